Context: an optimization exercise on an open-source flow, tuned for small area, a short achievable clock period and few clock cycles per item. The choices shown serve that exercise and are no tape-out recipe. Where RTL was checked, it was by simulation tests only, not by an equivalence proof against the original. The runs stand in the order in which they began. Some may have run side by side, so a run need not build on the results above it, and the first need not be the original design. Not every run is shown, and edits may drop behaviour that the tests do not exercise. For runs 2 to 10 and 14 to 17, only the layout was checked, not whether the RTL still works. Power and IR drop assume default switching activity.

[design.v]
`timescale 1ns / 1ps
module udp_parser_top(
    input clock,
    input reset,
    input out_tready,
    output in_tready,
    input [255:0] in_tdata,
    input in_tvalid,
    input in_tlast,
    output reg out_tvalid,
    output [255:0] out_tdata
    );
    parameter   IDLE = 0,                     
                FIRST_FRAME_RECEIVED = 1,     
                SECOND_FRAME_RECEIVED = 2;    
    reg [1:0] state;
    reg [15:0] opCode;           
    reg [255:0] data_under_operation;
    reg [7:0]   lane_valid;      
    reg         frame_valid;     
    reg         frame_first;     
    reg         frame_last;      
    reg [31:0] sum;
    reg [31:0] max;
    reg [31:0] min;
    reg [31:0] output_buffer;
    integer i;
    wire advance = ~out_tvalid | out_tready;
    assign in_tready = advance;
    wire in_fire = in_tvalid & advance;
    assign out_tdata = {224'd0, output_buffer};
    always @ (posedge clock) begin
        if (reset) begin
            state <= IDLE;
            opCode <= 0;
            data_under_operation <= 0;
            lane_valid <= 0;
            frame_valid <= 0;
            frame_first <= 0;
            frame_last <= 0;
        end
        else if (advance) begin
            frame_valid <= 0;
            frame_first <= 0;
            frame_last <= 0;
            case (state)
                IDLE: begin
                    if (in_fire) state <= FIRST_FRAME_RECEIVED;    
                end
                FIRST_FRAME_RECEIVED: begin
                    if (in_fire) begin
                        opCode <= in_tdata[160 +: 16];
                        data_under_operation <= {96'd0, in_tdata[0 +: 160]};
                        lane_valid <= 8'b0001_1111;
                        frame_valid <= 1;
                        frame_first <= 1;
                        state <= SECOND_FRAME_RECEIVED;
                    end
                end
                SECOND_FRAME_RECEIVED: begin
                    if (in_fire) begin
                        frame_valid <= 1;
                        if (in_tlast) begin
                            data_under_operation <= {128'd0, in_tdata[0 +: 128]};
                            lane_valid <= 8'b0000_1111;
                            frame_last <= 1;
                            state <= IDLE;
                        end
                        else begin
                            data_under_operation <= in_tdata;
                            lane_valid <= 8'b1111_1111;
                        end
                    end
                end
                default: state <= IDLE;
            endcase
        end
    end
    reg [31:0] sum_next, max_next, min_next;
    always @ (*) begin
        sum_next = frame_first ? 32'd0 : sum;
        max_next = frame_first ? 32'd0 : max;
        min_next = frame_first ? 32'hFFFF_FFFF : min;
        for (i = 0; i < 8; i = i + 1) begin
            if (lane_valid[i]) begin
                sum_next = sum_next + data_under_operation[i*32 +: 32];
                if (data_under_operation[i*32 +: 32] > max_next) max_next = data_under_operation[i*32 +: 32];
                if (data_under_operation[i*32 +: 32] < min_next) min_next = data_under_operation[i*32 +: 32];
            end
        end
    end
    always @ (posedge clock) begin
        if (reset) begin
            sum <= 0;
            max <= 0;
            min <= 32'hFFFF_FFFF;
            output_buffer <= 0;
            out_tvalid <= 0;
        end
        else if (advance) begin
            if (frame_valid) begin
                sum <= sum_next;
                max <= max_next;
                min <= min_next;
            end
            out_tvalid <= frame_valid & frame_last;
            if (frame_valid & frame_last) begin
                case (opCode)
                    0: output_buffer <= sum_next;
                    1: output_buffer <= max_next;
                    2: output_buffer <= min_next;
                    default: output_buffer <= 0;
                endcase
            end
        end
    end
endmodule
[run.sh]
#!/bin/bash
# synth_recipe.tcl (not shown) runs the flow's synth.tcl, then flattens the netlist and writes it again
# the make line also repeats each setting of config.mk as NAME=value (left out here)
make -C /OpenROAD-flow-scripts/flow DESIGN_CONFIG=/design/flow/config.mk WORK_HOME=/design/flow/orfs CLKGATE_MAP_FILE= SYNTH_SCRIPT=/design/flow/synth_recipe.tcl finish
[config.mk]
export PLATFORM = sky130hd
export DESIGN_NAME = udp_parser_top
export DESIGN_NICKNAME = udp_parser_top
export VERILOG_FILES = /design/flow/design.v
export SDC_FILE = /design/flow/constraint.sdc
export NUM_CORES = 4
export LEC_CHECK = 0
export CAP_MARGIN = 40
export CORE_MARGIN = 2
export CORE_UTILIZATION = 40
export SLEW_MARGIN = 40
[constraint.sdc]
create_clock -name core_clock -period 28.0 [get_ports {clock}]
set_input_delay 5.6000 -clock core_clock [delete_from_list [all_inputs] [get_ports {clock}]]
set_output_delay 5.6000 -clock core_clock [all_outputs]
set_load 0.01 [all_outputs]
==> results of run 1 <==
layout by cell type, fill, tap and decap left out, types with 113 or more instances in the layout:
master	n
nand2_1	660
ha_1	744
conb_1	224
nor3_1	183
a21oi_1	523
nor2b_1	118
nor2_1	524
clkdlybuf4s50_1	293
o21ai_0	369
a22oi_1	170
xnor2_1	113
mux2_2	212
inv_1	498
a21o_1	186
buf_4	196
dfxtp_1	406
critical path, delay by kind of cell (launching register included):
family,cells,cell delay [ns]
AND/OR/NAND/NOR,41,9.27
buffers and inverters,14,2.35
multiplexers,4,1.62
AO/OA/AOI/OAI,48,10.58
flip-flops,1,0.42
adder cells (fa/ha/maj),8,2.49
Yosys cell counts (10+ instances only):
master	n
nor3b_1	13
buf_1	29
mux2i_4	20
o21ai_0	386
o211ai_1	37
and3_1	52
or2_2	19
ha_1	744
o31ai_1	60
nand3_1	86
o21ai_1	29
o21bai_1	30
a211o_1	39
nor3_1	186
o21a_1	36
a21o_1	186
a21oi_1	525
nor2_1	529
xor2_1	60
a22oi_1	170
or3_1	48
inv_1	499
a211oi_1	69
o2111ai_1	16
nand2b_1	99
mux2i_1	69
nor4_1	14
nand4_1	107
a221o_1	24
a31oi_1	28
and2_1	43
a22o_1	11
buf_4	227
o41ai_1	10
a21boi_0	47
nand2_1	663
mux2_2	212
xnor2_1	113
dfxtp_1	409
nor2b_1	119
clkbuf_1	232
stage by stage:
stage                     std cells  hold WS [ns]
after floorplan                6712         0.432
after global placement         8342         0.442
after detailed placement       8345         0.448
after CTS                      8436         0.457
after global routing           8439         0.476
final                          8441         0.455
what timing repair did:
action                                  in CTS  in global routing
endpoints found under the setup margin       0                 64
hold buffers                                 0                  0
gates resized for setup                      0                 18
power groups by stage:
| stage | combinational (mW) | clock (mW) | sequential (mW) |
|---|---|---|---|
| 3_5_place_dp | 2.62 | 0 | 0.744 |
| 6_report | 2.73 | 0.722 | 0.734 |
| 2_1_floorplan | 1.59 | 0 | 0.680 |
| 3_3_place_gp | 2.60 | 0 | 0.744 |
| 5_1_grt | 2.89 | 0.752 | 0.734 |
| 4_1_cts | 2.63 | 0.732 | 0.731 |
layout make-up:
cell class / count / share of cell area, %
multi-input combinational: 5304 / 66.2
clock inverter: 25 / 0.674
timing repair buffer: 521 / 8.89
inverter: 502 / 3.38
tap: 1612 / 3.62
clock buffer: 66 / 2.50
sequential: 409 / 14.7
antenna: 2 / 0.00898
kinds of logic after synthesis:
logic type / Yosys count / share of synthesized area [%]
buffers and inverters: 999 / 9.54
other: 1 / 0.00771
flip-flops: 409 / 16.8
adder cells (fa/ha/maj): 752 / 19.5
multiplexers: 306 / 7.39
XOR/XNOR: 174 / 3.16
AND/OR/NAND/NOR: 2021 / 19.4
AO/OA/AOI/OAI: 1827 / 24.2
registers in the layout, indices dropped and copies added (netlist names):
register              cells
data_under_operation    256
frame_first               1
frame_last                1
frame_valid               1
lane_valid                3
max                      32
min                      32
opCode                   16
out_tvalid                1
output_buffer            32
state                     2
sum                      32
per-layer routing:
layer  wire length [um]  track usage (%)
met4              19200             25.3
met5                 20                0
met2             100000             55.1
met3              18700             5.80
met1             100000             47.9
worst max path at each step:
stage,cells after the start,endpoint
after floorplan,137,output_buffer[1]
after global placement,117,output_buffer[23]
after detailed placement,116,output_buffer[11]
after CTS,116,output_buffer[23]
after global routing,123,output_buffer[26]
final,115,output_buffer[23]
==> metrics.yaml, run 1 <==
status: "no timing/DRC/antenna violations"
yosysTopAreaCell: "ha_1"
stdcell_area_um2: 55700
h-tree-depth: 2
maxSlewViolCount: 0
grt_usage_pct: 36.6
dr.pass1.iters: 8
hold_path.class: "flop to flop"
reg2reg_from: "frame_first"
cts.sinks: 409
ant_nets: 0
io_buffers: 294
coreArea_um2: 120000
r2r_slack_ns: 1.01
rsz0062_at_grt: "no"
seq_area_um2: 8190
grt_max_degree: 87
die_x_um: 353
grt_pass1_vias: 46600
dpl_worst_slack_ns: 0.791
synth_ff_type: "dfxtp_1"
crit_start: "frame_first"
irDropWorstVdd_v: 0.0000515
p_seq_share_pct: 17.6
num-fill-cells: 12300
gp_congestion: 1.06
setup-tns-final_ns: 0
hold_path_end: "opCode[7]"
clock_skew_ns: 0.0316
numCtsBuffers: 49
drtIter0Drc: 5420
ioPinCount: 519
drcViolationCount: 0
postSynthAreaPerCell_um2: 7.50
clkPwrFrac_pct: 17.3
post_cts_buffers: 0
r2r-end: "output_buffer[23]"
rr_worst_depth: 115
yosys-top-cells-area: "ha_1, dfxtp_1, a21oi_1, nand2_1, mux2_2"
fin_ws_ns: 1.01
combPwrFrac_pct: 65.2
crit_type: "flop to flop"
synth_area_um2: 48600
yosysTopAreaCellShare_pct: 19.1
start_util_pct: 40.4
antenna_found_initial: 7
synth_seq_area_share_pct: 16.8
die_area_um2: 124000
worst_pin_slew_ns: 1.00
place_area_um2: 53800
finalPower_mw: 4.18
swShare_pct: 51.0
yosysUniqueCellTypes: 106
setup_viol: 0
power_switching_mw: 2.13
slowest_delay_ns: 0.73
slew_headroom_pct: 33.3
dp_hpwl_um: 195000
clkLatencyLatePin_ns: 0.69
fin_crit_sh_pct: 96.4
clk_pin_slew_worst_paths_ns: 0.06
min_path_cells: 2
finalHoldViolations: 0
drive_gt1_share_pct: 9.37
ys_ff_latch: 409
crit_fanout: 64
area_growth_pct: 14.6
wl_um: 238000
fp.dieH_um: 353
multi_input_area_um2: 36900
tritoncts: "done"
synthArstFlopShare_pct: 0
worstPathArrival_ns: 27.54
clockBufferDepth: 3
power.leakage_nw: 26.0
max_freq_mhz: 37.0
viasPerCell: 5.96
synth_warnings: 1
cp-start-kind: "flop"
crit_top_cell: "a21oi_1"
maxCapViolCount: 0
cp-end-kind: "flop"
holdCritStartpoint: "opCode[7]"
syn_inst: 6489
num_vias: 50300
period_needed_ns: 26.99
synth_edf_count: 0
num_rows: 127
finish.utilization_pct: 46.3
gr-total-overflow: 0
avgRoutedWirePerCell_um: 28.2
nets: 7800
root_buffer: "clkbuf_16"
powerDensity_nw_per_um2: 75.0
critPathSlowestCell: "o21ai_0"
timing.critical_path.required_ns: 28.55
grt_pass1_wl_um: 333000
internal_power_mw: 2.05
Testbench counts, summed over its fixed seeds: cycles 6,465, packets 512.
==> run 2, diff against run 1 <==
==> design.v (replaced) <==
`timescale 1ns / 1ps
module udp_parser_top(
    input clock,
    input reset,
    input out_tready,
    output in_tready,
    input [255:0] in_tdata,
    input in_tvalid,
    input in_tlast,
    output reg out_tvalid,
    output [255:0] out_tdata
    );
    localparam HDR = 2'd0, OPC = 2'd1, DAT = 2'd2;
    reg [1:0] state;
    reg       rdy;
    assign in_tready = rdy;
    wire fire = in_tvalid & rdy;
    reg [255:0] d1;
    reg v1, f1, l1;
    always @(posedge clock) begin
        d1 <= in_tdata;
        if (reset) begin
            state <= HDR;
            v1 <= 0; f1 <= 0; l1 <= 0;
        end else begin
            v1 <= fire & (state != HDR);
            f1 <= fire & (state == OPC);
            l1 <= fire & (state == DAT) & in_tlast;
            if (fire) begin
                case (state)
                    HDR: state <= OPC;
                    OPC: state <= DAT;
                    default: if (in_tlast) state <= HDR;
                endcase
            end
        end
    end
    reg m_sum, m_max, m_min;         
    wire [15:0] opc = d1[175:160];
    wire s_sum = f1 ? (opc == 16'd0) : m_sum;
    wire s_max = f1 ? (opc == 16'd1) : m_max;
    wire s_min = f1 ? (opc == 16'd2) : m_min;
    always @(posedge clock)
        if (f1) begin
            m_sum <= (opc == 16'd0);
            m_max <= (opc == 16'd1);
            m_min <= (opc == 16'd2);
        end
    wire mid = ~f1 & ~l1;
    wire [31:0] x0 = d1[0 +: 32], x1 = d1[32 +: 32], x2 = d1[64 +: 32], x3 = d1[96 +: 32];
    wire [31:0] x4 = d1[128 +: 32], x5 = d1[160 +: 32], x6 = d1[192 +: 32], x7 = d1[224 +: 32];
    wire [31:0] bsum = x0 + x1 + x2 + x3 + (x4 & {32{~l1}})
                     + ((x5 & {32{mid}}) + (x6 & {32{mid}}) + (x7 & {32{mid}}));
    function [31:0] pick;
        input [31:0] a, b;
        input use_b_ok, is_min;
        begin
            pick = (use_b_ok & ((b > a) ^ is_min)) ? b : a;
        end
    endfunction
    wire [31:0] p0 = pick(x0, x4, ~l1, s_min);
    wire [31:0] p1 = pick(x1, x5, mid, s_min);
    wire [31:0] p2 = pick(x2, x6, mid, s_min);
    wire [31:0] p3 = pick(x3, x7, mid, s_min);
    wire [31:0] q0 = pick(p0, p2, 1'b1, s_min);
    wire [31:0] q1 = pick(p1, p3, 1'b1, s_min);
    wire [31:0] bm = pick(q0, q1, 1'b1, s_min);
    reg  [31:0] acc;
    reg         done;                
    wire [31:0] acc_sum = (f1 ? 32'd0 : acc) + bsum;
    wire [31:0] acc_mm  = f1 ? bm : pick(acc, bm, 1'b1, s_min);
    wire [31:0] acc_nxt = s_sum ? acc_sum : (s_max | s_min) ? acc_mm : 32'd0;
    always @(posedge clock)
        if (v1) acc <= acc_nxt;
    reg  [31:0] obuf;
    reg  [1:0]  owed;                
    wire slot = ~out_tvalid | out_tready;
    wire xfer = done & slot;
    wire take = out_tvalid & out_tready;
    wire last_in = fire & (state == DAT) & in_tlast;
    wire [1:0] owed_nxt = owed + {1'b0, last_in} - {1'b0, take};
    assign out_tdata = {224'd0, obuf};
    always @(posedge clock) begin
        if (slot) obuf <= acc;
        if (reset) begin
            done <= 0;
            out_tvalid <= 0;
            owed <= 0;
            rdy <= 1;
        end else begin
            done <= (v1 & l1) | (done & ~xfer);
            if (slot) out_tvalid <= done;
            owed <= owed_nxt;
            rdy <= ~owed_nxt[1];
        end
    end
endmodule
==> run 2 against run 1 <==
  * Still clean on timing, DRC and antenna
  * Combinational power down 22%
  * Global-route usage is 11 points lower
  * Synthesized area down 47%
  * Final cell count shrank 56%
  * Critical path depth decreased by 72
  * Worst hold slack better by 0.019 ns
  * Sequential power fell by 24%
  * Utilization grew 1.5 points
  * Flip-flop and latch count shrank 76
  * Wire length down 64%
  * First-iteration DRC count fell by 79%
  * Largest cell class unchanged
  * Largest power group unchanged
==> metrics.yaml, run 2 <==
hold_buffers: 0
synth_edf_count: 64
top_regs: "d1 (256), acc (32), obuf (32)"
nets: 3599
top_register: "d1"
setup-tns-final_ns: 0
crit_fanout: 33
clkPwrFrac_pct: 16.1
setup_viol: 0
post_cts_buffers: 0
wl_um: 85100
ioPinCount: 519
clockBufferDepth: 3
layout_common_cells: "inv_1, clkdlybuf4s50_1, ha_1, dfxtp_1, conb_1"
combPwrFrac_pct: 66.5
yosysUniqueCellTypes: 69
synthArstFlopShare_pct: 0
maxSlewViolCount: 0
viasPerCell: 5.11
drcViolationCount: 0
fin_ws_ns: 14.31
yosysTopAreaCellShare_pct: 21.0
postSynthAreaPerCell_um2: 10.1
slowest_delay_ns: 0.71
gp_congestion: 0.926
start_util_pct: 40.6
wl_met2_um: 43200
cts-resized-gates: 0
yosys-top-cells-area: "dfxtp_1, fa_1, ha_1, edfxtp_1, buf_4"
worst_pin_slew_ns: 0.902
largest_reg_flops: 256
hold_path.class: "flop to flop"
grt_pass1_vias: 20200
grt_usage_pct: 25.4
avgRoutedWirePerCell_um: 22.9
yosysTopAreaCell: "dfxtp_1"
drtIter0Drc: 1142
h-tree-depth: 2
cts.sinks: 333
die_x_um: 257
timing.critical_path.required_ns: 28.24
die_area_um2: 66200
max_freq_mhz: 73.1
fp.dieH_um: 257
coreArea_um2: 63200
area_growth_pct: 17.7
slew_headroom_pct: 39.4
synth_ff_type: "dfxtp_1"
r2r_slack_ns: 14.31
ys_ff_latch: 333
p_seq_share_pct: 17.4
cp-end-kind: "flop"
synth.most_common_cell: "inv_1"
status: "no timing/DRC/antenna violations"
rsz0062_at_grt: "no"
grt_pass1_wl_um: 126000
crit_type: "flop to flop"
num_vias: 18900
final_common_cell: "inv_1"
dpl_worst_slack_ns: 14.36
critPathSlowestCell: "nor3_1"
swShare_pct: 46.6
internal_power_mw: 1.70
gr-total-overflow: 0
period_needed_ns: 13.69
synth_area_um2: 25700
top_layer_used: "met4"
irDropWorstVdd_v: 0.0000770
holdCritStartpoint: "done"
clock_skew_ns: 0.0201
place_area_um2: 28900
wl_met3_um: 3950
root_buffer: "clkbuf_16"
reg2reg_from: "d1[43]"
dr.pass1.iters: 5
num_rows: 92
antenna_found_initial: 1
numCtsBuffers: 39
syn_inst: 2529
maxCapViolCount: 0
stdcell_area_um2: 30200
ant_nets: 0
dp_hpwl_um: 70500
power_switching_mw: 1.49
power.leakage_nw: 14.4
io_buffers: 294
worstPathArrival_ns: 13.92
drive_gt1_share_pct: 5.83
fin_crit_sh_pct: 48.9
wirelength_met1_um: 35400
clkLatencyLatePin_ns: 0.58
synth_warnings: 1
synth_common_cells: "inv_1, ha_1, dfxtp_1"
grt_max_degree: 58
powerDensity_nw_per_um2: 106
cp-start-kind: "flop"
clk_pin_slew_worst_paths_ns: 0.06
synth_seq_area_share_pct: 28.5
finalHoldViolations: 0
diodes: 0
tritoncts: "done"
crit_start: "d1[43]"
## run 2: final timing paths
path	end	cells after the start
hold reg to reg	out_tvalid	2
setup reg to reg	acc[23]	43
setup / recovery	acc[23]	43
hold / removal	out_tvalid	2
## run 2: power by group through the flow
| stage | clock (mW) | sequential (mW) | combinational, mW |
|---|---|---|---|
| floorplan | 0 | 0.551 | 1.50 |
| global placement | 0 | 0.566 | 2.08 |
| detailed placement | 0 | 0.566 | 2.09 |
| CTS | 0.525 | 0.556 | 2.10 |
| global route | 0.543 | 0.558 | 2.33 |
| finish | 0.513 | 0.555 | 2.12 |
## run 2: layout make-up
cell class,count,area (um^2)
fill,5932,33000
multi-input combinational,1820,16200
clock buffer,52,1100
inverter,323,1210
tap,846,1060
clock inverter,19,181
sequential,333,7310
timing repair buffer,318,3150
## run 2: cells by family after synthesis
group                      Yosys count  share of synthesized area (%)
muxes                              206                           8.30
DFF                                333                           28.5
adders and majority gates          503                           30.8
and+or+nand+nor                    475                           9.03
other                                1                         0.0146
AOI/OAI and AO/OA                  366                           9.69
buffers and inverters              599                           12.2
xor gates and xnor gates            46                           1.57
## run 2: metrics by stage
step | std cells | power [mW] | utilization [%] | hold WS, ns
floorplan | 2752 | 2.05 | - | 0.426
global placement | 3636 | 2.64 | 45.7 | 0.459
detailed placement | 3640 | 2.65 | 45.8 | 0.462
CTS | 3711 | 3.19 | 47.8 | 0.480
global route | 3711 | 3.43 | 47.8 | 0.505
finish | 3711 | 3.19 | 47.8 | 0.474
## run 2: metal layers
metal | vias up | global-route usage [%]
li1 | 8801 | -
met2 | 630 | 45.9
met4 | 0 | 7.74
met5 | - | 0
met3 | 122 | 3.03
met1 | 9392 | 31.6
## run 2: worst max-delay path: cells and delay by family, from the launching register on
kind / cells / cell delay (ns)
AO/OA/AOI/OAI: 16 / 4.02
XOR/XNOR: 2 / 0.83
adder cells (fa/ha/maj): 4 / 1.34
buffers and inverters: 6 / 2.23
flip-flops: 1 / 0.40
multiplexers: 4 / 1.08
AND/OR/NAND/NOR: 11 / 3.36
==> run 3, diff against run 2 <==
==> design.v (replaced) <==
`timescale 1ns / 1ps
module udp_parser_top(
    input clock,
    input reset,
    input out_tready,
    output in_tready,
    input [255:0] in_tdata,
    input in_tvalid,
    input in_tlast,
    output reg out_tvalid,
    output [255:0] out_tdata
    );
    function [31:0] pick;
        input [31:0] a, b;
        input use_b_ok, is_min;
        begin
            pick = (use_b_ok & ((b > a) ^ is_min)) ? b : a;
        end
    endfunction
    localparam HDR = 2'd0, OPC = 2'd1, DAT = 2'd2;
    reg [1:0] state;
    reg       rdy;
    assign in_tready = rdy;
    wire fire = in_tvalid & rdy;
    reg m_sum, m_max, m_min;
    wire [15:0] opc = in_tdata[175:160];
    wire is_opc = (state == OPC);
    wire c_min = is_opc ? (opc == 16'd2) : m_min;
    always @(posedge clock)
        if (fire & is_opc) begin
            m_sum <= (opc == 16'd0);
            m_max <= (opc == 16'd1);
            m_min <= (opc == 16'd2);
        end
    wire ok4 = ~(state == DAT & in_tlast);
    wire ok5 = (state == DAT) & ~in_tlast;
    wire [31:0] x0 = in_tdata[0 +: 32], x1 = in_tdata[32 +: 32];
    wire [31:0] x2 = in_tdata[64 +: 32], x3 = in_tdata[96 +: 32];
    wire [31:0] x4 = in_tdata[128 +: 32], x5 = in_tdata[160 +: 32];
    wire [31:0] x6 = in_tdata[192 +: 32], x7 = in_tdata[224 +: 32];
    wire [31:0] y4 = x4 & {32{ok4}}, y5 = x5 & {32{ok5}};
    wire [31:0] y6 = x6 & {32{ok5}}, y7 = x7 & {32{ok5}};
    wire [31:0] a0 = x0 ^ x1 ^ x2, b0 = {(x0 & x1 | x0 & x2 | x1 & x2), 1'b0} ;
    wire [31:0] a1 = x3 ^ y4 ^ y5, b1 = {(x3 & y4 | x3 & y5 | y4 & y5), 1'b0};
    wire [31:0] a2 = y6 ^ y7 ^ a0, b2 = {(y6 & y7 | y6 & a0 | y7 & a0), 1'b0};
    wire [31:0] a3 = b0 ^ a1 ^ b1, b3 = {(b0 & a1 | b0 & b1 | a1 & b1), 1'b0};
    wire [31:0] a4 = a2 ^ b2 ^ a3, b4 = {(a2 & b2 | a2 & a3 | b2 & a3), 1'b0};
    wire [31:0] a5 = a4 ^ b4 ^ b3, b5 = {(a4 & b4 | a4 & b3 | b4 & b3), 1'b0};
    reg [31:0] w0, w1, w2, w3, cs_s, cs_c;
    reg v1, f1, l1;
    always @(posedge clock) begin
        w0 <= pick(x0, x4, ok4, c_min);
        w1 <= pick(x1, x5, ok5, c_min);
        w2 <= pick(x2, x6, ok5, c_min);
        w3 <= pick(x3, x7, ok5, c_min);
        cs_s <= a5;
        cs_c <= b5;
        if (reset) begin
            state <= HDR;
            v1 <= 0; f1 <= 0; l1 <= 0;
        end else begin
            v1 <= fire & (state != HDR);
            f1 <= fire & is_opc;
            l1 <= fire & (state == DAT) & in_tlast;
            if (fire) begin
                case (state)
                    HDR: state <= OPC;
                    OPC: state <= DAT;
                    default: if (in_tlast) state <= HDR;
                endcase
            end
        end
    end
    wire [31:0] q0 = pick(w0, w2, 1'b1, m_min);
    wire [31:0] q1 = pick(w1, w3, 1'b1, m_min);
    wire [31:0] bm = pick(q0, q1, 1'b1, m_min);
    reg  [31:0] acc;
    reg         done;                
    wire [31:0] acc_sum = (f1 ? 32'd0 : acc) + cs_s + cs_c;
    wire [31:0] acc_mm  = f1 ? bm : pick(acc, bm, 1'b1, m_min);
    wire [31:0] acc_nxt = m_sum ? acc_sum : (m_max | m_min) ? acc_mm : 32'd0;
    always @(posedge clock)
        if (v1) acc <= acc_nxt;
    reg  [31:0] obuf;
    reg  [1:0]  owed;                
    wire slot = ~out_tvalid | out_tready;
    wire xfer = done & slot;
    wire take = out_tvalid & out_tready;
    wire last_in = fire & (state == DAT) & in_tlast;
    wire [1:0] owed_nxt = owed + {1'b0, last_in} - {1'b0, take};
    assign out_tdata = {224'd0, obuf};
    always @(posedge clock) begin
        if (slot) obuf <= acc;
        if (reset) begin
            done <= 0;
            out_tvalid <= 0;
            owed <= 0;
            rdy <= 1;
        end else begin
            done <= (v1 & l1) | (done & ~xfer);
            if (slot) out_tvalid <= done;
            owed <= owed_nxt;
            rdy <= ~owed_nxt[1];
        end
    end
endmodule
==> run 3 against run 2 <==
  * Sequential share of layout area is 4.3 points lower
  * Setup slack better by 4.1 ns
  * Count of clock-buffer cells in the layout is 1 higher
  * Critical path depth is 13 lower
  * Fmax is 43% higher
  * Combinational power is 44% lower
  * Flip-flop and latch count is 66 lower
  * Final area is 0.34% higher
  * Clock power is 7.0% lower
  * First-iteration DRC count is 35% higher
  * Sequential power is 3% lower
==> metrics.yaml, run 3 <==
synthArstFlopShare_pct: 0
ioPinCount: 519
max_freq_mhz: 104
slowest_delay_ns: 0.70
io_buffers: 294
yosys-top-cells-area: "fa_1, dfxtp_1, ha_1, edfxtp_1, inv_1"
hold_buffers: 0
cp-start-kind: "flop"
syn_inst: 2729
worstPathArrival_ns: 9.79
setup-tns-final_ns: 0
cts.sinks: 267
rsz0062_at_grt: "no"
numCtsBuffers: 35
p_seq_share_pct: 24.5
fp.dieH_um: 259
gp_congestion: 0.937
slew_headroom_pct: 39.2
die_area_um2: 66900
min_path_cells: 0
post_cts_buffers: 0
gr-total-overflow: 0
die_x_um: 259
setup_viol: 0
cp-end-kind: "flop"
drive_gt1_share_pct: 8.16
timing.critical_path.required_ns: 28.19
synth_ff_type: "dfxtp_1"
internal_power_mw: 1.26
worst_pin_slew_ns: 0.913
start_util_pct: 40.4
multi_input_area_um2: 17000
maxCapViolCount: 0
fin_crit_sh_pct: 34.3
stdcell_area_um2: 30300
reg2reg_from: "w1[13]"
irDropWorstVdd_v: 0.0000437
synth_area_um2: 25900
holdCritStartpoint: "acc[30]"
finish.utilization_pct: 47.2
crit_type: "flop to flop"
grt_pass1_wl_um: 125000
antenna_found_initial: 4
seq_area_um2: 6020
swShare_pct: 42.6
wl_um: 85100
h-tree-depth: 2
hold_path_end: "obuf[30]"
coreArea_um2: 64200
synth_common_cells: "inv_1, ha_1, buf_4"
viasPerCell: 5.15
yosysUniqueCellTypes: 71
clkLatencyLatePin_ns: 0.55
power_switching_uw: 934
tritoncts: "done"
area_growth_pct: 16.9
ys_ff_latch: 267
grt_pass1_vias: 20500
maxSlewViolCount: 0
synth.most_common_cell: "inv_1"
yosysTopAreaCell: "fa_1"
ant_nets: 0
power.leakage_nw: 14.5
layout_common_cells: "inv_1, clkdlybuf4s50_1, ha_1, conb_1, fa_1"
final_common_cell: "inv_1"
hold_path.class: "flop to flop"
combPwrFrac_pct: 53.8
yosysTopAreaCellShare_pct: 16.4
rr_worst_depth: 30
crit_fanout: 36
root_buffer: "clkbuf_16"
grt_max_degree: 97
drtIter0Drc: 1547
holdWs_ns: 0.447
cts-resized-gates: 0
critPathSlowestCell: "nor4_1"
num_vias: 20100
synth_warnings: 1
clk_pin_slew_worst_paths_ns: 0.06
nets: 3778
period_needed_ns: 9.60
r2r-end: "acc[27]"
clkPwrFrac_pct: 21.7
place_area_um2: 29100
status: "no timing/DRC/antenna violations"
clockBufferDepth: 3
powerDensity_nw_per_um2: 72.4
drcViolationCount: 0
avgRoutedWirePerCell_um: 21.9
r2r_slack_ns: 18.40
synth_edf_count: 67
grt_usage_pct: 25.0
finalHoldViolations: 0
num_rows: 93
postSynthAreaPerCell_um2: 9.50
dr.pass1.iters: 5
clock_skew_ns: 0.0221
num-fill-cells: 6016
synth_seq_area_share_pct: 23.2
dp_hpwl_um: 71900
==> run 3: cell types whose count changed after synthesis, moves of 19 or more <==
cell and delta:
nor2_1 +54, inv_1 +182, nor2b_1 -25, clkbuf_1 +19, nand2_1 -110, o22ai_1 -26
a221oi_1 +51, mux2i_1 -89, dfxtp_1 -69, o21ai_0 +35, a221o_1 -19, and2_1 +92
mux2_2 +84
==> run 3: power groups by stage <==
| stage | clock network, mW | logic [mW] | registers (mW) |
|---|---|---|---|
| floorplan | 0 | 0.836 | 0.512 |
| global placement | 0 | 1.13 | 0.543 |
| detailed placement | 0 | 1.16 | 0.543 |
| CTS | 0.483 | 1.17 | 0.535 |
| global route | 0.498 | 1.31 | 0.540 |
| finish | 0.477 | 1.18 | 0.537 |
==> run 3: kinds of logic after synthesis <==
| group | share of synthesized area (%) |
|---|---|
| other | 0.0145 |
| and+or+nand+nor | 10.3 |
| muxes | 8.43 |
| buffers and inverters | 14.9 |
| adders and majority gates | 30.5 |
| DFF | 23.2 |
| AOI/OAI and AO/OA | 11.3 |
| xor gates and xnor gates | 1.45 |
==> run 3: layout make-up <==
| class | count | share of cell area, % |
|---|---|---|
| Antenna cell | 1 | 0.00826 |
| Multi-Input combinational cell | 1891 | 56.1 |
| Clock inverter | 10 | 0.434 |
| Clock buffer | 53 | 3.52 |
| Timing Repair Buffer | 315 | 10.3 |
| Sequential cell | 267 | 19.9 |
| Inverter | 503 | 6.23 |
| Tap cell | 855 | 3.53 |
==> run 3: metal layers <==
layer  share of wire, %  global-route usage [%]  up-vias
met5                  0                       0        -
met4                2.9                    7.56        0
met3                7.5                    4.05      115
met2                 46                    41.1      820
met1                 43                    33.9     9806
li1                   -                       -     9310
==> run 3: worst max path at each step <==
stage                        startpoint        to  slack [ns]  cells past startpoint
after global placement     in_tdata[58]     w1[8]       18.04                     10
after global routing             w1[13]   acc[27]       17.99                     31
after CTS                        w1[13]   acc[27]       18.56                     30
after floorplan                in_tlast  cs_s[10]       19.35                     11
after detailed placement  in_tdata[163]    w3[25]       18.28                      9
final                            w1[13]   acc[27]       18.40                     30
==> run 3: worst max-delay path, delay by kind of cell, from the launching register on <==
family	cells	cell delay [ns]
XOR/XNOR	2	0.41
buffers and inverters	5	1.67
AND/OR/NAND/NOR	14	3.82
adder cells (fa/ha/maj)	3	0.98
flip-flops	1	0.37
AO/OA/AOI/OAI	4	1.04
multiplexers	2	0.86
==> run 3: through the flow <==
step           setup slack, ns  instances  total power [mW]
2_1_floorplan            19.35       2952              1.35
3_3_place_gp             18.04       3827              1.68
3_5_place_dp             18.28       3830              1.70
4_1_cts                  18.56       3893              2.18
5_1_grt                  17.99       3894              2.35
6_report                 18.40       3895              2.19
==> run 4, diff against run 3 <==
==> design.v: back to that of run 2 <==
--- a/config.mk
+++ b/config.mk
@@ -10,2 +10,2 @@
 export CORE_UTILIZATION = 40
-export SLEW_MARGIN = 40
+export SLEW_MARGIN = 80
==> run 4 against run 3 <==
  * Wire length rose by 2.1%
  * Critical path depth grew 28
  * Sequential power increased by 4.3%
  * Fmax decreased by 28%
  * Clock power is 9.9% higher
  * Synthesized cell count is 7.3% lower
  * Sequential share of layout area rose by 2.5 points
  * Critical path type unchanged
  * Largest power group unchanged
==> metrics.yaml, run 4 <==
fp.dieH_um: 257
place_area_um2: 31200
synth_compound_area_share_pct: 9.69
top_regs: "d1 (256), acc (32), obuf (32)"
die_area_um2: 66200
yosys-top-cells-area: "dfxtp_1, fa_1, ha_1, edfxtp_1, buf_4"
endpoint: "acc[1]"
syn_inst: 2529
area_growth_pct: 28.0
r2r_slack_ns: 14.64
layout_common_cells: "inv_1, clkdlybuf4s50_1, ha_1, dfxtp_1, conb_1"
grt_usage_pct: 26.0
post_cts_buffers: 0
yosysUniqueCellTypes: 69
gr-total-overflow: 0
synthArstFlopShare_pct: 0
synthXorXnorAreaFrac_pct: 1.57
setup-tns-final_ns: 0
grt_pass1_vias: 21200
io_buffers: 294
multi_input_area_um2: 17900
num_rows: 92
synth_seq_area_share_pct: 28.5
yosys.area_share.adder_pct: 30.8
cts-resized-gates: 0
rsz0062_at_grt: "no"
clock_skew_ns: 0.0191
clkLatencyLatePin_ns: 0.58
powerDensity_nw_per_um2: 110
use_met1_pct: 32.4
postSynthAreaPerCell_um2: 10.1
dp_hpwl_um: 73900
top_register: "d1"
coreArea_um2: 63200
period_needed_ns: 13.36
ioPinCount: 519
synth_warnings: 1
rr_worst_depth: 58
dr.pass1.iters: 5
hold_path.class: "flop to flop"
grt_pass1_wl_um: 130000
cp-start-kind: "flop"
ys_ff_latch: 333
synth.most_common_cell: "inv_1"
synth_top_family_by_area: "adder cells"
diodes: 0
finalHoldViolations: 0
synth_ff_type: "dfxtp_1"
power.leakage_nw: 14.9
root_buffer: "clkbuf_16"
largest_reg_flops: 256
clk_pin_slew_worst_paths_ns: 0.06
fin_crit_sh_pct: 47.7
stdcell_area_um2: 32900
seq_area_um2: 7330
max_freq_mhz: 74.8
grtUsageMet3_pct: 2.56
reg2reg_from: "d1[31]"
clockBufferDepth: 3
wl_um: 86900
viasPerCell: 5.09
irDropWorstVdd_v: 0.0000949
synth_area_um2: 25700
worstPathArrival_ns: 13.63
h-tree-depth: 2
crit_type: "flop to flop"
cts.sinks: 333
grt_util_met2_pct: 46.8
drtIter0Drc: 1233
synthMuxAreaShare_pct: 8.30
slowest_delay_ns: 0.55
gp_congestion: 0.926
final_common_cell: "inv_1"
synth_edf_count: 64
holdWs_ns: 0.482
num_vias: 19500
numCtsBuffers: 39
timing.critical_path.required_ns: 28.27
top_usage_layer: "met2"
synth_common_cells: "inv_1, ha_1, dfxtp_1"
yosysTopAreaCellShare_pct: 21.0
synthSimpleGateAreaFrac_pct: 9.03
maxCapViolCount: 0
status: "no timing/DRC/antenna violations"
grt_max_degree: 38
crit_fanout: 24
nets: 3727
num-fill-cells: 5650
antenna_found_initial: 0
critPathSlowestCell: "clkdlybuf4s50_1"
ant_nets: 0
drcViolationCount: 0
r2r-end: "acc[1]"
die_x_um: 257
cp-end-kind: "flop"
start_util_pct: 40.6
avgRoutedWirePerCell_um: 22.6
crit_top_cell: "buf_2"
tritoncts: "done"
crit_start: "d1[31]"
setup_viol: 0
drive_gt1_share_pct: 16.0
finalPower_mw: 3.62
hold_buffers: 0
maxSlewViolCount: 0
finish.utilization_pct: 52.0
yosysTopAreaCell: "dfxtp_1"
[run 4: cell types whose count changed in the layout (fill, tap and decap cells not counted), sizes merged, moves of 19 or more]
cell    previous run  this run
nor2b             24        49
o22ai              2        30
inv              504       334
o21ai             80        40
dfxtp            200       269
nand2             65       175
buf               20       135
a221oi            66         2
nor2             118        64
mux2             138        54
and2             125        32
mux2i             63       152
a221o              1        20
[run 4: cells by family after synthesis]
kind of cell,count (synthesis)
multiplexers,206
XOR/XNOR,46
other,1
flip-flops,333
adder cells (fa/ha/maj),503
AND/OR/NAND/NOR,475
buffers and inverters,599
AO/OA/AOI/OAI,366
[run 4: routing by layer]
metal / vias up / share of wire (%)
met1: 9706 / 41
met5: - / 0
met4: 0 / 3.6
li1: 9070 / -
met2: 637 / 51
met3: 133 / 4.4
[run 4: worst min-delay path by stage]
| stage | from | endpoint | slack [ns] | depth (start not counted) |
|---|---|---|---|---|
| floorplan | acc[30] | obuf[30] | 0.43 | 0 |
| global placement | m_max | m_max | 0.46 | 2 |
| detailed placement | done | out_tvalid | 0.46 | 2 |
| CTS | done | out_tvalid | 0.49 | 2 |
| global route | done | out_tvalid | 0.52 | 2 |
| finish | done | out_tvalid | 0.48 | 2 |
[run 4: worst max-delay path, delay by kind of cell (launching register included)]
family,cells,cell delay [ns]
AOI/OAI and AO/OA,17,3.24
xor gates and xnor gates,2,0.37
adders and majority gates,4,1.21
buffers and inverters,24,5.14
DFF,1,0.46
muxes,5,1.53
and+or+nand+nor,6,1.03
[run 4: final cells by class]
type / instances / share of cell area (%)
multi-input combinational: 1820 / 54.4
sequential: 333 / 22.3
timing repair buffer: 446 / 12.4
inverter: 323 / 3.72
tap: 846 / 3.22
clock buffer: 47 / 3.22
clock inverter: 23 / 0.720
[run 4: where the power goes]
group          switching (mW)  internal, mW  total [mW]
logic                    1.42          1.12        2.54
clock network           0.222         0.301       0.524
registers              0.0379         0.523       0.560
[run 4: metrics by stage]
step / instances / worst slack, ns
2_1_floorplan: 2752 / 15.71
3_3_place_gp: 3636 / 14.06
3_5_place_dp: 3763 / 14.76
4_1_cts: 3833 / 14.71
5_1_grt: 3838 / 13.87
6_report: 3838 / 14.64
==> run 5, diff against run 4 <==
--- a/design.v
+++ b/design.v
@@ -12,2 +12,9 @@
     );
+    function [31:0] pick;
+        input [31:0] a, b;
+        input use_b_ok, is_min;
+        begin
+            pick = (use_b_ok & ((b > a) ^ is_min)) ? b : a;
+        end
+    endfunction
     localparam HDR = 2'd0, OPC = 2'd1, DAT = 2'd2;
@@ -39,4 +46,2 @@
     wire [15:0] opc = d1[175:160];
-    wire s_sum = f1 ? (opc == 16'd0) : m_sum;
-    wire s_max = f1 ? (opc == 16'd1) : m_max;
     wire s_min = f1 ? (opc == 16'd2) : m_min;
@@ -51,11 +56,2 @@
     wire [31:0] x4 = d1[128 +: 32], x5 = d1[160 +: 32], x6 = d1[192 +: 32], x7 = d1[224 +: 32];
-    wire [31:0] bsum = x0 + x1 + x2 + x3 + (x4 & {32{~l1}})
-                     + ((x5 & {32{mid}}) + (x6 & {32{mid}}) + (x7 & {32{mid}}));
-    function [31:0] pick;
-        input [31:0] a, b;
-        input use_b_ok, is_min;
-        begin
-            pick = (use_b_ok & ((b > a) ^ is_min)) ? b : a;
-        end
-    endfunction
     wire [31:0] p0 = pick(x0, x4, ~l1, s_min);
@@ -64,12 +60,23 @@
     wire [31:0] p3 = pick(x3, x7, mid, s_min);
-    wire [31:0] q0 = pick(p0, p2, 1'b1, s_min);
-    wire [31:0] q1 = pick(p1, p3, 1'b1, s_min);
-    wire [31:0] bm = pick(q0, q1, 1'b1, s_min);
+    reg [31:0] q0, q1, bsum;
+    reg v2, f2, l2;
+    always @(posedge clock) begin
+        q0 <= pick(p0, p2, 1'b1, s_min);
+        q1 <= pick(p1, p3, 1'b1, s_min);
+        bsum <= x0 + x1 + x2 + x3 + (x4 & {32{~l1}})
+              + ((x5 & {32{mid}}) + (x6 & {32{mid}}) + (x7 & {32{mid}}));
+        if (reset) begin
+            v2 <= 0; f2 <= 0; l2 <= 0;
+        end else begin
+            v2 <= v1; f2 <= f1; l2 <= v1 & l1;
+        end
+    end
+    wire [31:0] bm = pick(q0, q1, 1'b1, m_min);
     reg  [31:0] acc;
     reg         done;                
-    wire [31:0] acc_sum = (f1 ? 32'd0 : acc) + bsum;
-    wire [31:0] acc_mm  = f1 ? bm : pick(acc, bm, 1'b1, s_min);
-    wire [31:0] acc_nxt = s_sum ? acc_sum : (s_max | s_min) ? acc_mm : 32'd0;
+    wire [31:0] acc_sum = (f2 ? 32'd0 : acc) + bsum;
+    wire [31:0] acc_mm  = f2 ? bm : pick(acc, bm, 1'b1, m_min);
+    wire [31:0] acc_nxt = m_sum ? acc_sum : (m_max | m_min) ? acc_mm : 32'd0;
     always @(posedge clock)
-        if (v1) acc <= acc_nxt;
+        if (v2) acc <= acc_nxt;
     reg  [31:0] obuf;
@@ -90,3 +97,3 @@
         end else begin
-            done <= (v1 & l1) | (done & ~xfer);
+            done <= l2 | (done & ~xfer);
             if (slot) out_tvalid <= done;
--- a/config.mk
+++ b/config.mk
@@ -10,2 +10,2 @@
 export CORE_UTILIZATION = 40
-export SLEW_MARGIN = 80
+export SLEW_MARGIN = 40
==> run 5 against run 4 <==
  * Still clean on timing, DRC and antenna
  * Clock skew increased by 0.013 ns
  * First-iteration DRC count increased by 9.0%
  * Total power is 11% lower
  * Final area up 2.5%
  * Combinational power fell by 31%
==> metrics.yaml, run 5 <==
clkLatencyLatePin_ns: 0.61
gp_congestion: 0.911
yosysTopAreaCell: "dfxtp_1"
grt_pass1_vias: 20400
status: "no timing/DRC/antenna violations"
reg2reg_from: "q0[9]"
fin_crit_sh_pct: 25.9
worstPathArrival_ns: 7.51
largest_reg_flops: 256
ant_nets: 0
timing.critical_path.required_ns: 28.26
finish.utilization_pct: 47.2
max_freq_mhz: 138
num_rows: 98
synth_edf_count: 66
ioPinCount: 519
drcViolationCount: 0
coreArea_um2: 71400
nets: 3880
hold_buffers: 0
root_buffer: "clkbuf_16"
critPathSlowestCell: "a2111oi_1"
holdCritStartpoint: "l2"
slowest_delay_ns: 0.79
cts-resized-gates: 0
numCtsBuffers: 50
ys_ff_latch: 432
maxCapViolCount: 0
synthArstFlopShare_pct: 0
cp-end-kind: "flop"
maxSlewViolCount: 0
synth_seq_area_share_pct: 32.3
slew_headroom_pct: 41.5
grt_max_degree: 69
area_growth_pct: 17.0
clockBufferDepth: 3
tritoncts: "done"
crit_fanout: 20
top_register: "d1"
clock_skew_ns: 0.0321
wl_um: 82000
drtIter0Drc: 1344
power.leakage_nw: 16.2
synth.most_common_cell: "inv_1"
die_x_um: 272
antenna_found_initial: 6
dpl_worst_slack_ns: 20.19
period_needed_ns: 7.25
fin_ws_ns: 20.75
yosys-top-cells-area: "dfxtp_1, ha_1, fa_1, edfxtp_1, buf_4"
layout_common_cells: "inv_1, dfxtp_1, ha_1, clkdlybuf4s50_1, conb_1"
yosysTopAreaCellShare_pct: 25.5
drive_gt1_share_pct: 5.96
hold_path.class: "flop to flop"
cp-start-kind: "flop"
setup-tns-final_ns: 0
final_common_cell: "inv_1"
cts.sinks: 432
worst_pin_slew_ns: 0.870
yosysUniqueCellTypes: 80
path_cells: "inv_1 -> ha_1 -> a21oi_2 -> nor2_1 -> a2111oi_2 -> nor3_1 -> a2111oi_1 -> o21ai_1 -> xnor2_4 -> buf_4 -> mux2_4 -> ha_1 -> a21o_1 -> a21o_1 -> a21oi_1 -> o211ai_1 -> a221oi_1 -> o221ai_1 -> o31ai_1 -> mux2i_1 -> o31a_1 -> buf_4"
num-fill-cells: 6654
clk_pin_slew_worst_paths_ns: 0.06
irDropWorstVdd_v: 0.0000563
die_area_um2: 74100
fp.dieH_um: 272
grt_pass1_wl_um: 122000
h-tree-depth: 2
syn_inst: 2813
synth_ff_type: "dfxtp_1"
dp_hpwl_um: 69100
post_cts_buffers: 0
postSynthAreaPerCell_um2: 10.2
avgRoutedWirePerCell_um: 20.0
rsz0062_at_grt: "no"
num_vias: 20000
synth_area_um2: 28800
crit_type: "flop to flop"
start_util_pct: 40.3
grt_usage_pct: 21.9
dr.pass1.iters: 5
finalHoldViolations: 0
io_buffers: 294
viasPerCell: 4.86
gr-total-overflow: 0
synth_warnings: 1
setup_viol: 0
crit_start: "q0[9]"
powerDensity_nw_per_um2: 95.9
synth_common_cells: "inv_1, dfxtp_1, ha_1"
## run 5: kinds of logic (layout without fill, tap and decap cells)
family                   count (synthesis)  in the layout  synth area share, %
adder cells (fa/ha/maj)                505            505                 26.7
buffers and inverters                  654            773                 11.9
other                                    1            225               0.0130
XOR/XNOR                                68             68                 2.10
flip-flops                             432            432                 32.3
multiplexers                           201            201                 7.65
AO/OA/AOI/OAI                          424            424                 10.1
AND/OR/NAND/NOR                        528            528                 9.15
## run 5: path summary, 6_finish.rpt
path         cells after the start       to  slack (ns)
max                             22  acc[19]       20.75
min                              2     done        0.44
max reg2reg                     22  acc[19]       20.75
min reg2reg                      2     done        0.44
## run 5: per-layer routing
metal | wire length [um] | share of wire (%) | up-vias | global-route usage (%)
li1 | - | - | 9705 | -
met4 | 2450 | 3.0 | 4 | 6.51
met3 | 5070 | 6.2 | 122 | 4.07
met5 | 31 | 0.038 | - | 0
met2 | 37000 | 45 | 650 | 35.5
met1 | 37500 | 46 | 9490 | 29.8
## run 5: report_power, final
part / internal (mW) / switching [mW] / leakage (nW) / total, mW
clock network: 0.412 / 0.281 / 0.857 / 0.693
registers: 0.738 / 0.0602 / 3.73 / 0.799
logic: 0.735 / 1.00 / 11.6 / 1.74
## run 5: critical path: cells and delay by family, from the launching register on
family	cells	cell delay (ns)
and+or+nand+nor	2	0.18
muxes	2	0.62
AOI/OAI and AO/OA	12	3.48
buffers and inverters	3	0.91
xor gates and xnor gates	1	0.73
DFF	1	0.34
adders and majority gates	2	0.63
## run 5: layout make-up
class	instances	area, um^2	area share (%)
Timing Repair Buffer	308	3060	9.08
Clock buffer	68	1490	4.41
Tap cell	950	1190	3.53
Sequential cell	432	9310	27.7
Clock inverter	25	274	0.814
Antenna cell	1	2.50	0.00743
Inverter	372	1400	4.15
Multi-Input combinational cell	1950	17000	50.4
## run 5: through the flow
step | instance area (um^2) | hold slack, ns | std cells | total power [mW]
after global routing | 33700 | 0.471 | 4105 | 3.46
after floorplan | 29600 | 0.413 | 3036 | 2.01
after CTS | 33700 | 0.444 | 4105 | 3.23
final | 33700 | 0.435 | 4106 | 3.23
after global placement | 31900 | 0.425 | 4011 | 2.51
after detailed placement | 31900 | 0.432 | 4012 | 2.52
==> run 6, diff against run 5 <==
==> design.v (replaced) <==
`timescale 1ns / 1ps
module udp_parser_top(
    input clock,
    input reset,
    input out_tready,
    output in_tready,
    input [255:0] in_tdata,
    input in_tvalid,
    input in_tlast,
    output reg out_tvalid,
    output [255:0] out_tdata
    );
    function gt32;
        input [31:0] a, b;
        reg [31:0] g, l;
        integer k, n;
        begin
            g = a & ~b;
            l = ~a & b;
            for (n = 1; n < 32; n = n * 2)
                for (k = 0; k < 32; k = k + 2 * n) begin
                    g[k] = g[k + n] | (~l[k + n] & g[k]);
                    l[k] = l[k + n] | (~g[k + n] & l[k]);
                end
            gt32 = g[0];
        end
    endfunction
    function [31:0] pick;
        input [31:0] a, b;
        input use_b_ok, is_min;
        begin
            pick = (use_b_ok & (gt32(b, a) ^ is_min)) ? b : a;
        end
    endfunction
    localparam HDR = 2'd0, OPC = 2'd1, DAT = 2'd2;
    reg [1:0] state;
    reg       rdy;
    assign in_tready = rdy;
    wire fire = in_tvalid & rdy;
    reg m_sum, m_max, m_min;
    wire [15:0] opc = in_tdata[175:160];
    wire is_opc = (state == OPC);
    wire c_min = is_opc ? (opc == 16'd2) : m_min;
    always @(posedge clock)
        if (fire & is_opc) begin
            m_sum <= (opc == 16'd0);
            m_max <= (opc == 16'd1);
            m_min <= (opc == 16'd2);
        end
    wire ok4 = ~(state == DAT & in_tlast);
    wire ok5 = (state == DAT) & ~in_tlast;
    wire [31:0] x0 = in_tdata[0 +: 32], x1 = in_tdata[32 +: 32];
    wire [31:0] x2 = in_tdata[64 +: 32], x3 = in_tdata[96 +: 32];
    wire [31:0] x4 = in_tdata[128 +: 32], x5 = in_tdata[160 +: 32];
    wire [31:0] x6 = in_tdata[192 +: 32], x7 = in_tdata[224 +: 32];
    wire [31:0] y4 = x4 & {32{ok4}}, y5 = x5 & {32{ok5}};
    wire [31:0] y6 = x6 & {32{ok5}}, y7 = x7 & {32{ok5}};
    wire [31:0] a0 = x0 ^ x1 ^ x2, b0 = {(x0 & x1 | x0 & x2 | x1 & x2), 1'b0} ;
    wire [31:0] a1 = x3 ^ y4 ^ y5, b1 = {(x3 & y4 | x3 & y5 | y4 & y5), 1'b0};
    wire [31:0] a2 = y6 ^ y7 ^ a0, b2 = {(y6 & y7 | y6 & a0 | y7 & a0), 1'b0};
    wire [31:0] a3 = b0 ^ a1 ^ b1, b3 = {(b0 & a1 | b0 & b1 | a1 & b1), 1'b0};
    wire [31:0] a4 = a2 ^ b2 ^ a3, b4 = {(a2 & b2 | a2 & a3 | b2 & a3), 1'b0};
    wire [31:0] a5 = a4 ^ b4 ^ b3, b5 = {(a4 & b4 | a4 & b3 | b4 & b3), 1'b0};
    reg [31:0] w0, w1, w2, w3, cs_s, cs_c;
    reg v1, f1, l1;
    always @(posedge clock) begin
        w0 <= pick(x0, x4, ok4, c_min);
        w1 <= pick(x1, x5, ok5, c_min);
        w2 <= pick(x2, x6, ok5, c_min);
        w3 <= pick(x3, x7, ok5, c_min);
        cs_s <= a5;
        cs_c <= b5;
        if (reset) begin
            state <= HDR;
            v1 <= 0; f1 <= 0; l1 <= 0;
        end else begin
            v1 <= fire & (state != HDR);
            f1 <= fire & is_opc;
            l1 <= fire & (state == DAT) & in_tlast;
            if (fire) begin
                case (state)
                    HDR: state <= OPC;
                    OPC: state <= DAT;
                    default: if (in_tlast) state <= HDR;
                endcase
            end
        end
    end
    wire [31:0] q0 = pick(w0, w2, 1'b1, m_min);
    wire [31:0] q1 = pick(w1, w3, 1'b1, m_min);
    wire [31:0] bm = pick(q0, q1, 1'b1, m_min);
    reg  [31:0] acc;
    reg         done;                
    wire [31:0] acc_sum = (f1 ? 32'd0 : acc) + cs_s + cs_c;
    wire [31:0] acc_mm  = f1 ? bm : pick(acc, bm, 1'b1, m_min);
    wire [31:0] acc_nxt = m_sum ? acc_sum : (m_max | m_min) ? acc_mm : 32'd0;
    always @(posedge clock)
        if (v1) acc <= acc_nxt;
    reg  [31:0] obuf;
    reg  [1:0]  owed;                
    wire slot = ~out_tvalid | out_tready;
    wire xfer = done & slot;
    wire take = out_tvalid & out_tready;
    wire last_in = fire & (state == DAT) & in_tlast;
    wire [1:0] owed_nxt = owed + {1'b0, last_in} - {1'b0, take};
    assign out_tdata = {224'd0, obuf};
    always @(posedge clock) begin
        if (slot) obuf <= acc;
        if (reset) begin
            done <= 0;
            out_tvalid <= 0;
            owed <= 0;
            rdy <= 1;
        end else begin
            done <= (v1 & l1) | (done & ~xfer);
            if (slot) out_tvalid <= done;
            owed <= owed_nxt;
            rdy <= ~owed_nxt[1];
        end
    end
endmodule
--- a/config.mk
+++ b/config.mk
@@ -7,2 +7,3 @@
 export LEC_CHECK = 0
+export ABC_AREA = 1
 export CAP_MARGIN = 40
==> run 6 against run 5 <==
  * Via count rose by 7.8%
  * Die area fell by 16%
  * Critical path depth fell by 7
  * Flip-flop and latch count fell by 165
  * Sequential share of layout area fell by 6.2 points
  * Synthesized area fell by 16%
  * Count of clock-buffer cells in the layout fell by 19
  * Final area fell by 17%
  * Highest routed layer unchanged
  * Largest cell class unchanged
  * Sequential power fell by 33%
==> metrics.yaml, run 6 <==
synth.most_common_cell: "nand2_1"
irDropWorstVdd_v: 0.0000384
maxCapViolCount: 0
powerDensity_nw_per_um2: 74.4
avgRoutedWirePerCell_um: 17.6
yosys-top-cells-area: "fa_1, dfxtp_1, nand2_1, inv_1, edfxtp_1"
wl_um: 79500
dp_hpwl_um: 65900
cp-start-kind: "input port"
ioPinCount: 519
grt_max_degree: 77
slew_headroom_pct: 44.1
io_buffers: 294
finalHoldViolations: 0
clkLatencyLatePin_ns: 0.55
synth_top_family_by_area: "simple AND/OR/NAND/NOR gates"
synthSimpleGateAreaFrac_pct: 23.4
crit_top_cell: "o21ai_0"
synth_compound_area_share_pct: 12.1
grt_usage_pct: 25.2
synth_edf_count: 67
die_x_um: 249
cts.sinks: 267
dpl.cell_count: 4441
tritoncts: "done"
hold_path.class: "flop to flop"
num_rows: 89
drcViolationCount: 0
crit_type: "input port to flop"
critPathTopFamily: "compound AO/OA/AOI/OAI gates"
critPathSlowestCell: "clkdlybuf4s50_1"
coreArea_um2: 59200
yosysUniqueCellTypes: 59
clk_pin_slew_worst_paths_ns: 0.06
die_area_um2: 62200
slowest_delay_ns: 0.59
worst_pin_slew_ns: 0.834
maxSlewViolCount: 0
drtIter0Drc: 1669
yosysTopAreaCell: "fa_1"
num_vias: 21500
start_util_pct: 40.6
area_growth_pct: 16.6
power.leakage_nw: 14.6
synthMuxAreaShare_pct: 0
fp.dieH_um: 249
synth_ff_type: "dfxtp_1"
path_cells: "clkdlybuf4s50_1 -> nand2_1 -> a311o_1 -> a31oi_1 -> a21oi_1 -> o21ai_0 -> o21ai_0 -> a311oi_1 -> a2111oi_0 -> nor3_1 -> o21ai_0 -> a211o_1 -> o21ai_4 -> buf_4 -> o21ai_0"
final_common_cell: "nand2_1"
gr-total-overflow: 0
ys_ff_latch: 267
dr.pass1.iters: 6
clockBufferDepth: 3
synth_area_um2: 24100
numCtsBuffers: 34
hold_buffers: 0
layout_common_cells: "nand2_1, inv_1, nor2_1, clkdlybuf4s50_1, o21ai_0"
gp_congestion: 0.951
grt_pass1_vias: 20400
crit_fanout: 56
ant_nets: 0
viasPerCell: 4.77
status: "no timing/DRC/antenna violations"
syn_inst: 3429
cp-end-kind: "flop"
antenna_found_initial: 16
max_freq_mhz: 104
root_buffer: "clkbuf_16"
synth_warnings: 1
fin_crit_sh_pct: 34.2
h-tree-depth: 2
post_cts_buffers: 0
synthXorXnorAreaFrac_pct: 1.20
r2r_slack_ns: 20.68
nets: 4213
grt_pass1_wl_um: 119000
period_needed_ns: 9.58
yosys.area_share.adder_pct: 19.5
drive_gt1_share_pct: 3.11
rsz0062_at_grt: "no"
synth_seq_area_share_pct: 25.0
setup_viol: 0
synthArstFlopShare_pct: 0
clock_skew_ns: 0.0211
setup-tns-final_ns: 0
layoutNonFillerInstCount: 4513
yosysTopAreaCellShare_pct: 17.6
postSynthAreaPerCell_um2: 7.02
timing.critical_path.required_ns: 28.36
cts-resized-gates: 0
crit_buf_inv: 2
worstPathArrival_ns: 9.94
synth_common_cells: "nand2_1, inv_1, nor2_1"
## run 6: cell count changes after synthesis, moves of 45 or more
cell     change
mux2i_1    -140
nor2b_1     -52
ha_1       -285
nand2_1    +772
nand4_1     -45
o21ai_0    +168
a21o_1      -57
nor2_1     +221
nand3_1     +62
dfxtp_1    -166
inv_1      +288
## run 6: through the flow
step                setup slack [ns]  utilization (%)  hold WS (ns)  instance area [um^2]  power, mW
floorplan                      19.08                -         0.423                 24900       1.34
global placement               17.88             45.5         0.431                 26900       1.64
detailed placement             17.96             45.5         0.440                 27000       1.65
finish                         18.42             47.4         0.450                 28100       2.09
CTS                            18.54             47.3         0.452                 28000       2.09
global route                   18.32             47.4         0.469                 28100       2.27
## run 6: power by group
part           switching [mW]  leakage, nW  total, mW  internal (mW)
clock network           0.177        0.515      0.430          0.253
registers              0.0593         2.35      0.537          0.478
logic                   0.707         11.7       1.12          0.414
total                   0.944         14.6       2.09           1.14
## run 6: layout make-up
cell class | count | area [um^2]
tap | 773 | 967
fill | 6025 | 31200
timing repair buffer | 305 | 3030
antenna | 11 | 27.5
clock inverter | 12 | 95.1
multi-input combinational | 2426 | 14400
inverter | 670 | 2510
sequential | 267 | 6020
clock buffer | 49 | 978
## run 6: cell families after synthesis
group / Yosys count
xor gates and xnor gates: 33
adders and majority gates: 248
and+or+nand+nor: 1420
other: 1
DFF: 267
buffers and inverters: 959
AOI/OAI and AO/OA: 501
## run 6: final timing paths
path                                   start          to  cells after the start
worst max register to register         w1[3]     acc[15]                     35
worst min-delay path                    done  out_tvalid                      2
worst min register to register          done  out_tvalid                      2
worst max-delay path            in_tdata[98]      w3[25]                     15
## run 6: metal layers
metal	vias to the layer above	GRT usage [%]	wire, um
li1	10700	-	-
met1	9890	34.3	35300
met2	834	38.7	34600
met3	142	5.69	6780
met4	12	9.72	2810
met5	-	0	83
## run 6: worst min-delay path: stages (launching register included)
cell and delay (ns):
dfxtp_1 0.30, inv_1 0.05, a21oi_1 0.05
==> run 7, diff against run 6 <==
==> design.v: back to that of run 5 <==
--- a/config.mk
+++ b/config.mk
@@ -7,3 +7,2 @@
 export LEC_CHECK = 0
-export ABC_AREA = 1
 export CAP_MARGIN = 40
@@ -11,2 +10,3 @@
 export CORE_UTILIZATION = 40
+export CTS_BUF_LIST = sky130_fd_sc_hd__clkbuf_4
 export SLEW_MARGIN = 40
==> run 7 against run 6 <==
  * Synthesized cell count shrank 18%
  * Clock power grew 32%
  * Clock skew rose by 0.058 ns
  * Highest routed layer unchanged
  * Count of clock-buffer cells in the layout is 118 higher
  * Die area is 19% higher
  * Fmax grew 29%
  * Final area rose by 19%
  * Synthesized area up 20%
  * Critical path type is now flop to output pin
  * Via count decreased by 5.0%
  * Setup slack better by 2.2 ns
  * Total power rose by 49%
  * Still clean
==> metrics.yaml, run 7 <==
max_freq_mhz: 135
synth_area_um2: 28800
yosysTopAreaCell: "dfxtp_1"
syn_inst: 2813
viasPerCell: 4.84
grt_pass1_vias: 21200
fp.dieH_um: 272
clockBufferDepth: 3
synth_top_family_by_area: "adder cells"
avgRoutedWirePerCell_um: 19.5
postSynthAreaPerCell_um2: 10.2
crit_fanout: 4
irDropWorstVdd_v: 0.0000524
synthMuxAreaShare_pct: 7.65
cts-resized-gates: 0
tritoncts: "done"
slowest_delay_ns: 0.55
dr.pass1.iters: 7
final_common_cell: "inv_1"
synth_edf_count: 66
path_cells: "clkdlybuf4s50_1"
crit_buf_inv: 1
drtIter0Drc: 1472
synth_warnings: 1
drive_gt1_share_pct: 8.79
critPathSlowestCell: "clkdlybuf4s50_1"
finalHoldViolations: 0
clock_skew_ns: 0.0793
worst_pin_slew_ns: 0.843
start_util_pct: 40.3
finalPower_mw: 3.10
area_growth_pct: 16.1
synthXorXnorAreaFrac_pct: 2.10
antenna_found_initial: 6
setup_viol: 0
clk_pin_slew_worst_paths_ns: 0.06
gr-total-overflow: 0
maxCapViolCount: 0
worstPathArrival_ns: 1.81
cp-end-kind: "output pin"
ant_nets: 0
root_buffer: "clkbuf_4"
yosysUniqueCellTypes: 80
dp_hpwl_um: 69100
numCtsBuffers: 119
coreArea_um2: 71400
grt_pass1_wl_um: 124000
top_register: "d1"
status: "no timing/DRC/antenna violations"
grt_max_degree: 69
synth.most_common_cell: "inv_1"
hold_path.class: "flop to flop"
rsz0062_at_grt: "no"
num_rows: 98
nets: 3949
num_vias: 20500
gp_congestion: 0.911
wl_um: 82700
setup-tns-final_ns: 0
layout_common_cells: "inv_1, dfxtp_1, ha_1, clkdlybuf4s50_1, conb_1"
crit_type: "flop to output pin"
critPathTopFamily: "buffers and inverters"
io_buffers: 294
synthArstFlopShare_pct: 0
largest_reg_flops: 256
die_area_um2: 74100
hold_buffers: 0
ys_ff_latch: 432
cp-start-kind: "flop"
yosysTopAreaCellShare_pct: 25.5
yosys-top-cells-area: "dfxtp_1, ha_1, fa_1, edfxtp_1, buf_4"
clkLatencyLatePin_ns: 0.93
fin_crit_sh_pct: 26.5
cts.sinks: 432
ioPinCount: 519
timing.critical_path.required_ns: 22.40
synth_ff_type: "dfxtp_1"
post_cts_buffers: 0
r2r_slack_ns: 20.68
synth_common_cells: "inv_1, dfxtp_1, ha_1"
synth_compound_area_share_pct: 10.1
synthSimpleGateAreaFrac_pct: 9.15
synth_seq_area_share_pct: 32.3
slew_headroom_pct: 42.7
power.leakage_nw: 16.2
die_x_um: 272
h-tree-depth: 3
grt_usage_pct: 22.2
powerDensity_nw_per_um2: 92.8
drcViolationCount: 0
period_needed_ns: 7.41
yosys.area_share.adder_pct: 26.7
maxSlewViolCount: 0
-- run 7: cell count changes after synthesis, moves of 62 or more --
cell	previous run	this run
dfxtp_1	200	366
o21ai_0	227	59
inv_1	660	372
mux2i_1	0	140
nand3_1	102	40
ha_1	36	321
nor2_1	332	111
nand2_1	921	149
-- run 7: report_power, final --
part	total, mW	leakage, nW	switching [mW]	internal (mW)
registers	0.798	3.73	0.0601	0.738
logic	1.74	11.6	1.00	0.736
clock network	0.569	0.908	0.275	0.293
-- run 7: per-layer routing --
metal	vias to the layer above	track usage (%)	routed length, um
met5	-	0	13
met4	2	6.68	1750
met3	115	3.58	4840
met2	651	36.4	38300
met1	9789	30.1	37800
li1	9906	-	-
-- run 7: final timing paths --
check	from	endpoint	cells past startpoint
max	rdy	in_tready	1
min	acc[12]	obuf[12]	0
max reg2reg	d1[89]	q0[28]	24
min reg2reg	acc[12]	obuf[12]	0
-- run 7: cells by family (layout without fill, tap and decap cells) --
group,count (synthesis),count (layout)
other,1,229
buffers and inverters,654,894
muxes,201,201
AOI/OAI and AO/OA,424,424
and+or+nand+nor,528,528
adders and majority gates,505,505
xor gates and xnor gates,68,68
DFF,432,432
-- run 7: area by class of cell --
cell class | count | area (um^2)
repair buffers | 308 | 3060
diodes | 5 | 12.5
well taps | 950 | 1190
multi-input cells | 1950 | 17000
fillers | 6791 | 37900
inverters | 372 | 1400
flip-flops and latches | 432 | 9310
clock inverters | 47 | 245
clock buffers | 167 | 1250
-- run 7: per-stage QoR --
stage / setup slack, ns / hold WS, ns / instances / cell area (um^2) / util, %
2_1_floorplan: 20.80 / 0.413 / 3036 / 29600 / -
3_3_place_gp: 20.18 / 0.425 / 4011 / 31900 / 44.7
3_5_place_dp: 20.19 / 0.432 / 4012 / 31900 / 44.7
4_1_cts: 20.47 / 0.447 / 4226 / 33400 / 46.8
5_1_grt: 20.39 / 0.473 / 4231 / 33400 / 46.8
6_report: 20.59 / 0.426 / 4231 / 33400 / 46.8
==> run 8, diff against run 7 <==
--- a/config.mk
+++ b/config.mk
@@ -10,3 +10,3 @@
 export CORE_UTILIZATION = 40
-export CTS_BUF_LIST = sky130_fd_sc_hd__clkbuf_4
+export CTS_BUF_LIST = sky130_fd_sc_hd__clkbuf_8
 export SLEW_MARGIN = 40
==> run 8 against run 7 <==
  * Still clean on timing, DRC and antenna
  * Combinational power is essentially flat
  * Utilization grew 0.32 points
  * Clock skew shrank 0.029 ns
  * Synthesized area is the same
  * Critical path depth grew 21
  * Wire length grew 0.19%
  * Fmax grew 2.5%
  * Critical path type is now flop to flop
  * Critical endpoint is now acc[10]
  * Largest power group unchanged
==> metrics.yaml, run 8 <==
dpl_worst_slack_ns: 20.19
drtIter0Drc: 1410
fin_crit_sh_pct: 25.8
irDropWorstVdd_v: 0.0000596
gr-total-overflow: 0
timing.critical_path.required_ns: 28.34
root_buffer: "clkbuf_8"
grt_max_degree: 69
antenna_found_initial: 7
num_rows: 98
top_register: "d1"
yosysUniqueCellTypes: 80
powerDensity_nw_per_um2: 94.9
finish.utilization_pct: 47.1
slowest_delay_ns: 0.75
synth_edf_count: 66
status: "no timing/DRC/antenna violations"
viasPerCell: 4.86
setup-tns-final_ns: 0
coreArea_um2: 71400
dr.pass1.iters: 5
clkPwrFrac_pct: 20.6
power_switching_mw: 1.35
postSynthAreaPerCell_um2: 10.2
largest_reg_flops: 256
combPwrFrac_pct: 54.4
num_vias: 20200
rsz0062_at_grt: "no"
drcViolationCount: 0
wl_um: 82800
p_seq_share_pct: 25.0
maxCapViolCount: 0
grt_pass1_wl_um: 123000
layout_common_cells: "inv_1, dfxtp_1, ha_1, clkdlybuf4s50_1, conb_1"
max_freq_mhz: 138
gp_congestion: 0.911
setup_viol: 0
die_area_um2: 74100
power.leakage_nw: 16.2
critPathSlowestCell: "a2111oi_1"
cp-end-kind: "flop"
tritoncts: "done"
synth_warnings: 1
h-tree-depth: 3
die_x_um: 272
yosysTopAreaCellShare_pct: 25.5
fp.dieH_um: 272
grt_pass1_vias: 20800
yosys-top-cells-area: "dfxtp_1, ha_1, fa_1, edfxtp_1, buf_4"
period_needed_ns: 7.23
avgRoutedWirePerCell_um: 19.9
synth_ff_type: "dfxtp_1"
synth.most_common_cell: "inv_1"
synth_seq_area_share_pct: 32.3
worst_pin_slew_ns: 0.824
hold_buffers: 0
clockBufferDepth: 3
crit_buf_inv: 3
yosysTopAreaCell: "dfxtp_1"
drive_gt1_share_pct: 7.27
numCtsBuffers: 77
clock_skew_ns: 0.0504
slew_headroom_pct: 44.0
ant_nets: 0
ys_ff_latch: 432
num-fill-cells: 6712
area_growth_pct: 16.9
worstPathArrival_ns: 7.57
cts-resized-gates: 0
synthArstFlopShare_pct: 0
nets: 3907
crit_fanout: 20
critPathTopFamily: "compound AO/OA/AOI/OAI gates"
clk_pin_slew_worst_paths_ns: 0.07
path_cells: "inv_1 -> ha_1 -> a21oi_2 -> nor2_1 -> a2111oi_2 -> nor3_1 -> a2111oi_1 -> o21ai_1 -> xnor2_4 -> buf_4 -> mux2_4 -> ha_1 -> a21o_1 -> a21o_1 -> a21oi_1 -> o211ai_1 -> a221oi_1 -> o221ai_1 -> o31ai_1 -> mux2i_1 -> o31a_1 -> buf_4"
internal_power_mw: 1.84
ioPinCount: 519
final_common_cell: "inv_1"
crit_type: "flop to flop"
post_cts_buffers: 0
swShare_pct: 42.4
dp_hpwl_um: 69100
syn_inst: 2813
io_buffers: 294
cts.sinks: 432
maxSlewViolCount: 0
cp-start-kind: "flop"
synth_common_cells: "inv_1, dfxtp_1, ha_1"
synth_area_um2: 28800
finalHoldViolations: 0
clkLatencyLatePin_ns: 0.70
fin_ws_ns: 20.77
start_util_pct: 40.3
grt_usage_pct: 22.2
hold_path.class: "flop to flop"
## run 8: cell types whose count changed in the layout (fill, tap and decap cells not counted)
cell,change
diode_2,+1
bufinv_16,+3
clkinv_4,+4
clkbuf_8,+98
inv_2,-4
clkinv_1,-25
inv_1,+8
clkinvlp_4,+10
inv_6,+1
clkbuf_4,-167
## run 8: stage by stage
stage	power, mW	hold WS [ns]	cells	instance area, um^2
2_1_floorplan	2.01	0.413	3036	29600
3_3_place_gp	2.51	0.425	4011	31900
3_5_place_dp	2.52	0.432	4012	31900
4_1_cts	3.19	0.445	4154	33600
5_1_grt	3.43	0.472	4159	33600
6_report	3.19	0.435	4160	33600
## run 8: logic make-up (layout without fill, tap and decap cells)
| family | count (synthesis) | in the layout | share of synthesized area, % |
|---|---|---|---|
| XOR/XNOR | 68 | 68 | 2.10 |
| adder cells (fa/ha/maj) | 505 | 505 | 26.7 |
| other | 1 | 230 | 0.0130 |
| buffers and inverters | 654 | 822 | 11.9 |
| flip-flops | 432 | 432 | 32.3 |
| multiplexers | 201 | 201 | 7.65 |
| AO/OA/AOI/OAI | 424 | 424 | 10.1 |
| AND/OR/NAND/NOR | 528 | 528 | 9.15 |
## run 8: tightest hold or removal path: cells and delay by family (launching register included)
| kind | cells | cell delay, ns |
|---|---|---|
| flops | 1 | 0.30 |
| simple gates | 1 | 0.06 |
| compound gates | 1 | 0.03 |
## run 8: power groups by stage
stage               logic [mW]  registers (mW)  clock network (mW)
CTS                       1.72           0.798               0.677
global route              1.92           0.805               0.704
floorplan                 1.23           0.783                   0
finish                    1.74           0.799               0.657
global placement          1.70           0.810                   0
detailed placement        1.71           0.811                   0
## run 8: final timing paths
kind / startpoint / endpoint / slack (ns) / cells past startpoint
max: q0[9] / acc[10] / 20.77 / 22
min: l2 / done / 0.44 / 2
max reg2reg: q0[9] / acc[10] / 20.77 / 22
min reg2reg: l2 / done / 0.44 / 2
## run 8: routing by layer
metal | vias up | part of all wire [%] | track usage, %
met5 | - | 0.037 | 0
met4 | 4 | 2.7 | 7.29
met3 | 130 | 6.7 | 4.23
met2 | 680 | 46 | 35.9
met1 | 9621 | 45 | 29.9
li1 | 9766 | - | -
## run 8: area by class of cell
cell class              count  area [um^2]  share of cell area, %
diodes                      6         15.0                 0.0446
clock buffers              98         1350                   4.01
clock inverters            44          375                   1.12
inverters                 372         1400                   4.15
multi-input cells        1950        17000                   50.4
flip-flops and latches    432         9310                   27.7
well taps                 950         1190                   3.53
repair buffers            308         3060                   9.08
==> run 9, diff against run 8 <==
==> design.v (replaced) <==
`timescale 1ns / 1ps
module udp_parser_top(
    input clock,
    input reset,
    input out_tready,
    output in_tready,
    input [255:0] in_tdata,
    input in_tvalid,
    input in_tlast,
    output reg out_tvalid,
    output [255:0] out_tdata
    );
    function [31:0] pick;
        input [31:0] a, b;
        input is_min;
        begin
            pick = ((b > a) ^ is_min) ? b : a;
        end
    endfunction
    localparam HDR = 2'd0, OPC = 2'd1, DAT = 2'd2;
    reg [1:0] state;
    reg       rdy;
    assign in_tready = rdy;
    wire fire = in_tvalid & rdy;
    wire is_opc = (state == OPC);
    wire is_dat = (state == DAT);
    reg m_sum, m_max, m_min;
    wire [15:0] opc = in_tdata[175:160];
    wire c_min = is_opc ? (opc == 16'd2) : m_min;
    wire ok4 = ~(is_dat & in_tlast);
    wire ok5 = is_dat & ~in_tlast;
    wire [31:0] x0 = in_tdata[0 +: 32], x1 = in_tdata[32 +: 32];
    wire [31:0] x2 = in_tdata[64 +: 32], x3 = in_tdata[96 +: 32];
    wire [31:0] x4 = in_tdata[128 +: 32], x5 = in_tdata[160 +: 32];
    wire [31:0] x6 = in_tdata[192 +: 32], x7 = in_tdata[224 +: 32];
    reg [255:0] d1;                  
    reg [3:0]   s1;                  
    reg v1, f1, l1;
    always @(posedge clock) begin
        d1 <= {x7 & {32{ok5}}, x6 & {32{ok5}}, x5 & {32{ok5}}, x4 & {32{ok4}},
               x3, x2, x1, x0};
        s1[0] <= ok4 & ((x4 > x0) ^ c_min);
        s1[1] <= ok5 & ((x5 > x1) ^ c_min);
        s1[2] <= ok5 & ((x6 > x2) ^ c_min);
        s1[3] <= ok5 & ((x7 > x3) ^ c_min);
        if (fire & is_opc) begin
            m_sum <= (opc == 16'd0);
            m_max <= (opc == 16'd1);
            m_min <= (opc == 16'd2);
        end
        if (reset) begin
            state <= HDR;
            v1 <= 0; f1 <= 0; l1 <= 0;
        end else begin
            v1 <= fire & ~(state == HDR);
            f1 <= fire & is_opc;
            l1 <= fire & is_dat & in_tlast;
            if (fire) begin
                case (state)
                    HDR: state <= OPC;
                    OPC: state <= DAT;
                    default: if (in_tlast) state <= HDR;
                endcase
            end
        end
    end
    wire [31:0] y0 = d1[0 +: 32], y1 = d1[32 +: 32], y2 = d1[64 +: 32], y3 = d1[96 +: 32];
    wire [31:0] y4 = d1[128 +: 32], y5 = d1[160 +: 32], y6 = d1[192 +: 32], y7 = d1[224 +: 32];
    wire [31:0] p0 = s1[0] ? y4 : y0;
    wire [31:0] p1 = s1[1] ? y5 : y1;
    wire [31:0] p2 = s1[2] ? y6 : y2;
    wire [31:0] p3 = s1[3] ? y7 : y3;
    reg [31:0] q0, q1, bsum;
    reg v2, f2, l2;
    always @(posedge clock) begin
        q0 <= pick(p0, p2, m_min);
        q1 <= pick(p1, p3, m_min);
        bsum <= ((y0 + y1) + (y2 + y3)) + ((y4 + y5) + (y6 + y7));
        if (reset) begin
            v2 <= 0; f2 <= 0; l2 <= 0;
        end else begin
            v2 <= v1; f2 <= f1; l2 <= v1 & l1;
        end
    end
    wire [31:0] bm = pick(q0, q1, m_min);
    reg  [31:0] acc;
    reg         done;                
    wire [31:0] acc_sum = (f2 ? 32'd0 : acc) + bsum;
    wire [31:0] acc_mm  = f2 ? bm : pick(acc, bm, m_min);
    wire [31:0] acc_nxt = m_sum ? acc_sum : (m_max | m_min) ? acc_mm : 32'd0;
    always @(posedge clock)
        if (v2) acc <= acc_nxt;
    reg  [31:0] obuf;
    reg  [1:0]  owed;                
    wire slot = ~out_tvalid | out_tready;
    wire xfer = done & slot;
    wire take = out_tvalid & out_tready;
    wire last_in = fire & is_dat & in_tlast;
    wire [1:0] owed_nxt = owed + {1'b0, last_in} - {1'b0, take};
    assign out_tdata = {224'd0, obuf};
    always @(posedge clock) begin
        if (slot) obuf <= acc;
        if (reset) begin
            done <= 0;
            out_tvalid <= 0;
            owed <= 0;
            rdy <= 1;
        end else begin
            done <= l2 | (done & ~xfer);
            if (slot) out_tvalid <= done;
            owed <= owed_nxt;
            rdy <= ~owed_nxt[1];
        end
    end
endmodule
--- a/config.mk
+++ b/config.mk
@@ -10,3 +10,2 @@
 export CORE_UTILIZATION = 40
-export CTS_BUF_LIST = sky130_fd_sc_hd__clkbuf_8
 export SLEW_MARGIN = 40
==> run 9 against run 8 <==
  * Utilization is 0.29 points lower
  * Final area rose by 3.2%
  * Synthesized area grew 3.6%
  * Die area up 3.6%
  * Non-clock buffer count rose by 6
  * Flip-flop and latch count is 4 higher
  * Global-route usage is 0.40 points lower
  * Critical path type is now input port to flop
  * Critical endpoint is now s1[2]
  * Largest cell class unchanged
==> metrics.yaml, run 9 <==
tritoncts: "done"
io_buffers: 294
num-fill-cells: 7018
synth_edf_count: 67
use_met1_pct: 29.8
antenna_found_initial: 4
crit_start: "in_tdata[95]"
cts-resized-gates: 0
status: "no timing/DRC/antenna violations"
cts.sinks: 436
synth_ff_type: "dfxtp_1"
slew_headroom_pct: 42.7
power.leakage_nw: 16.2
fin_ws_ns: 19.95
worst_pin_slew_ns: 0.859
crit_type: "input port to flop"
numCtsBuffers: 50
clockBufferDepth: 3
top_register: "d1"
worstPathArrival_ns: 8.57
grt_max_degree: 81
seq_area_um2: 9400
top_usage_layer: "met2"
drive_gt1_share_pct: 4.94
dr.pass1.iters: 8
layout_common_cells: "inv_1, dfxtp_1, ha_1, clkdlybuf4s50_1, conb_1"
cp-end-kind: "flop"
yosysTopAreaCell: "dfxtp_1"
grt_pass1_vias: 21300
gr-total-overflow: 0
wl_um: 85400
fp.dieH_um: 277
largest_reg_flops: 256
dpl_worst_slack_ns: 19.35
multi_input_area_um2: 17400
coreArea_um2: 74100
synth_area_um2: 29800
drcViolationCount: 0
hold_buffers: 0
synth_common_cells: "inv_1, dfxtp_1, ha_1"
crit_fanout: 2
h-tree-depth: 2
syn_inst: 2994
num_rows: 100
irDropWorstVdd_v: 0.0000522
finalPower_mw: 2.55
holdCritStartpoint: "l1"
finalHoldViolations: 0
grt_pass1_wl_um: 128000
ioPinCount: 519
dp_hpwl_um: 71400
num_vias: 21100
setup_viol: 0
start_util_pct: 40.3
gp_congestion: 0.887
holdWs_ns: 0.425
die_area_um2: 76800
ant_nets: 0
avgRoutedWirePerCell_um: 19.9
yosysUniqueCellTypes: 72
yosys-top-cells-area: "dfxtp_1, ha_1, fa_1, edfxtp_1, inv_1"
fin_crit_sh_pct: 28.7
clkLatencyLatePin_ns: 0.61
nets: 4044
grt_util_met2_pct: 36.1
powerDensity_nw_per_um2: 73.4
synth_warnings: 1
grt_usage_pct: 21.8
timing.critical_path.required_ns: 28.53
yosysTopAreaCellShare_pct: 24.8
cp-start-kind: "input port"
maxCapViolCount: 0
maxSlewViolCount: 0
final_common_cell: "inv_1"
root_buffer: "clkbuf_16"
clock_skew_ns: 0.0253
clk_pin_slew_worst_paths_ns: 0.06
grtUsageMet3_pct: 2.81
ys_ff_latch: 436
synth_seq_area_share_pct: 31.5
die_x_um: 277
max_freq_mhz: 124
drtIter0Drc: 1571
viasPerCell: 4.92
rsz0062_at_grt: "no"
post_cts_buffers: 0
postSynthAreaPerCell_um2: 9.96
hold_path.class: "flop to flop"
setup-tns-final_ns: 0
synth.most_common_cell: "inv_1"
area_growth_pct: 16.4
reg2reg_from: "q0[11]"
synthArstFlopShare_pct: 0
period_needed_ns: 8.05
-- run 9: cell count changes after synthesis, moves of 32 or more --
cell      delta
inv_1      +114
and2_1      +98
nand2_1     -86
o221ai_1    +59
a21o_1      +32
-- run 9: logic make-up after synthesis --
| group | after synthesis | share of synthesized area (%) |
|---|---|---|
| other cells | 1 | 0.0126 |
| xor+xnor | 68 | 2.00 |
| compound gates | 508 | 12.2 |
| simple gates | 485 | 8.71 |
| flops | 436 | 31.5 |
| buf+inv | 792 | 12.9 |
| fa+ha+maj | 505 | 25.8 |
| mux | 199 | 6.82 |
-- run 9: path summary, 6_finish.rpt --
kind	to	slack, ns	cells after the start
setup / recovery	s1[2]	19.95	11
hold / removal	l2	0.43	1
setup reg to reg	acc[16]	21.72	21
hold reg to reg	l2	0.43	1
-- run 9: final cells by class --
class,count,area share [%]
multi-input cells,1989,50.3
repair buffers,314,8.91
well taps,969,3.49
clock inverters,27,0.898
flip-flops and latches,436,27.1
clock buffers,64,4.05
diodes,3,0.0216
inverters,487,5.27
-- run 9: worst max-delay path, cell delays in order --
cell and delay [ns]:
clkdlybuf4s50_1 0.49, inv_1 0.05, ha_1 0.31, nand4_1 0.23, nor2_1 0.21, nand2_1 0.18
nor3_1 0.27, nand2_1 0.20, or4_1 0.65, o21ai_0 0.16, mux2i_1 0.21
-- run 9: stage by stage --
step / util (%) / area, um^2 / cells
6_report: 46.9 / 34700 / 4289
5_1_grt: 46.9 / 34700 / 4289
4_1_cts: 46.9 / 34700 / 4286
3_5_place_dp: 44.5 / 33000 / 4195
3_3_place_gp: 44.5 / 33000 / 4195
2_1_floorplan: - / 30700 / 3217
-- run 9: power breakdown --
| group | switching (mW) | total (mW) | leakage, nW | internal, mW |
|---|---|---|---|---|
| clock network | 0.278 | 0.689 | 0.849 | 0.411 |
| logic | 0.621 | 1.12 | 11.6 | 0.496 |
| registers | 0.0346 | 0.742 | 3.74 | 0.708 |
-- run 9: per-layer routing --
layer  vias to the layer above  routed length (um)
li1                      10300                   -
met2                       606               39800
met5                         -                   0
met3                       108                4220
met1                     10100               39100
met4                         0                2380
==> run 10, diff against run 9 <==
==> design.v (replaced) <==
`timescale 1ns / 1ps
module udp_parser_top(
    input clock,
    input reset,
    input out_tready,
    output in_tready,
    input [255:0] in_tdata,
    input in_tvalid,
    input in_tlast,
    output reg out_tvalid,
    output [255:0] out_tdata
    );
    function [31:0] pick;
        input [31:0] a, b;
        input use_b_ok, is_min;
        begin
            pick = (use_b_ok & ((b > a) ^ is_min)) ? b : a;
        end
    endfunction
    localparam HDR = 2'd0, OPC = 2'd1, DAT = 2'd2;
    reg [1:0] state;
    reg       rdy;
    assign in_tready = rdy;
    wire fire = in_tvalid & rdy;
    reg [255:0] d1;
    reg v1, f1, l1;
    reg op0, op1, op2;               
    always @(posedge clock) begin
        op0 <= (in_tdata[175:160] == 16'd0);
        op1 <= (in_tdata[175:160] == 16'd1);
        op2 <= (in_tdata[175:160] == 16'd2);
        d1 <= in_tdata;
        if (reset) begin
            state <= HDR;
            v1 <= 0; f1 <= 0; l1 <= 0;
        end else begin
            v1 <= fire & (state != HDR);
            f1 <= fire & (state == OPC);
            l1 <= fire & (state == DAT) & in_tlast;
            if (fire) begin
                case (state)
                    HDR: state <= OPC;
                    OPC: state <= DAT;
                    default: if (in_tlast) state <= HDR;
                endcase
            end
        end
    end
    reg m_sum, m_max, m_min;         
    wire s_min = f1 ? op2 : m_min;
    always @(posedge clock)
        if (f1) begin
            m_sum <= op0;
            m_max <= op1;
            m_min <= op2;
        end
    wire mid = ~f1 & ~l1;
    wire [31:0] x0 = d1[0 +: 32], x1 = d1[32 +: 32], x2 = d1[64 +: 32], x3 = d1[96 +: 32];
    wire [31:0] x4 = d1[128 +: 32], x5 = d1[160 +: 32], x6 = d1[192 +: 32], x7 = d1[224 +: 32];
    wire [31:0] p0 = pick(x0, x4, ~l1, s_min);
    wire [31:0] p1 = pick(x1, x5, mid, s_min);
    wire [31:0] p2 = pick(x2, x6, mid, s_min);
    wire [31:0] p3 = pick(x3, x7, mid, s_min);
    wire [31:0] t0 = x5 ^ x6 ^ x7;
    wire [31:0] t1 = {x5[30:0] & x6[30:0] | x5[30:0] & x7[30:0] | x6[30:0] & x7[30:0], 1'b0};
    wire [31:0] bsum_nxt = x0 + x1 + x2 + x3 + (x4 & {32{~l1}})
                         + (t0 & {32{mid}}) + (t1 & {32{mid}});
    reg [31:0] q0, q1, bsum;
    reg v2, f2, l2;
    always @(posedge clock) begin
        q0 <= pick(p0, p2, 1'b1, s_min);
        q1 <= pick(p1, p3, 1'b1, s_min);
        bsum <= bsum_nxt;
        if (reset) begin
            v2 <= 0; f2 <= 0; l2 <= 0;
        end else begin
            v2 <= v1; f2 <= f1; l2 <= v1 & l1;
        end
    end
    wire [31:0] bm = pick(q0, q1, 1'b1, m_min);
    reg  [31:0] acc;
    reg         done;                
    wire [31:0] acc_sum = (f2 ? 32'd0 : acc) + bsum;
    wire [31:0] acc_mm  = f2 ? bm : pick(acc, bm, 1'b1, m_min);
    wire [31:0] acc_nxt = m_sum ? acc_sum : (m_max | m_min) ? acc_mm : 32'd0;
    always @(posedge clock)
        if (v2) acc <= acc_nxt;
    reg  [31:0] obuf;
    reg  [1:0]  owed;                
    wire slot = ~out_tvalid | out_tready;
    wire xfer = done & slot;
    wire take = out_tvalid & out_tready;
    wire last_in = fire & (state == DAT) & in_tlast;
    wire [1:0] owed_nxt = owed + {1'b0, last_in} - {1'b0, take};
    assign out_tdata = {224'd0, obuf};
    always @(posedge clock) begin
        if (slot) obuf <= acc;
        if (reset) begin
            done <= 0;
            out_tvalid <= 0;
            owed <= 0;
            rdy <= 1;
        end else begin
            done <= l2 | (done & ~xfer);
            if (slot) out_tvalid <= done;
            owed <= owed_nxt;
            rdy <= ~owed_nxt[1];
        end
    end
endmodule
==> flow/run.sh (new file) <==
#!/bin/bash
# The standard layout (standard.sh), with plain buffers (buf_2) on the
# ports in place of the delay-cell buffers that port buffering picks itself.
# The whole make output goes to standard.log; each ORFS step keeps its own
# log under orfs/logs/.
set -o pipefail
export BUFFER_PORTS_ARGS="-buffer_cell sky130_fd_sc_hd__buf_2"
bash standard.sh > standard.log 2>&1
==> standard.sh (new file) <==
#!/bin/bash
# synth_recipe.tcl (not shown) runs the flow's synth.tcl, then flattens the netlist and writes it again
# the make line also repeats each setting of config.mk as NAME=value (left out here)
make -C /OpenROAD-flow-scripts/flow DESIGN_CONFIG=/design/flow/config.mk WORK_HOME=/design/flow/orfs CLKGATE_MAP_FILE= SYNTH_SCRIPT=/design/flow/synth_recipe.tcl "${@:-finish}"
removed: run.sh
==> run 10 against run 9 <==
  * Non-clock buffer count decreased by 4
  * Clock power decreased by 7.8%
  * Global-route usage decreased by 0.60 points
  * Fmax increased by 9.2%
  * Setup slack improved by 0.68 ns
  * Critical path depth increased by 13
  * Largest cell class unchanged
  * Largest power group unchanged
==> metrics.yaml, run 10 <==
ant_nets: 0
synth_seq_area_share_pct: 32.9
syn_inst: 2776
synth_area_um2: 28500
setup_viol: 0
holdWs_ns: 0.440
yosysTopAreaCellShare_pct: 25.9
diodes: 0
period_needed_ns: 7.37
dr.pass1.iters: 5
wl_um: 78700
synth_warnings: 1
grt_usage_pct: 21.2
antenna_found_initial: 2
num-fill-cells: 6723
post_cts_buffers: 0
final_common_cell: "inv_1"
slew_headroom_pct: 45.6
grt_pass1_wl_um: 118000
nets: 3854
gr-total-overflow: 0
drtIter0Drc: 1296
stdcell_area_um2: 31900
timing.critical_path.required_ns: 28.51
die_area_um2: 73300
yosysTopAreaCell: "dfxtp_1"
rsz0062_at_grt: "no"
coreArea_um2: 70300
clock_skew_ns: 0.0201
crit_type: "flop to flop"
postSynthAreaPerCell_um2: 10.3
powerDensity_nw_per_um2: 96.8
numCtsBuffers: 45
power.leakage_nw: 16.5
clk_pin_slew_worst_paths_ns: 0.07
synth_ff_type: "dfxtp_1"
maxCapViolCount: 0
status: "no timing/DRC/antenna violations"
rr_worst_depth: 24
endpoint: "q0[7]"
multi_input_area_um2: 16500
fin_crit_sh_pct: 26.3
synth.most_common_cell: "inv_1"
layout_common_cells: "inv_1, dfxtp_1, ha_1, buf_2, conb_1"
cp-end-kind: "flop"
num_rows: 97
r2r_slack_ns: 20.63
root_buffer: "clkbuf_16"
seq_area_um2: 9370
r2r-end: "q0[7]"
synth_edf_count: 66
drcViolationCount: 0
worstPathArrival_ns: 7.88
place_area_um2: 30300
clockBufferDepth: 3
irDropWorstVdd_v: 0.0000606
area_growth_pct: 11.9
max_freq_mhz: 136
holdCritStartpoint: "l2"
gp_congestion: 0.905
num_vias: 19600
viasPerCell: 4.81
top_register: "d1"
hold_buffers: 0
yosys-top-cells-area: "dfxtp_1, ha_1, fa_1, edfxtp_1, mux2i_1"
ys_ff_latch: 435
cts.sinks: 435
h-tree-depth: 2
fp.dieH_um: 271
hold_path.class: "flop to flop"
io_buffers: 294
start_util_pct: 40.5
synthArstFlopShare_pct: 0
grt_max_degree: 39
setup-tns-final_ns: 0
ioPinCount: 519
die_x_um: 271
synth_common_cells: "inv_1, dfxtp_1, ha_1"
drive_gt1_share_pct: 14.2
crit_fanout: 20
clkLatencyLatePin_ns: 0.58
dp_hpwl_um: 66300
tritoncts: "done"
finalHoldViolations: 0
largest_reg_flops: 256
reg2reg_from: "d1[25]"
grt_pass1_vias: 19600
avgRoutedWirePerCell_um: 19.4
worst_pin_slew_ns: 0.799
yosysUniqueCellTypes: 74
maxSlewViolCount: 0
cp-start-kind: "flop"
crit_start: "d1[25]"
cts-resized-gates: 0
[run 10: cell count changes after synthesis, sizes merged, moves of 6 or more]
cell,delta
mux2i,+32
nand2b,+28
inv,-53
and2,-104
o211ai,-8
o221ai,-60
buf,-14
a222oi,-31
clkbuf,-24
nand2,+7
nor2,+6
[run 10: worst max-delay path, stage by stage, from the launching register on]
cell	delay, ns
dfxtp_1	0.40
inv_1	0.07
ha_1	0.31
a21o_1	0.18
a21o_1	0.17
a21oi_1	0.35
o211ai_1	0.15
a221oi_1	0.58
a41oi_1	0.11
a21oi_2	0.24
mux2i_4	0.73
buf_4	0.52
mux2i_1	0.35
ha_1	0.30
a21oi_1	0.15
nor2b_1	0.06
o21ai_0	0.15
a21oi_1	0.10
o21a_1	0.18
o21ai_0	0.42
a2111oi_0	0.19
o21ai_0	0.47
xnor2_4	0.33
buf_4	0.50
mux2i_1	0.24
[run 10: worst min path at each step]
| stage | to | slack [ns] | cells after the start |
|---|---|---|---|
| after floorplan | m_max | 0.39 | 0 |
| after global placement | done | 0.43 | 2 |
| after detailed placement | done | 0.43 | 2 |
| after CTS | done | 0.45 | 2 |
| after global routing | obuf[7] | 0.47 | 0 |
| final | done | 0.44 | 2 |
[run 10: area by class of cell]
class / instances / area share (%)
Multi-Input combinational cell: 1863 / 51.9
Sequential cell: 435 / 29.4
Inverter: 434 / 5.11
Timing Repair Buffer: 310 / 5.01
Clock buffer: 54 / 3.96
Tap cell: 940 / 3.69
Clock inverter: 27 / 0.927
[run 10: logic make-up after synthesis]
logic type / Yosys count / synth area share, %
other: 1 / 0.0132
adders and majority gates: 504 / 27.0
xor gates and xnor gates: 68 / 2.12
buffers and inverters: 701 / 12.4
and+or+nand+nor: 428 / 7.77
muxes: 229 / 8.20
AOI/OAI and AO/OA: 410 / 9.63
DFF: 435 / 32.9
[run 10: stage by stage]
stage          worst slack, ns  std cells  total power, mW  util (%)
2_1_floorplan            20.80       2999             2.03         -
3_3_place_gp             20.63       3981             2.44      43.1
3_5_place_dp             20.57       3982             2.44      43.1
4_1_cts                  20.65       4063             3.09      45.4
5_1_grt                  20.35       4063             3.32      45.4
6_report                 20.63       4063             3.09      45.4
[run 10: layer usage]
metal  global-route usage (%)  share of wire, %  vias to the layer above  routed length [um]
li1                         -                 -                     9513                   -
met5                        0             0.015                        -                  12
met3                     3.12               5.3                       90                4210
met1                     29.7                47                     9316               37000
met2                     34.3                45                      631               35600
met4                     5.35               2.3                        2                1820
[run 10: where the power goes]
part           switching, mW  total (mW)  leakage (nW)  internal (mW)
Clock                  0.265       0.635         0.773          0.371
Sequential            0.0554       0.796          3.75          0.740
Combinational          0.923        1.65          11.9          0.731
Total                   1.24        3.09          16.5           1.84
==> run 11, diff against run 10 <==
--- a/design.v
+++ b/design.v
@@ -27,2 +27,4 @@
     reg op0, op1, op2;               
+    wire ok4 = ~((state == DAT) & in_tlast);
+    wire ok5 = (state == DAT) & ~in_tlast;
     always @(posedge clock) begin
@@ -31,3 +33,3 @@
         op2 <= (in_tdata[175:160] == 16'd2);
-        d1 <= in_tdata;
+        d1 <= {in_tdata[255:160] & {96{ok5}}, in_tdata[159:128] & {32{ok4}}, in_tdata[127:0]};
         if (reset) begin
@@ -63,6 +65,2 @@
     wire [31:0] p3 = pick(x3, x7, mid, s_min);
-    wire [31:0] t0 = x5 ^ x6 ^ x7;
-    wire [31:0] t1 = {x5[30:0] & x6[30:0] | x5[30:0] & x7[30:0] | x6[30:0] & x7[30:0], 1'b0};
-    wire [31:0] bsum_nxt = x0 + x1 + x2 + x3 + (x4 & {32{~l1}})
-                         + (t0 & {32{mid}}) + (t1 & {32{mid}});
     reg [31:0] q0, q1, bsum;
@@ -72,3 +70,3 @@
         q1 <= pick(p1, p3, 1'b1, s_min);
-        bsum <= bsum_nxt;
+        bsum <= ((x0 + x1) + (x2 + x3)) + ((x4 + x5) + (x6 + x7));
         if (reset) begin
==> run 11 against run 10 <==
  * Still clean on timing, DRC and antenna
  * Flip-flop and latch count did not move
  * Total power fell by 19%
  * Utilization rose by 0.14 points
  * Sequential share of layout area fell by 0.68 points
  * Critical path type is now input port to flop
  * Critical endpoint is now rdy
  * Highest routed layer unchanged
==> metrics.yaml, run 11 <==
largest_reg_flops: 256
layout_common_cells: "inv_1, dfxtp_1, ha_1, buf_2, conb_1"
avgRoutedWirePerCell_um: 19.3
synth_seq_area_share_pct: 32.2
antenna_found_initial: 5
worst_pin_slew_ns: 0.894
crit_fanout: 34
fin_crit_sh_pct: 24.9
period_needed_ns: 6.97
timing.critical_path.required_ns: 28.47
ant_nets: 0
ioPinCount: 519
yosysTopAreaCell: "dfxtp_1"
yosys-top-cells-area: "dfxtp_1, ha_1, fa_1, mux2i_1, edfxtp_1"
cp-start-kind: "input port"
grt_pass1_vias: 20400
num_rows: 98
h-tree-depth: 2
yosysTopAreaCellShare_pct: 25.4
clk_pin_slew_worst_paths_ns: 0.06
syn_inst: 2881
hold_buffers: 0
drive_gt1_share_pct: 14.0
synth_edf_count: 66
viasPerCell: 4.82
synth.most_common_cell: "inv_1"
drcViolationCount: 0
synth_common_cells: "inv_1, dfxtp_1, ha_1"
synthArstFlopShare_pct: 0
stdcell_area_um2: 32600
dp_hpwl_um: 67800
postSynthAreaPerCell_um2: 10.1
status: "no timing/DRC/antenna violations"
root_buffer: "clkbuf_16"
fp.dieH_um: 274
yosysUniqueCellTypes: 77
finish.utilization_pct: 45.5
slew_headroom_pct: 38.9
io_buffers: 294
numCtsBuffers: 50
finalHoldViolations: 0
setup_viol: 0
setup-tns-final_ns: 0
synth_warnings: 1
max_freq_mhz: 143
wl_um: 80900
top_register: "d1"
maxCapViolCount: 0
clockBufferDepth: 3
coreArea_um2: 71700
num_vias: 20200
clock_skew_ns: 0.0391
crit_type: "input port to flop"
synth_area_um2: 29100
area_growth_pct: 12.3
cp-end-kind: "flop"
powerDensity_nw_per_um2: 76.3
grt_pass1_wl_um: 121000
rsz0062_at_grt: "no"
tritoncts: "done"
ys_ff_latch: 435
cts.sinks: 435
final_common_cell: "inv_1"
hold_path.class: "flop to flop"
grt_max_degree: 97
clkLatencyLatePin_ns: 0.61
dr.pass1.iters: 5
worstPathArrival_ns: 7.44
post_cts_buffers: 0
power.leakage_nw: 16.8
maxSlewViolCount: 0
drtIter0Drc: 1218
start_util_pct: 40.5
die_x_um: 274
irDropWorstVdd_v: 0.0000469
synth_ff_type: "dfxtp_1"
gr-total-overflow: 0
place_area_um2: 30900
die_area_um2: 74800
cts-resized-gates: 0
gp_congestion: 0.903
grt_usage_pct: 21.5
nets: 3961
==> run 11: cells by family (layout without fill, tap and decap cells) <==
logic type	count (synthesis)	in the layout	synth area share, %
compound gates	417	417	9.40
flops	435	435	32.2
buf+inv	734	865	12.6
fa+ha+maj	505	505	26.5
other cells	1	225	0.0129
xor+xnor	67	67	2.02
simple gates	492	492	9.20
mux	230	230	8.06
==> run 11: critical path, cell delays in order <==
cell and delay (ns):
buf_2 0.12, nand3b_1 0.08, buf_4 0.29, or2_2 0.36, ha_1 0.28, inv_1 0.04, ha_1 0.17, xnor2_1 0.16
xnor2_1 0.13, nor2b_1 0.16, inv_1 0.05
==> run 11: final cells by class <==
| class | count | area [um^2] |
|---|---|---|
| timing repair buffer | 311 | 1600 |
| clock buffer | 71 | 1480 |
| tap | 950 | 1190 |
| multi-input combinational | 1935 | 17000 |
| inverter | 462 | 1730 |
| fill | 6837 | 39100 |
| sequential | 435 | 9370 |
| antenna | 1 | 2.50 |
| clock inverter | 21 | 270 |
==> run 11: through the flow <==
stage | hold WS [ns] | instances | power [mW] | setup WS (ns)
after CTS | 0.448 | 4185 | 2.50 | 21.03
after floorplan | 0.386 | 3104 | 1.52 | 20.90
final | 0.439 | 4186 | 2.49 | 21.03
after global placement | 0.424 | 4093 | 1.79 | 20.39
after detailed placement | 0.421 | 4093 | 1.80 | 20.40
after global routing | 0.456 | 4185 | 2.66 | 20.76
==> run 11: routing by layer <==
layer  GRT usage, %  vias to the layer above  routed length [um]
met5              0                        -                  24
met4           7.19                        4                2630
met3           4.18                      131                5030
met2           33.7                      612               36000
met1           29.7                     9614               37200
li1               -                     9834                   -
==> run 11: worst paths after layout <==
path                            startpoint    end  slack (ns)  cells past startpoint
worst min register to register          l2   done        0.44                      2
worst min-delay path                    l2   done        0.44                      2
worst max-delay path              in_tlast    rdy       21.03                     11
worst max register to register      d1[41]  q1[0]       21.18                     22
==> run 11: power breakdown <==
part | total [mW] | leakage (nW) | internal (mW) | switching [mW]
logic | 1.05 | 12.2 | 0.449 | 0.606
clock network | 0.688 | 0.860 | 0.414 | 0.274
registers | 0.747 | 3.73 | 0.703 | 0.0440
total | 2.49 | 16.8 | 1.57 | 0.924
Testbench counts for the RTL of run 11, summed over its fixed seeds: cycles 6,503, packets 512.
==> run 12, diff against run 11 <==
--- a/config.mk
+++ b/config.mk
@@ -10,2 +10,4 @@
 export CORE_UTILIZATION = 40
+export CTS_CLUSTER_DIAMETER = 100
+export CTS_CLUSTER_SIZE = 24
 export SLEW_MARGIN = 40
==> run 12 against run 11 <==
  * Register-to-register slack barely moved
  * Wire length is 1.0% lower
  * Setup slack gained 0.017 ns
  * Clock power shrank 39%
  * Worst hold slack improved by 0.0067 ns
  * Via count decreased by 0.99%
  * Die area stayed put
  * Utilization fell by 1.3 points
  * Sequential power barely moved
==> metrics.yaml, run 12 <==
finish.utilization_pct: 44.2
slew_headroom_pct: 42.8
start_util_pct: 40.5
hold_buffers: 0
crit_fanout: 34
worst_pin_slew_ns: 0.837
power.leakage_nw: 16.4
clk_pin_slew_worst_paths_ns: 0.09
period_needed_ns: 6.95
tritoncts: "done"
avgRoutedWirePerCell_um: 19.4
max_freq_mhz: 144
synth_compound_area_share_pct: 9.40
syn_inst: 2881
layout_common_cells: "inv_1, dfxtp_1, ha_1, buf_2, conb_1"
dp_hpwl_um: 67800
wl_um: 80100
gp_congestion: 0.903
synth_top_family_by_area: "adder cells"
clkPwrFrac_pct: 18.9
power_switching_uw: 885
internal_power_mw: 1.33
timing.critical_path.required_ns: 28.49
ys_ff_latch: 435
antenna_found_initial: 5
synth_common_cells: "inv_1, dfxtp_1, ha_1"
clkLatencyLatePin_ns: 0.63
num_rows: 98
p_seq_share_pct: 33.7
cp-start-kind: "input port"
hold_path.class: "flop to flop"
swShare_pct: 40.0
drcViolationCount: 0
area_growth_pct: 9.14
num_vias: 20000
gr-total-overflow: 0
largest_reg_flops: 256
fin_crit_sh_pct: 24.8
yosys.area_share.adder_pct: 26.5
crit_type: "input port to flop"
use_met1_pct: 29.8
synth_warnings: 1
synthSimpleGateAreaFrac_pct: 9.20
synthXorXnorAreaFrac_pct: 2.02
maxSlewViolCount: 0
synth.most_common_cell: "inv_1"
fp.dieH_um: 274
status: "no timing/DRC/antenna violations"
synth_edf_count: 66
yosysUniqueCellTypes: 77
nets: 3937
rsz0062_at_grt: "no"
io_buffers: 294
die_x_um: 274
ant_nets: 0
setup_viol: 0
top_register: "d1"
cp-end-kind: "flop"
ioPinCount: 519
grt_max_degree: 97
dr.pass1.iters: 5
final_common_cell: "inv_1"
powerDensity_nw_per_um2: 69.9
synth_seq_area_share_pct: 32.2
grt_util_met2_pct: 33.7
yosysTopAreaCellShare_pct: 25.4
clockBufferDepth: 3
grt_pass1_wl_um: 119000
cts-resized-gates: 0
synthMuxAreaShare_pct: 8.06
postSynthAreaPerCell_um2: 10.1
post_cts_buffers: 0
h-tree-depth: 1
viasPerCell: 4.83
root_buffer: "clkbuf_16"
numCtsBuffers: 26
maxCapViolCount: 0
grtUsageMet3_pct: 3.28
cts.sinks: 435
clock_skew_ns: 0.0571
drtIter0Drc: 1178
top_usage_layer: "met2"
grt_pass1_vias: 20100
combPwrFrac_pct: 47.5
yosys-top-cells-area: "dfxtp_1, ha_1, fa_1, mux2i_1, edfxtp_1"
drive_gt1_share_pct: 12.8
holdWs_ns: 0.446
worstPathArrival_ns: 7.44
setup-tns-final_ns: 0
synthArstFlopShare_pct: 0
synth_area_um2: 29100
coreArea_um2: 71700
irDropWorstVdd_v: 0.0000490
grt_usage_pct: 21.2
synth_ff_type: "dfxtp_1"
finalPower_mw: 2.22
yosysTopAreaCell: "dfxtp_1"
die_area_um2: 74800
finalHoldViolations: 0
==> run 12: worst max-delay path, stage by stage <==
cell and delay [ns]:
buf_2 0.13, nand3b_1 0.08, buf_4 0.29, or2_2 0.36
ha_1 0.28, inv_1 0.04, ha_1 0.17, xnor2_1 0.16
xnor2_1 0.13, nor2b_1 0.17, inv_1 0.05
==> run 12: cell type report <==
class	instances	area (um^2)
antenna	1	2.50
clock buffer	29	662
clock inverter	14	169
fill	6927	40000
inverter	462	1730
multi-input combinational	1935	17000
sequential	435	9370
tap	950	1190
timing repair buffer	311	1600
==> run 12: power by group through the flow <==
stage	registers, mW	logic [mW]	clock network [mW]
after global placement	0.759	1.03	0
after floorplan	0.741	0.778	0
after global routing	0.752	1.18	0.454
after detailed placement	0.760	1.04	0
after CTS	0.746	1.05	0.432
final	0.746	1.05	0.418
==> run 12: worst paths after layout <==
check / start / to / slack, ns / cells after the start
setup / recovery: in_tlast / rdy / 21.05 / 11
hold / removal: l2 / done / 0.45 / 2
setup reg to reg: d1[87] / q0[24] / 21.18 / 22
hold reg to reg: l2 / done / 0.45 / 2
==> run 12: metal layers <==
| layer | vias to the layer above | wire (um) |
|---|---|---|
| met2 | 609 | 35900 |
| li1 | 9752 | - |
| met5 | - | 24 |
| met1 | 9532 | 37300 |
| met4 | 4 | 2220 |
| met3 | 98 | 4660 |
==> run 12: cells by family (layout without fill, tap and decap cells) <==
family / count (synthesis) / in the layout
adder cells (fa/ha/maj): 505 / 505
XOR/XNOR: 67 / 67
flip-flops: 435 / 435
multiplexers: 230 / 230
other: 1 / 225
AO/OA/AOI/OAI: 417 / 417
buffers and inverters: 734 / 816
AND/OR/NAND/NOR: 492 / 492
==> run 12: stage by stage <==
stage / instance area [um^2] / setup WS [ns] / instances
after floorplan: 29900 / 20.90 / 3104
after global placement: 30800 / 20.39 / 4093
after detailed placement: 30900 / 20.40 / 4093
after CTS: 31700 / 21.04 / 4136
after global routing: 31700 / 20.76 / 4136
final: 31700 / 21.05 / 4137
==> run 13, diff against run 12 <==
==> flow/run.sh (replaced) <==
#!/bin/bash
# The standard layout (standard.sh) with two changes:
#  - plain buffers (buf_2) on the ports in place of the delay-cell buffers
#    that port buffering picks itself;
#  - after global placement, constant output ports share tie cells
#    (merge_ties.tcl) instead of having one each.
# Each step's output goes to a log of its own here; ORFS keeps its step logs
# under orfs/logs/.
set -euo pipefail
export BUFFER_PORTS_ARGS="-buffer_cell sky130_fd_sc_hd__buf_2"
bash standard.sh 3_3_place_gp > standard_to_gp.log 2>&1
ODB_IN=$(ls -d "$PWD"/orfs/results/*/udp_parser_top/base)/3_3_place_gp.odb TIE_GROUP=12 \
  openroad -no_init -exit flow/merge_ties.tcl > merge_ties.log 2>&1
bash standard.sh > standard.log 2>&1
==> flow/merge_ties.tcl (new file) <==
# Share tie cells between constant output ports. Port buffering leaves one
# tie cell per constant output; after global placement, neighbouring
# ports along the die edge are put on one tie cell, $::env(TIE_GROUP) at a time.
read_db $::env(ODB_IN)
set block [ord::get_db_block]
set die [$block getDieArea]
set W [$die xMax]
set H [$die yMax]
# position of a point along the die's perimeter, counter-clockwise from (0,0)
proc perim {x y} {
  global W H
  set d [list [expr {$y}] [expr {$W - $x}] [expr {$H - $y}] [expr {$x}]]
  set m [lsort -integer [list [lindex $d 0] [lindex $d 1] [lindex $d 2] [lindex $d 3]]]
  set m [lindex $m 0]
  if {$m == [lindex $d 0]} { return $x }
  if {$m == [lindex $d 1]} { return [expr {$W + $y}] }
  if {$m == [lindex $d 2]} { return [expr {$W + $H + ($W - $x)}] }
  return [expr {2 * $W + $H + ($H - $y)}]
}
set ties {}
foreach inst [$block getInsts] {
  if {[[$inst getMaster] getName] ne "sky130_fd_sc_hd__conb_1"} continue
  foreach pin {LO HI} {
    set it [$inst findITerm $pin]
    set net [$it getNet]
    if {$net eq "NULL"} continue
    set bts [$net getBTerms]
    if {[llength $bts] != 1 || [llength [$net getITerms]] != 1} continue
    set bt [lindex $bts 0]
    set bb [$bt getBBox]
    set p [perim [expr {([$bb xMin] + [$bb xMax]) / 2}] [expr {([$bb yMin] + [$bb yMax]) / 2}]]
    lappend ties [list $p $pin $inst $net $bt]
  }
}
set n 0
set removed 0
foreach pin {LO HI} {
  set group {}
  foreach t [lsort -real -index 0 $ties] {
    if {[lindex $t 1] ne $pin} continue
    lappend group $t
  }
  set i 0
  set lead ""
  foreach t $group {
    if {$i % $::env(TIE_GROUP) == 0} {
      set lead [lindex $t 3]
      incr n
    } else {
      set bt [lindex $t 4]
      set net [lindex $t 3]
      $bt disconnect
      $bt connect $lead
      odb::dbInst_destroy [lindex $t 2]
      odb::dbNet_destroy $net
      incr removed
    }
    incr i
  }
}
puts "merge_ties: [llength $ties] tie cells on output ports, kept $n, removed $removed"
write_db $::env(ODB_IN)
--- a/config.mk
+++ b/config.mk
@@ -10,4 +10,2 @@
 export CORE_UTILIZATION = 40
-export CTS_CLUSTER_DIAMETER = 100
-export CTS_CLUSTER_SIZE = 24
 export SLEW_MARGIN = 40
==> run 13 against run 12 <==
  * Final area is 0.51% higher
  * Synthesized cell count stayed put
  * Utilization is 0.23 points higher
  * Setup slack better by 0.0041 ns
  * Non-clock buffer count stayed put
  * Total power is 12% higher
  * Wire length is 1.0% higher
  * Clock skew is 0.026 ns lower
  * Flip-flop and latch count stayed put
  * Critical endpoint unchanged
  * Largest power group unchanged
==> metrics.yaml, run 13 <==
die_area_um2: 74800
h-tree-depth: 2
syn_inst: 2881
hold_path.class: "flop to flop"
max_freq_mhz: 144
post_cts_buffers: 0
finalHoldViolations: 0
coreArea_um2: 71700
synth_common_cells: "inv_1, dfxtp_1, ha_1"
crit_fanout: 34
synth_ff_type: "dfxtp_1"
fin_crit_sh_pct: 24.8
internal_power_mw: 1.55
grt_max_degree: 97
irDropWorstVdd_v: 0.0000475
avgRoutedWirePerCell_um: 20.3
dpl_worst_slack_ns: 20.41
clockBufferDepth: 3
yosys-top-cells-area: "dfxtp_1, ha_1, fa_1, mux2i_1, edfxtp_1"
crit_start: "in_tlast"
antenna_found_initial: 5
ioPinCount: 519
ys_ff_latch: 435
numCtsBuffers: 51
setup_viol: 0
clock_skew_ns: 0.0313
crit_buf_inv: 4
root_buffer: "clkbuf_16"
period_needed_ns: 6.95
start_util_pct: 40.5
nets: 3757
largest_reg_flops: 256
dp_hpwl_um: 67200
ant_nets: 0
timing.critical_path.required_ns: 28.50
synth_area_um2: 29100
wl_um: 80900
grt_pass1_vias: 20600
area_growth_pct: 9.70
worst_pin_slew_ns: 0.826
power.leakage_nw: 16.2
slowest_delay_ns: 0.36
clkPwrFrac_pct: 27.6
synthArstFlopShare_pct: 0
setup-tns-final_ns: 0
worstPathArrival_ns: 7.45
critPathSlowestCell: "or2_2"
status: "no timing/DRC/antenna violations"
rsz0062_at_grt: "no"
fin_ws_ns: 21.05
crit_type: "input port to flop"
postSynthAreaPerCell_um2: 10.1
powerDensity_nw_per_um2: 78.1
num_vias: 19700
grt_usage_pct: 21.7
slew_headroom_pct: 43.8
yosysTopAreaCellShare_pct: 25.4
path_cells: "buf_2 -> nand3b_1 -> buf_4 -> or2_2 -> ha_1 -> inv_1 -> ha_1 -> xnor2_1 -> xnor2_1 -> nor2b_1 -> inv_1"
num_rows: 98
gp_congestion: 0.903
layout_common_cells: "inv_1, dfxtp_1, ha_1, buf_2, mux2i_1"
grt_pass1_wl_um: 122000
synth.most_common_cell: "inv_1"
yosysTopAreaCell: "dfxtp_1"
reg2reg_from: "d1[87]"
power_switching_uw: 937
cts.sinks: 435
r2r_slack_ns: 21.31
critPathTopFamily: "simple AND/OR/NAND/NOR gates"
rr_worst_depth: 22
min_path_cells: 2
maxCapViolCount: 0
clkLatencyLatePin_ns: 0.63
die_x_um: 274
gr-total-overflow: 0
synth_seq_area_share_pct: 32.2
io_buffers: 294
synth_edf_count: 66
viasPerCell: 4.95
drcViolationCount: 0
cp-end-kind: "flop"
tritoncts: "done"
cts-resized-gates: 0
final_common_cell: "inv_1"
dr.pass1.iters: 5
top_register: "d1"
swShare_pct: 37.6
p_seq_share_pct: 30.0
drive_gt1_share_pct: 15.2
fp.dieH_um: 274
combPwrFrac_pct: 42.4
drtIter0Drc: 1202
num-fill-cells: 6910
clk_pin_slew_worst_paths_ns: 0.06
hold_buffers: 0
crit_cells: 11
holdCritStartpoint: "l2"
synth_warnings: 1
maxSlewViolCount: 0
cp-start-kind: "input port"
yosysUniqueCellTypes: 77
-- run 13: cell counts after synthesis --
Identical to the previous run, type by type.
-- run 13: metrics by stage --
step                      power, mW  utilization (%)  hold slack (ns)  std cells  cell area (um^2)
after floorplan                1.52                -            0.386       3104             29900
after global placement         1.79             43.0            0.424       4093             30800
after detailed placement       1.80             42.0            0.430       3888             30100
after CTS                      2.50             44.4            0.443       3983             31900
after global routing           2.66             44.4            0.475       3983             31900
final                          2.49             44.4            0.440       3984             31900
-- run 13: path summary, 6_finish.rpt --
path | to
worst max-delay path | rdy
worst max register to register | q0[24]
worst min-delay path | done
worst min register to register | done
-- run 13: final cells by class --
| type | instances | area, um^2 | area share [%] |
|---|---|---|---|
| clock inverters | 26 | 255 | 0.801 |
| inverters | 462 | 1730 | 5.44 |
| clock buffers | 69 | 1510 | 4.73 |
| repair buffers | 311 | 1600 | 5.03 |
| diodes | 1 | 2.50 | 0.00785 |
| multi-input cells | 1730 | 16200 | 50.9 |
| well taps | 950 | 1190 | 3.73 |
| flip-flops and latches | 435 | 9370 | 29.4 |
-- run 13: power groups by stage --
stage          clock (mW)  combinational, mW  sequential, mW
6_report            0.687               1.06           0.747
5_1_grt             0.727               1.18           0.752
4_1_cts             0.702               1.05           0.747
3_5_place_dp            0               1.04           0.760
3_3_place_gp            0               1.03           0.759
2_1_floorplan           0              0.778           0.741
-- run 13: layer usage --
metal | vias to the layer above | wire length, um | GRT usage [%]
met2 | 508 | 36600 | 34.8
li1 | 9627 | - | -
met3 | 112 | 4320 | 3.76
met4 | 4 | 2000 | 5.68
met1 | 9488 | 38000 | 30.0
met5 | - | 22 | 0
-- run 13: worst reg2reg max path: stages, from the launching register on --
cell,delay (ns)
dfxtp_1,0.47
inv_1,0.08
ha_1,0.31
nand4_1,0.22
a21oi_1,0.10
a211oi_1,0.55
o21ai_0,0.29
o2bb2ai_1,0.25
mux2i_4,0.55
buf_4,0.59
mux2i_1,0.38
inv_1,0.07
ha_1,0.34
a21o_1,0.19
a21oi_1,0.18
nor2b_1,0.06
o21ai_0,0.18
a221o_1,0.23
o2111ai_1,0.24
o22ai_1,0.38
xnor2_2,0.16
buf_4,0.41
mux2i_1,0.37
-- run 13: logic make-up after synthesis --
logic type / Yosys count / share of synthesized area [%]
AO/OA/AOI/OAI: 417 / 9.40
XOR/XNOR: 67 / 2.02
adder cells (fa/ha/maj): 505 / 26.5
buffers and inverters: 734 / 12.6
flip-flops: 435 / 32.2
multiplexers: 230 / 8.06
other: 1 / 0.0129
AND/OR/NAND/NOR: 492 / 9.20
==> run 14, diff against run 13 <==
--- a/design.v
+++ b/design.v
@@ -86,3 +86,3 @@
     reg  [31:0] obuf;
-    reg  [1:0]  owed;                
+    reg         owed1, owed2;
     wire slot = ~out_tvalid | out_tready;
@@ -91,3 +91,4 @@
     wire last_in = fire & (state == DAT) & in_tlast;
-    wire [1:0] owed_nxt = owed + {1'b0, last_in} - {1'b0, take};
+    wire owed2_nxt = ~take & (owed2 | (owed1 & last_in));
+    wire owed1_nxt = last_in | (take ? owed2 : owed1);
     assign out_tdata = {224'd0, obuf};
@@ -98,3 +99,4 @@
             out_tvalid <= 0;
-            owed <= 0;
+            owed1 <= 0;
+            owed2 <= 0;
             rdy <= 1;
@@ -103,4 +105,5 @@
             if (slot) out_tvalid <= done;
-            owed <= owed_nxt;
-            rdy <= ~owed_nxt[1];
+            owed1 <= owed1_nxt;
+            owed2 <= owed2_nxt;
+            rdy <= ~owed2_nxt;
         end
--- a/config.mk
+++ b/config.mk
@@ -10,2 +10,4 @@
 export CORE_UTILIZATION = 40
+export CTS_CLUSTER_DIAMETER = 100
+export CTS_CLUSTER_SIZE = 24
 export SLEW_MARGIN = 40
==> run 14 against run 13 <==
  * Critical endpoint is now q1[23]
  * Flip-flop and latch count stayed put
  * Die area is 0.34% higher
  * Sequential power is 0.7% higher
==> metrics.yaml, run 14 <==
status: "no timing/DRC/antenna violations"
reg2reg_from: "d1[55]"
syn_inst: 2893
r2r_slack_ns: 21.09
num_vias: 19600
synth_ff_type: "dfxtp_1"
synth_area_um2: 29200
post_cts_buffers: 0
drive_gt1_share_pct: 13.5
num-fill-cells: 7081
postSynthAreaPerCell_um2: 10.1
synth_seq_area_share_pct: 32.1
nets: 3736
die_x_um: 274
fin_crit_sh_pct: 24.7
top_usage_layer: "met2"
finalHoldViolations: 0
final_common_cell: "inv_1"
layout_common_cells: "inv_1, dfxtp_1, ha_1, buf_2, mux2i_1"
rr_worst_depth: 22
dp_hpwl_um: 67800
grt_usage_pct: 21.3
tritoncts: "done"
gp_congestion: 0.930
top_register: "d1"
crit_type: "flop to flop"
period_needed_ns: 6.91
cp-start-kind: "flop"
rsz0062_at_grt: "no"
internal_power_mw: 1.35
synth_common_cells: "inv_1, dfxtp_1, ha_1"
p_seq_share_pct: 33.1
largest_reg_flops: 256
grt_util_met2_pct: 33.4
clkLatencyLatePin_ns: 0.61
clkPwrFrac_pct: 18.6
swShare_pct: 40.5
die_area_um2: 75100
ioPinCount: 519
synthArstFlopShare_pct: 0
hold_path_end: "done"
clk_pin_slew_worst_paths_ns: 0.10
yosysUniqueCellTypes: 81
synth_warnings: 1
worst_pin_slew_ns: 0.875
setup-tns-final_ns: 0
area_growth_pct: 5.93
coreArea_um2: 71900
timing.critical_path.required_ns: 28.54
powerDensity_nw_per_um2: 73.5
grt_pass1_vias: 20000
clock_skew_ns: 0.0322
wl_um: 80200
use_met1_pct: 29.4
io_buffers: 294
yosys-top-cells-area: "dfxtp_1, ha_1, fa_1, edfxtp_1, mux2i_1"
grtUsageMet3_pct: 4.76
maxSlewViolCount: 0
hold_path.class: "flop to flop"
holdCritStartpoint: "l2"
combPwrFrac_pct: 48.2
ant_nets: 0
irDropWorstVdd_v: 0.0000524
r2r-end: "q1[23]"
yosysTopAreaCell: "dfxtp_1"
dr.pass1.iters: 5
fp.dieH_um: 274
maxCapViolCount: 0
num_rows: 98
antenna_found_initial: 6
holdWs_ns: 0.454
cts-resized-gates: 0
root_buffer: "clkbuf_16"
max_freq_mhz: 145
hold_buffers: 0
start_util_pct: 40.6
clockBufferDepth: 3
gr-total-overflow: 0
setup_viol: 0
avgRoutedWirePerCell_um: 20.4
min_path_cells: 2
numCtsBuffers: 26
cts.sinks: 435
viasPerCell: 4.97
power_switching_uw: 919
drtIter0Drc: 1180
cp-end-kind: "flop"
power.leakage_nw: 15.3
ys_ff_latch: 435
h-tree-depth: 1
synth.most_common_cell: "inv_1"
crit_fanout: 24
grt_max_degree: 97
drcViolationCount: 0
synth_edf_count: 66
yosysTopAreaCellShare_pct: 25.3
slew_headroom_pct: 41.1
worstPathArrival_ns: 7.45
grt_pass1_wl_um: 120000
-- run 14: cell count changes after synthesis, sizes merged, moves of 7 or more --
cell / change
inv: +7
nor3: +9
nor2b: -8
nand2: +12
a21oi: -8
o21ai: +7
a21o: -26
-- run 14: kinds of logic after synthesis --
kind of cell / after synthesis / synth area share (%)
buf+inv: 747 / 13.0
simple gates: 509 / 9.32
fa+ha+maj: 503 / 26.3
flops: 435 / 32.1
compound gates: 403 / 9.08
mux: 230 / 8.07
xor+xnor: 65 / 2.04
other cells: 1 / 0.0129
-- run 14: layout make-up --
cell class | count | area, um^2 | share of cell area, %
clock buffers | 28 | 689 | 2.23
flip-flops and latches | 435 | 9370 | 30.3
clock inverters | 14 | 140 | 0.454
multi-input cells | 1729 | 16100 | 52.2
well taps | 950 | 1190 | 3.85
repair buffers | 310 | 1600 | 5.19
inverters | 470 | 1760 | 5.71
diodes | 1 | 2.50 | 0.00810
-- run 14: per-layer routing --
metal / wire length (um) / up-vias
li1: - / 9573
met1: 37300 / 9328
met2: 35100 / 576
met3: 5720 / 101
met4: 2150 / 0
met5: 0 / -
-- run 14: worst max path at each step --
stage	startpoint	to	depth (start not counted)
finish	d1[55]	q1[23]	22
global route	d1[55]	q1[23]	20
floorplan	out_tready	obuf[0]	2
global placement	in_tdata[175]	op1	4
CTS	obuf[15]	out_tdata[15]	1
detailed placement	in_tlast	d1[208]	4
-- run 14: metrics by stage --
step	utilization, %	power (mW)	instance area (um^2)	instances	setup slack (ns)
2_1_floorplan	-	1.55	30000	3116	21.33
3_3_place_gp	42.8	1.83	30800	4098	20.88
3_5_place_dp	41.8	1.84	30000	3894	21.13
4_1_cts	43.0	2.27	30900	3936	21.17
5_1_grt	43.0	2.44	30900	3936	20.73
6_report	43.0	2.27	30900	3937	21.09
-- run 14: worst max-delay path, cell delays in order (launching register included) --
cell and delay (ns):
dfxtp_1 0.46, inv_1 0.07, ha_1 0.31, and4_1 0.28, nand4_1 0.31, nor3_1 0.45
o21ai_0 0.17, nand3_1 0.14, a2bb2oi_2 0.21, mux2i_4 0.58, buf_4 0.46, mux2i_1 0.32
ha_1 0.31, nor2b_1 0.14, o21a_1 0.17, o211ai_1 0.21, nand3_1 0.19, a221o_1 0.35
o41ai_2 0.33, a31oi_2 0.21, xnor2_4 0.40, buf_4 0.48, mux2i_1 0.24
-- run 14: power groups by stage --
stage | logic, mW | clock network, mW | registers (mW)
finish | 1.09 | 0.423 | 0.752
global route | 1.22 | 0.460 | 0.758
CTS | 1.08 | 0.438 | 0.752
detailed placement | 1.07 | 0 | 0.766
global placement | 1.07 | 0 | 0.766
floorplan | 0.807 | 0 | 0.744
==> run 15, diff against run 14 <==
--- a/design.v
+++ b/design.v
@@ -88,3 +88,2 @@
     wire slot = ~out_tvalid | out_tready;
-    wire xfer = done & slot;
     wire take = out_tvalid & out_tready;
@@ -95,3 +94,3 @@
     always @(posedge clock) begin
-        if (slot) obuf <= acc;
+        if (slot) obuf <= l2 ? acc_nxt : acc;
         if (reset) begin
@@ -103,4 +102,4 @@
         end else begin
-            done <= l2 | (done & ~xfer);
-            if (slot) out_tvalid <= done;
+            done <= ~slot & (l2 | done);
+            if (slot) out_tvalid <= l2 | done;
             owed1 <= owed1_nxt;
==> run 15 against run 14 <==
  * Count of clock-buffer cells in the layout rose by 2
  * Clock skew rose by 0.012 ns
  * Combinational power is essentially flat
  * Sequential share of layout area down 0.78 points
  * Largest cell class unchanged
  * Largest power group unchanged
  * Fmax fell by 5.1%
  * Setup slack lost 0.37 ns
  * Flip-flop and latch count is the same
  * Still clean
  * Register-to-register slack got worse by 0.37 ns
==> metrics.yaml, run 15 <==
synth_top_family_by_area: "adder cells"
final_common_cell: "inv_1"
finalPower_mw: 2.27
numCtsBuffers: 26
drcViolationCount: 0
synth_compound_area_share_pct: 11.0
hold_path.class: "flop to flop"
stdcell_area_um2: 31700
drive_gt1_share_pct: 12.8
dpl_worst_slack_ns: 20.79
crit_fanout: 24
fin_ws_ns: 20.72
seq_area_um2: 9370
finalHoldViolations: 0
worstPathArrival_ns: 7.81
synth_edf_count: 66
rsz0062_at_grt: "no"
yosys-top-cells-area: "dfxtp_1, ha_1, fa_1, mux2i_1, edfxtp_1"
tritoncts: "done"
synthSimpleGateAreaFrac_pct: 9.39
synthXorXnorAreaFrac_pct: 1.93
layout_common_cells: "inv_1, dfxtp_1, ha_1, buf_2, mux2i_1"
start_util_pct: 40.3
grt_max_degree: 97
num-fill-cells: 7272
viasPerCell: 5.03
synthArstFlopShare_pct: 0
num_rows: 100
slew_headroom_pct: 45.7
num_vias: 20700
root_buffer: "clkbuf_16"
power.leakage_nw: 16.1
clockBufferDepth: 3
area_growth_pct: 6.06
syn_inst: 3063
coreArea_um2: 74200
synth.most_common_cell: "inv_1"
top_register: "d1"
finish.utilization_pct: 42.7
nets: 3899
gr-total-overflow: 0
max_freq_mhz: 137
cp-end-kind: "flop"
antenna_found_initial: 3
cts.sinks: 435
yosysTopAreaCell: "dfxtp_1"
io_buffers: 294
grt_usage_pct: 21.7
h-tree-depth: 1
cts-resized-gates: 0
synth_area_um2: 29900
status: "no timing/DRC/antenna violations"
die_x_um: 277
maxSlewViolCount: 0
synth_common_cells: "inv_1, dfxtp_1, ha_1"
fin_crit_sh_pct: 26.0
powerDensity_nw_per_um2: 71.7
timing.critical_path.required_ns: 28.53
synthMuxAreaShare_pct: 7.75
clock_skew_ns: 0.0440
setup-tns-final_ns: 0
cp-start-kind: "flop"
synth_seq_area_share_pct: 31.3
ant_nets: 0
yosys.area_share.adder_pct: 25.7
diodes: 0
yosysTopAreaCellShare_pct: 24.7
yosysUniqueCellTypes: 76
multi_input_area_um2: 16800
wl_um: 84500
crit_type: "flop to flop"
irDropWorstVdd_v: 0.0000501
setup_viol: 0
postSynthAreaPerCell_um2: 9.76
largest_reg_flops: 256
ioPinCount: 519
grt_pass1_vias: 21000
synth_warnings: 1
place_area_um2: 30900
ys_ff_latch: 435
dr.pass1.iters: 5
fp.dieH_um: 277
worst_pin_slew_ns: 0.814
period_needed_ns: 7.28
dp_hpwl_um: 70400
clk_pin_slew_worst_paths_ns: 0.09
clkLatencyLatePin_ns: 0.62
avgRoutedWirePerCell_um: 20.5
die_area_um2: 77000
drtIter0Drc: 1388
post_cts_buffers: 0
grt_pass1_wl_um: 127000
hold_buffers: 0
maxCapViolCount: 0
synth_ff_type: "dfxtp_1"
gp_congestion: 0.922
==> run 15: changes by cell type after synthesis, sizes merged, moves of 21 or more <==
cell,change
inv,+21
a21oi,+46
a22oi,+23
nor2,+33
o21ai,+33
a21o,+37
==> run 15: metal layers <==
layer	wire length [um]	part of all wire, %	GRT usage, %
met4	1630	1.9	4.56
met2	39700	47	36.6
met3	4200	5.0	2.43
met5	23	0.027	0
met1	39000	46	29.8
==> run 15: layout make-up <==
cell class / instances / area share [%]
flip-flops and latches: 435 / 29.6
clock inverters: 14 / 0.505
inverters: 490 / 5.80
clock buffers: 30 / 2.13
well taps: 969 / 3.82
multi-input cells: 1869 / 53.1
repair buffers: 313 / 5.10
==> run 15: cells by family (layout without fill, tap and decap cells) <==
kind of cell,count (synthesis),after routing
XOR/XNOR,65,65
multiplexers,229,229
buffers and inverters,777,847
flip-flops,435,435
other,1,19
AND/OR/NAND/NOR,542,542
AO/OA/AOI/OAI,511,511
adder cells (fa/ha/maj),503,503
==> run 15: report_power, final <==
group / internal (mW) / total, mW / switching, mW
combinational: 0.453 / 1.10 / 0.643
sequential: 0.702 / 0.752 / 0.0494
clock: 0.183 / 0.427 / 0.243
==> run 15: metrics by stage <==
| step | hold WS [ns] | std cells |
|---|---|---|
| after global placement | 0.442 | 4280 |
| after detailed placement | 0.439 | 4076 |
| final | 0.442 | 4120 |
| after floorplan | 0.386 | 3286 |
| after global routing | 0.439 | 4120 |
| after CTS | 0.445 | 4120 |
==> run 15: path summary, 6_finish.rpt <==
check | startpoint | endpoint | slack (ns) | cells past startpoint
max reg2reg | d1[193] | q0[15] | 20.72 | 23
max | d1[193] | q0[15] | 20.72 | 23
min reg2reg | op0 | m_sum | 0.44 | 0
min | op0 | m_sum | 0.44 | 0
==> run 15: critical path: stages (launching register included) <==
cell and delay (ns):
dfxtp_1 0.46, ha_1 0.29, nor2b_1 0.13, o21a_1 0.16
o21a_1 0.16, o21ai_0 0.54, a211oi_1 0.18, a211o_2 0.38
a311oi_4 0.72, buf_4 0.55, mux2i_1 0.29, inv_1 0.07
ha_1 0.31, a21o_1 0.19, a21o_1 0.17, a21oi_1 0.23
o21ai_0 0.11, a21oi_1 0.32, nor4_1 0.12, a211o_1 0.29
o21ai_0 0.30, xnor2_2 0.32, buf_4 0.55, mux2i_1 0.29
==> run 16, diff against run 15 <==
--- a/design.v
+++ b/design.v
@@ -51,2 +51,3 @@
     reg m_sum, m_max, m_min;         
+    wire s_sum = f1 ? op0 : m_sum;
     wire s_min = f1 ? op2 : m_min;
@@ -65,3 +66,3 @@
     wire [31:0] p3 = pick(x3, x7, mid, s_min);
-    reg [31:0] q0, q1, bsum;
+    reg [31:0] q0, q1;
     reg v2, f2, l2;
@@ -69,4 +70,4 @@
         q0 <= pick(p0, p2, 1'b1, s_min);
-        q1 <= pick(p1, p3, 1'b1, s_min);
-        bsum <= ((x0 + x1) + (x2 + x3)) + ((x4 + x5) + (x6 + x7));
+        q1 <= s_sum ? ((x0 + x1) + (x2 + x3)) + ((x4 + x5) + (x6 + x7))
+                    : pick(p1, p3, 1'b1, s_min);
         if (reset) begin
@@ -80,3 +81,3 @@
     reg         done;                
-    wire [31:0] acc_sum = (f2 ? 32'd0 : acc) + bsum;
+    wire [31:0] acc_sum = (f2 ? 32'd0 : acc) + q1;
     wire [31:0] acc_mm  = f2 ? bm : pick(acc, bm, 1'b1, m_min);
==> run 16 against run 15 <==
  * Still clean on timing, DRC and antenna
  * Via count increased by 2.0%
  * First-iteration DRC count up 16%
  * Sequential power decreased by 6.0%
  * Combinational power increased by 5%
  * Global-route usage increased by 0.91 points
  * Clock skew is 0.020 ns lower
  * Wire length is 1.2% higher
  * Critical path type unchanged
  * Critical endpoint is now q1[27]
  * Largest cell class unchanged
  * Largest power group unchanged
  * Highest routed layer unchanged
==> metrics.yaml, run 16 <==
slew_headroom_pct: 42.6
largest_reg_flops: 256
nets: 3888
hold_path.class: "flop to flop"
rsz0062_at_grt: "no"
yosysTopAreaCellShare_pct: 23.2
yosysTopAreaCell: "dfxtp_1"
area_growth_pct: 6.00
yosysUniqueCellTypes: 76
avgRoutedWirePerCell_um: 20.9
hold_buffers: 0
gr-total-overflow: 0
gp_congestion: 0.964
finalHoldViolations: 0
max_freq_mhz: 145
start_util_pct: 40.2
syn_inst: 3063
num_vias: 21200
drive_gt1_share_pct: 12.9
synth_warnings: 1
setup-tns-final_ns: 0
post_cts_buffers: 0
period_needed_ns: 6.90
layout_common_cells: "inv_1, dfxtp_1, ha_1, buf_2, fa_1"
drtIter0Drc: 1614
worst_pin_slew_ns: 0.860
viasPerCell: 5.16
setup_viol: 0
synthArstFlopShare_pct: 0
crit_type: "flop to flop"
num-fill-cells: 7235
synth_seq_area_share_pct: 29.9
worstPathArrival_ns: 7.37
multi_input_area_um2: 17000
final_common_cell: "inv_1"
drcViolationCount: 0
clock_skew_ns: 0.0236
maxSlewViolCount: 0
cp-start-kind: "flop"
die_area_um2: 75200
synth_common_cells: "inv_1, dfxtp_1, ha_1"
grt_pass1_wl_um: 128000
yosys-top-cells-area: "dfxtp_1, ha_1, fa_1, edfxtp_1, buf_4"
h-tree-depth: 1
postSynthAreaPerCell_um2: 9.53
grt_usage_pct: 22.6
io_buffers: 294
powerDensity_nw_per_um2: 72.6
die_x_um: 274
seq_area_um2: 8720
cts.sinks: 403
clkLatencyLatePin_ns: 0.60
status: "no timing/DRC/antenna violations"
grt_pass1_vias: 21000
stdcell_area_um2: 30900
rr_worst_depth: 21
numCtsBuffers: 24
antenna_found_initial: 6
wl_um: 85500
endpoint: "q1[27]"
dpl_worst_slack_ns: 20.59
crit_start: "d1[113]"
fp.dieH_um: 274
dp_hpwl_um: 71900
synth_ff_type: "dfxtp_1"
r2r-end: "q1[27]"
fin_crit_sh_pct: 24.6
synth_edf_count: 65
timing.critical_path.required_ns: 28.47
synth.most_common_cell: "inv_1"
root_buffer: "clkbuf_16"
top_register: "d1"
place_area_um2: 30200
irDropWorstVdd_v: 0.0000497
coreArea_um2: 72600
ant_nets: 0
clockBufferDepth: 3
num_rows: 99
grt_max_degree: 97
cp-end-kind: "flop"
r2r_slack_ns: 21.10
tritoncts: "done"
reg2reg_from: "d1[113]"
maxCapViolCount: 0
holdCritStartpoint: "v1"
crit_fanout: 40
clk_pin_slew_worst_paths_ns: 0.09
power.leakage_nw: 15.0
fin_ws_ns: 21.10
dr.pass1.iters: 6
ioPinCount: 519
synth_area_um2: 29200
cts-resized-gates: 0
ys_ff_latch: 403
run 16: final cells by class:
type,count,area share (%)
sequential,403,28.2
timing repair buffer,314,5.30
clock buffer,27,2.05
inverter,418,5.07
antenna,4,0.0323
tap,959,3.88
clock inverter,12,0.441
multi-input combinational,1963,55.1
run 16: worst max-delay path, cell delays in order, from the launching register on:
cell	delay, ns
dfxtp_1	0.55
inv_1	0.08
ha_1	0.31
a21oi_1	0.24
o221a_2	0.23
o21ai_0	0.19
a221o_1	0.44
o22ai_1	0.32
mux2i_4	0.72
buf_4	0.52
o21ai_0	0.26
ha_1	0.36
nand4_1	0.11
nor2_1	0.16
o21ai_0	0.13
o211a_1	0.13
o21ai_0	0.26
o22ai_1	0.23
xnor2_4	0.54
buf_4	0.47
o21ai_0	0.14
o21ai_1	0.33
run 16: cell families (layout without fill, tap and decap cells):
| group | Yosys count | count (layout) | share of synthesized area, % |
|---|---|---|---|
| buffers and inverters | 715 | 771 | 12.2 |
| flip-flops | 403 | 403 | 29.9 |
| XOR/XNOR | 65 | 65 | 1.95 |
| AO/OA/AOI/OAI | 584 | 584 | 12.6 |
| adder cells (fa/ha/maj) | 503 | 503 | 26.3 |
| multiplexers | 175 | 175 | 6.20 |
| other | 1 | 23 | 0.0128 |
| AND/OR/NAND/NOR | 617 | 617 | 10.8 |
run 16: how the worst min path moves through the flow:
| stage | end | depth (start not counted) |
|---|---|---|
| 2_1_floorplan | m_max | 0 |
| 3_3_place_gp | v2 | 1 |
| 3_5_place_dp | v2 | 1 |
| 4_1_cts | v2 | 1 |
| 5_1_grt | v2 | 1 |
| 6_report | v2 | 1 |
run 16: stage by stage:
| step | std cells | hold WS [ns] | total power, mW | utilization [%] |
|---|---|---|---|---|
| after floorplan | 3286 | 0.386 | 1.56 | - |
| after global placement | 4260 | 0.441 | 1.84 | 42.6 |
| after detailed placement | 4057 | 0.444 | 1.85 | 41.6 |
| after CTS | 4096 | 0.458 | 2.25 | 42.6 |
| after global routing | 4096 | 0.471 | 2.41 | 42.6 |
| final | 4100 | 0.456 | 2.25 | 42.6 |
run 16: where the power goes:
part	internal (mW)	switching (mW)
sequential	0.645	0.0617
combinational	0.478	0.667
clock	0.175	0.221
total	1.30	0.950
run 16: routing by layer:
layer  track usage, %  vias up  wire length [um]
met5                0        -                77
met4             5.36        8              2350
met3             2.47      112              5300
met2             37.3      709             39100
met1             31.7    10100             38700
li1                 -    10300                 -
==> run 17, diff against run 16 <==
--- a/design.v
+++ b/design.v
@@ -51,3 +51,2 @@
     reg m_sum, m_max, m_min;         
-    wire s_sum = f1 ? op0 : m_sum;
     wire s_min = f1 ? op2 : m_min;
@@ -66,3 +65,3 @@
     wire [31:0] p3 = pick(x3, x7, mid, s_min);
-    reg [31:0] q0, q1;
+    reg [31:0] q0, q1, bsum;
     reg v2, f2, l2;
@@ -70,4 +69,4 @@
         q0 <= pick(p0, p2, 1'b1, s_min);
-        q1 <= s_sum ? ((x0 + x1) + (x2 + x3)) + ((x4 + x5) + (x6 + x7))
-                    : pick(p1, p3, 1'b1, s_min);
+        q1 <= pick(p1, p3, 1'b1, s_min);
+        bsum <= ((x0 + x1) + (x2 + x3)) + ((x4 + x5) + (x6 + x7));
         if (reset) begin
@@ -81,3 +80,3 @@
     reg         done;                
-    wire [31:0] acc_sum = (f2 ? 32'd0 : acc) + q1;
+    wire [31:0] acc_sum = (f2 ? 32'd0 : acc) + bsum;
     wire [31:0] acc_mm  = f2 ? bm : pick(acc, bm, 1'b1, m_min);
--- a/config.mk
+++ b/config.mk
@@ -9,5 +9,6 @@
 export CORE_MARGIN = 2
-export CORE_UTILIZATION = 40
+export CORE_UTILIZATION = 65
 export CTS_CLUSTER_DIAMETER = 100
 export CTS_CLUSTER_SIZE = 24
+export PLACE_DENSITY = 0.75
 export SLEW_MARGIN = 40
==> run 17 against run 16 <==
  * Via count increased by 2.7%
  * Synthesized cell count unchanged
  * Flip-flop and latch count increased by 32
  * Sequential power increased by 5.8%
  * Combinational power about the same
  * Clock skew decreased by 0.0019 ns
  * Setup slack got worse by 0.20 ns
  * Global-route usage increased by 11 points
  * Wire length decreased by 5.3%
  * Die area decreased by 37%
  * Count of clock-buffer cells in the layout unchanged
==> metrics.yaml, run 17 <==
clockBufferDepth: 3
maxSlewViolCount: 0
avgRoutedWirePerCell_um: 21.6
maxCapViolCount: 0
worst_pin_slew_ns: 0.817
drtIter0Drc: 1781
wl_um: 81000
ioPinCount: 519
yosysTopAreaCellShare_pct: 24.7
largest_reg_flops: 256
io_buffers: 294
cp-end-kind: "flop"
top_register: "d1"
powerDensity_nw_per_um2: 72.8
cts-resized-gates: 0
die_x_um: 218
hold_path.class: "flop to flop"
use_met1_pct: 45.2
cp-start-kind: "flop"
synth_area_um2: 29900
clock_skew_ns: 0.0217
yosysTopAreaCell: "dfxtp_1"
synth_ff_type: "dfxtp_1"
area_growth_pct: 3.82
grt_pass1_wl_um: 123000
period_needed_ns: 7.10
post_cts_buffers: 0
syn_inst: 3063
viasPerCell: 5.80
irDropWorstVdd_v: 0.0000602
crit_type: "flop to flop"
num_rows: 78
slew_headroom_pct: 45.0
synth_edf_count: 66
numCtsBuffers: 22
top_usage_layer: "met2"
worstPathArrival_ns: 7.60
synth_seq_area_share_pct: 31.3
setup_viol: 0
root_buffer: "clkbuf_16"
drcViolationCount: 0
drive_gt1_share_pct: 12.3
yosys-top-cells-area: "dfxtp_1, ha_1, fa_1, mux2i_1, edfxtp_1"
crit_fanout: 24
grt_pass1_vias: 22000
die_area_um2: 47700
synthArstFlopShare_pct: 0
num_vias: 21700
synth_common_cells: "inv_1, dfxtp_1, ha_1"
clk_pin_slew_worst_paths_ns: 0.10
rsz0062_at_grt: "no"
nets: 3897
grt_util_met2_pct: 56.5
start_util_pct: 65.9
fp.dieH_um: 218
max_freq_mhz: 141
grtUsageMet3_pct: 4.30
clkLatencyLatePin_ns: 0.58
ant_nets: 0
postSynthAreaPerCell_um2: 9.76
status: "no timing/DRC/antenna violations"
layout_common_cells: "inv_1, dfxtp_1, ha_1, buf_2, mux2i_1"
dpl_worst_slack_ns: 20.98
fin_ws_ns: 20.90
gr-total-overflow: 0
grt_usage_pct: 33.8
h-tree-depth: 1
timing.critical_path.required_ns: 28.50
antenna_found_initial: 2
power.leakage_nw: 16.0
grt_max_degree: 66
num-fill-cells: 3599
yosysUniqueCellTypes: 76
setup-tns-final_ns: 0
dr.pass1.iters: 7
fin_crit_sh_pct: 25.4
finalHoldViolations: 0
cts.sinks: 435
ys_ff_latch: 435
dp_hpwl_um: 67700
gp_congestion: 0.989
coreArea_um2: 45400
synth_warnings: 1
final_common_cell: "inv_1"
tritoncts: "done"
synth.most_common_cell: "inv_1"
hold_buffers: 0
## run 17: cell types whose count changed in the layout (fill, tap and decap cells not counted), sizes merged, moves of 16 or more
cell	before	now
a22o	3	19
dfxtp	338	369
inv	426	491
a21oi	142	168
nand2	138	87
o211ai	26	10
o21ai	184	111
and2	148	130
mux2i	150	212
## run 17: cells by family (layout without fill, tap and decap cells)
group	Yosys count	after routing	synth area share, %
xor gates and xnor gates	65	65	1.93
adders and majority gates	503	503	25.7
and+or+nand+nor	542	542	9.39
AOI/OAI and AO/OA	511	511	11.0
muxes	229	229	7.75
other	1	20	0.0125
DFF	435	435	31.3
buffers and inverters	777	836	12.9
## run 17: power by group
group          leakage [nW]  total, mW  internal, mW  switching (mW)
clock network         0.307      0.360         0.153           0.207
registers              3.73      0.748         0.702          0.0456
logic                  12.0       1.15         0.457           0.697
total                  16.0       2.26          1.31           0.949
## run 17: layout make-up
cell class,instances,area [um^2],share of cell area (%)
Clock buffer,27,601,1.93
Antenna cell,1,2.50,0.00806
Multi-Input combinational cell,1869,16800,54.2
Clock inverter,4,26.3,0.0846
Inverter,490,1840,5.93
Sequential cell,435,9370,30.2
Tap cell,600,751,2.42
Timing Repair Buffer,315,1640,5.27
## run 17: final timing paths
check | from | to | slack [ns] | cells after the start
worst max-delay path | d1[95] | q0[16] | 20.90 | 24
worst min-delay path | v1 | v2 | 0.46 | 1
worst max register to register | d1[95] | q0[16] | 20.90 | 24
worst min register to register | v1 | v2 | 0.46 | 1
## run 17: per-layer routing
metal  vias up  wire length [um]
met5         -                 9
met4         2              3050
met3       160              6120
met2       890             38100
met1     10500             33800
li1      10100                 -
## run 17: through the flow
stage	power [mW]	area, um^2	std cells	hold WS [ns]	util (%)
2_1_floorplan	1.57	30700	3286	0.386	-
3_3_place_gp	1.85	31200	3912	0.440	68.6
3_5_place_dp	1.88	30400	3709	0.446	67.0
4_1_cts	2.24	31000	3740	0.461	68.4
5_1_grt	2.40	31000	3740	0.473	68.4
6_report	2.26	31000	3741	0.457	68.4
## run 17: critical path, cell delays in order (launching register included)
cell	delay [ns]
dfxtp_1	0.40
inv_1	0.06
ha_1	0.29
nand4_1	0.28
or2_1	0.37
nor3_2	0.29
nand2_1	0.08
a211oi_1	0.20
a211o_2	0.18
o221ai_1	0.16
a311oi_4	0.71
buf_4	0.55
mux2i_1	0.41
inv_1	0.08
ha_1	0.32
a21o_1	0.14
a21oi_1	0.07
o21ai_0	0.25
a21oi_1	0.16
nor4_1	0.36
a211o_1	0.15
o21ai_0	0.13
xnor2_2	0.55
buf_4	0.52
mux2i_1	0.25
==> run 18, diff against run 17 <==
--- a/design.v
+++ b/design.v
@@ -25,3 +25,5 @@
     reg [255:0] d1;
+    integer i;
     reg v1, f1, l1;
+    reg [15:0] cg, ce;
     reg op0, op1, op2;               
@@ -30,2 +32,6 @@
     always @(posedge clock) begin
+        for (i = 0; i < 16; i = i + 1) begin
+            cg[i] <= in_tdata[128 + 32 * (i / 4) + 8 * (i % 4) +: 8] > in_tdata[32 * (i / 4) + 8 * (i % 4) +: 8];
+            ce[i] <= in_tdata[128 + 32 * (i / 4) + 8 * (i % 4) +: 8] == in_tdata[32 * (i / 4) + 8 * (i % 4) +: 8];
+        end
         op0 <= (in_tdata[175:160] == 16'd0);
@@ -51,2 +57,3 @@
     reg m_sum, m_max, m_min;         
+    wire s_sum = f1 ? op0 : m_sum;
     wire s_min = f1 ? op2 : m_min;
@@ -61,7 +68,18 @@
     wire [31:0] x4 = d1[128 +: 32], x5 = d1[160 +: 32], x6 = d1[192 +: 32], x7 = d1[224 +: 32];
-    wire [31:0] p0 = pick(x0, x4, ~l1, s_min);
-    wire [31:0] p1 = pick(x1, x5, mid, s_min);
-    wire [31:0] p2 = pick(x2, x6, mid, s_min);
-    wire [31:0] p3 = pick(x3, x7, mid, s_min);
-    reg [31:0] q0, q1, bsum;
+    function gt4;
+        input [3:0] g, e;
+        begin
+            gt4 = g[3] | e[3] & (g[2] | e[2] & (g[1] | e[1] & g[0]));
+        end
+    endfunction
+    wire [3:0] sel;
+    assign sel[0] = ~l1 & (gt4(cg[3:0], ce[3:0]) ^ s_min);
+    assign sel[1] = mid & (gt4(cg[7:4], ce[7:4]) ^ s_min);
+    assign sel[2] = mid & (gt4(cg[11:8], ce[11:8]) ^ s_min);
+    assign sel[3] = mid & (gt4(cg[15:12], ce[15:12]) ^ s_min);
+    wire [31:0] p0 = sel[0] ? x4 : x0;
+    wire [31:0] p1 = sel[1] ? x5 : x1;
+    wire [31:0] p2 = sel[2] ? x6 : x2;
+    wire [31:0] p3 = sel[3] ? x7 : x3;
+    reg [31:0] q0, q1;
     reg v2, f2, l2;
@@ -69,4 +87,4 @@
         q0 <= pick(p0, p2, 1'b1, s_min);
-        q1 <= pick(p1, p3, 1'b1, s_min);
-        bsum <= ((x0 + x1) + (x2 + x3)) + ((x4 + x5) + (x6 + x7));
+        q1 <= s_sum ? ((x0 + x1) + (x2 + x3)) + ((x4 + x5) + (x6 + x7))
+                    : pick(p1, p3, 1'b1, s_min);
         if (reset) begin
@@ -80,3 +98,3 @@
     reg         done;                
-    wire [31:0] acc_sum = (f2 ? 32'd0 : acc) + bsum;
+    wire [31:0] acc_sum = (f2 ? 32'd0 : acc) + q1;
     wire [31:0] acc_mm  = f2 ? bm : pick(acc, bm, 1'b1, m_min);
@@ -88,2 +106,3 @@
     wire slot = ~out_tvalid | out_tready;
+    wire xfer = done & slot;
     wire take = out_tvalid & out_tready;
@@ -94,3 +113,3 @@
     always @(posedge clock) begin
-        if (slot) obuf <= l2 ? acc_nxt : acc;
+        if (slot) obuf <= acc;
         if (reset) begin
@@ -102,7 +121,7 @@
         end else begin
-            done <= ~slot & (l2 | done);
-            if (slot) out_tvalid <= l2 | done;
+            done <= l2 | (done & ~xfer);
+            if (slot) out_tvalid <= done;
             owed1 <= owed1_nxt;
             owed2 <= owed2_nxt;
-            rdy <= ~owed2_nxt;
+            rdy <= take | ~owed2 | ((state == HDR) & ~fire);
         end
--- a/config.mk
+++ b/config.mk
@@ -9,6 +9,5 @@
 export CORE_MARGIN = 2
-export CORE_UTILIZATION = 65
+export CORE_UTILIZATION = 40
 export CTS_CLUSTER_DIAMETER = 100
 export CTS_CLUSTER_SIZE = 24
-export PLACE_DENSITY = 0.75
 export SLEW_MARGIN = 40
==> run 18 against run 17 <==
  * Global-route usage down 13 points
  * First-iteration DRC count shrank 40%
  * Largest cell class unchanged
  * Final cell count grew 7.8%
  * Register-to-register slack improved by 0.68 ns
==> metrics.yaml, run 18 <==
status: "no timing/DRC/antenna violations"
dp_hpwl_um: 65300
yosysUniqueCellTypes: 70
fin_crit_sh_pct: 24.2
layout_common_cells: "inv_1, dfxtp_1, ha_1, buf_2, fa_1"
final_common_cell: "inv_1"
clkPwrFrac_pct: 16.8
crit_buf_inv: 2
avgRoutedWirePerCell_um: 19.1
viasPerCell: 4.92
clkLatencyLatePin_ns: 0.60
die_area_um2: 75100
slew_headroom_pct: 48.9
clk_pin_slew_worst_paths_ns: 0.09
nets: 3825
dpl.cell_count: 3994
power_switching_uw: 967
synth_compound_area_share_pct: 11.5
synthSimpleGateAreaFrac_pct: 11.1
synthMuxAreaShare_pct: 5.22
yosysTopAreaCellShare_pct: 25.1
crit_top_cell: "o21a_1"
tritoncts: "done"
postSynthAreaPerCell_um2: 9.74
synth.most_common_cell: "inv_1"
fp.dieH_um: 274
num_rows: 99
crit_fanout: 2
coreArea_um2: 72600
ys_ff_latch: 431
cp-start-kind: "input port"
drtIter0Drc: 1068
power.leakage_nw: 14.9
hold_buffers: 0
num_vias: 19800
cts.sinks: 431
io_buffers: 294
dr.pass1.iters: 5
path_cells: "buf_2 -> inv_1 -> ha_1 -> nor2b_1 -> o21a_1 -> o21a_1 -> o21a_1 -> o21a_1 -> o21ai_0 -> nand2b_1 -> a21oi_1 -> nor2_1"
synth_seq_area_share_pct: 31.8
hold_path.class: "flop to flop"
synth_top_family_by_area: "adder cells"
powerDensity_nw_per_um2: 76.8
gr-total-overflow: 0
grt_usage_pct: 20.4
crit_type: "input port to flop"
synthXorXnorAreaFrac_pct: 2.13
largest_reg_flops: 256
irDropWorstVdd_v: 0.0000492
setup-tns-final_ns: 0
synth_ff_type: "dfxtp_1"
synth_common_cells: "inv_1, dfxtp_1, ha_1"
h-tree-depth: 1
rsz0062_at_grt: "no"
synthArstFlopShare_pct: 0
antenna_found_initial: 5
maxSlewViolCount: 0
p_seq_share_pct: 31.3
synth_warnings: 1
die_x_um: 274
timing.critical_path.required_ns: 28.48
clock_skew_ns: 0.0288
numCtsBuffers: 24
yosys-top-cells-area: "dfxtp_1, ha_1, fa_1, edfxtp_1, buf_4"
max_freq_mhz: 148
critPathTopFamily: "compound AO/OA/AOI/OAI gates"
area_growth_pct: 5.93
syn_inst: 2996
ioPinCount: 519
ant_nets: 0
period_needed_ns: 6.76
internal_power_mw: 1.41
drive_gt1_share_pct: 13.2
num-fill-cells: 7181
drcViolationCount: 0
gp_congestion: 0.881
maxCapViolCount: 0
grt_pass1_vias: 20200
grt_pass1_wl_um: 118000
start_util_pct: 40.2
finalHoldViolations: 0
grt_max_degree: 79
root_buffer: "clkbuf_16"
cts-resized-gates: 0
top_register: "d1"
layoutNonFillerInstCount: 4031
synth_area_um2: 29200
worstPathArrival_ns: 7.24
critPathSlowestCell: "ha_1"
synth_edf_count: 65
slowest_delay_ns: 0.30
setup_viol: 0
combPwrFrac_pct: 51.9
yosys.area_share.adder_pct: 26.3
swShare_pct: 40.7
post_cts_buffers: 0
wl_um: 77000
clockBufferDepth: 3
cp-end-kind: "flop"
yosysTopAreaCell: "dfxtp_1"
worst_pin_slew_ns: 0.762
-- run 18: logic make-up after synthesis --
family / Yosys count
compound gates: 514
xor+xnor: 70
fa+ha+maj: 503
buf+inv: 698
flops: 431
mux: 147
other cells: 1
simple gates: 632
-- run 18: cell type report --
cell class | instances | area, um^2 | share of cell area [%]
Antenna cell | 2 | 5.00 | 0.0162
Clock buffer | 28 | 637 | 2.06
Clock inverter | 7 | 121 | 0.393
Inverter | 409 | 1540 | 4.97
Multi-Input combinational cell | 1885 | 16500 | 53.5
Sequential cell | 431 | 9280 | 30.0
Tap cell | 959 | 1200 | 3.88
Timing Repair Buffer | 310 | 1590 | 5.15
-- run 18: per-layer routing --
layer	part of all wire, %	vias up	track usage (%)
li1	-	9900	-
met1	48	9357	29.3
met2	45	499	32.9
met3	4.6	78	2.33
met4	2.2	2	4.61
met5	0.018	-	0
-- run 18: stage by stage --
step           util [%]  setup slack [ns]  hold WS [ns]  total power [mW]  cell area [um^2]
5_1_grt            42.6             21.12         0.451              2.56             30900
4_1_cts            42.6             21.19         0.422              2.38             30900
6_report           42.6             21.24         0.414              2.37             30900
3_5_place_dp       41.5             20.64         0.390              1.98             30200
3_3_place_gp       42.6             20.67         0.397              1.97             30900
2_1_floorplan         -             20.88         0.371              1.69             30000
-- run 18: worst paths after layout --
path	startpoint	end	slack, ns	cells after the start
setup / recovery	in_tdata[49]	cg[6]	21.24	12
hold / removal	owed2	rdy	0.41	1
setup reg to reg	f1	q0[23]	21.58	18
hold reg to reg	owed2	rdy	0.41	1
-- run 18: power groups by stage --
stage / sequential, mW / combinational, mW / clock [mW]
after floorplan: 0.730 / 0.958 / 0
after global placement: 0.757 / 1.21 / 0
after detailed placement: 0.757 / 1.22 / 0
after CTS: 0.743 / 1.23 / 0.410
after global routing: 0.751 / 1.38 / 0.428
final: 0.744 / 1.23 / 0.399
Testbench counts for the RTL of run 18, summed over its fixed seeds: cycles 6,481, packets 512.
==> run 19, diff against run 18 <==
==> flow/run.sh (replaced) <==
#!/bin/bash
# The standard layout (standard.sh), with plain buffers (buf_2) on the
# ports in place of the delay-cell buffers that port buffering picks itself.
# The whole make output goes to standard.log; each ORFS step keeps its own
# log under orfs/logs/.
set -o pipefail
export BUFFER_PORTS_ARGS="-buffer_cell sky130_fd_sc_hd__buf_2"
bash standard.sh > standard.log 2>&1
removed: flow/merge_ties.tcl
==> run 19 against run 18 <==
  * Wire length up 0.26%
  * Critical endpoint is now cg[1]
  * Largest power group unchanged
  * Total power is 0.11% lower
  * Still clean
  * Combinational power is essentially flat
  * Critical path depth unchanged
  * Flip-flop and latch count did not move
  * First-iteration DRC count down 1.8%
==> metrics.yaml, run 19 <==
clockBufferDepth: 3
dpl.cell_count: 4199
synth_seq_area_share_pct: 31.8
power.leakage_nw: 15.6
synth_warnings: 1
irDropWorstVdd_v: 0.0000603
grt_pass1_wl_um: 118000
slew_headroom_pct: 50.7
finalHoldViolations: 0
setup-tns-final_ns: 0
synth_area_um2: 29200
grt_max_degree: 79
area_growth_pct: 8.58
nets: 4031
synthSimpleGateAreaFrac_pct: 11.1
die_x_um: 274
synth_top_family_by_area: "adder cells"
ys_ff_latch: 431
cp-start-kind: "input port"
synth_compound_area_share_pct: 11.5
gr-total-overflow: 0
synthArstFlopShare_pct: 0
timing.critical_path.required_ns: 28.49
num_vias: 20200
yosysTopAreaCellShare_pct: 25.1
largest_reg_flops: 256
synthXorXnorAreaFrac_pct: 2.13
gp_congestion: 0.881
crit_top_cell: "o21a_1"
avgRoutedWirePerCell_um: 18.2
critPathTopFamily: "compound AO/OA/AOI/OAI gates"
slowest_delay_ns: 0.30
postSynthAreaPerCell_um2: 9.74
cts.sinks: 431
hold_path.class: "flop to flop"
ant_nets: 0
cts-resized-gates: 0
synthMuxAreaShare_pct: 5.22
die_area_um2: 75100
wl_um: 77200
yosys-top-cells-area: "dfxtp_1, ha_1, fa_1, edfxtp_1, buf_4"
syn_inst: 2996
maxCapViolCount: 0
crit_buf_inv: 2
finish.utilization_pct: 43.7
clkLatencyLatePin_ns: 0.59
coreArea_um2: 72600
antenna_found_initial: 3
num-fill-cells: 7159
status: "no timing/DRC/antenna violations"
synth_edf_count: 65
yosysTopAreaCell: "dfxtp_1"
hold_buffers: 0
synth.most_common_cell: "inv_1"
viasPerCell: 4.77
powerDensity_nw_per_um2: 74.8
crit_fanout: 2
cp-end-kind: "flop"
grt_usage_pct: 20.3
setup_viol: 0
rsz0062_at_grt: "no"
drcViolationCount: 0
fin_crit_sh_pct: 24.3
yosysUniqueCellTypes: 70
path_cells: "buf_2 -> inv_1 -> ha_1 -> nor2b_1 -> o21a_1 -> o21a_1 -> o21a_1 -> o21a_1 -> o21ai_0 -> nand2b_1 -> a21oi_1 -> nor2_1"
clock_skew_ns: 0.0300
synth_ff_type: "dfxtp_1"
io_buffers: 294
top_register: "d1"
maxSlewViolCount: 0
critPathSlowestCell: "ha_1"
grt_pass1_vias: 20100
layout_common_cells: "inv_1, dfxtp_1, ha_1, buf_2, conb_1"
drive_gt1_share_pct: 12.4
final_common_cell: "inv_1"
numCtsBuffers: 25
drtIter0Drc: 1049
root_buffer: "clkbuf_16"
start_util_pct: 40.2
post_cts_buffers: 0
max_freq_mhz: 147
period_needed_ns: 6.80
tritoncts: "done"
dr.pass1.iters: 5
ioPinCount: 519
clk_pin_slew_worst_paths_ns: 0.09
fp.dieH_um: 274
num_rows: 99
layoutNonFillerInstCount: 4236
worst_pin_slew_ns: 0.735
dp_hpwl_um: 65900
crit_type: "input port to flop"
yosys.area_share.adder_pct: 26.3
h-tree-depth: 1
synth_common_cells: "inv_1, dfxtp_1, ha_1"
worstPathArrival_ns: 7.28
run 19: cell count changes in the layout (fill, tap and decap cells not counted):
cell	delta
clkbuf_1	-1
bufinv_16	-1
inv_12	+2
inv_8	-1
conb_1	+205
clkinv_8	+1
run 19: metal layers:
layer / up-vias / wire, um / track usage, %
met2: 483 / 35400 / 33.2
met4: 2 / 1120 / 3.33
met5: - / 12 / 0
met1: 9550 / 37300 / 29.5
li1: 10100 / - / -
met3: 51 / 3390 / 1.88
run 19: path summary, 6_finish.rpt:
check	from	to	slack (ns)	cells past startpoint
max	in_tdata[9]	cg[1]	21.20	12
min	owed2	rdy	0.41	1
min reg2reg	owed2	rdy	0.41	1
max reg2reg	f1	q0[9]	21.63	18
run 19: final cells by class:
type	instances	area, um^2	area share, %
Antenna cell	2	5.00	0.0158
Tap cell	959	1200	3.79
Inverter	409	1540	4.84
Timing Repair Buffer	310	1590	5.02
Clock inverter	8	129	0.407
Multi-Input combinational cell	2090	17300	54.6
Sequential cell	431	9280	29.3
Clock buffer	27	633	2.00
run 19: metrics by stage:
stage	hold WS [ns]	setup slack (ns)	total power, mW	area [um^2]
5_1_grt	0.431	21.12	2.56	31700
6_report	0.409	21.20	2.37	31700
3_3_place_gp	0.397	20.67	1.97	30900
2_1_floorplan	0.371	20.88	1.69	30000
3_5_place_dp	0.392	20.63	1.98	30900
4_1_cts	0.413	21.17	2.38	31700
run 19: cells by family (layout without fill, tap and decap cells):
kind of cell               Yosys count  count (layout)
other                                1             226
AOI/OAI and AO/OA                  514             514
DFF                                431             431
and+or+nand+nor                    632             632
adders and majority gates          503             503
xor gates and xnor gates            70              70
muxes                              147             147
buffers and inverters              698             754
run 19: power by group:
part	internal [mW]	switching (mW)
Clock	0.171	0.226
Sequential	0.687	0.0565
Combinational	0.543	0.688
Total	1.40	0.970
==> run 20, diff against run 19 <==
--- a/config.mk
+++ b/config.mk
@@ -10,4 +10,4 @@
 export CORE_UTILIZATION = 40
-export CTS_CLUSTER_DIAMETER = 100
-export CTS_CLUSTER_SIZE = 24
+export CTS_CLUSTER_DIAMETER = 60
+export CTS_CLUSTER_SIZE = 40
 export SLEW_MARGIN = 40
==> run 20 against run 19 <==
  * Non-clock buffer count did not move
  * Wire length rose by 0.34%
  * Sequential share of layout area fell by 0.56 points
  * Die area did not move
  * Utilization rose by 0.85 points
  * Register-to-register slack got worse by 0.10 ns
  * Largest cell class unchanged
  * Largest power group unchanged
==> metrics.yaml, run 20 <==
fp.dieH_um: 274
irDropWorstVdd_v: 0.0000449
setup_viol: 0
place_area_um2: 30900
cts-resized-gates: 0
finalHoldViolations: 0
avgRoutedWirePerCell_um: 18.2
max_freq_mhz: 147
wl_um: 77500
powerDensity_nw_per_um2: 78.8
dpl.cell_count: 4199
synthArstFlopShare_pct: 0
synth_seq_area_share_pct: 31.8
yosysTopAreaCell: "dfxtp_1"
clock_skew_ns: 0.0421
die_x_um: 274
synth.most_common_cell: "inv_1"
dr.pass1.iters: 5
timing.critical_path.required_ns: 28.49
yosys-top-cells-area: "dfxtp_1, ha_1, fa_1, edfxtp_1, buf_4"
crit_fanout: 2
slew_headroom_pct: 50.1
root_buffer: "clkbuf_16"
gr-total-overflow: 0
layoutNonFillerInstCount: 4268
drive_gt1_share_pct: 13.3
top_register: "d1"
cp-start-kind: "input port"
clk_pin_slew_worst_paths_ns: 0.09
num_vias: 20300
postSynthAreaPerCell_um2: 9.74
fin_crit_sh_pct: 24.3
ant_nets: 0
synth_common_cells: "inv_1, dfxtp_1, ha_1"
die_area_um2: 75100
num-fill-cells: 7096
power.leakage_nw: 15.9
grt_usage_pct: 20.5
syn_inst: 2996
yosysUniqueCellTypes: 70
grt_pass1_vias: 20200
crit_type: "input port to flop"
grt_max_degree: 79
hold_path.class: "flop to flop"
area_growth_pct: 10.7
layout_common_cells: "inv_1, dfxtp_1, ha_1, buf_2, conb_1"
maxSlewViolCount: 0
worstPathArrival_ns: 7.30
synth_warnings: 1
drtIter0Drc: 1122
numCtsBuffers: 37
post_cts_buffers: 0
dp_hpwl_um: 65900
h-tree-depth: 2
yosysTopAreaCellShare_pct: 25.1
stdcell_area_um2: 32300
status: "no timing/DRC/antenna violations"
nets: 4043
cts.sinks: 431
ys_ff_latch: 431
clockBufferDepth: 3
holdCritStartpoint: "owed2"
gp_congestion: 0.881
reg2reg_from: "f1"
clkLatencyLatePin_ns: 0.60
seq_area_um2: 9280
tritoncts: "done"
antenna_found_initial: 4
coreArea_um2: 72600
worst_pin_slew_ns: 0.746
hold_buffers: 0
crit_start: "in_tdata[9]"
final_common_cell: "inv_1"
largest_reg_flops: 256
period_needed_ns: 6.81
cp-end-kind: "flop"
io_buffers: 294
num_rows: 99
setup-tns-final_ns: 0
synth_edf_count: 65
ioPinCount: 519
drcViolationCount: 0
rsz0062_at_grt: "no"
multi_input_area_um2: 17300
viasPerCell: 4.75
grt_pass1_wl_um: 118000
start_util_pct: 40.2
synth_area_um2: 29200
synth_ff_type: "dfxtp_1"
maxCapViolCount: 0
[run 20: changes by cell type in the layout (fill, tap and decap cells not counted), sizes merged]
cell,previous run,this run
clkinv,4,9
inv,413,428
clkbuf,27,38
clkinvlp,0,1
[run 20: worst max-delay path, cell delays in order]
cell,delay (ns)
buf_2,0.09
inv_1,0.04
ha_1,0.30
nor2b_1,0.13
o21a_1,0.16
o21a_1,0.19
o21a_1,0.17
o21a_1,0.15
o21ai_0,0.18
nand2b_1,0.09
a21oi_1,0.15
nor2_1,0.05
[run 20: logic make-up after synthesis]
kind of cell,Yosys count,share of synthesized area [%]
buffers and inverters,698,12.0
AOI/OAI and AO/OA,514,11.5
xor gates and xnor gates,70,2.13
adders and majority gates,503,26.3
DFF,431,31.8
muxes,147,5.22
and+or+nand+nor,632,11.1
other,1,0.0128
[run 20: path summary, 6_finish.rpt]
| kind | to | slack (ns) | depth (start not counted) |
|---|---|---|---|
| hold reg to reg | rdy | 0.41 | 1 |
| setup / recovery | cg[1] | 21.19 | 12 |
| setup reg to reg | q0[22] | 21.53 | 18 |
| hold / removal | rdy | 0.41 | 1 |
[run 20: layout make-up]
class | count | share of cell area (%)
Antenna cell | 2 | 0.0155
Inverter | 409 | 4.75
Sequential cell | 431 | 28.7
Tap cell | 959 | 3.71
Timing Repair Buffer | 310 | 4.93
Clock inverter | 29 | 1.37
Clock buffer | 38 | 2.91
Multi-Input combinational cell | 2090 | 53.6
[run 20: stage by stage]
step | power (mW) | setup slack (ns) | hold WS (ns) | util [%]
after floorplan | 1.69 | 20.88 | 0.371 | -
after global placement | 1.97 | 20.67 | 0.397 | 42.6
after detailed placement | 1.98 | 20.63 | 0.392 | 42.6
after CTS | 2.56 | 21.20 | 0.408 | 44.5
after global routing | 2.74 | 21.12 | 0.423 | 44.5
final | 2.55 | 21.19 | 0.411 | 44.5
[run 20: power by group]
| group | total [mW] | switching (mW) | internal [mW] | leakage, nW |
|---|---|---|---|---|
| Clock | 0.571 | 0.295 | 0.276 | 0.665 |
| Combinational | 1.23 | 0.688 | 0.543 | 11.5 |
| Sequential | 0.743 | 0.0564 | 0.687 | 3.69 |
[run 20: layer usage]
layer	vias to the layer above	global-route usage (%)	routed length [um]
li1	10200	-	-
met1	9533	29.3	37100
met2	513	32.4	34600
met3	84	2.75	3770
met4	2	5.43	1980
met5	-	0	5
==> run 21, diff against run 20 <==
--- a/config.mk
+++ b/config.mk
@@ -7,2 +7,3 @@
 export LEC_CHECK = 0
+export ABC_AREA = 1
 export CAP_MARGIN = 40
@@ -10,4 +11,4 @@
 export CORE_UTILIZATION = 40
-export CTS_CLUSTER_DIAMETER = 60
-export CTS_CLUSTER_SIZE = 40
+export CTS_CLUSTER_DIAMETER = 100
+export CTS_CLUSTER_SIZE = 24
 export SLEW_MARGIN = 40
==> run 21 against run 20 <==
  * Still clean on timing, DRC and antenna
  * Worst hold slack better by 0.038 ns
  * Clock skew is 0.016 ns lower
  * Sequential power is 5.2% higher
  * Largest cell class unchanged
  * Largest power group unchanged
  * Highest routed layer unchanged
==> metrics.yaml, run 21 <==
status: "no timing/DRC/antenna violations"
dpl.cell_count: 5350
num-fill-cells: 8110
wl_um: 93100
worst_pin_slew_ns: 0.832
synth_seq_area_share_pct: 29.4
hold_path.class: "flop to flop"
cp-start-kind: "flop"
cp-end-kind: "output pin"
slowest_delay_ns: 0.40
coreArea_um2: 77700
drcViolationCount: 0
top_usage_layer: "met2"
critPathTopFamily: "flip-flops"
fin_ws_ns: 21.23
viasPerCell: 4.76
postSynthAreaPerCell_um2: 7.71
grt_pass1_wl_um: 143000
post_cts_buffers: 0
drive_gt1_share_pct: 9.24
layoutNonFillerInstCount: 5391
crit_buf_inv: 1
cts.sinks: 431
maxCapViolCount: 0
synth_ff_type: "dfxtp_1"
top_register: "d1"
gr-total-overflow: 0
grt_usage_pct: 22.6
seq_area_um2: 9280
maxSlewViolCount: 0
avgRoutedWirePerCell_um: 17.3
timing.critical_path.required_ns: 22.40
root_buffer: "clkbuf_16"
final_common_cell: "inv_1"
synth_common_cells: "inv_1, nand2_1, nor2_1"
start_util_pct: 40.6
area_growth_pct: 8.06
cts-resized-gates: 0
die_x_um: 285
critPathSlowestCell: "edfxtp_1"
grt_max_degree: 75
finish.utilization_pct: 43.9
layout_common_cells: "inv_1, nand2_1, nor2_1, dfxtp_1, nand3_1"
numCtsBuffers: 26
diodes: 0
syn_inst: 4091
max_freq_mhz: 148
slew_headroom_pct: 44.5
num_rows: 102
grt_util_met2_pct: 38.7
largest_reg_flops: 256
nets: 5103
yosysUniqueCellTypes: 52
finalHoldViolations: 0
path_cells: "buf_2"
h-tree-depth: 1
yosysTopAreaCell: "dfxtp_1"
setup_viol: 0
use_met1_pct: 30.1
ant_nets: 0
hold_buffers: 0
synth_area_um2: 31500
clock_skew_ns: 0.0259
powerDensity_nw_per_um2: 89.8
io_buffers: 294
die_area_um2: 81100
ys_ff_latch: 431
synthArstFlopShare_pct: 0
setup-tns-final_ns: 0
clkLatencyLatePin_ns: 0.61
period_needed_ns: 6.77
ioPinCount: 519
multi_input_area_um2: 17900
synth_edf_count: 65
yosysTopAreaCellShare_pct: 23.2
irDropWorstVdd_v: 0.0000566
clockBufferDepth: 3
dr.pass1.iters: 7
antenna_found_initial: 8
power.leakage_nw: 18.3
synth_warnings: 1
dpl_worst_slack_ns: 20.72
fin_crit_sh_pct: 24.2
yosys-top-cells-area: "dfxtp_1, ha_1, fa_1, inv_1, nand2_1"
fp.dieH_um: 285
crit_fanout: 1
num_vias: 25700
rsz0062_at_grt: "no"
grt_pass1_vias: 25600
synth.most_common_cell: "inv_1"
worstPathArrival_ns: 1.17
drtIter0Drc: 1676
tritoncts: "done"
gp_congestion: 0.904
clk_pin_slew_worst_paths_ns: 0.10
crit_type: "flop to output pin"
dp_hpwl_um: 79300
grtUsageMet3_pct: 3.06
## run 21: cell type report
class	count	area share, %
clock buffer	27	1.98
clock inverter	13	0.452
inverter	836	9.21
multi-input combinational	2730	52.5
sequential	431	27.2
tap	1040	3.82
timing repair buffer	314	4.79
## run 21: path summary, 6_finish.rpt
check / start / endpoint / slack (ns) / depth (start not counted)
max reg2reg: f1 / q0[22] / 22.03 / 21
min reg2reg: v1 / v2 / 0.45 / 2
min: v1 / v2 / 0.45 / 2
max: obuf[24] / out_tdata[24] / 21.23 / 1
## run 21: per-layer routing
layer | wire length [um] | vias to the layer above | share of wire (%)
li1 | - | 12900 | -
met1 | 41000 | 11900 | 44
met2 | 44100 | 726 | 47
met3 | 5380 | 116 | 5.8
met4 | 2620 | 4 | 2.8
met5 | 25 | - | 0.027
## run 21: metrics by stage
step	instance area [um^2]	power [mW]	hold WS, ns
2_1_floorplan	32400	2.12	0.386
3_3_place_gp	33200	2.62	0.420
3_5_place_dp	33200	2.64	0.432
4_1_cts	34100	3.06	0.452
5_1_grt	34100	3.36	0.470
6_report	34100	3.06	0.449
## run 21: cell families after synthesis
| kind of cell | Yosys count | synth area share, % |
|---|---|---|
| DFF | 431 | 29.4 |
| adders and majority gates | 503 | 24.3 |
| AOI/OAI and AO/OA | 470 | 8.32 |
| buffers and inverters | 1153 | 16.6 |
| other | 1 | 0.0119 |
| and+or+nand+nor | 1502 | 20.4 |
| xor gates and xnor gates | 31 | 0.861 |
## run 21: power by group
group / total, mW / switching, mW / internal (mW)
clock: 0.417 / 0.233 / 0.184
sequential: 0.782 / 0.0681 / 0.714
combinational: 1.86 / 1.21 / 0.650
==> run 22, diff against run 21 <==
--- a/config.mk
+++ b/config.mk
@@ -7,8 +7,8 @@
 export LEC_CHECK = 0
-export ABC_AREA = 1
 export CAP_MARGIN = 40
 export CORE_MARGIN = 2
-export CORE_UTILIZATION = 40
+export CORE_UTILIZATION = 60
 export CTS_CLUSTER_DIAMETER = 100
 export CTS_CLUSTER_SIZE = 24
+export PLACE_DENSITY = 0.7
 export SLEW_MARGIN = 40
==> run 22 against run 21 <==
  * Count of clock-buffer cells in the layout is the same
  * First-iteration DRC count shrank 2.0%
  * Critical path depth grew 11
  * Synthesized cell count shrank 27%
  * Final area shrank 8.8%
  * Register-to-register slack lost 0.49 ns
  * Total power shrank 23%
  * Sequential power shrank 4.6%
  * Sequential share of layout area grew 2.6 points
  * Worst hold slack lost 0.016 ns
  * Synthesized area shrank 7.5%
==> metrics.yaml, run 22 <==
status: "no timing/DRC/antenna violations"
maxSlewViolCount: 0
crit_buf_inv: 2
gr-total-overflow: 0
numCtsBuffers: 22
yosys.area_share.adder_pct: 26.3
post_cts_buffers: 0
die_x_um: 225
yosysTopAreaCell: "dfxtp_1"
grt_usage_pct: 31.0
ys_ff_latch: 431
grt_max_degree: 97
powerDensity_nw_per_um2: 75.9
synth_warnings: 1
largest_reg_flops: 256
slowest_delay_ns: 0.29
slew_headroom_pct: 47.9
critPathSlowestCell: "ha_1"
seq_area_um2: 9280
area_growth_pct: 6.56
multi_input_area_um2: 17300
tritoncts: "done"
critPathTopFamily: "compound AO/OA/AOI/OAI gates"
cp-start-kind: "input port"
finalPower_mw: 2.36
r2r-end: "acc[18]"
final_common_cell: "inv_1"
maxCapViolCount: 0
layoutNonFillerInstCount: 3890
cp-end-kind: "flop"
dr.pass1.iters: 6
cts-resized-gates: 0
num_vias: 21200
h-tree-depth: 1
min_path_cells: 1
num-fill-cells: 4031
drcViolationCount: 0
worstPathArrival_ns: 7.28
max_freq_mhz: 147
coreArea_um2: 47800
drtIter0Drc: 1642
nets: 4027
dpl.cell_count: 3854
fp.dieH_um: 225
avgRoutedWirePerCell_um: 20.4
yosys-top-cells-area: "dfxtp_1, ha_1, fa_1, edfxtp_1, buf_4"
clock_skew_ns: 0.0318
ant_nets: 0
irDropWorstVdd_v: 0.0000416
drive_gt1_share_pct: 12.1
fin_crit_sh_pct: 24.3
setup_viol: 0
gp_congestion: 0.966
path_cells: "buf_2 -> inv_1 -> ha_1 -> nor2b_1 -> o21a_1 -> o21a_1 -> o21a_1 -> o21a_1 -> o21ai_0 -> nand2b_1 -> a21oi_1 -> nor2_1"
io_buffers: 294
hold_path.class: "flop to flop"
hold_buffers: 0
setup-tns-final_ns: 0
num_rows: 80
synth_area_um2: 29200
synth_top_family_by_area: "adder cells"
finish.utilization_pct: 65.0
syn_inst: 2996
timing.critical_path.required_ns: 28.47
synth.most_common_cell: "inv_1"
power.leakage_nw: 15.5
root_buffer: "clkbuf_16"
crit_top_cell: "o21a_1"
yosysUniqueCellTypes: 70
cts.sinks: 431
synth_ff_type: "dfxtp_1"
ioPinCount: 519
period_needed_ns: 6.81
finalHoldViolations: 0
clkLatencyLatePin_ns: 0.59
worst_pin_slew_ns: 0.774
reg2reg_from: "q0[9]"
viasPerCell: 5.45
grt_pass1_vias: 21200
holdCritStartpoint: "owed2"
crit_type: "input port to flop"
die_area_um2: 50400
synthArstFlopShare_pct: 0
clockBufferDepth: 3
clk_pin_slew_worst_paths_ns: 0.10
synthXorXnorAreaFrac_pct: 2.13
synthSimpleGateAreaFrac_pct: 11.1
rsz0062_at_grt: "no"
synth_common_cells: "inv_1, dfxtp_1, ha_1"
hold_path_end: "rdy"
grt_pass1_wl_um: 120000
postSynthAreaPerCell_um2: 9.74
antenna_found_initial: 8
synthMuxAreaShare_pct: 5.22
wl_um: 79200
top_register: "d1"
crit_fanout: 2
yosysTopAreaCellShare_pct: 25.1
dp_hpwl_um: 66600
layout_common_cells: "inv_1, dfxtp_1, ha_1, buf_2, conb_1"
synth_seq_area_share_pct: 31.8
r2r_slack_ns: 21.54
synth_edf_count: 65
synth_compound_area_share_pct: 11.5
rr_worst_depth: 22
start_util_pct: 61.0
## run 22: logic make-up (layout without fill, tap and decap cells)
kind of cell    Yosys count  after routing
compound gates          514            514
xor+xnor                 70             70
fa+ha+maj               503            503
buf+inv                 698            749
flops                   431            431
mux                     147            147
other cells               1            229
simple gates            632            632
## run 22: per-stage QoR
step                      area (um^2)  setup WS, ns  hold WS, ns
after floorplan                 30000         20.88        0.371
after global placement          30500         20.67        0.395
after detailed placement        30500         20.62        0.404
after CTS                       31100         21.25        0.433
after global routing            31100         21.06        0.443
final                           31100         21.19        0.433
## run 22: power breakdown
part | internal, mW | leakage, nW | switching, mW | total (mW)
Clock | 0.152 | 0.307 | 0.209 | 0.360
Combinational | 0.545 | 11.5 | 0.710 | 1.26
Sequential | 0.687 | 3.69 | 0.0590 | 0.746
## run 22: metal layers
metal / vias to the layer above / part of all wire [%] / GRT usage [%]
li1: 10100 / - / -
met1: 10200 / 44 / 41.7
met2: 735 / 47 / 52.1
met3: 148 / 5.1 / 3.02
met4: 4 / 3.9 / 11.4
met5: - / 0.024 / 0
## run 22: area by class of cell
class	count	share of cell area, %
multi-input cells	2090	55.6
flip-flops and latches	431	29.8
repair buffers	309	5.11
inverters	409	4.94
well taps	615	2.47
clock buffers	27	1.90
clock inverters	4	0.113
diodes	5	0.0402
## run 22: worst register-to-register path, cell delays in order, from the launching register on
cell and delay, ns:
dfxtp_1 0.42, inv_1 0.07, ha_1 0.30, nand4_1 0.13, or4_4 0.52, a21oi_1 0.21
a211o_1 0.14, o21bai_1 0.11, a41oi_2 0.26, xnor2_2 0.15, buf_4 0.27, mux2_2 0.39
ha_1 0.30, a21o_1 0.16, a21o_1 0.16, a21oi_1 0.31, o211ai_1 0.16, a221o_1 0.32
o21a_1 0.19, o31ai_1 0.37, xnor2_1 0.17, o31a_1 0.62, buf_4 0.42
## run 22: how the worst max path moves through the flow
stage	cells past startpoint	endpoint	start	slack [ns]
floorplan	11	cg[15]	in_tdata[121]	20.88
global placement	12	cg[2]	in_tdata[17]	20.67
finish	12	cg[7]	in_tdata[57]	21.19
CTS	12	cg[9]	in_tdata[73]	21.25
detailed placement	12	cg[7]	in_tdata[57]	20.62
global route	12	cg[3]	in_tdata[25]	21.06
==> run 23, diff against run 22 <==
==> flow/run.sh (replaced) <==
#!/bin/bash
set -o pipefail
export BUFFER_PORTS_ARGS="-buffer_cell sky130_fd_sc_hd__buf_2"
export CTS_ARGS="-sink_clustering_enable -repair_clock_nets -sink_clustering_size 24 -sink_clustering_max_diameter 100 -dont_use_dummy_load"
bash standard.sh > standard.log 2>&1
--- a/config.mk
+++ b/config.mk
@@ -9,6 +9,5 @@
 export CORE_MARGIN = 2
-export CORE_UTILIZATION = 60
+export CORE_UTILIZATION = 40
 export CTS_CLUSTER_DIAMETER = 100
 export CTS_CLUSTER_SIZE = 24
-export PLACE_DENSITY = 0.7
 export SLEW_MARGIN = 40
==> run 23 against run 22 <==
  * Still clean on timing, DRC and antenna
  * Global-route usage is 11 points lower
  * Register-to-register slack better by 0.09 ns
  * Final area is 1.5% higher
  * Sequential power hardly changed
  * Synthesized cell count stayed put
  * Synthesized area stayed put
  * Die area is 49% higher
  * Critical endpoint is now cg[2]
==> metrics.yaml, run 23 <==
status: "no timing/DRC/antenna violations"
cts-resized-gates: 0
synth_common_cells: "inv_1, dfxtp_1, ha_1"
hold_buffers: 0
coreArea_um2: 72600
synth_seq_area_share_pct: 31.8
crit_type: "input port to flop"
clock_skew_ns: 0.0599
synthMuxAreaShare_pct: 5.22
postSynthAreaPerCell_um2: 9.74
dp_hpwl_um: 65900
rsz0062_at_grt: "no"
synthArstFlopShare_pct: 0
synth_compound_area_share_pct: 11.5
synth_ff_type: "dfxtp_1"
cp-start-kind: "input port"
grt_max_degree: 79
cp-end-kind: "flop"
synthXorXnorAreaFrac_pct: 2.13
area_growth_pct: 8.11
gp_congestion: 0.881
maxSlewViolCount: 0
synth_warnings: 1
powerDensity_nw_per_um2: 74.0
power.leakage_nw: 15.5
drive_gt1_share_pct: 12.2
synth_area_um2: 29200
clkLatencyLatePin_ns: 0.59
cts.sinks: 431
final_common_cell: "inv_1"
timing.critical_path.required_ns: 28.46
worstPathArrival_ns: 7.27
num_rows: 99
path_cells: "buf_2 -> inv_1 -> ha_1 -> nor2b_1 -> o21a_1 -> o21a_1 -> o21a_1 -> o21a_1 -> o21ai_0 -> nand2b_1 -> a21oi_1 -> nor2_1"
yosys-top-cells-area: "dfxtp_1, ha_1, fa_1, edfxtp_1, buf_4"
worst_pin_slew_ns: 0.743
crit_top_cell: "o21a_1"
num-fill-cells: 7167
layout_common_cells: "inv_1, dfxtp_1, ha_1, buf_2, conb_1"
fp.dieH_um: 274
drtIter0Drc: 1172
h-tree-depth: 1
gr-total-overflow: 0
dr.pass1.iters: 5
post_cts_buffers: 0
largest_reg_flops: 256
crit_buf_inv: 2
ioPinCount: 519
num_vias: 20200
numCtsBuffers: 25
io_buffers: 294
ant_nets: 0
viasPerCell: 4.78
nets: 4031
synth_edf_count: 65
synth_top_family_by_area: "adder cells"
layoutNonFillerInstCount: 4225
seq_area_um2: 9280
tritoncts: "done"
yosys.area_share.adder_pct: 26.3
irDropWorstVdd_v: 0.0000609
slew_headroom_pct: 50.2
setup_viol: 0
yosysTopAreaCellShare_pct: 25.1
dpl.cell_count: 4199
critPathSlowestCell: "ha_1"
grt_pass1_wl_um: 118000
die_x_um: 274
finalHoldViolations: 0
yosysUniqueCellTypes: 70
yosysTopAreaCell: "dfxtp_1"
maxCapViolCount: 0
period_needed_ns: 6.81
synth.most_common_cell: "inv_1"
start_util_pct: 40.2
wl_um: 77200
slowest_delay_ns: 0.29
clockBufferDepth: 3
critPathTopFamily: "compound AO/OA/AOI/OAI gates"
antenna_found_initial: 3
setup-tns-final_ns: 0
top_register: "d1"
grt_pass1_vias: 20100
synthSimpleGateAreaFrac_pct: 11.1
max_freq_mhz: 147
drcViolationCount: 0
die_area_um2: 75100
clk_pin_slew_worst_paths_ns: 0.09
finalPower_mw: 2.34
avgRoutedWirePerCell_um: 18.3
syn_inst: 2996
root_buffer: "clkbuf_16"
crit_fanout: 2
multi_input_area_um2: 17300
hold_path.class: "flop to flop"
grt_usage_pct: 20.3
ys_ff_latch: 431
fin_crit_sh_pct: 24.3
-- run 23: cell counts after synthesis --
No cell type changed its count.
-- run 23: cell families after synthesis --
kind of cell | after synthesis
buffers and inverters | 698
flip-flops | 431
adder cells (fa/ha/maj) | 503
XOR/XNOR | 70
AND/OR/NAND/NOR | 632
multiplexers | 147
other | 1
AO/OA/AOI/OAI | 514
-- run 23: worst register-to-register path, delay by kind of cell, from the launching register on --
kind | cells | cell delay, ns
flops | 1 | 0.58
fa+ha+maj | 1 | 0.31
buf+inv | 4 | 1.30
mux | 3 | 1.52
simple gates | 2 | 0.36
xor+xnor | 2 | 0.72
compound gates | 6 | 1.47
-- run 23: power breakdown --
part	switching, mW	internal (mW)
registers	0.0562	0.687
logic	0.688	0.543
clock network	0.203	0.158
-- run 23: final timing paths --
check / startpoint / to / slack [ns] / cells past startpoint
max: in_tdata[17] / cg[2] / 21.19 / 12
min: owed2 / rdy / 0.41 / 1
max reg2reg: f1 / q0[22] / 21.63 / 18
min reg2reg: owed2 / rdy / 0.41 / 1
-- run 23: per-layer routing --
| metal | up-vias | track usage, % | part of all wire [%] |
|---|---|---|---|
| met5 | - | 0 | 0.016 |
| met1 | 9567 | 29.4 | 48 |
| met3 | 58 | 1.86 | 4.4 |
| met4 | 2 | 3.33 | 1.5 |
| li1 | 10100 | - | - |
| met2 | 477 | 33.3 | 46 |
-- run 23: area by class of cell --
class,instances,share of cell area (%)
diodes,1,0.00793
clock buffers,25,1.98
inverters,409,4.87
multi-input cells,2090,54.9
flip-flops and latches,431,29.4
well taps,959,3.80
repair buffers,310,5.04
-- run 23: stage by stage --
stage	setup WS, ns	hold WS [ns]	utilization (%)	instance area (um^2)
floorplan	20.88	0.371	-	30000
global placement	20.67	0.397	42.6	30900
detailed placement	20.63	0.392	42.6	30900
CTS	21.20	0.410	43.5	31500
global route	21.10	0.427	43.5	31600
finish	21.19	0.406	43.5	31600
==> run 24, diff against run 23 <==
==> flow/run.sh (replaced) <==
#!/bin/bash
set -o pipefail
export BUFFER_PORTS_ARGS="-buffer_cell sky130_fd_sc_hd__buf_2"
export CTS_ARGS="-sink_clustering_enable -repair_clock_nets -sink_clustering_size 30 -sink_clustering_max_diameter 80 -dont_use_dummy_load -distance_between_buffers 1000 -branching_point_buffers_distance 1000"
bash standard.sh > standard.log 2>&1
--- a/config.mk
+++ b/config.mk
@@ -10,4 +10,4 @@
 export CORE_UTILIZATION = 40
-export CTS_CLUSTER_DIAMETER = 100
-export CTS_CLUSTER_SIZE = 24
+export CTS_CLUSTER_DIAMETER = 80
+export CTS_CLUSTER_SIZE = 30
 export SLEW_MARGIN = 40
==> run 24 against run 23 <==
  * Count of clock-buffer cells in the layout grew 1
  * Register-to-register slack lost 0.07 ns
  * Synthesized cell count is the same
  * Setup slack gained 0.045 ns
  * Wire length shrank 0.19%
  * Flip-flop and latch count is the same
  * Clock skew grew 0.013 ns
  * Worst hold slack lost 0.0022 ns
  * Utilization is essentially flat
==> metrics.yaml, run 24 <==
final_common_cell: "inv_1"
layoutNonFillerInstCount: 4227
stdcell_area_um2: 31600
h-tree-depth: 1
holdWs_ns: 0.404
drcViolationCount: 0
worstPathArrival_ns: 1.16
irDropWorstVdd_v: 0.0000634
cp-start-kind: "flop"
slowest_delay_ns: 0.42
coreArea_um2: 72600
ys_ff_latch: 431
dr.pass1.iters: 5
tritoncts: "done"
crit_buf_inv: 1
path_cells: "buf_2"
antenna_found_initial: 5
fin_ws_ns: 21.24
largest_reg_flops: 256
cts-resized-gates: 0
fp.dieH_um: 274
period_needed_ns: 6.76
die_area_um2: 75100
root_buffer: "clkbuf_16"
critPathTopFamily: "flip-flops"
clkLatencyLatePin_ns: 0.62
grt_max_degree: 79
gr-total-overflow: 0
ioPinCount: 519
crit_fanout: 1
avgRoutedWirePerCell_um: 18.2
synthArstFlopShare_pct: 0
grt_pass1_vias: 20100
grt_pass1_wl_um: 117000
finalPower_mw: 2.34
setup_viol: 0
fin_crit_sh_pct: 24.1
synth_area_um2: 29200
setup-tns-final_ns: 0
max_freq_mhz: 148
nets: 4032
area_growth_pct: 8.20
yosysUniqueCellTypes: 70
grt_usage_pct: 20.2
num_rows: 99
status: "no timing/DRC/antenna violations"
top_register: "d1"
drtIter0Drc: 1083
place_area_um2: 30900
slew_headroom_pct: 48.8
die_x_um: 274
synth_warnings: 1
drive_gt1_share_pct: 12.2
finalHoldViolations: 0
critPathSlowestCell: "edfxtp_1"
dpl_worst_slack_ns: 20.63
synth_seq_area_share_pct: 31.8
crit_type: "flop to output pin"
maxSlewViolCount: 0
clockBufferDepth: 3
rsz0062_at_grt: "no"
yosysTopAreaCellShare_pct: 25.1
synth.most_common_cell: "inv_1"
post_cts_buffers: 0
power.leakage_nw: 15.5
worst_pin_slew_ns: 0.762
num_vias: 20200
ant_nets: 0
synth_common_cells: "inv_1, dfxtp_1, ha_1"
viasPerCell: 4.78
powerDensity_nw_per_um2: 74.1
layout_common_cells: "inv_1, dfxtp_1, ha_1, buf_2, conb_1"
cts.sinks: 431
finish.utilization_pct: 43.5
wl_um: 77000
yosysTopAreaCell: "dfxtp_1"
hold_path.class: "flop to flop"
yosys-top-cells-area: "dfxtp_1, ha_1, fa_1, edfxtp_1, buf_4"
synth_edf_count: 65
synth_ff_type: "dfxtp_1"
gp_congestion: 0.881
dp_hpwl_um: 65900
clk_pin_slew_worst_paths_ns: 0.08
numCtsBuffers: 26
hold_buffers: 0
postSynthAreaPerCell_um2: 9.74
io_buffers: 294
clock_skew_ns: 0.0727
cp-end-kind: "output pin"
syn_inst: 2996
start_util_pct: 40.2
timing.critical_path.required_ns: 22.40
dpl.cell_count: 4199
maxCapViolCount: 0
run 24: metal layers:
metal	global-route usage [%]	wire (um)
met1	29.1	36800
met2	32.3	34400
met3	2.31	3860
met4	5.18	1980
met5	0	18
run 24: report_power, final:
group	internal, mW	switching, mW
Clock	0.164	0.203
Combinational	0.543	0.687
Sequential	0.687	0.0564
Total	1.39	0.947
run 24: final cells by class:
type	count	area [um^2]
Antenna cell	2	5.00
Clock buffer	26	651
Fill cell	7157	41000
Inverter	409	1540
Multi-Input combinational cell	2090	17300
Sequential cell	431	9280
Tap cell	959	1200
Timing Repair Buffer	310	1590
run 24: worst paths after layout:
check	from	end	slack, ns	cells past startpoint
max	obuf[22]	out_tdata[22]	21.24	1
min	owed2	rdy	0.40	1
max reg2reg	f1	q0[23]	21.56	18
min reg2reg	owed2	rdy	0.40	1
run 24: cells by family (layout without fill, tap and decap cells):
| family | after synthesis | in the layout | share of synthesized area (%) |
|---|---|---|---|
| XOR/XNOR | 70 | 70 | 2.13 |
| adder cells (fa/ha/maj) | 503 | 503 | 26.3 |
| buffers and inverters | 698 | 745 | 12.0 |
| other | 1 | 226 | 0.0128 |
| AO/OA/AOI/OAI | 514 | 514 | 11.5 |
| flip-flops | 431 | 431 | 31.8 |
| multiplexers | 147 | 147 | 5.22 |
| AND/OR/NAND/NOR | 632 | 632 | 11.1 |
==> run 25, diff against run 24 <==
==> flow/run.sh (replaced) <==
#!/bin/bash
set -o pipefail
export BUFFER_PORTS_ARGS="-buffer_cell sky130_fd_sc_hd__buf_2"
export CTS_ARGS="-sink_clustering_enable -repair_clock_nets -sink_clustering_size 30 -sink_clustering_max_diameter 80 -dont_use_dummy_load -sink_clustering_levels 1"
bash standard.sh > standard.log 2>&1
==> run 25 against run 24 <==
  * Still clean
  * Global-route usage is the same
  * Setup slack unchanged
  * Die area stayed put
  * Non-clock buffer count did not move
  * Register-to-register slack is essentially flat
  * Final area is the same
  * Largest power group unchanged
==> metrics.yaml, run 25 <==
synth_seq_area_share_pct: 31.8
yosys-top-cells-area: "dfxtp_1, ha_1, fa_1, edfxtp_1, buf_4"
ys_ff_latch: 431
cts.sinks: 431
synth_top_family_by_area: "adder cells"
syn_inst: 2996
drive_gt1_share_pct: 12.2
maxCapViolCount: 0
ioPinCount: 519
cp-start-kind: "flop"
finish.utilization_pct: 43.5
worstPathArrival_ns: 1.16
avgRoutedWirePerCell_um: 18.2
final_common_cell: "inv_1"
internal_power_mw: 1.39
synthMuxAreaShare_pct: 5.22
clk_pin_slew_worst_paths_ns: 0.08
clock_skew_ns: 0.0727
maxSlewViolCount: 0
viasPerCell: 4.78
finalHoldViolations: 0
gp_congestion: 0.881
max_freq_mhz: 148
synth_area_um2: 29200
critPathSlowestCell: "edfxtp_1"
hold_buffers: 0
powerDensity_nw_per_um2: 74.1
synth_ff_type: "dfxtp_1"
swShare_pct: 40.4
irDropWorstVdd_v: 0.0000634
top_register: "d1"
setup_viol: 0
synth.most_common_cell: "inv_1"
critPathTopFamily: "flip-flops"
yosysUniqueCellTypes: 70
h-tree-depth: 1
power.leakage_nw: 15.5
cp-end-kind: "output pin"
slew_headroom_pct: 48.8
root_buffer: "clkbuf_16"
yosys.area_share.adder_pct: 26.3
r2r_slack_ns: 21.56
drcViolationCount: 0
io_buffers: 294
post_cts_buffers: 0
yosysTopAreaCellShare_pct: 25.1
synth_edf_count: 65
combPwrFrac_pct: 52.6
fp.dieH_um: 274
dpl_worst_slack_ns: 20.63
grt_pass1_vias: 20100
worst_pin_slew_ns: 0.762
synth_compound_area_share_pct: 11.5
area_growth_pct: 8.20
cts-resized-gates: 0
synthArstFlopShare_pct: 0
period_needed_ns: 6.76
path_cells: "buf_2"
crit_buf_inv: 1
clkLatencyLatePin_ns: 0.62
layout_common_cells: "inv_1, dfxtp_1, ha_1, buf_2, conb_1"
yosysTopAreaCell: "dfxtp_1"
ant_nets: 0
dp_hpwl_um: 65900
largest_reg_flops: 256
grt_max_degree: 79
hold_path.class: "flop to flop"
timing.critical_path.required_ns: 22.40
synth_warnings: 1
fin_ws_ns: 21.24
rsz0062_at_grt: "no"
synthXorXnorAreaFrac_pct: 2.13
synthSimpleGateAreaFrac_pct: 11.1
start_util_pct: 40.2
postSynthAreaPerCell_um2: 9.74
setup-tns-final_ns: 0
wl_um: 77000
slowest_delay_ns: 0.42
p_seq_share_pct: 31.8
synth_common_cells: "inv_1, dfxtp_1, ha_1"
clockBufferDepth: 3
status: "no timing/DRC/antenna violations"
clkPwrFrac_pct: 15.7
grt_pass1_wl_um: 117000
num_rows: 99
grt_usage_pct: 20.2
die_x_um: 274
nets: 4032
crit_type: "flop to output pin"
drtIter0Drc: 1083
tritoncts: "done"
power_switching_uw: 947
crit_fanout: 1
gr-total-overflow: 0
antenna_found_initial: 5
fin_crit_sh_pct: 24.1
dr.pass1.iters: 5
die_area_um2: 75100
coreArea_um2: 72600
num_vias: 20200
numCtsBuffers: 26
-- run 25: layer usage --
layer	vias up	global-route usage (%)	part of all wire [%]
met1	9510	29.1	48
met3	84	2.31	5.0
met5	-	0	0.023
li1	10100	-	-
met2	534	32.3	45
met4	4	5.18	2.6
-- run 25: power groups by stage --
stage	sequential (mW)	clock [mW]	combinational, mW
global placement	0.757	0	1.21
CTS	0.743	0.377	1.23
global route	0.751	0.397	1.38
detailed placement	0.757	0	1.22
finish	0.744	0.367	1.23
floorplan	0.730	0	0.958
-- run 25: cells by family (layout without fill, tap and decap cells) --
group | after synthesis | in the layout
other | 1 | 226
AND/OR/NAND/NOR | 632 | 632
multiplexers | 147 | 147
XOR/XNOR | 70 | 70
flip-flops | 431 | 431
adder cells (fa/ha/maj) | 503 | 503
AO/OA/AOI/OAI | 514 | 514
buffers and inverters | 698 | 745
-- run 25: stage by stage --
step | cells | area, um^2 | hold slack (ns) | total power [mW]
6_report | 4227 | 31600 | 0.404 | 2.34
5_1_grt | 4226 | 31600 | 0.424 | 2.53
4_1_cts | 4225 | 31600 | 0.408 | 2.35
3_5_place_dp | 4199 | 30900 | 0.392 | 1.98
3_3_place_gp | 4199 | 30900 | 0.397 | 1.97
2_1_floorplan | 3219 | 30000 | 0.371 | 1.69
-- run 25: final cells by class --
cell class,instances,area (um^2)
well taps,959,1200
repair buffers,310,1590
multi-input cells,2090,17300
inverters,409,1540
flip-flops and latches,431,9280
fillers,7157,41000
clock buffers,26,651
diodes,2,5.00
-- run 25: path summary, 6_finish.rpt --
check	from	to	cells after the start
max	obuf[22]	out_tdata[22]	1
min	owed2	rdy	1
max reg2reg	f1	q0[23]	18
min reg2reg	owed2	rdy	1
==> run 26, diff against run 25 <==
==> flow/run.sh (replaced) <==
#!/bin/bash
set -euo pipefail
export BUFFER_PORTS_ARGS="-buffer_cell sky130_fd_sc_hd__buf_2"
export CTS_ARGS="-sink_clustering_enable -repair_clock_nets -sink_clustering_size 30 -sink_clustering_max_diameter 80 -dont_use_dummy_load"
bash standard.sh 3_3_place_gp > standard_to_gp.log 2>&1
ODB_IN=$(ls -d "$PWD"/orfs/results/*/udp_parser_top/base)/3_3_place_gp.odb TIE_GROUP=2 \
  openroad -no_init -exit flow/merge_ties.tcl > merge_ties.log 2>&1
bash standard.sh > standard.log 2>&1
==> flow/merge_ties.tcl (new file) <==
# Share tie cells between constant output ports. Port buffering leaves one
# tie cell per constant output; after global placement, neighbouring
# ports along the die edge are put on one tie cell, $::env(TIE_GROUP) at a time.
read_db $::env(ODB_IN)
set block [ord::get_db_block]
set die [$block getDieArea]
set W [$die xMax]
set H [$die yMax]
# position of a point along the die's perimeter, counter-clockwise from (0,0)
proc perim {x y} {
  global W H
  set d [list [expr {$y}] [expr {$W - $x}] [expr {$H - $y}] [expr {$x}]]
  set m [lsort -integer [list [lindex $d 0] [lindex $d 1] [lindex $d 2] [lindex $d 3]]]
  set m [lindex $m 0]
  if {$m == [lindex $d 0]} { return $x }
  if {$m == [lindex $d 1]} { return [expr {$W + $y}] }
  if {$m == [lindex $d 2]} { return [expr {$W + $H + ($W - $x)}] }
  return [expr {2 * $W + $H + ($H - $y)}]
}
set ties {}
foreach inst [$block getInsts] {
  if {[[$inst getMaster] getName] ne "sky130_fd_sc_hd__conb_1"} continue
  foreach pin {LO HI} {
    set it [$inst findITerm $pin]
    set net [$it getNet]
    if {$net eq "NULL"} continue
    set bts [$net getBTerms]
    if {[llength $bts] != 1 || [llength [$net getITerms]] != 1} continue
    set bt [lindex $bts 0]
    set bb [$bt getBBox]
    set p [perim [expr {([$bb xMin] + [$bb xMax]) / 2}] [expr {([$bb yMin] + [$bb yMax]) / 2}]]
    lappend ties [list $p $pin $inst $net $bt]
  }
}
set n 0
set removed 0
foreach pin {LO HI} {
  set group {}
  foreach t [lsort -real -index 0 $ties] {
    if {[lindex $t 1] ne $pin} continue
    lappend group $t
  }
  set i 0
  set lead ""
  foreach t $group {
    if {$i % $::env(TIE_GROUP) == 0} {
      set lead [lindex $t 3]
      incr n
    } else {
      set bt [lindex $t 4]
      set net [lindex $t 3]
      $bt disconnect
      $bt connect $lead
      odb::dbInst_destroy [lindex $t 2]
      odb::dbNet_destroy $net
      incr removed
    }
    incr i
  }
}
puts "merge_ties: [llength $ties] tie cells on output ports, kept $n, removed $removed"
write_db $::env(ODB_IN)
==> run 26 against run 25 <==
  * Combinational power barely moved
  * Die area is the same
  * Largest power group unchanged
  * Worst hold slack gained 0.0041 ns
  * Total power decreased by 0.38%
  * Global-route usage barely moved
  * Largest cell class unchanged
  * Count of clock-buffer cells in the layout decreased by 1
==> metrics.yaml, run 26 <==
fin_crit_sh_pct: 24.2
numCtsBuffers: 25
dr.pass1.iters: 5
root_buffer: "clkbuf_16"
num_vias: 19800
area_growth_pct: 6.67
status: "no timing/DRC/antenna violations"
irDropWorstVdd_v: 0.0000543
clock_skew_ns: 0.0807
grt_pass1_wl_um: 117000
grt_max_degree: 79
synth.most_common_cell: "inv_1"
nets: 3919
worst_pin_slew_ns: 0.749
synth_seq_area_share_pct: 31.8
cts.sinks: 431
setup_viol: 0
crit_fanout: 2
multi_input_area_um2: 16900
fin_ws_ns: 21.24
tritoncts: "done"
dpl_worst_slack_ns: 20.61
synth_area_um2: 29200
maxCapViolCount: 0
start_util_pct: 40.2
seq_area_um2: 9280
setup-tns-final_ns: 0
grt_usage_pct: 20.2
die_x_um: 274
die_area_um2: 75100
crit_buf_inv: 2
synthArstFlopShare_pct: 0
yosys-top-cells-area: "dfxtp_1, ha_1, fa_1, edfxtp_1, buf_4"
hold_buffers: 0
yosysTopAreaCell: "dfxtp_1"
h-tree-depth: 1
layout_common_cells: "inv_1, dfxtp_1, ha_1, buf_2, fa_1"
final_common_cell: "inv_1"
antenna_found_initial: 4
top_register: "d1"
path_cells: "buf_2 -> inv_1 -> ha_1 -> nor2b_1 -> o21a_1 -> o21a_1 -> o21a_1 -> o21a_1 -> o21ai_0 -> nand2b_1 -> a21oi_1 -> nor2_1"
clk_pin_slew_worst_paths_ns: 0.11
num-fill-cells: 7196
slew_headroom_pct: 49.6
slowest_delay_ns: 0.29
yosysTopAreaCellShare_pct: 25.1
synth_edf_count: 65
coreArea_um2: 72600
drtIter0Drc: 902
hold_path.class: "flop to flop"
ant_nets: 0
synth_warnings: 1
period_needed_ns: 6.76
dp_hpwl_um: 65400
grt_pass1_vias: 20100
post_cts_buffers: 0
io_buffers: 294
max_freq_mhz: 148
finalPower_mw: 2.33
cp-start-kind: "input port"
finalHoldViolations: 0
critPathTopFamily: "compound AO/OA/AOI/OAI gates"
worstPathArrival_ns: 7.26
timing.critical_path.required_ns: 28.50
critPathSlowestCell: "ha_1"
drcViolationCount: 0
clockBufferDepth: 3
clkLatencyLatePin_ns: 0.60
drive_gt1_share_pct: 12.6
power.leakage_nw: 15.2
powerDensity_nw_per_um2: 74.9
rsz0062_at_grt: "no"
avgRoutedWirePerCell_um: 18.6
largest_reg_flops: 256
synth_common_cells: "inv_1, dfxtp_1, ha_1"
holdWs_ns: 0.408
gr-total-overflow: 0
viasPerCell: 4.82
syn_inst: 2996
postSynthAreaPerCell_um2: 9.74
synth_ff_type: "dfxtp_1"
crit_top_cell: "o21a_1"
cts-resized-gates: 0
gp_congestion: 0.881
wl_um: 76700
cp-end-kind: "flop"
crit_type: "input port to flop"
yosysUniqueCellTypes: 70
num_rows: 99
fp.dieH_um: 274
maxSlewViolCount: 0
ioPinCount: 519
ys_ff_latch: 431
-- run 26: cell counts after synthesis --
No cell type changed its count.
-- run 26: path summary, 6_finish.rpt --
| kind | from | to | slack, ns | depth (start not counted) |
|---|---|---|---|---|
| worst max-delay path | in_tdata[9] | cg[1] | 21.24 | 12 |
| worst min-delay path | owed2 | rdy | 0.41 | 1 |
| worst max register to register | f1 | q0[9] | 21.57 | 18 |
| worst min register to register | owed2 | rdy | 0.41 | 1 |
-- run 26: cells by family (layout without fill, tap and decap cells) --
kind of cell,count (synthesis),after routing,share of synthesized area (%)
buffers and inverters,698,744,12.0
AO/OA/AOI/OAI,514,514,11.5
other,1,114,0.0128
multiplexers,147,147,5.22
adder cells (fa/ha/maj),503,503,26.3
XOR/XNOR,70,70,2.13
flip-flops,431,431,31.8
AND/OR/NAND/NOR,632,632,11.1
-- run 26: cell type report --
| class | count | area share [%] |
|---|---|---|
| multi-input cells | 1978 | 54.3 |
| flip-flops and latches | 431 | 29.8 |
| repair buffers | 310 | 5.11 |
| inverters | 409 | 4.93 |
| well taps | 959 | 3.85 |
| clock buffers | 25 | 2.01 |
| diodes | 2 | 0.0161 |
-- run 26: per-layer routing --
layer | share of wire (%) | vias to the layer above | track usage [%]
met5 | 0 | - | 0
li1 | - | 9974 | -
met3 | 4.5 | 81 | 2.50
met2 | 45 | 414 | 32.2
met4 | 2.3 | 0 | 4.89
met1 | 49 | 9360 | 29.1
-- run 26: where the power goes --
part | leakage, nW | internal (mW) | switching [mW]
logic | 11.2 | 0.543 | 0.687
clock network | 0.308 | 0.158 | 0.199
registers | 3.69 | 0.687 | 0.0572
total | 15.2 | 1.39 | 0.944
-- run 26: stage by stage --
stage / instances / instance area [um^2] / util [%]
finish: 4114 / 31100 / 42.9
global route: 4113 / 31100 / 42.9
CTS: 4112 / 31100 / 42.9
detailed placement: 4087 / 30500 / 42.0
global placement: 4199 / 30900 / 42.6
floorplan: 3219 / 30000 / -
==> run 27, diff against run 26 <==
==> flow/run.sh (replaced) <==
#!/bin/bash
set -o pipefail
export BUFFER_PORTS_ARGS="-buffer_cell sky130_fd_sc_hd__buf_2"
export CTS_ARGS="-sink_clustering_enable -repair_clock_nets -sink_clustering_size 30 -sink_clustering_max_diameter 80 -dont_use_dummy_load"
bash standard.sh > standard.log 2>&1
removed: flow/merge_ties.tcl
==> run 27 against run 26 <==
  * Critical endpoint is now out_tdata[22]
  * Largest cell class unchanged
  * Die area did not move
  * Combinational power barely moved
  * Wire length rose by 0.40%
  * Clock skew fell by 0.0079 ns
  * Clock power rose by 3%
  * Via count rose by 2.0%
  * Non-clock buffer count did not move
  * Register-to-register slack barely moved
  * Sequential power barely moved
==> metrics.yaml, run 27 <==
synth_ff_type: "dfxtp_1"
crit_type: "flop to output pin"
coreArea_um2: 72600
drtIter0Drc: 1083
synth.most_common_cell: "inv_1"
powerDensity_nw_per_um2: 74.1
layout_common_cells: "inv_1, dfxtp_1, ha_1, buf_2, conb_1"
gr-total-overflow: 0
postSynthAreaPerCell_um2: 9.74
ys_ff_latch: 431
top_register: "d1"
grt_pass1_vias: 20100
area_growth_pct: 8.20
synth_seq_area_share_pct: 31.8
yosys-top-cells-area: "dfxtp_1, ha_1, fa_1, edfxtp_1, buf_4"
period_needed_ns: 6.76
crit_fanout: 1
cts-resized-gates: 0
max_freq_mhz: 148
syn_inst: 2996
cp-start-kind: "flop"
numCtsBuffers: 26
combPwrFrac_pct: 52.6
r2r-end: "q0[23]"
synthArstFlopShare_pct: 0
power.leakage_nw: 15.5
post_cts_buffers: 0
hold_buffers: 0
crit_start: "obuf[22]"
irDropWorstVdd_v: 0.0000634
clockBufferDepth: 3
yosysTopAreaCell: "dfxtp_1"
gp_congestion: 0.881
status: "no timing/DRC/antenna violations"
synth_common_cells: "inv_1, dfxtp_1, ha_1"
crit_cells: 1
rsz0062_at_grt: "no"
crit_buf_inv: 1
internal_power_mw: 1.39
die_area_um2: 75100
maxSlewViolCount: 0
ioPinCount: 519
drcViolationCount: 0
slew_headroom_pct: 48.8
synth_warnings: 1
nets: 4032
maxCapViolCount: 0
place_area_um2: 30900
hold_path.class: "flop to flop"
root_buffer: "clkbuf_16"
io_buffers: 294
clkLatencyLatePin_ns: 0.62
power_switching_uw: 947
tritoncts: "done"
endpoint: "out_tdata[22]"
num-fill-cells: 7157
num_vias: 20200
antenna_found_initial: 5
final_common_cell: "inv_1"
synth_area_um2: 29200
grt_usage_pct: 20.2
rr_worst_depth: 18
cts.sinks: 431
die_x_um: 274
viasPerCell: 4.78
slowest_delay_ns: 0.42
num_rows: 99
finalHoldViolations: 0
grt_max_degree: 79
yosysUniqueCellTypes: 70
dr.pass1.iters: 5
path_cells: "buf_2"
stdcell_area_um2: 31600
multi_input_area_um2: 17300
h-tree-depth: 1
avgRoutedWirePerCell_um: 18.2
clkPwrFrac_pct: 15.7
setup-tns-final_ns: 0
critPathTopFamily: "flip-flops"
worst_pin_slew_ns: 0.762
p_seq_share_pct: 31.8
wl_um: 77000
setup_viol: 0
ant_nets: 0
seq_area_um2: 9280
clock_skew_ns: 0.0727
grt_pass1_wl_um: 117000
r2r_slack_ns: 21.56
dp_hpwl_um: 65900
clk_pin_slew_worst_paths_ns: 0.08
swShare_pct: 40.4
start_util_pct: 40.2
yosysTopAreaCellShare_pct: 25.1
synth_edf_count: 65
critPathSlowestCell: "edfxtp_1"
cp-end-kind: "output pin"
fp.dieH_um: 274
largest_reg_flops: 256
reg2reg_from: "f1"
fin_crit_sh_pct: 24.1
worstPathArrival_ns: 1.16
timing.critical_path.required_ns: 22.40
drive_gt1_share_pct: 12.2
[run 27: layout make-up]
class	instances	share of cell area, %
multi-input combinational	2090	54.8
sequential	431	29.4
timing repair buffer	310	5.04
inverter	409	4.86
tap	959	3.80
clock buffer	26	2.06
antenna	2	0.0158
[run 27: per-stage QoR]
stage / hold WS, ns / cells / setup slack (ns) / power, mW / utilization (%)
after floorplan: 0.371 / 3219 / 20.88 / 1.69 / -
after global placement: 0.397 / 4199 / 20.67 / 1.97 / 42.6
after detailed placement: 0.392 / 4199 / 20.63 / 1.98 / 42.6
after CTS: 0.408 / 4225 / 21.19 / 2.35 / 43.5
after global routing: 0.424 / 4226 / 21.15 / 2.53 / 43.5
final: 0.404 / 4227 / 21.24 / 2.34 / 43.5
[run 27: how the worst min path moves through the flow]
stage          slack (ns)  endpoint  cells after the start  startpoint
4_1_cts              0.41       rdy                      1       owed2
3_3_place_gp         0.40       rdy                      1       owed2
2_1_floorplan        0.37       rdy                      1       owed2
5_1_grt              0.42       rdy                      1       owed2
6_report             0.40       rdy                      1       owed2
3_5_place_dp         0.39       rdy                      1       owed2
[run 27: per-layer routing]
layer  global-route usage [%]  up-vias  wire length (um)  share of wire, %
met5                        0        -                18             0.023
met4                     5.18        4              1980               2.6
met3                     2.31       84              3860               5.0
met2                     32.3      534             34400                45
met1                     29.1     9510             36800                48
li1                         -    10100                 -                 -
[run 27: power groups by stage]
stage	Combinational (mW)	Sequential (mW)	Clock, mW
floorplan	0.958	0.730	0
global placement	1.21	0.757	0
detailed placement	1.22	0.757	0
CTS	1.23	0.743	0.377
global route	1.38	0.751	0.397
finish	1.23	0.744	0.367
[run 27: logic make-up after synthesis]
logic type               synth area share, %
XOR/XNOR                                2.13
AO/OA/AOI/OAI                           11.5
multiplexers                            5.22
adder cells (fa/ha/maj)                 26.3
buffers and inverters                   12.0
flip-flops                              31.8
AND/OR/NAND/NOR                         11.1
other                                 0.0128
==> run 28, diff against run 27 <==
==> flow/run.sh (replaced) <==
#!/bin/bash
set -euo pipefail
export BUFFER_PORTS_ARGS="-buffer_cell sky130_fd_sc_hd__buf_2"
export CTS_ARGS="-sink_clustering_enable -repair_clock_nets -sink_clustering_size 30 -sink_clustering_max_diameter 80 -dont_use_dummy_load"
bash standard.sh 3_3_place_gp > standard_to_gp.log 2>&1
ODB_IN=$(ls -d "$PWD"/orfs/results/*/udp_parser_top/base)/3_3_place_gp.odb TIE_GROUP=3 \
  openroad -no_init -exit flow/merge_ties.tcl > merge_ties.log 2>&1
bash standard.sh > standard.log 2>&1
==> flow/merge_ties.tcl (new file) <==
# Share tie cells between constant output ports. Port buffering leaves one
# tie cell per constant output; after global placement, neighbouring
# ports along the die edge are put on one tie cell, $::env(TIE_GROUP) at a time.
read_db $::env(ODB_IN)
set block [ord::get_db_block]
set die [$block getDieArea]
set W [$die xMax]
set H [$die yMax]
# position of a point along the die's perimeter, counter-clockwise from (0,0)
proc perim {x y} {
  global W H
  set d [list [expr {$y}] [expr {$W - $x}] [expr {$H - $y}] [expr {$x}]]
  set m [lsort -integer [list [lindex $d 0] [lindex $d 1] [lindex $d 2] [lindex $d 3]]]
  set m [lindex $m 0]
  if {$m == [lindex $d 0]} { return $x }
  if {$m == [lindex $d 1]} { return [expr {$W + $y}] }
  if {$m == [lindex $d 2]} { return [expr {$W + $H + ($W - $x)}] }
  return [expr {2 * $W + $H + ($H - $y)}]
}
set ties {}
foreach inst [$block getInsts] {
  if {[[$inst getMaster] getName] ne "sky130_fd_sc_hd__conb_1"} continue
  foreach pin {LO HI} {
    set it [$inst findITerm $pin]
    set net [$it getNet]
    if {$net eq "NULL"} continue
    set bts [$net getBTerms]
    if {[llength $bts] != 1 || [llength [$net getITerms]] != 1} continue
    set bt [lindex $bts 0]
    set bb [$bt getBBox]
    set p [perim [expr {([$bb xMin] + [$bb xMax]) / 2}] [expr {([$bb yMin] + [$bb yMax]) / 2}]]
    lappend ties [list $p $pin $inst $net $bt]
  }
}
set n 0
set removed 0
foreach pin {LO HI} {
  set group {}
  foreach t [lsort -real -index 0 $ties] {
    if {[lindex $t 1] ne $pin} continue
    lappend group $t
  }
  set i 0
  set lead ""
  foreach t $group {
    if {$i % $::env(TIE_GROUP) == 0} {
      set lead [lindex $t 3]
      incr n
    } else {
      set bt [lindex $t 4]
      set net [lindex $t 3]
      $bt disconnect
      $bt connect $lead
      odb::dbInst_destroy [lindex $t 2]
      odb::dbNet_destroy $net
      incr removed
    }
    incr i
  }
}
puts "merge_ties: [llength $ties] tie cells on output ports, kept $n, removed $removed"
write_db $::env(ODB_IN)
==> run 28 against run 27 <==
  * Sequential power barely moved
  * Sequential share of layout area rose by 0.56 points
  * Critical path depth unchanged
  * Synthesized cell count stayed put
  * Final area shrank 1.9%
  * Via count fell by 1.6%
  * Non-clock buffer count unchanged
  * Die area stayed put
==> metrics.yaml, run 28 <==
status: "no timing/DRC/antenna violations"
powerDensity_nw_per_um2: 75.2
yosysTopAreaCellShare_pct: 25.1
cts.sinks: 431
layout_common_cells: "inv_1, dfxtp_1, ha_1, buf_2, fa_1"
fp.dieH_um: 274
critPathTopFamily: "flip-flops"
synth_seq_area_share_pct: 31.8
synth_edf_count: 65
grt_pass1_vias: 20100
irDropWorstVdd_v: 0.0000482
setup-tns-final_ns: 0
h-tree-depth: 1
maxCapViolCount: 0
nets: 3882
grt_max_degree: 79
setup_viol: 0
top_register: "d1"
numCtsBuffers: 25
gp_congestion: 0.881
timing.critical_path.required_ns: 22.40
drcViolationCount: 0
worst_pin_slew_ns: 0.755
drtIter0Drc: 1064
finish.utilization_pct: 42.7
viasPerCell: 4.88
dp_hpwl_um: 65300
die_x_um: 274
crit_buf_inv: 1
multi_input_area_um2: 16800
gr-total-overflow: 0
tritoncts: "done"
root_buffer: "clkbuf_16"
yosysUniqueCellTypes: 70
num_vias: 19900
grt_usage_pct: 20.2
synth_ff_type: "dfxtp_1"
synth_warnings: 1
crit_type: "flop to output pin"
synth_common_cells: "inv_1, dfxtp_1, ha_1"
die_area_um2: 75100
synth_area_um2: 29200
clockBufferDepth: 3
maxSlewViolCount: 0
seq_area_um2: 9280
finalHoldViolations: 0
start_util_pct: 40.2
num_rows: 99
clk_pin_slew_worst_paths_ns: 0.08
yosysTopAreaCell: "dfxtp_1"
layoutNonFillerInstCount: 4076
postSynthAreaPerCell_um2: 9.74
num-fill-cells: 7221
holdWs_ns: 0.404
cp-start-kind: "flop"
rsz0062_at_grt: "no"
cp-end-kind: "output pin"
yosys-top-cells-area: "dfxtp_1, ha_1, fa_1, edfxtp_1, buf_4"
fin_ws_ns: 21.24
dpl.cell_count: 4050
ant_nets: 0
wl_um: 76400
clock_skew_ns: 0.0724
slowest_delay_ns: 0.42
cts-resized-gates: 0
slew_headroom_pct: 49.7
area_growth_pct: 6.19
drive_gt1_share_pct: 12.7
syn_inst: 2996
power.leakage_nw: 15.0
worstPathArrival_ns: 1.16
ys_ff_latch: 431
io_buffers: 294
synthArstFlopShare_pct: 0
finalPower_mw: 2.33
hold_buffers: 0
avgRoutedWirePerCell_um: 18.7
place_area_um2: 30400
stdcell_area_um2: 31000
path_cells: "buf_2"
grt_pass1_wl_um: 117000
ioPinCount: 519
hold_path.class: "flop to flop"
period_needed_ns: 6.76
synth.most_common_cell: "inv_1"
coreArea_um2: 72600
dr.pass1.iters: 5
antenna_found_initial: 4
max_freq_mhz: 148
fin_crit_sh_pct: 24.1
final_common_cell: "inv_1"
post_cts_buffers: 0
critPathSlowestCell: "edfxtp_1"
clkLatencyLatePin_ns: 0.60
crit_fanout: 1
largest_reg_flops: 256
dpl_worst_slack_ns: 20.63
==> run 28: power by group <==
group	internal [mW]	switching, mW
clock	0.158	0.199
sequential	0.687	0.0564
combinational	0.543	0.686
total	1.39	0.942
==> run 28: worst reg2reg max path, stage by stage (launching register included) <==
cell	delay (ns)
dfxtp_1	0.60
mux2i_2	0.61
inv_2	0.26
xnor2_1	0.20
nand2_2	0.24
buf_4	0.53
mux2i_1	0.45
inv_1	0.08
ha_1	0.31
nor2b_1	0.13
o21a_1	0.16
o21ai_0	0.18
a21oi_1	0.11
o31a_1	0.23
o21ai_0	0.45
a31oi_1	0.31
xnor2_4	0.52
buf_4	0.44
mux2i_1	0.47
==> run 28: cell type report <==
class                           count  share of cell area, %
Tap cell                          959                   3.87
Multi-Input combinational cell   1941                   54.1
Sequential cell                   431                   29.9
Inverter                          409                   4.95
Antenna cell                        1                0.00807
Timing Repair Buffer              310                   5.14
Clock buffer                       25                   2.02
==> run 28: per-layer routing <==
metal	wire length [um]	GRT usage [%]
met5	30	0
met4	1900	5.19
met3	3550	2.42
met2	34000	32.1
met1	36900	29.0
==> run 28: cell families after synthesis <==
family	after synthesis	synth area share [%]
buffers and inverters	698	12.0
and+or+nand+nor	632	11.1
AOI/OAI and AO/OA	514	11.5
adders and majority gates	503	26.3
DFF	431	31.8
muxes	147	5.22
xor gates and xnor gates	70	2.13
other	1	0.0128
==> run 28: path summary, 6_finish.rpt <==
kind | cells after the start | startpoint | slack [ns] | end
worst max register to register | 18 | f1 | 21.60 | q0[23]
worst max-delay path | 1 | obuf[21] | 21.24 | out_tdata[21]
worst min-delay path | 1 | owed2 | 0.40 | rdy
worst min register to register | 1 | owed2 | 0.40 | rdy
==> run 29, diff against run 28 <==
--- a/flow/run.sh
+++ b/flow/run.sh
@@ -2,3 +2,3 @@
 set -euo pipefail
-export BUFFER_PORTS_ARGS="-buffer_cell sky130_fd_sc_hd__buf_2"
+export BUFFER_PORTS_ARGS="-buffer_cell sky130_fd_sc_hd__buf_1"
 export CTS_ARGS="-sink_clustering_enable -repair_clock_nets -sink_clustering_size 30 -sink_clustering_max_diameter 80 -dont_use_dummy_load"
==> run 29 against run 28 <==
  * Fmax is 3.9% lower
  * Largest power group unchanged
  * Non-clock buffer count is 1 higher
  * Still clean on timing, DRC and antenna
  * Clock power is 5% higher
==> metrics.yaml, run 29 <==
status: "no timing/DRC/antenna violations"
top_register: "d1"
slew_headroom_pct: 44.1
finalHoldViolations: 0
maxSlewViolCount: 0
drive_gt1_share_pct: 3.37
synth_seq_area_share_pct: 31.8
start_util_pct: 40.2
coreArea_um2: 72600
num_vias: 19800
reg2reg_from: "f1"
rsz0062_at_grt: "no"
wl_um: 76300
yosys-top-cells-area: "dfxtp_1, ha_1, fa_1, edfxtp_1, buf_4"
root_buffer: "clkbuf_16"
viasPerCell: 4.85
internal_power_mw: 1.39
postSynthAreaPerCell_um2: 9.74
tritoncts: "done"
grt_max_degree: 78
clock_skew_ns: 0.0751
setup_viol: 0
synth_area_um2: 29200
ys_ff_latch: 431
clockBufferDepth: 3
post_cts_buffers: 0
powerDensity_nw_per_um2: 76.5
place_area_um2: 30000
irDropWorstVdd_v: 0.0000500
fin_ws_ns: 20.97
clkLatencyLatePin_ns: 0.61
hold_path_end: "rdy"
max_freq_mhz: 142
worstPathArrival_ns: 7.56
dpl.cell_count: 4051
cp-end-kind: "flop"
gp_congestion: 0.868
die_area_um2: 75100
synth_warnings: 1
num_rows: 99
layoutNonFillerInstCount: 4079
nets: 3885
holdWs_ns: 0.400
finalPower_mw: 2.35
min_path_cells: 1
rr_worst_depth: 19
worst_pin_slew_ns: 0.835
num-fill-cells: 7334
synth_ff_type: "dfxtp_1"
clkPwrFrac_pct: 16.0
hold_path.class: "flop to flop"
yosysUniqueCellTypes: 70
cts-resized-gates: 0
die_x_um: 274
dpl_worst_slack_ns: 20.31
yosysTopAreaCellShare_pct: 25.1
gr-total-overflow: 0
synth_edf_count: 65
ant_nets: 0
h-tree-depth: 1
power_switching_uw: 951
power.leakage_nw: 14.3
timing.critical_path.required_ns: 28.53
grt_usage_pct: 20.2
synth_common_cells: "inv_1, dfxtp_1, ha_1"
final_common_cell: "inv_1"
largest_reg_flops: 256
layout_common_cells: "inv_1, dfxtp_1, ha_1, buf_1, fa_1"
p_seq_share_pct: 31.7
synthArstFlopShare_pct: 0
maxCapViolCount: 0
fp.dieH_um: 274
cts.sinks: 431
r2r_slack_ns: 21.35
dp_hpwl_um: 64700
numCtsBuffers: 27
yosysTopAreaCell: "dfxtp_1"
dr.pass1.iters: 5
clk_pin_slew_worst_paths_ns: 0.08
combPwrFrac_pct: 52.3
synth.most_common_cell: "inv_1"
area_growth_pct: 5.08
cp-start-kind: "input port"
finish.utilization_pct: 42.2
crit_fanout: 77
grt_pass1_wl_um: 117000
grt_pass1_vias: 20400
ioPinCount: 519
stdcell_area_um2: 30700
swShare_pct: 40.6
setup-tns-final_ns: 0
avgRoutedWirePerCell_um: 18.7
period_needed_ns: 7.03
io_buffers: 294
hold_buffers: 0
syn_inst: 2996
holdCritStartpoint: "owed2"
crit_type: "input port to flop"
r2r-end: "q0[23]"
drcViolationCount: 0
fin_crit_sh_pct: 25.1
drtIter0Drc: 1123
antenna_found_initial: 1
[run 29: layout make-up]
class	instances	area [um^2]	share of cell area (%)
well taps	959	1200	3.91
clock buffers	27	676	2.20
flip-flops and latches	431	9280	30.3
multi-input cells	1941	16700	54.6
repair buffers	311	1230	4.01
diodes	1	2.50	0.00816
inverters	409	1540	5.01
[run 29: worst max path at each step]
stage                  start      end  slack (ns)  cells after the start
2_1_floorplan  in_tdata[121]   cg[15]       20.88                     11
3_3_place_gp        in_tlast  d1[194]       20.39                      5
3_5_place_dp        in_tlast  d1[193]       20.31                      5
4_1_cts             in_tlast  d1[171]       20.93                      5
5_1_grt             in_tlast  d1[165]       20.85                      5
6_report            in_tlast  d1[165]       20.97                      5
[run 29: logic make-up (layout without fill, tap and decap cells)]
| family | after synthesis | in the layout | share of synthesized area (%) |
|---|---|---|---|
| DFF | 431 | 431 | 31.8 |
| other | 1 | 76 | 0.0128 |
| AOI/OAI and AO/OA | 514 | 514 | 11.5 |
| xor gates and xnor gates | 70 | 70 | 2.13 |
| and+or+nand+nor | 632 | 632 | 11.1 |
| adders and majority gates | 503 | 503 | 26.3 |
| muxes | 147 | 147 | 5.22 |
| buffers and inverters | 698 | 747 | 12.0 |
[run 29: worst max-delay path: stages]
cell	delay, ns
buf_1	0.12
nor3b_2	0.69
buf_4	0.30
buf_4	0.53
and2_1	0.21
[run 29: layer usage]
metal,share of wire [%],global-route usage (%),vias to the layer above
li1,-,-,9936
met1,49,29.2,9364
met2,46,33.3,436
met3,4.2,2.00,60
met4,1.2,3.00,2
met5,0.014,0,-
[run 29: power groups by stage]
| stage | Combinational [mW] | Sequential [mW] | Clock, mW |
|---|---|---|---|
| final | 1.23 | 0.744 | 0.375 |
| after global routing | 1.38 | 0.751 | 0.405 |
| after CTS | 1.22 | 0.744 | 0.385 |
| after detailed placement | 1.21 | 0.758 | 0 |
| after global placement | 1.21 | 0.758 | 0 |
| after floorplan | 0.958 | 0.730 | 0 |

separate check: timing with driven ports:
No port has a modelled driver above. Below, the same layouts with a new extraction and two added sets of constraints. Step 1, drivers: a clkbuf_16 drives clock and a buf_2 each remaining input, both assumed. Step 2 adds t to the input delays and takes it off the output delays; t is the mean of the earliest and latest rising clock arrival at the registers after step 1. Input paths then give back, and output paths get back, about the clock's delay inside the block. a / b / c = ideal / step 1 / step 2; a / b = the first two.
| run | t (ns) | setup slack, ns | hold WS [ns] | worst setup path at the end |
|---|---|---|---|---|
| run 1 | 0.756 | 1.009 / 1.009 / 1.009 | 0.455 / 0.455 / 0.455 | register to register |
| run 2 | 0.633 | 14.314 / 14.314 / 14.314 | 0.474 / 0.474 / 0.474 | register to register |
| run 3 | 0.605 | 18.399 / 18.399 / 18.043 | 0.447 / 0.447 / 0.447 | input to register |
| run 4 | 0.631 | 14.638 / 14.638 / 14.638 | 0.482 / 0.482 / 0.482 | register to register |
| run 5 | 0.659 | 20.750 / 20.750 / 20.200 | 0.435 / 0.435 / 0.435 | input to register |
| run 6 | 0.597 | 18.422 / 18.432 / 17.835 | 0.450 / 0.450 / 0.450 | input to register |
| run 7 | 0.957 | 20.591 / 20.529 / 20.197 | 0.426 / 0.426 / 0.426 | input to register |
| run 8 | 0.742 | 20.770 / 20.747 / 20.189 | 0.435 / 0.435 / 0.435 | input to register |
| run 9 | 0.647 | 19.954 / 19.977 / 19.330 | 0.425 / 0.425 / 0.425 | input to register |
| run 10 | 0.641 | 20.631 / 20.631 / 20.576 | 0.440 / 0.440 / 0.440 | input to register |
| run 11 | 0.655 | 21.029 / 21.066 / 20.411 | 0.439 / 0.439 / 0.439 | input to register |
| run 12 | 0.662 | 21.046 / 21.082 / 20.419 | 0.446 / 0.446 / 0.446 | input to register |
| run 13 | 0.673 | 21.050 / 21.087 / 20.414 | 0.440 / 0.440 / 0.440 | input to register |
| run 14 | 0.661 | 21.088 / 21.088 / 21.088 | 0.454 / 0.454 / 0.454 | register to register |
| run 15 | 0.669 | 20.719 / 20.719 / 20.719 | 0.442 / 0.442 / 0.442 | register to register |
| run 16 | 0.653 | 21.101 / 21.101 / 20.677 | 0.456 / 0.456 / 0.456 | input to register |
| run 17 | 0.633 | 20.899 / 20.899 / 20.899 | 0.457 / 0.457 / 0.457 | register to register |
| run 18 | 0.635 | 21.237 / 21.198 / 20.630 | 0.414 / 0.414 / 0.414 | input to register |
| run 19 | 0.631 | 21.203 / 21.166 / 20.605 | 0.409 / 0.409 / 0.409 | input to register |
| run 20 | 0.633 | 21.193 / 21.193 / 20.596 | 0.411 / 0.411 / 0.411 | input to register |
| run 21 | 0.666 | 21.235 / 21.168 / 20.741 | 0.449 / 0.449 / 0.449 | input to register |
| run 22 | 0.635 | 21.194 / 21.207 / 20.598 | 0.433 / 0.433 / 0.433 | input to register |
| run 23 | 0.613 | 21.194 / 21.192 / 20.614 | 0.406 / 0.406 / 0.406 | input to register |
| run 24 | 0.643 | 21.239 / 21.183 / 20.641 | 0.404 / 0.404 / 0.404 | input to register |
| run 25 | 0.643 | 21.239 / 21.183 / 20.641 | 0.404 / 0.404 / 0.404 | input to register |
| run 26 | 0.613 | 21.235 / 21.185 / 20.652 | 0.408 / 0.408 / 0.408 | input to register |
| run 27 | 0.643 | 21.239 / 21.183 / 20.641 | 0.404 / 0.404 / 0.404 | input to register |
| run 28 | 0.617 | 21.243 / 21.190 / 20.658 | 0.404 / 0.404 / 0.404 | input to register |
| run 29 | 0.622 | 20.966 / 20.989 / 20.367 | 0.400 / 0.400 / 0.400 | input to register |
After both steps every run listed still meets setup and hold. The setup slack of run 13, which loses most, moves by +0.037 ns with the drivers and by -0.636 ns with both steps.
